Background: an optimization exercise with open tools, aiming at small area. Do not read the settings as production practice.
At most, simulation tests tie the RTL to the original design; equivalence was not proved.
Runs are listed by start time; runs that overlapped did not see each other's results, and the first one shown may already differ from the original design.
Not every run is shown, and edits may drop behaviour that the tests do not exercise.
Only the layout flow was run in runs 3 to 7, 16 and 26; the RTL was not checked for function there.

==> design/flow/design.v <==
module median_filter_resource_optimized
(
    input                ck100m,
    input                srst_n,
    input                enable,        
    input        [15:0]  in,
    output reg           out_enable,    
    output reg   [15:0]  out            
);
    localparam int DEPTH = 11;
    localparam int MEDIAN_INDEX = DEPTH / 2;
    localparam [1:0] ST_IDLE   = 2'b00,  
                     ST_SORT   = 2'b01,  
                     ST_OUTPUT = 2'b10;  
    reg [1:0] state;
    reg [15:0] window     [0:DEPTH-1];  
    reg [15:0] sort_array [0:DEPTH-1];  
    reg [$clog2(DEPTH):0] sort_count;   
    always @(posedge ck100m or negedge srst_n) begin
        if (~srst_n) begin
            for (int i = 0; i < DEPTH; i++) begin
                window[i] <= 16'd0;
            end
        end else if (enable) begin
            window[0] <= in;
            for (int i = 1; i < DEPTH; i++) begin
                window[i] <= window[i-1];
            end
        end
    end
    always @(posedge ck100m or negedge srst_n) begin
        if (~srst_n) begin
            state       <= ST_IDLE;
            sort_count  <= '0;
            out_enable  <= 1'b0;
            out         <= 16'd0;
            for (int i = 0; i < DEPTH; i++) sort_array[i] <= 16'd0;
        end else begin
            out_enable <= 1'b0;
            case (state)
                ST_IDLE: begin
                    if (enable) begin
                        sort_array[0] <= in;
                        for (int i = 1; i < DEPTH; i++) begin
                            sort_array[i] <= window[i-1];
                        end
                        sort_count <= '0;
                        state      <= ST_SORT;
                    end
                end
                ST_SORT: begin
                    for (int i = 0; i < (DEPTH/2); i++) begin
                        int idx1, idx2;
                        if (sort_count[0] == 1'b0) begin  
                            idx1 = 2*i;
                            idx2 = 2*i + 1;
                        end else begin                  
                            idx1 = 2*i + 1;
                            idx2 = 2*i + 2;
                        end
                        if (idx2 < DEPTH) begin
                            logic [15:0] d1, d2;  
                            d1 = sort_array[idx1];
                            d2 = sort_array[idx2];
                            sort_array[idx1] <= (d1 <= d2) ? d1 : d2;  
                            sort_array[idx2] <= (d1 <= d2) ? d2 : d1;  
                        end
                    end
                    sort_count <= sort_count + 1'b1;
                    if (sort_count == (DEPTH - 1)) begin
                        state <= ST_OUTPUT;
                    end
                end
                ST_OUTPUT: begin
                    out        <= sort_array[MEDIAN_INDEX];
                    out_enable <= 1'b1;
                    state      <= ST_IDLE;  
                end
                default: begin
                    state <= ST_IDLE;
                end
            endcase
        end
    end
endmodule
==> design/flow/run.sh <==
#!/bin/bash
# synth_recipe.tcl (not shown) runs the flow's synth.tcl, then flattens the netlist and writes it again
# the make line also repeats each setting of config.mk as NAME=value (left out here)
make -C /OpenROAD-flow-scripts/flow DESIGN_CONFIG=/design/flow/config.mk WORK_HOME=/design/flow/orfs CLKGATE_MAP_FILE= SYNTH_SCRIPT=/design/flow/synth_recipe.tcl finish
==> design/flow/config.mk <==
export PLATFORM = sky130hd
export DESIGN_NAME = median_filter_resource_optimized
export DESIGN_NICKNAME = median_filter_resource_optimized
export VERILOG_FILES = /design/flow/design.v
export SDC_FILE = /design/flow/constraint.sdc
export NUM_CORES = 4
export LEC_CHECK = 0
export CAP_MARGIN = 20
export CORE_MARGIN = 2
export CORE_UTILIZATION = 40
export SLEW_MARGIN = 20
==> design/flow/constraint.sdc <==
create_clock -name core_clock -period 5.0 [get_ports {ck100m}]
set_input_delay 1.0000 -clock core_clock [delete_from_list [all_inputs] [get_ports {ck100m}]]
set_output_delay 1.0000 -clock core_clock [all_outputs]
set_load 0.01 [all_outputs]
==> flow_summary.ini, run 1 <==
[status]
status = no timing/DRC/antenna violations

[timing]
fin_ws_ps = 354.5
finalHoldViolations = 0
tns_ps = 0
setup_viol = 0
grt_setup_unrepaired = false
finalMaxSlewViolations = 0
max_freq_mhz = 215.3
period_share_pct = 92.91
period_needed_ps = 4645
clock_skew_ps = 37.56
worst_slew_pin_slew_ps = 1066
maxSlewHeadroom_pct = 28.80

[yosys]
synth_nets = 2210
yosys.area_share.simple_pct = 12.55
synthXorXnorAreaFrac_pct = 0.08380
async_reset_ff_share_pct = 100.0
synth_top_family_by_area = compound AO/OA/AOI/OAI gates
synth_top_cells_by_area = dfrtp_1, mux2_2, mux2i_1, ha_1, a21oi_1
synth.mux.area_fraction_pct = 16.94
synth_top_cell_area_share_pct = 43.10
synthFlopType = dfrtp_1
synth_fa_ha_area_share_pct = 4.908
yosysUniqueCellTypes = 67
avgSynthCellArea_um2 = 9.912
yosys_warnings = 3
seq_area_frac_synth_pct = 43.10
synth_edf_count = 0
synth_compound_area_share_pct = 18.11
synthTopCellsByCount = dfrtp_1, nand2_1, mux2_2
synth-seq-cells = 360
synth_area_leader_cell = dfrtp_1
yosysMostFrequentCell = dfrtp_1
syn-cell-area_mm2 = 0.02090
synthCells = 2109

[setup_path]
critPathMaxStageDelay_ps = 750
cp_max_fo = 38
slowest_stage = o21ai_2
crit_required_ps = 5500
worstPathArrival_ps = 5150
critPathTopFamily = simple AND/OR/NAND/NOR gates
rr_startpoint = sort_count[0]$_DFFE_PN0P_
r2r_slack_ps = 350
critPathLaunchType = register
worst-r2r-cell-count = 9
path_class = register to register
end_kind = register
cp.buffers_inverters = 1
path_cells = inv_2, o21ai_0, ha_1, nand4_1, nor4_1, nand2_1, and2_1, o21ai_2, a221o_1
r2r_end = sort_array[9][0]$_DFFE_PN0P_

[die]
dieHeight_um = 232.6
die_area_mm2 = 0.05411
io_pins = 36
core_area_mm2 = 0.05151
row_count = 83
initial_utilization_pct = 40.58
die_x_um = 232.6

[detailed_routing]
dr.pass1.iters = 5
remaining_drc_errors = 0
detail-route-antenna-nets = 0
drt_iter0_markers = 1494
routed_wl_mm = 64.20
vias = 17160
routed_via_density = 6.152
wl_per_cell_um = 23.02

[place]
gp_congestion = 0.9051
placed_cell_area_mm2 = 0.02190
post-place-ws_ps = 442.9
place_hpwl_mm = 42.69
io_buffers = 35

[cts]
cts.path.max_buffers = 3
clkTransAtPathRegs_ps = 60
cts-root-buf = clkbuf_16
numCtsBuffers = 43
cts_resized = 0
post_cts_buffers = 0
clkSinkCount = 360
tritoncts = done
ctsHtreeMaxLevel = 2
hold_buffers = 0
worstSkewPairLatency_ps = 590

[final_layout]
fin_nets = 2177
layout-drive-gt1-share_pct = 17.27
design_area_mm2 = 0.02326
area_growth_syn_to_layout_pct = 11.26
nFillCells = 4951
post-route-util_pct = 45.15

[global_route]
grt_util_met2_pct = 37.83
antenna_found_initial = 0
track_usage_pct = 24.01
met3_usage_pct = 3.566
grt_pass1_vias = 17210
grt_pass1_wl_mm = 101.9
grt-ovfl-total = 0
grt.busiest_layer = met2
grt_use_met1_pct = 33.81
grt_max_degree = 164

[flow_run]
drv_cap = 0

[worst_hold_path]
hold_class = input port to async pin
## worst register-to-register path: cells and delay by family, from the launching register on
| family | cells | cell delay, ps |
|---|---|---|
| AOI/OAI and AO/OA | 3 | 1310 |
| adders and majority gates | 1 | 340 |
| buffers and inverters | 1 | 540 |
| DFF | 1 | 600 |
| and+or+nand+nor | 4 | 1750 |
## per-layer routing
| layer | up-vias | wire [um] |
|---|---|---|
| met5 | - | 0 |
| met3 | 122 | 3882 |
| met1 | 8598 | 29130 |
| met2 | 628 | 29270 |
| li1 | 7809 | - |
| met4 | 0 | 1910 |
## flip-flops by register name (all words and copies together) (netlist names)
name and flops:
sort_array 176, state 2, out_enable 1, out 16, window 160, sort_count 5
## layout make-up
cell class              instances  area [um^2]  area share [%]
clock inverters                13        86.33          0.3712
clock buffers                  64         1266           5.444
diodes                          1        2.502         0.01076
repair buffers                 82        772.0           3.319
flip-flops and latches        360         9012           38.75
inverters                      58        217.7          0.9360
well taps                     680        850.8           3.658
multi-input cells            1531        11050           47.51
## through the flow
stage               hold slack (ps)  instances
detailed placement            491.1       2711
CTS                           431.0       2788
floorplan                     462.6       2109
global placement              465.0       2711
finish                        397.7       2789
global route                  459.1       2788
## kinds of logic (layout without fill, tap and decap cells)
| group | Yosys count | in the layout |
|---|---|---|
| and+or+nand+nor | 553 | 553 |
| other | 0 | 1 |
| xor gates and xnor gates | 2 | 2 |
| adders and majority gates | 82 | 82 |
| DFF | 360 | 360 |
| muxes | 326 | 326 |
| buffers and inverters | 218 | 217 |
| AOI/OAI and AO/OA | 568 | 568 |
## worst max path at each step
| stage | startpoint | to | slack, ps | depth (start not counted) |
|---|---|---|---|---|
| final | sort_count[0]$_DFFE_PN0P_ | sort_array[9][0]$_DFFE_PN0P_ | 350 | 9 |
| after global routing | sort_count[0]$_DFFE_PN0P_ | sort_array[9][0]$_DFFE_PN0P_ | 50 | 9 |
| after CTS | sort_count[0]$_DFFE_PN0P_ | sort_array[9][0]$_DFFE_PN0P_ | 430 | 9 |
| after detailed placement | sort_count[0]$_DFFE_PN0P_ | sort_array[9][4]$_DFFE_PN0P_ | 440 | 9 |
| after global placement | sort_count[0]$_DFFE_PN0P_ | sort_array[9][0]$_DFFE_PN0P_ | 470 | 9 |
| after floorplan | sort_count[0]$_DFFE_PN0P_ | sort_array[1][13]$_DFFE_PN0P_ | 1280 | 14 |
## layout by cell type (no fill, tap or decap), drive strengths merged, types with 59 or more instances in the layout
cell type,Yosys,routed
a21oi,200,200
inv,57,60
clkbuf,115,64
nand3,62,62
and3,82,82
nand2,252,252
ha,82,82
nor2,59,59
mux2i,104,104
o21ai,90,90
mux2,222,222
dfrtp,360,360
a221o,62,62
Power of run 1 is not shown: the default activity estimate is doubtful for this run.
==> run 2: changes to the inputs <==
==> design/flow/design.v (replaced) <==
module median_filter_resource_optimized
(
    input                ck100m,
    input                srst_n,
    input                enable,
    input        [15:0]  in,
    output               out_enable,
    output reg   [15:0]  out
);
    localparam int B  = 2;             
    localparam int S  = 16 / B;        
    localparam int NT = S - 1;         
    localparam int L  = 10 + NT;       
    reg [15:0] win [0:9];
    reg [15:0] tail [0:NT-1];          
    reg [L-1:0] cand;
    reg [2:0] k;                       
    reg [3:0] nval;                    
    reg [3:0] cnt;                     
    wire idle  = (cnt == 4'd0) | (cnt == 4'd13);
    wire start = idle & enable;
    assign out_enable = (cnt == 4'd13);
    always @(posedge ck100m or negedge srst_n) begin
        if (~srst_n) begin
            cnt  <= 4'd0;
            nval <= 4'd0;
        end else begin
            cnt <= start ? 4'd1 : (idle ? 4'd0 : cnt + 4'd1);
            if (enable && nval != 4'd10) nval <= nval + 4'd1;
        end
    end
    always @(posedge ck100m) begin
        if (enable) begin
            win[0] <= in;
            for (int i = 1; i < 10; i++) win[i] <= win[i-1];
            for (int t = 0; t < NT; t++) begin
                for (int b = 0; b < 16 - B*(t+1); b++)
                    tail[t][b] <= (t == 0) ? win[9][b] : tail[t-1][b];
            end
        end
    end
    logic [B-1:0] lane [0:L-1];
    always_comb begin
        for (int q = 0; q < L; q++) begin
            lane[q] = '0;
            if (start) begin
                if (q == 0)       lane[q] = in[15 -: B];
                else if (q <= 10) lane[q] = win[q-1][15 -: B];
            end else begin
                for (int j = 1; j < S; j++)
                    if (cnt == j) begin
                        if (q < 10)            lane[q] = win[q][15-B*j -: B];
                        else if (j >= q - 9)   lane[q] = tail[q-10][15-B*j -: B];
                    end
            end
        end
    end
    logic [L-1:0] c_cur, c_zero;
    logic [2:0] k_cur;
    logic [4:0] pc;
    logic [B-1:0] dbits;
    always_comb begin
        if (start) begin
            for (int q = 0; q < L; q++) c_cur[q] = (q == 0) || (q <= 10 && q <= nval);
            k_cur = (nval < 4'd5) ? 3'd7 : 3'(nval - 4'd5);
        end else begin
            c_cur = cand;
            k_cur = k;
        end
        for (int i = B - 1; i >= 0; i--) begin
            for (int q = 0; q < L; q++) c_zero[q] = c_cur[q] & ~lane[q][i];
            pc = '0;
            for (int q = 0; q < L; q++) pc = pc + {4'd0, c_zero[q]};
            dbits[i] = (k_cur != 3'd7) && (pc <= {2'd0, k_cur});
            if (dbits[i]) begin
                k_cur = k_cur - pc[2:0];
                for (int q = 0; q < L; q++) c_cur[q] = c_cur[q] & lane[q][i];
            end else begin
                c_cur = c_zero;
            end
        end
    end
    always @(posedge ck100m) begin
        k <= k_cur;
        for (int q = 0; q < L; q++)
            cand[q] <= (enable && !start) ? ((q == 0) ? 1'b0 : c_cur[q-1]) : c_cur[q];
        if (start) out[15 -: B] <= dbits;
        for (int j = 1; j < S; j++)
            if (cnt == j) out[15-B*j -: B] <= dbits;
    end
endmodule
==> flow_summary.ini, run 2 <==
[setup_path]
crit_required_ps = 5430
critPathMaxStageDelay_ps = 570
end_kind = register
slowest_stage = fa_1
worstPathArrival_ps = 11740
crit_path_frequent_cell = fa_1
path_class = register to register
cp_max_fo = 12
critPathLaunchType = register

[yosys]
async_reset_ff_share_pct = 3.077
yosysUniqueCellTypes = 83
synth-seq-cells = 260
yosys.area_share.simple_pct = 10.80
synthTopCellsByCount = edfxtp_1, inv_1, nand2_1
synth.mux.area_fraction_pct = 0.7661
seq_area_frac_synth_pct = 60.96
synth_compound_area_share_pct = 14.94
synth_fa_ha_area_share_pct = 6.592
avgSynthCellArea_um2 = 12.78
synth_edf_count = 232
synth_area_leader_cell = edfxtp_1
synthXorXnorAreaFrac_pct = 1.623
synth_top_cell_area_share_pct = 56.12
synthFlopType = edfxtp_1
synth_top_family_by_area = compound AO/OA/AOI/OAI gates
yosysMostFrequentCell = edfxtp_1
synthCells = 971
syn-cell-area_mm2 = 0.01241
yosys_warnings = 4
synth_nets = 1041
synth_top_cells_by_area = edfxtp_1, fa_1, dfxtp_1, ha_1, inv_1

[detailed_routing]
drt_iter0_markers = 789
dr.pass1.iters = 5
detail-route-antenna-nets = 0
routed_wl_mm = 32.59
remaining_drc_errors = 0
wl_per_cell_um = 19.58
vias = 9090
routed_via_density = 5.459

[final_layout]
fin_nets = 1319
most-common-layout-cells = buf_4, edfxtp_1, inv_1
layout_commonest_cell = buf_4
max_flop_register = win
area_growth_syn_to_layout_pct = 32.89
design_area_mm2 = 0.01650
antennaDiodeCount = 0
layout-drive-gt1-share_pct = 31.52
finalNonFillerCells = 1665
reg_top3 = win x160, tail x56, cand x17
post-route-util_pct = 53.93
largest_reg_flops = 160

[global_route]
grt_pass1_wl_mm = 50.89
grt_max_degree = 82
grt-ovfl-total = 0
grt_pass1_vias = 9175
antenna_found_initial = 0
track_usage_pct = 19.83

[die]
die_area_mm2 = 0.03246
core_area_mm2 = 0.03059
io_pins = 36
dieHeight_um = 180.2
initial_utilization_pct = 40.58
die_x_um = 180.2
row_count = 64

[cts]
cts-root-buf = clkbuf_16
clkTransAtPathRegs_ps = 60
tritoncts = done
ctsHtreeMaxLevel = 1
numCtsBuffers = 28
clkSinkCount = 260
hold_buffers = 0
worstSkewPairLatency_ps = 540
cts.path.max_buffers = 3

[place]
gp_congestion = 0.9062
io_buffers = 35
placed_cell_area_mm2 = 0.01511
placed_cells = 1601
place_hpwl_mm = 23.55

[timing]
finalMaxSlewViolations = 0
period_share_pct = 226.1
grt_setup_unrepaired = true
tns_ps = -184900
max_freq_mhz = 88.47
worst_slew_pin_slew_ps = 1000
setup_viol = 36
finalHoldViolations = 0
maxSlewHeadroom_pct = 33.31
period_needed_ps = 11300
fin_ws_ps = -6304
clock_skew_ps = 7.142

[flow_run]
drv_cap = 0

[worst_hold_path]
hold_class = register to register

[status]
so_faults = negative setup slack
status = finished with violations
run 2: per-stage QoR:
stage	hold WS, ps	worst slack, ps
finish	442.8	-6304
global route	450.7	-6664
CTS	443.3	-6359
detailed placement	429.6	-6919
global placement	425.0	-6707
floorplan	420.8	-6640
run 2: layout make-up:
type                    instances  area (um^2)
clock buffers                  37        755.7
clock inverters                13        117.6
fillers                      2562        14090
inverters                      72        277.8
multi-input cells             582         4786
flip-flops and latches        260         7569
well taps                     396        495.5
repair buffers                305         2495
run 2: worst paths after layout:
| kind | depth (start not counted) | to | from | slack, ps |
|---|---|---|---|---|
| min in group asynchronous | 1 | nval[0]$_DFFE_PN0P_ | srst_n | 790 |
| worst max register to register | 40 | cand[1]$_DFF_P_ | cnt[0]$_DFF_PN0_ | -6300 |
| worst max-delay path | 40 | cand[1]$_DFF_P_ | cnt[0]$_DFF_PN0_ | -6300 |
| max in group asynchronous | 1 | cnt[0]$_DFF_PN0_ | srst_n | 3850 |
| worst min-delay path | 0 | win[3][8]$_DFFE_PP_ | win[2][8]$_DFFE_PP_ | 440 |
| worst min register to register | 0 | win[3][8]$_DFFE_PP_ | win[2][8]$_DFFE_PP_ | 440 |
run 2: metal layers:
layer | wire (um) | part of all wire (%) | track usage, % | up-vias
li1 | - | - | - | 4283
met5 | 0 | 0 | 0 | -
met1 | 14460 | 44 | 27.27 | 4499
met4 | 955 | 2.9 | 5.968 | 0
met3 | 1715 | 5.3 | 3.234 | 57
met2 | 15460 | 47 | 32.44 | 251
run 2: critical path, delay by kind of cell, from the launching register on:
family | cells | cell delay (ps)
AOI/OAI and AO/OA | 9 | 1430
adders and majority gates | 15 | 6480
DFF | 1 | 430
xor gates and xnor gates | 1 | 220
muxes | 1 | 310
and+or+nand+nor | 7 | 1600
buffers and inverters | 7 | 700
run 2: cell families (layout without fill, tap and decap cells):
logic type	count (synthesis)	count (layout)
flops	260	260
compound gates	254	254
simple gates	245	245
fa+ha+maj	51	51
xor+xnor	23	23
buf+inv	129	427
mux	9	9
run 2: timing repair:
item,4_1_cts,5_1_grt
pin swaps,43,13
setup buffers,11,4
gates cloned,1,0
endpoints found under the setup margin,36,36
resized for setup,47,31
Power of run 2 is not shown: the default activity estimate is doubtful for this run.
==> run 3: changes to the inputs <==
--- a/design/flow/design.v
+++ b/design/flow/design.v
@@ -7,7 +7,7 @@
     output               out_enable,
     output reg   [15:0]  out
 );
-    localparam int B  = 2;             
+    localparam int B  = 4;             
     localparam int S  = 16 / B;        
     localparam int NT = S - 1;         
     localparam int L  = 10 + NT;       
==> flow_summary.ini, run 3 <==
[yosys]
synthFlopType = edfxtp_1
synthCells = 951
async_reset_ff_share_pct = 3.571
synthTopCellsByCount = edfxtp_1, o21ai_0, nand2_1
syn-cell-area_mm2 = 0.01155
yosysMostFrequentCell = edfxtp_1
yosysUniqueCellTypes = 67
avgSynthCellArea_um2 = 12.14
synth_top_cell_area_share_pct = 52.00
synth_area_leader_cell = edfxtp_1
synth_nets = 1046
yosys_warnings = 4
synth-seq-cells = 224
synth_edf_count = 200
synth_top_cells_by_area = edfxtp_1, fa_1, ha_1, o21ai_0, nand2_1
seq_area_frac_synth_pct = 56.51

[detailed_routing]
drt_iter0_markers = 789
routed_wl_mm = 34.05
vias = 9314
dr.pass1.iters = 5
detail-route-antenna-nets = 0
wl_per_cell_um = 19.16
remaining_drc_errors = 0
routed_via_density = 5.241

[die]
core_area_mm2 = 0.02855
initial_utilization_pct = 40.46
die_area_mm2 = 0.03025
die_x_um = 173.9
dieHeight_um = 173.9
row_count = 62
io_pins = 36

[setup_path]
cp_max_fo = 8
crit_path_frequent_cell = buf_4
worstPathArrival_ps = 21310
slowest_stage = fa_1
end_kind = register
cp.buffers_inverters = 57
critPathMaxStageDelay_ps = 540
crit_required_ps = 5440
critPathTopFamily = adder cells
critPathLaunchType = register
path_class = register to register

[place]
gp_congestion = 0.9081
io_buffers = 35
place_hpwl_mm = 20.72

[global_route]
grt_pass1_vias = 9498
antenna_found_initial = 0
grt_pass1_wl_mm = 51.92
track_usage_pct = 21.99
grt_max_degree = 74
grt-ovfl-total = 0

[final_layout]
layout-drive-gt1-share_pct = 39.91
nFillCells = 2313
most-common-layout-cells = buf_4, edfxtp_1, nand2_1
max_flop_register = win
antennaDiodeCount = 0
reg_top3 = win x160, tail x24, out x16
area_growth_syn_to_layout_pct = 45.05
fin_nets = 1471
largest_reg_flops = 160
layout_commonest_cell = buf_4

[cts]
tritoncts = done
ctsHtreeMaxLevel = 1
cts-root-buf = clkbuf_16
clkSinkCount = 224
clkTransAtPathRegs_ps = 60
cts.path.max_buffers = 3
numCtsBuffers = 25
hold_buffers = 0
worstSkewPairLatency_ps = 540

[worst_hold_path]
hold_class = register to register

[timing]
setup_viol = 32
finalMaxSlewViolations = 0
max_freq_mhz = 47.92
worst_slew_pin_slew_ps = 915.2
finalHoldViolations = 0
period_needed_ps = 20870
period_share_pct = 417.4
tns_ps = -382340
maxSlewHeadroom_pct = 38.99
grt_setup_unrepaired = true
clock_skew_ps = 29.16
fin_ws_ps = -15870

[flow_run]
drv_cap = 0

[status]
status = finished with violations
so_faults = negative setup slack
## run 3: changes by cell type after synthesis, sizes merged, moves of 15 or more
| cell | before | now |
|---|---|---|
| xor2 | 3 | 24 |
| a221o | 8 | 29 |
| nand2 | 58 | 95 |
| edfxtp | 232 | 200 |
| o21ai | 42 | 99 |
| a22oi | 19 | 0 |
| a22o | 15 | 0 |
| o22ai | 17 | 2 |
## run 3: area by class of cell
class	instances	area (um^2)	area share, %
Sequential cell	224	6528	38.96
Multi-Input combinational cell	615	5167	30.84
Timing Repair Buffer	440	3536	21.11
Clock buffer	29	640.6	3.824
Tap cell	384	480.5	2.868
Inverter	68	277.8	1.658
Clock inverter	15	108.9	0.6497
Timing Repair inverter	2	15.01	0.08962
## run 3: cell families after synthesis
group,Yosys count,synth area share [%]
adders and majority gates,76,10.57
DFF,224,56.51
AOI/OAI and AO/OA,231,13.70
muxes,9,0.8883
xor gates and xnor gates,56,4.247
buffers and inverters,113,3.857
and+or+nand+nor,242,10.23
## run 3: what timing repair did
action / CTS / global route
endpoints found under the setup margin: 32 / 32
pin swaps: 10 / 30
buffers inserted: 120 / 16
gates cloned: 4 / 0
resized for setup: 70 / 52
## run 3: final timing paths
kind | startpoint | end | slack, ps | cells past startpoint
setup / recovery | cnt[0]$_DFF_PN0_ | cand[4]$_DFF_P_ | -15870 | 104
hold / removal | win[5][3]$_DFFE_PP_ | win[6][3]$_DFFE_PP_ | 440 | 0
setup reg to reg | cnt[0]$_DFF_PN0_ | cand[4]$_DFF_P_ | -15870 | 104
hold reg to reg | win[5][3]$_DFFE_PP_ | win[6][3]$_DFFE_PP_ | 440 | 0
max in group asynchronous | srst_n | cnt[0]$_DFF_PN0_ | 3930 | 1
min in group asynchronous | srst_n | nval[1]$_DFFE_PN0P_ | 770 | 1
## run 3: stage by stage
step / std cells / utilization (%) / setup slack [ps] / hold slack [ps] / cell area [um^2]
finish: 1777 / 58.69 / -15870 / 437.9 / 16750
floorplan: 951 / - / -15420 / 420.8 / 11740
CTS: 1762 / 57.28 / -15130 / 436.9 / 16350
global route: 1777 / 58.69 / -16500 / 446.6 / 16750
detailed placement: 1598 / 50.39 / -15420 / 425.7 / 14380
global placement: 1598 / 50.39 / -15160 / 421.3 / 14380
## run 3: per-layer routing
metal	up-vias	track usage, %	routed length, um
met3	102	3.150	1746
met5	-	0	0
met2	315	37.05	16620
li1	4327	-	-
met1	4570	28.23	13960
met4	0	9.979	1720
Power of run 3 is not shown: the default activity estimate is doubtful for this run.
==> run 4: changes to the inputs <==
--- a/design/flow/design.v
+++ b/design/flow/design.v
@@ -7,7 +7,7 @@
     output               out_enable,
     output reg   [15:0]  out
 );
-    localparam int B  = 4;             
+    localparam int B  = 2;             
     localparam int S  = 16 / B;        
     localparam int NT = S - 1;         
     localparam int L  = 10 + NT;       
@@ -55,6 +55,26 @@
             end
         end
     end
+    function automatic [4:0] popcnt17(input [16:0] x);
+        logic t1, t2, t3, t4, t5, t6, t7, t8, t9, t10, t11, t12, t13, t14, t15, t16, t17, t18, t19, t20, t21, t22, t23, t24, t25, t26, t27, t28, t29, t30, t31, t32;
+        t1 = x[0] ^ x[1] ^ x[2]; t2 = (x[0] & x[1]) | (x[0] & x[2]) | (x[1] & x[2]);
+        t3 = x[3] ^ x[4] ^ x[5]; t4 = (x[3] & x[4]) | (x[3] & x[5]) | (x[4] & x[5]);
+        t5 = x[6] ^ x[7] ^ x[8]; t6 = (x[6] & x[7]) | (x[6] & x[8]) | (x[7] & x[8]);
+        t7 = x[9] ^ x[10] ^ x[11]; t8 = (x[9] & x[10]) | (x[9] & x[11]) | (x[10] & x[11]);
+        t9 = x[12] ^ x[13] ^ x[14]; t10 = (x[12] & x[13]) | (x[12] & x[14]) | (x[13] & x[14]);
+        t11 = x[15] ^ x[16]; t12 = x[15] & x[16];
+        t13 = t1 ^ t3 ^ t5; t14 = (t1 & t3) | (t1 & t5) | (t3 & t5);
+        t15 = t7 ^ t9 ^ t11; t16 = (t7 & t9) | (t7 & t11) | (t9 & t11);
+        t17 = t2 ^ t4 ^ t6; t18 = (t2 & t4) | (t2 & t6) | (t4 & t6);
+        t19 = t8 ^ t10 ^ t12; t20 = (t8 & t10) | (t8 & t12) | (t10 & t12);
+        t21 = t13 ^ t15; t22 = t13 & t15;
+        t23 = t14 ^ t16 ^ t17; t24 = (t14 & t16) | (t14 & t17) | (t16 & t17);
+        t25 = t22 ^ t23 ^ t19; t26 = (t22 & t23) | (t22 & t19) | (t23 & t19);
+        t27 = t24 ^ t18 ^ t20; t28 = (t24 & t18) | (t24 & t20) | (t18 & t20);
+        t29 = t26 ^ t27; t30 = t26 & t27;
+        t31 = t30 ^ t28; t32 = t30 & t28;
+        popcnt17 = {t32, t31, t29, t25, t21};
+    endfunction
     logic [L-1:0] c_cur, c_zero;
     logic [2:0] k_cur;
     logic [4:0] pc;
@@ -69,8 +89,7 @@
         end
         for (int i = B - 1; i >= 0; i--) begin
             for (int q = 0; q < L; q++) c_zero[q] = c_cur[q] & ~lane[q][i];
-            pc = '0;
-            for (int q = 0; q < L; q++) pc = pc + {4'd0, c_zero[q]};
+            pc = popcnt17(c_zero);
             dbits[i] = (k_cur != 3'd7) && (pc <= {2'd0, k_cur});
             if (dbits[i]) begin
                 k_cur = k_cur - pc[2:0];
==> flow_summary.ini, run 4 <==
[status]
status = finished with violations
so_faults = negative setup slack

[die]
die_area_mm2 = 0.03225
die_x_um = 179.6
initial_utilization_pct = 40.42
core_area_mm2 = 0.03051
io_pins = 36
row_count = 64
dieHeight_um = 179.6

[final_layout]
most-common-layout-cells = buf_4, edfxtp_1, nand2_1
layout_commonest_cell = buf_4
area_growth_syn_to_layout_pct = 38.75
layout-drive-gt1-share_pct = 34.15
post-route-util_pct = 56.09
antennaDiodeCount = 0
max_flop_register = win
reg_top3 = win x160, tail x56, cand x17
fin_nets = 1356
design_area_mm2 = 0.01711
largest_reg_flops = 160

[timing]
fin_ws_ps = -4229
setup_viol = 36
clock_skew_ps = 15.57
finalMaxSlewViolations = 0
max_freq_mhz = 108.4
worst_slew_pin_slew_ps = 953.2
grt_setup_unrepaired = true
period_needed_ps = 9229
maxSlewHeadroom_pct = 36.45
period_share_pct = 184.6
finalHoldViolations = 0

[yosys]
synth_top_cells_by_area = edfxtp_1, dfxtp_1, fa_1, ha_1, a21oi_1
synth_edf_count = 232
synthTopCellsByCount = edfxtp_1, nand2_1, a21oi_1
synth_nets = 1072
synthCells = 1003
synthFlopType = edfxtp_1
avgSynthCellArea_um2 = 12.30
synth_top_family_by_area = compound AO/OA/AOI/OAI gates
synth_area_leader_cell = edfxtp_1
synth-seq-cells = 260
synth_compound_area_share_pct = 14.64
yosys.area_share.simple_pct = 9.952
syn-cell-area_mm2 = 0.01233
yosysMostFrequentCell = edfxtp_1
synth_fa_ha_area_share_pct = 6.452
synth_top_cell_area_share_pct = 56.49
seq_area_frac_synth_pct = 61.36
synth.mux.area_fraction_pct = 0.4565
synthXorXnorAreaFrac_pct = 2.820
yosys_warnings = 4
yosysUniqueCellTypes = 77
async_reset_ff_share_pct = 3.077

[setup_path]
critPathLaunchType = register
critPathMaxStageDelay_ps = 540
worstPathArrival_ps = 9620
worst-r2r-cell-count = 43
cp_max_fo = 6
slowest_stage = fa_1
r2r_end = cand[15]$_DFF_P_
endpoint = cand[15]$_DFF_P_
cp.buffers_inverters = 13
critPathTopFamily = adder cells
r2r_slack_ps = -4230
rr_startpoint = cnt[0]$_DFF_PN0_
end_kind = register
crit_cells = 43
cp-startpoint = cnt[0]$_DFF_PN0_
crit_required_ps = 5390
path_class = register to register

[global_route]
grt_pass1_vias = 9095
track_usage_pct = 19.68
antenna_found_initial = 0
grt_util_met2_pct = 33.00
grt_pass1_wl_mm = 50.09
grt_max_degree = 160
grt.busiest_layer = met2
met3_usage_pct = 2.330
grt_use_met1_pct = 27.38
grt-ovfl-total = 0

[cts]
cts.path.max_buffers = 3
clkTransAtPathRegs_ps = 60
worstSkewPairLatency_ps = 540
cts-root-buf = clkbuf_16
tritoncts = done
clkSinkCount = 260
ctsHtreeMaxLevel = 1
hold_buffers = 0
numCtsBuffers = 29

[place]
place_hpwl_mm = 21.94
post-place-ws_ps = -4430
io_buffers = 35
placed_cell_area_mm2 = 0.01486
gp_congestion = 0.8474

[detailed_routing]
wl_per_cell_um = 19.12
detail-route-antenna-nets = 0
dr.pass1.iters = 5
vias = 8936
drt_iter0_markers = 767
routed_via_density = 5.241
remaining_drc_errors = 0
routed_wl_mm = 32.61

[flow_run]
drv_cap = 0

[worst_hold_path]
hold_class = register to register
worstHoldStart = win[1][9]$_DFFE_PP_
## run 4: changes by cell type after synthesis, sizes merged, moves of 12 or more
cell and delta:
a21oi +41, o21ai -34, edfxtp +32, a221o -25, nor2 +20, fa -16
a22oi +14, o22ai +12
## run 4: worst register-to-register path: cells and delay by family, from the launching register on
kind                     cells  cell delay, ps
adder cells (fa/ha/maj)     11            4100
AO/OA/AOI/OAI                7            1340
buffers and inverters       13            1320
AND/OR/NAND/NOR             10            1250
XOR/XNOR                     2             680
flip-flops                   1             400
## run 4: logic make-up after synthesis
| logic type | count (synthesis) |
|---|---|
| AO/OA/AOI/OAI | 270 |
| adder cells (fa/ha/maj) | 52 |
| flip-flops | 260 |
| XOR/XNOR | 38 |
| AND/OR/NAND/NOR | 252 |
| buffers and inverters | 126 |
| multiplexers | 5 |
## run 4: final cells by class
type / count / area [um^2]
Multi-Input combinational cell: 617 / 5062
Clock inverter: 14 / 146.4
Clock buffer: 39 / 773.2
Sequential cell: 260 / 7570
Inverter: 67 / 275.3
Timing Repair Buffer: 312 / 2790
Tap cell: 396 / 495.5
Fill cell: 2540 / 13400
## run 4: worst min-delay path by stage
stage / cells after the start / endpoint / slack (ps)
after floorplan: 0 / win[8][3]$_DFFE_PP_ / 420
after global placement: 0 / tail[1][0]$_DFFE_PP_ / 420
after detailed placement: 0 / win[2][9]$_DFFE_PP_ / 420
after CTS: 0 / win[2][9]$_DFFE_PP_ / 440
after global routing: 0 / win[5][7]$_DFFE_PP_ / 450
final: 0 / win[2][9]$_DFFE_PP_ / 440
## run 4: metrics by stage
stage / std cells / hold slack (ps) / TNS (ps)
floorplan: 1003 / 416.6 / -107480
global placement: 1604 / 422.5 / -121240
detailed placement: 1604 / 424.3 / -126430
CTS: 1695 / 438.9 / -114460
global route: 1705 / 448.2 / -130360
finish: 1705 / 437.3 / -119870
## run 4: metal layers
layer,vias to the layer above,routed length [um]
li1,4307,-
met1,4382,14770
met2,200,15840
met3,47,1288
met4,0,716
met5,-,0
## run 4: what timing repair did
action                                  CTS  global route
buffers inserted                         39             9
endpoints found under the setup margin   36            36
gates cloned                              3             2
resized for setup                       107            62
pin swaps                                47            34
Power of run 4 is left out: the tool's default activity adds up to more than one toggle a clock period on the data nets, which glitch-free logic cannot reach.
==> run 5: changes to the inputs <==
==> design/flow/design.v (replaced) <==
module median_filter_resource_optimized
(
    input                ck100m,
    input                srst_n,
    input                enable,
    input        [15:0]  in,
    output               out_enable,
    output reg   [15:0]  out
);
    localparam int NT = 7;              
    localparam int L  = 17;             
    localparam int N  = 18;             
    reg [15:0] win  [0:9];
    reg [15:0] tail [0:NT-1];
    reg [L-1:0] cand;
    reg [2:0]  k;
    reg [3:0]  nval;                     
    reg [3:0]  cnt;                      
    wire idle  = (cnt == 4'd0) | (cnt == 4'd13);
    wire start = idle & enable;
    assign out_enable = (cnt == 4'd13);
    wire [2:0] dig = idle ? 3'd0 : cnt[2:0];
    always @(posedge ck100m or negedge srst_n) begin
        if (~srst_n) begin
            cnt  <= 4'd0;
            nval <= 4'd0;
        end else begin
            cnt <= start ? 4'd1 : (idle ? 4'd0 : cnt + 4'd1);
            if (enable && nval != 4'd10) nval <= nval + 4'd1;
        end
    end
    always @(posedge ck100m) begin
        if (enable) begin
            win[0] <= in;
            for (int i = 1; i < 10; i++) win[i] <= win[i-1];
            for (int t = 0; t < NT; t++)
                for (int b = 0; b < 14 - 2*t; b++)
                    tail[t][b] <= (t == 0) ? win[9][b] : tail[t-1][b];
        end
    end
    logic [1:0] lane [0:N-1];
    always_comb begin
        for (int n = 0; n < N; n++) lane[n] = 2'b00;
        for (int n = 0; n < 10; n++)
            for (int j = 0; j < 8; j++)
                if (dig == j) lane[n] = win[n][15-2*j -: 2];
        for (int t = 0; t < NT; t++)
            for (int j = t + 1; j < 8; j++)
                if (dig == j) lane[10+t] = tail[t][15-2*j -: 2];
        lane[L] = in[15:14];
    end
    function automatic [4:0] popcnt18(input [17:0] x);
        logic t1, t2, t3, t4, t5, t6, t7, t8, t9, t10, t11, t12, t13, t14, t15, t16, t17, t18, t19, t20, t21, t22, t23, t24, t25, t26, t27, t28, t29, t30, t31, t32;
        t1 = x[0] ^ x[1] ^ x[2]; t2 = (x[0] & x[1]) | (x[0] & x[2]) | (x[1] & x[2]);
        t3 = x[3] ^ x[4] ^ x[5]; t4 = (x[3] & x[4]) | (x[3] & x[5]) | (x[4] & x[5]);
        t5 = x[6] ^ x[7] ^ x[8]; t6 = (x[6] & x[7]) | (x[6] & x[8]) | (x[7] & x[8]);
        t7 = x[9] ^ x[10] ^ x[11]; t8 = (x[9] & x[10]) | (x[9] & x[11]) | (x[10] & x[11]);
        t9 = x[12] ^ x[13] ^ x[14]; t10 = (x[12] & x[13]) | (x[12] & x[14]) | (x[13] & x[14]);
        t11 = x[15] ^ x[16] ^ x[17]; t12 = (x[15] & x[16]) | (x[15] & x[17]) | (x[16] & x[17]);
        t13 = t1 ^ t3 ^ t5; t14 = (t1 & t3) | (t1 & t5) | (t3 & t5);
        t15 = t7 ^ t9 ^ t11; t16 = (t7 & t9) | (t7 & t11) | (t9 & t11);
        t17 = t2 ^ t4 ^ t6; t18 = (t2 & t4) | (t2 & t6) | (t4 & t6);
        t19 = t8 ^ t10 ^ t12; t20 = (t8 & t10) | (t8 & t12) | (t10 & t12);
        t21 = t13 ^ t15; t22 = t13 & t15;
        t23 = t14 ^ t16 ^ t17; t24 = (t14 & t16) | (t14 & t17) | (t16 & t17);
        t25 = t22 ^ t23 ^ t19; t26 = (t22 & t23) | (t22 & t19) | (t23 & t19);
        t27 = t24 ^ t18 ^ t20; t28 = (t24 & t18) | (t24 & t20) | (t18 & t20);
        t29 = t26 ^ t27; t30 = t26 & t27;
        t31 = t30 ^ t28; t32 = t30 & t28;
        popcnt18 = {t32, t31, t29, t25, t21};
    endfunction
    logic [N-1:0] c_cur, lt1, lt2, lt3, c_new;
    logic [4:0] a1, a2, a3, asel;
    logic [2:0] k_cur, k_new;
    logic [1:0] d;
    always_comb begin
        if (idle) begin
            for (int n = 0; n < L; n++) c_cur[n] = (n < 10) && (n < nval);
            c_cur[L] = 1'b1;
            k_cur = (nval < 4'd5) ? 3'd7 : nval[2:0] - 3'd5;
        end else begin
            c_cur = {1'b0, cand};
            k_cur = k;
        end
        for (int n = 0; n < N; n++) begin
            lt1[n] = c_cur[n] & ~lane[n][1] & ~lane[n][0];
            lt2[n] = c_cur[n] & ~lane[n][1];
            lt3[n] = c_cur[n] & ~(lane[n][1] & lane[n][0]);
        end
        a1 = popcnt18(lt1);
        a2 = popcnt18(lt2);
        a3 = popcnt18(lt3);
        if (k_cur == 3'd7)                              begin d = 2'd0; asel = 5'd0; end
        else if (a3[4:3] == 2'b00 && a3[2:0] <= k_cur) begin d = 2'd3; asel = a3; end
        else if (a2[4:3] == 2'b00 && a2[2:0] <= k_cur) begin d = 2'd2; asel = a2; end
        else if (a1[4:3] == 2'b00 && a1[2:0] <= k_cur) begin d = 2'd1; asel = a1; end
        else                                            begin d = 2'd0; asel = 5'd0; end
        k_new = k_cur - asel[2:0];
        for (int n = 0; n < N; n++) c_new[n] = c_cur[n] & (lane[n] == d);
    end
    always @(posedge ck100m) begin
        k <= k_new;
        cand <= enable ? c_new[L-1:0] << 1 | {{(L-1){1'b0}}, c_new[L]} : c_new[L-1:0];
        for (int j = 0; j < 8; j++)
            if (dig == j && (j == 0 ? idle : !cnt[3])) out[15-2*j -: 2] <= d;
    end
endmodule
==> flow_summary.ini, run 5 <==
[cts]
cts.path.max_buffers = 3
numCtsBuffers = 28
cts-root-buf = clkbuf_16
worstSkewPairLatency_ps = 550
ctsHtreeMaxLevel = 1
clkTransAtPathRegs_ps = 60
clkSinkCount = 260
tritoncts = done

[global_route]
grt_pass1_wl_mm = 47.27
grt_pass1_vias = 8650
track_usage_pct = 19.09
antenna_found_initial = 0
grt_max_degree = 110
grt-ovfl-total = 0

[timing]
maxSlewHeadroom_pct = 48.15
fin_ws_ps = -1531
clock_skew_ps = 16.03
grt_setup_unrepaired = true
period_share_pct = 130.6
setup_viol = 36
finalHoldViolations = 0
worst_slew_pin_slew_ps = 777.7
period_needed_ps = 6531
tns_ps = -45150
max_freq_mhz = 153.1
finalMaxSlewViolations = 0

[place]
io_buffers = 35
gp_congestion = 0.8851
placed_cells = 1542
place_hpwl_mm = 20.69

[final_layout]
max_flop_register = win
area_growth_syn_to_layout_pct = 38.28
most-common-layout-cells = edfxtp_1, buf_4, nand2_1
layout_commonest_cell = edfxtp_1
finalNonFillerCells = 1631
layout-drive-gt1-share_pct = 38.46
largest_reg_flops = 160
fin_nets = 1297
antennaDiodeCount = 0
reg_top3 = win x160, tail x56, cand x17

[detailed_routing]
dr.pass1.iters = 7
remaining_drc_errors = 0
wl_per_cell_um = 18.74
routed_via_density = 5.285
drt_iter0_markers = 673
routed_wl_mm = 30.56
detail-route-antenna-nets = 0
vias = 8620

[yosys]
seq_area_frac_synth_pct = 61.58
yosysUniqueCellTypes = 66
avgSynthCellArea_um2 = 12.92
async_reset_ff_share_pct = 3.077
synthTopCellsByCount = edfxtp_1, nand2_1, nor2_1
syn-cell-area_mm2 = 0.01229
synth_edf_count = 232
synth_top_cell_area_share_pct = 56.69
synth_nets = 1034
yosysMostFrequentCell = edfxtp_1
synthCells = 951
synth-seq-cells = 260
yosys_warnings = 4
synth_top_cells_by_area = edfxtp_1, fa_1, dfxtp_1, ha_1, nand2_1
synthFlopType = edfxtp_1
synth_area_leader_cell = edfxtp_1

[die]
io_pins = 36
core_area_mm2 = 0.03043
die_area_mm2 = 0.03214
initial_utilization_pct = 40.39
dieHeight_um = 179.3
die_x_um = 179.3
row_count = 64

[setup_path]
worstPathArrival_ps = 6990
cp.buffers_inverters = 9
path_class = register to register
cp-startpoint = cnt[0]$_DFF_PN0_
crit_required_ps = 5460
slowest_stage = fa_2
rr_startpoint = cnt[0]$_DFF_PN0_
cp_max_fo = 5
critPathTopFamily = adder cells
worst-r2r-cell-count = 28
end_kind = register
critPathLaunchType = register
r2r_slack_ps = -1530
r2r_end = cand[13]$_DFF_P_
critPathMaxStageDelay_ps = 550

[worst_hold_path]
hold_end = win[5][6]$_DFFE_PP_
worstHoldStart = win[4][6]$_DFFE_PP_
whs_path_depth = 0
hold_class = register to register

[status]
status = finished with violations
so_faults = negative setup slack

[flow_run]
drv_cap = 0
## run 5: cell types whose count changed in the layout (fill, tap and decap cells not counted), sizes merged, moves of 9 or more
cell     before  now
xnor2        23   32
a21oi        72   56
nor2         65   78
a2bb2oi       1   13
nand2b       14    4
o22ai        14   26
o32ai        12    2
fa           20   39
buf         276  243
o21ai        65   37
mux2i         3   14
o221ai       11    0
nand3b       12    0
## run 5: cell type report
cell class | count | area (um^2)
Clock buffer | 38 | 748.2
Clock inverter | 13 | 107.6
Fill cell | 2472 | 13440
Inverter | 60 | 241.5
Multi-Input combinational cell | 586 | 5366
Sequential cell | 260 | 7569
Tap cell | 396 | 495.5
Timing Repair Buffer | 278 | 2466
## run 5: routing by layer
layer | vias to the layer above | GRT usage [%] | wire length [um] | share of wire, %
li1 | 4040 | - | - | -
met1 | 4314 | 25.81 | 13350 | 44
met2 | 220 | 32.34 | 14960 | 49
met3 | 46 | 2.566 | 1474 | 4.8
met4 | 0 | 5.108 | 770 | 2.5
met5 | - | 0 | 0 | 0
## run 5: what timing repair did
action / in CTS / in global routing
setup buffers: 27 / 13
gates resized for setup: 124 / 73
hold buffers: 0 / 0
endpoints found under the setup margin: 36 / 36
pin swaps: 44 / 42
gates cloned: 2 / 1
## run 5: kinds of logic (layout without fill, tap and decap cells)
kind of cell               count (synthesis)  count (layout)  synth area share (%)
buffers and inverters                    105             389                 3.543
adders and majority gates                 65              65                 8.980
AOI/OAI and AO/OA                        218             218                 12.01
DFF                                      260             260                 61.58
xor gates and xnor gates                  43              43                 3.065
muxes                                     24              24                 2.148
and+or+nand+nor                          236             236                 8.674
## run 5: stage by stage
step | worst slack (ps) | hold slack [ps] | utilization, % | instance area [um^2]
floorplan | -1581 | 418.0 | - | 12550
global placement | -1724 | 424.4 | 48.56 | 14780
detailed placement | -1763 | 429.9 | 48.56 | 14780
CTS | -1448 | 443.0 | 54.21 | 16500
global route | -1722 | 453.0 | 55.85 | 16990
finish | -1531 | 441.7 | 55.85 | 16990
## run 5: worst reg2reg max path, delay by kind of cell (launching register included)
kind	cells	cell delay, ps
AOI/OAI and AO/OA	7	1130
xor gates and xnor gates	1	150
adders and majority gates	6	2290
buffers and inverters	9	1060
DFF	1	440
and+or+nand+nor	5	1380
## run 5: how the worst max path moves through the flow
stage,to,slack [ps],cells after the start
3_5_place_dp,k[2]$_DFF_P_,-1760,25
6_report,cand[13]$_DFF_P_,-1530,28
3_3_place_gp,k[2]$_DFF_P_,-1720,25
2_1_floorplan,k[2]$_DFF_P_,-1580,31
5_1_grt,k[2]$_DFF_P_,-1720,28
4_1_cts,k[2]$_DFF_P_,-1450,29
Power of run 5 is left out for the same reason.
==> run 6: changes to the inputs <==
==> design/flow/design.v (replaced) <==
module median_filter_resource_optimized
(
    input                ck100m,
    input                srst_n,
    input                enable,
    input        [15:0]  in,
    output               out_enable,
    output reg   [15:0]  out
);
    localparam int NT = 7;              
    localparam int L  = 17;             
    localparam int N  = 18;             
    reg [15:0] win  [0:9];
    reg [15:0] tail [0:NT-1];            
    reg [L-1:0] cand;
    reg [3:0]  m;
    reg [3:0]  nval;                     
    reg [3:0]  cnt;
    wire [2:0] dig   = cnt[2:0];
    wire       idle  = (dig == 3'd0);
    wire       start = idle & enable;
    assign out_enable = (cnt == 4'd8);
    always @(posedge ck100m or negedge srst_n) begin
        if (~srst_n) begin
            cnt  <= 4'd0;
            nval <= 4'd0;
        end else begin
            if (idle)              cnt <= enable ? 4'd1 : 4'd0;
            else if (cnt == 4'd7)  cnt <= 4'd9;
            else if (cnt == 4'd13) cnt <= 4'd8;
            else                   cnt <= cnt + 4'd1;
            if (enable && nval != 4'd10) nval <= nval + 4'd1;
        end
    end
    logic [15:0] w9sh;
    always_comb begin
        w9sh = '0;
        for (int j = 0; j < 7; j++)
            if (dig == j) w9sh = win[9] << (2*j + 2);
    end
    always @(posedge ck100m) begin
        if (enable) begin
            win[0] <= in;
            for (int i = 1; i < 10; i++) win[i] <= win[i-1];
        end
        for (int t = 0; t < NT; t++)
            for (int b = 2 + 2*t; b < 16; b++)
                tail[t][b] <= enable ? ((t == 0) ? w9sh[b] : tail[t-1][b-2]) : tail[t][b-2];
    end
    logic [1:0] lane [0:N-1];
    always_comb begin
        for (int n = 0; n < 10; n++) begin
            lane[n] = 2'b00;
            for (int j = 0; j < 8; j++)
                if (dig == j) lane[n] = win[n][15-2*j -: 2];
        end
        for (int t = 0; t < NT; t++) lane[10+t] = tail[t][15:14];
        lane[L] = in[15:14];
    end
    function automatic [3:0] tsum(input [17:0] x, input [3:0] m);
        logic t1, t2, t3, t4, t5, t6, t7, t8, t9, t10, t11, t12, t13, t14, t15, t16, t17, t18, t19, t20, t21, t22, t23, t24, t25, t26, t27, t28, t29, t30, t31, t32, t33, t34, t35, t36, t37, t38, t39, t40;
        t1 = x[0] ^ x[1] ^ x[2]; t2 = (x[0] & x[1]) | (x[0] & x[2]) | (x[1] & x[2]);
        t3 = x[3] ^ x[4] ^ x[5]; t4 = (x[3] & x[4]) | (x[3] & x[5]) | (x[4] & x[5]);
        t5 = x[6] ^ x[7] ^ x[8]; t6 = (x[6] & x[7]) | (x[6] & x[8]) | (x[7] & x[8]);
        t7 = x[9] ^ x[10] ^ x[11]; t8 = (x[9] & x[10]) | (x[9] & x[11]) | (x[10] & x[11]);
        t9 = x[12] ^ x[13] ^ x[14]; t10 = (x[12] & x[13]) | (x[12] & x[14]) | (x[13] & x[14]);
        t11 = x[15] ^ x[16] ^ x[17]; t12 = (x[15] & x[16]) | (x[15] & x[17]) | (x[16] & x[17]);
        t13 = t1 ^ t3 ^ t5; t14 = (t1 & t3) | (t1 & t5) | (t3 & t5);
        t15 = t7 ^ t9 ^ t11; t16 = (t7 & t9) | (t7 & t11) | (t9 & t11);
        t17 = t2 ^ t4 ^ t6; t18 = (t2 & t4) | (t2 & t6) | (t4 & t6);
        t19 = t8 ^ t10 ^ t12; t20 = (t8 & t10) | (t8 & t12) | (t10 & t12);
        t21 = t13 ^ t15 ^ m[0]; t22 = (t13 & t15) | (t13 & m[0]) | (t15 & m[0]);
        t23 = t14 ^ t16 ^ t17; t24 = (t14 & t16) | (t14 & t17) | (t16 & t17);
        t25 = t19 ^ m[1]; t26 = t19 & m[1];
        t27 = t18 ^ t20 ^ m[2]; t28 = (t18 & t20) | (t18 & m[2]) | (t20 & m[2]);
        t29 = t22 ^ t23 ^ t25; t30 = (t22 & t23) | (t22 & t25) | (t23 & t25);
        t31 = t24 ^ t26 ^ t27; t32 = (t24 & t26) | (t24 & t27) | (t26 & t27);
        t33 = t30 ^ t31; t34 = t30 & t31;
        t35 = t32 ^ t28 ^ m[3]; t36 = (t32 & t28) | (t32 & m[3]) | (t28 & m[3]);
        t37 = t34 ^ t35; t38 = t34 & t35;
        t39 = t38 ^ t36; t40 = t38 & t36;
        tsum = {(t37 | t39 | t40), t33, t29, t21};
    endfunction
    logic [N-1:0] c_cur, lt1, lt2, lt3, c_new;
    logic [3:0] m_cur, t1, t2, t3, m_new;
    logic [1:0] d;
    always_comb begin
        if (idle) begin
            for (int n = 0; n < L; n++) c_cur[n] = (n < 10) && (n < nval);
            c_cur[L] = 1'b1;
            m_cur = 4'd12 - nval;
        end else begin
            c_cur = {1'b0, cand};
            m_cur = m;
        end
        for (int n = 0; n < N; n++) begin
            lt1[n] = c_cur[n] & ~lane[n][1] & ~lane[n][0];
            lt2[n] = c_cur[n] & ~lane[n][1];
            lt3[n] = c_cur[n] & ~(lane[n][1] & lane[n][0]);
        end
        t1 = tsum(lt1, m_cur);
        t2 = tsum(lt2, m_cur);
        t3 = tsum(lt3, m_cur);
        if (!t3[3])      begin d = 2'd3; m_new = t3; end
        else if (!t2[3]) begin d = 2'd2; m_new = t2; end
        else if (!t1[3]) begin d = 2'd1; m_new = t1; end
        else             begin d = 2'd0; m_new = m_cur; end
        for (int n = 0; n < N; n++) c_new[n] = c_cur[n] & (lane[n] == d);
    end
    always @(posedge ck100m) begin
        m <= m_new;
        cand <= enable ? {c_new[L-2:0], c_new[L]} : c_new[L-1:0];
        for (int j = 0; j < 8; j++)
            if (dig == j && (j == 0 || !cnt[3])) out[15-2*j -: 2] <= d;
    end
endmodule
==> flow_summary.ini, run 6 <==
[detailed_routing]
detail-route-antenna-nets = 0
dr.pass1.iters = 5
remaining_drc_errors = 0
wl_per_cell_um = 21.27
routed_wl_mm = 36.78
routed_via_density = 5.475
vias = 9466
drt_iter0_markers = 895

[yosys]
seq_area_frac_synth_pct = 55.07
async_reset_ff_share_pct = 3.065
synth-seq-cells = 261
synth_area_leader_cell = edfxtp_1
yosysMostFrequentCell = edfxtp_1
synthFlopType = edfxtp_1
synthCells = 1034
yosys_warnings = 18
synth_top_cells_by_area = edfxtp_1, dfxtp_1, fa_1, mux2_2, xnor2_1
synth_top_cell_area_share_pct = 41.42
syn-cell-area_mm2 = 0.01276
synthTopCellsByCount = edfxtp_1, dfxtp_1, inv_1
yosysUniqueCellTypes = 89
synth_nets = 1115
synth_edf_count = 176
avgSynthCellArea_um2 = 12.34

[die]
die_area_mm2 = 0.03334
core_area_mm2 = 0.03147
io_pins = 36
dieHeight_um = 182.6
die_x_um = 182.6
initial_utilization_pct = 40.54
row_count = 65

[worst_hold_path]
hold_end = tail[6][14]$_DFF_P_
worstHoldStart = tail[5][12]$_DFF_P_
whs_path_depth = 0
hold_class = register to register

[timing]
grt_setup_unrepaired = true
period_share_pct = 119.0
period_needed_ps = 5948
maxSlewHeadroom_pct = 36.55
max_freq_mhz = 168.1
fin_ws_ps = -948.3
tns_ps = -27580
worst_slew_pin_slew_ps = 950.7
setup_viol = 37
finalMaxSlewViolations = 0
clock_skew_ps = 13.91
finalHoldViolations = 0

[setup_path]
cp_max_fo = 6
worstPathArrival_ps = 6450
path_class = register to register
r2r_slack_ps = -950
worst-r2r-cell-count = 27
end_kind = register
r2r_end = cand[5]$_DFF_P_
critPathLaunchType = register
crit_required_ps = 5500
rr_startpoint = cnt[0]$_DFF_PN0_

[place]
io_buffers = 35
placed_cell_area_mm2 = 0.01523
place_hpwl_mm = 26.32
gp_congestion = 0.9235
placed_cells = 1632
post-place-ws_ps = -1406

[cts]
clkTransAtPathRegs_ps = 60
worstSkewPairLatency_ps = 560
hold_buffers = 0
cts-root-buf = clkbuf_16
clkSinkCount = 261
ctsHtreeMaxLevel = 1
cts.path.max_buffers = 3
numCtsBuffers = 29
tritoncts = done

[final_layout]
reg_top3 = win x160, tail x56, cand x17
finalNonFillerCells = 1729
nFillCells = 2570
layout_commonest_cell = buf_4
largest_reg_flops = 160
antennaDiodeCount = 0
layout-drive-gt1-share_pct = 40.92
design_area_mm2 = 0.01736
max_flop_register = win
most-common-layout-cells = buf_4, edfxtp_1, dfxtp_1
fin_nets = 1385
area_growth_syn_to_layout_pct = 36.06

[global_route]
antenna_found_initial = 1
grt_pass1_vias = 9677
grt_max_degree = 72
track_usage_pct = 22.14
grt_pass1_wl_mm = 56.04
grt-ovfl-total = 0

[status]
so_faults = negative setup slack
status = finished with violations

[flow_run]
drv_cap = 0
run 6: changes by cell type after synthesis, moves of 9 or more:
| cell | delta |
|---|---|
| nor2_1 | -16 |
| edfxtp_1 | -56 |
| inv_1 | +16 |
| o22ai_1 | -16 |
| dfxtp_1 | +57 |
| nand3b_1 | +9 |
| nand2_1 | -26 |
| mux2_2 | +34 |
| a221oi_1 | -14 |
| xnor2_1 | +9 |
run 6: worst max-delay path, cell delays in order (launching register included):
cell	delay, ps
dfrtp_2	420
inv_2	80
nor2_4	50
buf_6	110
ha_4	180
buf_6	130
a21o_4	190
a2111oi_4	460
nor2_2	140
or2_1	240
a21o_1	180
fa_2	340
fa_1	530
inv_2	50
fa_2	370
inv_2	60
fa_2	180
inv_2	40
fa_1	480
ha_2	190
ha_4	200
nor3_4	170
a21oi_4	120
buf_6	140
buf_6	110
or3_4	340
a211oi_4	220
a32o_1	160
run 6: layer usage:
layer / global-route usage [%] / wire (um) / vias to the layer above
li1: - / - / 4322
met1: 29.98 / 15710 / 4695
met2: 35.70 / 17230 / 387
met3: 4.011 / 2729 / 62
met4: 8.097 / 1122 / 0
met5: 0 / 0 / -
run 6: cells by family (layout without fill, tap and decap cells):
logic type / after synthesis / in the layout / synth area share [%]
DFF: 261 / 261 / 55.07
AOI/OAI and AO/OA: 234 / 234 / 13.43
and+or+nand+nor: 234 / 234 / 9.639
buffers and inverters: 135 / 428 / 4.570
adders and majority gates: 64 / 64 / 8.884
muxes: 60 / 60 / 5.138
xor gates and xnor gates: 46 / 46 / 3.265
run 6: layout make-up:
class                      count  area, um^2  share of cell area [%]
tap                          402       503.0                   2.897
clock buffer                  33       770.7                   4.440
multi-input combinational    638        5987                   34.49
inverter                      79       321.6                   1.852
clock inverter                21       180.2                   1.038
sequential                   261        7030                   40.50
timing repair buffer         295        2567                   14.79
run 6: stage by stage:
step           util (%)  hold WS [ps]
2_1_floorplan         -         327.2
3_3_place_gp      48.40         330.8
3_5_place_dp      48.40         334.5
4_1_cts           54.12         348.2
5_1_grt           55.16         355.6
6_report          55.16         348.2
run 6: worst max-delay path by stage:
stage,slack [ps],to,cells after the start,from
3_3_place_gp,-1390,cand[10]$_DFF_P_,23,cnt[1]$_DFF_PN0_
4_1_cts,-990,cand[6]$_DFF_P_,28,cnt[1]$_DFF_PN0_
5_1_grt,-1180,cand[5]$_DFF_P_,27,cnt[0]$_DFF_PN0_
2_1_floorplan,-780,cand[7]$_DFF_P_,27,cnt[1]$_DFF_PN0_
3_5_place_dp,-1410,cand[10]$_DFF_P_,24,cnt[1]$_DFF_PN0_
6_report,-950,cand[5]$_DFF_P_,27,cnt[0]$_DFF_PN0_
run 6: what timing repair did:
item / CTS / global route
setup buffers: 34 / 9
pin swaps: 58 / 30
cloned: 2 / 0
endpoints found under the setup margin: 37 / 37
gates resized for setup: 116 / 50
endpoints found under the hold margin: 0 / 0
Power of run 6 is not shown: the default activity estimate is doubtful for this run.
==> run 7: changes to the inputs <==
==> design/flow/design.v (replaced) <==
module median_filter_resource_optimized
(
    input                ck100m,
    input                srst_n,
    input                enable,
    input        [15:0]  in,
    output               out_enable,
    output reg   [15:0]  out
);
    localparam int NT = 7;              
    localparam int L  = 17;             
    reg [15:0] win  [0:9];
    reg [15:0] tail [0:NT-1];            
    reg [L-1:0] cand;
    reg [3:0]  m;
    reg [3:0]  nval;                     
    reg [6:0]  q;                        
    wire idle = ~q[6] & ~q[1];           
    assign out_enable = ~q[1] & q[0];    
    logic [7:0] sel;                     
    always_comb begin
        sel[0] = idle;
        for (int j = 1; j < 7; j++) sel[j] = q[7-j] & ~q[6-j];
        sel[7] = q[6] & q[0];
    end
    always @(posedge ck100m or negedge srst_n) begin
        if (~srst_n) begin
            q    <= 7'd0;
            nval <= 4'd0;
        end else begin
            q <= {idle ? enable : ~q[0], q[6:1]};
            if (enable && nval != 4'd10) nval <= nval + 4'd1;
        end
    end
    logic [15:0] w9sh;
    always_comb begin
        w9sh = '0;
        for (int j = 0; j < 7; j++)
            if (sel[j]) w9sh = w9sh | (win[9] << (2*j + 2));
    end
    always @(posedge ck100m) begin
        if (enable) begin
            win[0] <= in;
            for (int i = 1; i < 10; i++) win[i] <= win[i-1];
        end
        tail[0][15:2] <= w9sh[15:2];
        for (int t = 1; t < NT; t++)
            for (int b = 2 + 2*t; b < 16; b++) tail[t][b] <= tail[t-1][b-2];
    end
    logic [1:0] lane [0:L-1];
    always_comb begin
        for (int n = 0; n < 10; n++) begin
            lane[n] = 2'b00;
            for (int j = 0; j < 8; j++)
                if (sel[j]) lane[n] = lane[n] | win[n][15-2*j -: 2];
        end
        for (int t = 0; t < NT; t++) lane[10+t] = tail[t][15:14];
    end
    function automatic [3:0] tsum(input [16:0] x, input [3:0] m);
        logic t1, t2, t3, t4, t5, t6, t7, t8, t9, t10, t11, t12, t13, t14, t15, t16, t17, t18, t19, t20, t21, t22, t23, t24, t25, t26, t27, t28, t29, t30, t31, t32, t33, t34, t35, t36, t37, t38, t39, t40;
        t1 = x[0] ^ x[1] ^ x[2]; t2 = (x[0] & x[1]) | (x[0] & x[2]) | (x[1] & x[2]);
        t3 = x[3] ^ x[4] ^ x[5]; t4 = (x[3] & x[4]) | (x[3] & x[5]) | (x[4] & x[5]);
        t5 = x[6] ^ x[7] ^ x[8]; t6 = (x[6] & x[7]) | (x[6] & x[8]) | (x[7] & x[8]);
        t7 = x[9] ^ x[10] ^ x[11]; t8 = (x[9] & x[10]) | (x[9] & x[11]) | (x[10] & x[11]);
        t9 = x[12] ^ x[13] ^ x[14]; t10 = (x[12] & x[13]) | (x[12] & x[14]) | (x[13] & x[14]);
        t11 = x[15] ^ x[16] ^ m[0]; t12 = (x[15] & x[16]) | (x[15] & m[0]) | (x[16] & m[0]);
        t13 = t1 ^ t3 ^ t5; t14 = (t1 & t3) | (t1 & t5) | (t3 & t5);
        t15 = t7 ^ t9 ^ t11; t16 = (t7 & t9) | (t7 & t11) | (t9 & t11);
        t17 = t2 ^ t4 ^ t6; t18 = (t2 & t4) | (t2 & t6) | (t4 & t6);
        t19 = t8 ^ t10 ^ t12; t20 = (t8 & t10) | (t8 & t12) | (t10 & t12);
        t21 = t13 ^ t15; t22 = t13 & t15;
        t23 = t14 ^ t16 ^ t17; t24 = (t14 & t16) | (t14 & t17) | (t16 & t17);
        t25 = t19 ^ m[1]; t26 = t19 & m[1];
        t27 = t18 ^ t20 ^ m[2]; t28 = (t18 & t20) | (t18 & m[2]) | (t20 & m[2]);
        t29 = t22 ^ t23 ^ t25; t30 = (t22 & t23) | (t22 & t25) | (t23 & t25);
        t31 = t24 ^ t26 ^ t27; t32 = (t24 & t26) | (t24 & t27) | (t26 & t27);
        t33 = t30 ^ t31; t34 = t30 & t31;
        t35 = t32 ^ t28 ^ m[3]; t36 = (t32 & t28) | (t32 & m[3]) | (t28 & m[3]);
        t37 = t34 ^ t35; t38 = t34 & t35;
        t39 = t38 ^ t36; t40 = t38 & t36;
        tsum = {(t37 | t39 | t40), t33, t29, t21};
    endfunction
    logic [L-1:0] c_cur, lt1, lt2, lt3, c_new;
    logic [3:0] m_cur, s1, s2, s3, m_new;
    logic i1, i2, i3, ok1, ok2, ok3, cin;
    logic [1:0] d;
    always_comb begin
        if (idle) begin
            for (int n = 0; n < L; n++) c_cur[n] = (n < 10) && (n < nval);
            m_cur = 4'd12 - nval;
        end else begin
            c_cur = cand;
            m_cur = m;
        end
        for (int n = 0; n < L; n++) begin
            lt1[n] = c_cur[n] & ~lane[n][1] & ~lane[n][0];
            lt2[n] = c_cur[n] & ~lane[n][1];
            lt3[n] = c_cur[n] & ~(lane[n][1] & lane[n][0]);
        end
        i1 = idle & ~in[15] & ~in[14];
        i2 = idle & ~in[15];
        i3 = idle & ~(in[15] & in[14]);
        s1 = tsum(lt1, m_cur);
        s2 = tsum(lt2, m_cur);
        s3 = tsum(lt3, m_cur);
        ok1 = ~s1[3] & ~(i1 & (s1[2:0] == 3'd7));
        ok2 = ~s2[3] & ~(i2 & (s2[2:0] == 3'd7));
        ok3 = ~s3[3] & ~(i3 & (s3[2:0] == 3'd7));
        if (ok3)      begin d = 2'd3; m_new = s3 + {3'd0, i3}; end
        else if (ok2) begin d = 2'd2; m_new = s2 + {3'd0, i2}; end
        else if (ok1) begin d = 2'd1; m_new = s1 + {3'd0, i1}; end
        else          begin d = 2'd0; m_new = m_cur; end
        for (int n = 0; n < L; n++) c_new[n] = c_cur[n] & (lane[n] == d);
        cin = idle & (in[15:14] == d);
    end
    always @(posedge ck100m) begin
        m <= m_new;
        cand[9:0]    <= enable ? {c_new[8:0], cin} : c_new[9:0];
        cand[10]     <= enable & c_new[9];
        cand[L-1:11] <= c_new[L-2:10];
        for (int j = 0; j < 8; j++)
            if (sel[j]) out[15-2*j -: 2] <= d;
    end
endmodule
==> flow_summary.ini, run 7 <==
[status]
status = finished with violations
so_faults = negative setup slack

[place]
placed_cells = 1503
place_hpwl_mm = 20.68
post-place-ws_ps = -1047
io_buffers = 35
gp_congestion = 0.8690

[timing]
clock_skew_ps = 32.59
worst_slew_pin_slew_ps = 943.7
finalHoldViolations = 0
period_needed_ps = 5839
setup_viol = 37
finalMaxSlewViolations = 0
max_freq_mhz = 171.3
tns_ps = -24670
grt_setup_unrepaired = true
fin_ws_ps = -838.8
maxSlewHeadroom_pct = 36.60
period_share_pct = 116.8

[setup_path]
critPathLaunchType = register
crit_path_frequent_cell = fa_2
r2r_end = cand[6]$_DFF_P_
cp-startpoint = q[1]$_DFF_PN0_
cp_max_fo = 8
critPathTopFamily = adder cells
crit_required_ps = 5450
end_kind = register
crit_cells = 24
rr_startpoint = q[1]$_DFF_PN0_
worstPathArrival_ps = 6290
r2r_slack_ps = -840
path_class = register to register
slowest_stage = or4_4
cp.buffers_inverters = 6
worst-r2r-cell-count = 24
critPathMaxStageDelay_ps = 560
path_cells = or2_4, inv_8, buf_6, a32o_1, or4_4, buf_4, nand2_2, nand2_1, fa_2, fa_1, inv_1, fa_2, inv_2, fa_2, inv_1, fa_1, ha_4, ha_4, or3_4, a31o_4, nand2_8, nor3b_4, a311o_1, a32o_1

[yosys]
synthCells = 936
seq_area_frac_synth_pct = 60.01
yosysUniqueCellTypes = 66
synth_nets = 1024
synth_top_cells_by_area = edfxtp_1, dfxtp_1, fa_1, inv_1, ha_1
synth_edf_count = 176
avgSynthCellArea_um2 = 12.64
synth-seq-cells = 264
syn-cell-area_mm2 = 0.01184
synth_top_cell_area_share_pct = 44.66
yosysMostFrequentCell = edfxtp_1
yosys_warnings = 4
synth_area_leader_cell = edfxtp_1
async_reset_ff_share_pct = 4.167
synthFlopType = edfxtp_1
synthTopCellsByCount = edfxtp_1, inv_1, dfxtp_1, nand2_1, fa_1

[global_route]
antenna_found_initial = 0
grt-ovfl-total = 0
grt_pass1_vias = 8077
track_usage_pct = 18.78
grt_max_degree = 84
grt_pass1_wl_mm = 44.80

[final_layout]
post-route-util_pct = 54.41
largest_reg_flops = 160
multi_input_area_mm2 = 0.004747
layout_commonest_cell = buf_4
fin_nets = 1264
max_flop_register = win
finalNonFillerCells = 1581
area_growth_syn_to_layout_pct = 33.02
ff_latch_area_mm2 = 0.007104
reg_top3 = win x160, tail x56, cand x17
most-common-layout-cells = buf_4, edfxtp_1, dfxtp_1
layout-drive-gt1-share_pct = 33.50
antennaDiodeCount = 0
nFillCells = 2457

[worst_hold_path]
whs_path_depth = 0
hold_end = tail[2][14]$_DFF_P_
worstHoldStart = tail[1][12]$_DFF_P_
hold_class = register to register

[cts]
cts.path.max_buffers = 3
numCtsBuffers = 28
hold_buffers = 0
ctsHtreeMaxLevel = 1
clkTransAtPathRegs_ps = 60
clkSinkCount = 264
tritoncts = done
cts-root-buf = clkbuf_16
worstSkewPairLatency_ps = 560

[detailed_routing]
wl_per_cell_um = 18.11
drt_iter0_markers = 605
dr.pass1.iters = 5
vias = 8036
routed_wl_mm = 28.63
routed_via_density = 5.083
remaining_drc_errors = 0
detail-route-antenna-nets = 0

[die]
die_x_um = 176.0
row_count = 62
dieHeight_um = 176.0
io_pins = 36
core_area_mm2 = 0.02894
initial_utilization_pct = 40.90
die_area_mm2 = 0.03098

[flow_run]
drv_cap = 0
## run 7: cell count changes in the layout (fill, tap and decap cells not counted), sizes merged, moves of 20 or more
cell   previous run  this run
nand2            57        77
buf             259       222
a21oi            59        22
nor2             62        33
xnor2            41        16
a22oi             7        32
mux2             44         1
## run 7: routing by layer
metal	vias to the layer above	part of all wire [%]	wire [um]	track usage [%]
met1	3968	44	12480	25.15
li1	3845	-	-	-
met5	-	0	0	0
met2	179	50	14180	32.22
met4	0	2.8	792	5.165
met3	44	4.1	1177	2.519
## run 7: repair_timing
| action | 4_1_cts | 5_1_grt |
|---|---|---|
| cloned | 0 | 0 |
| setup buffers | 12 | 16 |
| resized for setup | 73 | 59 |
| pin swaps | 43 | 45 |
| endpoints found under the setup margin | 37 | 37 |
## run 7: kinds of logic (layout without fill, tap and decap cells)
kind of cell             after synthesis  count (layout)  share of synthesized area (%)
AO/OA/AOI/OAI                        168             168                          10.40
buffers and inverters                144             405                          5.159
AND/OR/NAND/NOR                      261             261                          12.03
adder cells (fa/ha/maj)               69              69                          10.15
multiplexers                           2               2                         0.1797
XOR/XNOR                              28              28                          2.072
flip-flops                           264             264                          60.01
## run 7: per-stage QoR
step	cell area [um^2]	hold WS, ps
final	15740	319.6
after global routing	15740	324.0
after CTS	15420	322.9
after detailed placement	14140	312.1
after global placement	14140	310.4
after floorplan	12060	309.6
## run 7: area by class of cell
| class | count | area share [%] |
|---|---|---|
| sequential | 264 | 45.13 |
| inverter | 98 | 2.416 |
| clock inverter | 6 | 0.3418 |
| timing repair buffer | 256 | 13.98 |
| clock buffer | 45 | 4.928 |
| tap | 384 | 3.052 |
| multi-input combinational | 528 | 30.15 |
## run 7: worst max path at each step
stage                  endpoint  slack (ps)
2_1_floorplan  cand[10]$_DFF_P_        -570
3_3_place_gp    cand[2]$_DFF_P_        -950
3_5_place_dp   cand[15]$_DFF_P_       -1050
4_1_cts         cand[8]$_DFF_P_        -760
5_1_grt         cand[8]$_DFF_P_        -970
6_report        cand[6]$_DFF_P_        -840
## run 7: worst register-to-register path: stages, from the launching register on
cell	delay [ps]
dfrtp_2	400
or2_4	180
inv_8	50
buf_6	100
a32o_1	200
or4_4	560
buf_4	170
nand2_2	50
nand2_1	80
fa_2	420
fa_1	510
inv_1	60
fa_2	330
inv_2	70
fa_2	180
inv_1	40
fa_1	470
ha_4	190
ha_4	230
or3_4	410
a31o_4	270
nand2_8	120
nor3b_4	50
a311o_1	340
a32o_1	250
Power of run 7 is not shown: default switching activity piles up to over one toggle a cycle in this logic, so the estimate is an artifact.
==> run 8: changes to the inputs <==
==> design/flow/design.v (replaced) <==
module median_filter_resource_optimized
(
    input                ck100m,
    input                srst_n,
    input                enable,
    input        [15:0]  in,
    output               out_enable,
    output reg   [15:0]  out
);
    localparam int NT = 7;              
    localparam int L  = 17;             
    reg [15:0] win  [0:9];
    reg [15:0] tail [0:NT-1];            
    reg [1:0]  lane [0:9];               
    reg [L-1:0] cand;
    reg [3:0]  m;
    reg [3:0]  nval;                     
    reg [6:0]  q;                        
    wire idle = ~q[6] & ~q[1];           
    assign out_enable = ~q[1] & q[0];    
    wire s12  = ~q[2] & q[1];            
    logic [7:0] sel;                     
    logic [7:0] nsel;                    
    logic nidle;                         
    always_comb begin
        sel[0] = idle;
        for (int j = 1; j < 7; j++) sel[j] = q[7-j] & ~q[6-j];
        sel[7] = q[6] & q[0];
        nidle = (idle & ~enable) | s12;
        nsel[0] = nidle;
        nsel[1] = idle & enable;
        for (int j = 2; j < 8; j++) nsel[j] = sel[j-1];
    end
    logic [3:0] nval_next;
    always_comb nval_next = nval + {3'd0, enable && nval != 4'd10};
    always @(posedge ck100m or negedge srst_n) begin
        if (~srst_n) begin
            q    <= 7'd0;
            nval <= 4'd0;
        end else begin
            q    <= {idle ? enable : ~q[0], q[6:1]};
            nval <= nval_next;
        end
    end
    logic [15:0] w9sh;
    always_comb begin
        w9sh = '0;
        for (int j = 0; j < 7; j++)
            if (sel[j]) w9sh = w9sh | (win[9] << (2*j + 2));
    end
    logic [1:0] xw [0:9];
    logic [1:0] xin;
    always_comb begin
        for (int n = 0; n < 10; n++) begin
            xw[n] = 2'b00;
            for (int j = 0; j < 8; j++)
                if (nsel[j]) xw[n] = xw[n] | win[n][15-2*j -: 2];
        end
        xin = 2'b00;
        for (int j = 0; j < 8; j++)
            if (nsel[j]) xin = xin | in[15-2*j -: 2];
    end
    always @(posedge ck100m) begin
        if (enable) begin
            win[0]  <= in;
            lane[0] <= xin;
            for (int i = 1; i < 10; i++) begin
                win[i]  <= win[i-1];
                lane[i] <= xw[i-1];
            end
        end else begin
            for (int i = 0; i < 10; i++) lane[i] <= xw[i];
        end
        tail[0][15:2] <= w9sh[15:2];
        for (int t = 1; t < NT; t++)
            for (int b = 2 + 2*t; b < 16; b++) tail[t][b] <= tail[t-1][b-2];
    end
    function automatic [3:0] tsum(input [16:0] x, input [3:0] m);
        logic t1, t2, t3, t4, t5, t6, t7, t8, t9, t10, t11, t12, t13, t14, t15, t16, t17, t18, t19, t20, t21, t22, t23, t24, t25, t26, t27, t28, t29, t30, g0, g1, g2, p0, p1, p2, c1, c2, c3;
        t1 = m[0] ^ x[0] ^ x[10]; t2 = (m[0] & x[0]) | (m[0] & x[10]) | (x[0] & x[10]);
        t3 = x[11] ^ x[12] ^ x[13]; t4 = (x[11] & x[12]) | (x[11] & x[13]) | (x[12] & x[13]);
        t5 = x[14] ^ x[15] ^ x[16]; t6 = (x[14] & x[15]) | (x[14] & x[16]) | (x[15] & x[16]);
        t7 = x[1] ^ x[2] ^ x[3]; t8 = (x[1] & x[2]) | (x[1] & x[3]) | (x[2] & x[3]);
        t9 = x[4] ^ x[5] ^ x[6]; t10 = (x[4] & x[5]) | (x[4] & x[6]) | (x[5] & x[6]);
        t11 = x[7] ^ x[8] ^ x[9]; t12 = (x[7] & x[8]) | (x[7] & x[9]) | (x[8] & x[9]);
        t13 = t1 ^ t11 ^ t3; t14 = (t1 & t11) | (t1 & t3) | (t11 & t3);
        t15 = t5 ^ t7 ^ t9; t16 = (t5 & t7) | (t5 & t9) | (t7 & t9);
        t17 = m[1] ^ t10 ^ t12; t18 = (m[1] & t10) | (m[1] & t12) | (t10 & t12);
        t19 = t2 ^ t4 ^ t6; t20 = (t2 & t4) | (t2 & t6) | (t4 & t6);
        t21 = t8 ^ t14 ^ t16; t22 = (t8 & t14) | (t8 & t16) | (t14 & t16);
        t23 = t17 ^ t19 ^ t21; t24 = (t17 & t19) | (t17 & t21) | (t19 & t21);
        t25 = m[2] ^ t18 ^ t20; t26 = (m[2] & t18) | (m[2] & t20) | (t18 & t20);
        t27 = t22 ^ t25 ^ t24; t28 = (t22 & t25) | (t22 & t24) | (t25 & t24);
        t29 = m[3] ^ t26 ^ t28; t30 = (m[3] & t26) | (m[3] & t28) | (t26 & t28);
        g0 = t13 & t15; p0 = t13 ^ t15;
        g1 = t23 & 1'b0; p1 = t23 ^ 1'b0;
        g2 = t27 & 1'b0; p2 = t27 ^ 1'b0;
        c1 = g0; c2 = g1 | (p1 & g0); c3 = g2 | (p2 & g1) | (p2 & p1 & g0);
        tsum = {c3 | t29 | t30, p2 ^ c2, p1 ^ c1, p0};
    endfunction
    logic [1:0] ln [0:L-1];
    logic [L-1:0] lt1, lt2, lt3, c_new;
    logic [3:0] s1, s2, s3, m_new;
    logic i1, i2, i3, ok1, ok2, ok3, cin;
    logic [1:0] d;
    always_comb begin
        for (int n = 0; n < 10; n++) ln[n] = lane[n];
        for (int t = 0; t < NT; t++) ln[10+t] = tail[t][15:14];
        for (int n = 0; n < L; n++) begin
            lt1[n] = cand[n] & ~ln[n][1] & ~ln[n][0];
            lt2[n] = cand[n] & ~ln[n][1];
            lt3[n] = cand[n] & ~(ln[n][1] & ln[n][0]);
        end
        i1 = idle & ~in[15] & ~in[14];
        i2 = idle & ~in[15];
        i3 = idle & ~(in[15] & in[14]);
        s1 = tsum(lt1, m);
        s2 = tsum(lt2, m);
        s3 = tsum(lt3, m);
        ok1 = ~s1[3] & ~(i1 & (s1[2:0] == 3'd7));
        ok2 = ~s2[3] & ~(i2 & (s2[2:0] == 3'd7));
        ok3 = ~s3[3] & ~(i3 & (s3[2:0] == 3'd7));
        if (ok3)      begin d = 2'd3; m_new = s3 + {3'd0, i3}; end
        else if (ok2) begin d = 2'd2; m_new = s2 + {3'd0, i2}; end
        else if (ok1) begin d = 2'd1; m_new = s1 + {3'd0, i1}; end
        else          begin d = 2'd0; m_new = m; end
        for (int n = 0; n < L; n++) c_new[n] = cand[n] & (ln[n] == d);
        cin = idle & (in[15:14] == d);
    end
    always @(posedge ck100m or negedge srst_n) begin
        if (~srst_n) begin
            cand <= '0;
            m    <= 4'd12;
        end else if (nidle) begin
            for (int n = 0; n < L; n++) cand[n] <= (n < 10) && (n < nval_next);
            m <= 4'd12 - nval_next;
        end else begin
            m <= m_new;
            cand[9:0]    <= enable ? {c_new[8:0], cin} : c_new[9:0];
            cand[10]     <= enable & c_new[9];
            cand[L-1:11] <= c_new[L-2:10];
        end
    end
    always @(posedge ck100m) begin
        for (int j = 0; j < 8; j++)
            if (sel[j]) out[15-2*j -: 2] <= d;
    end
endmodule
==> flow_summary.ini, run 8 <==
[status]
status = no timing/DRC/antenna violations

[yosys]
yosysMostFrequentCell = edfxtp_1
synth_top_cell_area_share_pct = 42.71
synth_compound_area_share_pct = 11.89
syn-cell-area_mm2 = 0.01237
async_reset_ff_share_pct = 11.27
synth_area_leader_cell = edfxtp_1
synthCells = 941
synth_fa_ha_area_share_pct = 8.392
synth_top_family_by_area = compound AO/OA/AOI/OAI gates
avgSynthCellArea_um2 = 13.15
seq_area_frac_synth_pct = 61.50
synth_nets = 1017
synth_top_cells_by_area = edfxtp_1, dfxtp_1, fa_1, dfrtp_1, a22oi_1
synth-seq-cells = 284
synthTopCellsByCount = edfxtp_1, dfxtp_1, nand2_1
synthXorXnorAreaFrac_pct = 2.548
yosysUniqueCellTypes = 78
synth_edf_count = 176
yosys.area_share.simple_pct = 10.42
synthFlopType = edfxtp_1
synth.mux.area_fraction_pct = 1.790
yosys_warnings = 6

[cts]
clkTransAtPathRegs_ps = 60
ctsHtreeMaxLevel = 1
numCtsBuffers = 29
worstSkewPairLatency_ps = 560
cts-root-buf = clkbuf_16
cts.path.max_buffers = 3
tritoncts = done
clkSinkCount = 284
hold_buffers = 0

[final_layout]
layout_commonest_cell = edfxtp_1
area_growth_syn_to_layout_pct = 16.69
design_area_mm2 = 0.01444
antennaDiodeCount = 0
reg_top3 = win x160, tail x56, lane x20
post-route-util_pct = 47.33
max_flop_register = win
most-common-layout-cells = edfxtp_1, dfxtp_1, nand2_1
layout-drive-gt1-share_pct = 13.86
fin_nets = 1092
largest_reg_flops = 160

[die]
initial_utilization_pct = 40.56
dieHeight_um = 179.9
io_pins = 36
die_area_mm2 = 0.03236
row_count = 64
core_area_mm2 = 0.03051
die_x_um = 179.9

[global_route]
grt_pass1_vias = 7848
grt_max_degree = 86
antenna_found_initial = 0
track_usage_pct = 16.91
grt-ovfl-total = 0
grt_pass1_wl_mm = 42.89

[setup_path]
cp_max_fo = 3
rr_startpoint = cand[14]$_DFF_PN0_
cp-startpoint = cand[14]$_DFF_PN0_
r2r_slack_ps = 190
worstPathArrival_ps = 5250
r2r_end = cand[3]$_DFF_PN0_
end_kind = register
critPathLaunchType = register
path_class = register to register
worst-r2r-cell-count = 14
crit_required_ps = 5440
endpoint = cand[3]$_DFF_PN0_

[timing]
finalMaxSlewViolations = 0
maxSlewHeadroom_pct = 28.94
setup_viol = 0
period_share_pct = 96.27
finalHoldViolations = 0
worst_slew_pin_slew_ps = 1066
tns_ps = 0
clock_skew_ps = 18.00
whs_ps = 323.4
period_needed_ps = 4813
max_freq_mhz = 207.7

[detailed_routing]
drt_iter0_markers = 642
dr.pass1.iters = 6
vias = 7718
detail-route-antenna-nets = 0
routed_wl_mm = 27.78
remaining_drc_errors = 0
wl_per_cell_um = 19.36
routed_via_density = 5.378

[flow_run]
drv_cap = 0

[place]
gp_congestion = 0.8744
place_hpwl_mm = 19.38
io_buffers = 35
placed_cell_area_mm2 = 0.01338

[worst_hold_path]
hold_class = register to register
run 8: changes by cell type in the layout (fill, tap and decap cells not counted), moves of 17 or more:
cell,delta
a21oi_1,+17
a22oi_1,+21
buf_4,-144
dfrtp_1,+21
inv_1,-22
inv_2,-17
mux2i_1,+21
nand3_1,+28
nand3b_1,-23
xnor2_1,+17
run 8: how the worst min path moves through the flow:
| stage | startpoint | to | slack (ps) | depth (start not counted) |
|---|---|---|---|---|
| 6_report | tail[3][9]$_DFF_P_ | tail[4][11]$_DFF_P_ | 320 | 0 |
| 5_1_grt | tail[2][13]$_DFF_P_ | tail[3][15]$_DFF_P_ | 330 | 0 |
| 4_1_cts | tail[0][8]$_DFF_P_ | tail[1][10]$_DFF_P_ | 330 | 0 |
| 3_5_place_dp | tail[0][8]$_DFF_P_ | tail[1][10]$_DFF_P_ | 310 | 0 |
| 3_3_place_gp | tail[0][5]$_DFF_P_ | tail[1][7]$_DFF_P_ | 310 | 0 |
| 2_1_floorplan | tail[0][8]$_DFF_P_ | tail[1][10]$_DFF_P_ | 310 | 0 |
run 8: area by class of cell:
class / instances / area [um^2]
fill: 2660 / 16070
sequential: 284 / 7611
multi-input combinational: 558 / 4398
clock buffer: 49 / 882.1
timing repair buffer: 87 / 774.5
tap: 396 / 495.5
inverter: 56 / 210.2
clock inverter: 5 / 68.82
run 8: layer usage:
layer	vias up	part of all wire [%]	wire [um]	GRT usage [%]
met3	58	6.6	1837	3.566
li1	3643	-	-	-
met1	3763	43	11970	21.95
met2	254	47	13000	27.97
met4	0	3.5	972	6.309
met5	-	0	0	0
run 8: timing repair:
action	4_1_cts	5_1_grt
pin swaps	1	12
setup endpoints to repair	1	29
gates resized for setup	0	21
buffers inserted	3	3
run 8: cell families after synthesis:
group	count (synthesis)
AOI/OAI and AO/OA	201
adders and majority gates	58
muxes	22
buffers and inverters	99
and+or+nand+nor	241
xor gates and xnor gates	36
DFF	284
run 8: worst max-delay path: stages (launching register included):
cell      delay (ps)
dfrtp_1          380
a21boi_0         150
fa_1             560
inv_1             80
fa_2             390
fa_1             450
fa_2             350
fa_2             340
inv_2             60
fa_1             430
or3_4            410
o211ai_1         280
mux2i_1          120
a32o_1           300
a2111o_1         400
run 8: metrics by stage:
stage / worst slack [ps] / std cells
2_1_floorplan: 235.9 / 941
3_3_place_gp: 92.85 / 1375
3_5_place_dp: -18.00 / 1375
4_1_cts: 6.902 / 1432
5_1_grt: -14.11 / 1435
6_report: 186.5 / 1435
Power of run 8 is not shown: the default activity estimate is doubtful for this run.
==> run 9: changes to the inputs <==
--- a/design/flow/config.mk
+++ b/design/flow/config.mk
@@ -8,4 +8,5 @@
 export CAP_MARGIN = 20
 export CORE_MARGIN = 2
 export CORE_UTILIZATION = 40
+export CTS_BUF_LIST = sky130_fd_sc_hd__clkbuf_4 sky130_fd_sc_hd__clkbuf_8
 export SLEW_MARGIN = 20
==> flow_summary.ini, run 9 <==
[final_layout]
antennaDiodeCount = 0
area_growth_syn_to_layout_pct = 17.15
reg_top3 = win x160, tail x56, lane x20
most-common-layout-cells = edfxtp_1, dfxtp_1, nand2_1
largest_reg_flops = 160
fin_nets = 1111
finalNonFillerCells = 1469
layout-drive-gt1-share_pct = 17.80
max_flop_register = win
layout_commonest_cell = edfxtp_1

[cts]
ctsHtreeMaxLevel = 2
clkTransAtPathRegs_ps = 70
cts-root-buf = clkbuf_8
numCtsBuffers = 46
tritoncts = done
worstSkewPairLatency_ps = 580
cts.path.max_buffers = 3
clkSinkCount = 284

[detailed_routing]
detail-route-antenna-nets = 0
routed_wl_mm = 28.10
vias = 7861
wl_per_cell_um = 19.13
dr.pass1.iters = 5
remaining_drc_errors = 0
drt_iter0_markers = 596
routed_via_density = 5.351

[global_route]
grt-ovfl-total = 0
grt_pass1_vias = 8077
grt_max_degree = 86
antenna_found_initial = 0
grt_pass1_wl_mm = 43.23
track_usage_pct = 17.16

[setup_path]
crit_required_ps = 5450
slowest_stage = fa_1
critPathMaxStageDelay_ps = 610
cp.buffers_inverters = 3
end_kind = register
worstPathArrival_ps = 5320
r2r_slack_ps = 120
path_class = register to register
path_cells = a21boi_0, fa_1, inv_1, fa_1, fa_1, fa_2, fa_2, inv_2, fa_1, or3_4, o211ai_1, buf_4, mux2i_1, a32o_2, a2111o_1
cp_max_fo = 3
critPathLaunchType = register
crit_path_frequent_cell = fa_1
critPathTopFamily = adder cells

[yosys]
synth_area_leader_cell = edfxtp_1
avgSynthCellArea_um2 = 13.15
seq_area_frac_synth_pct = 61.50
synthFlopType = edfxtp_1
yosys_warnings = 6
synth_top_cell_area_share_pct = 42.71
synthCells = 941
synth_edf_count = 176
async_reset_ff_share_pct = 11.27
yosysUniqueCellTypes = 78
synth_nets = 1017
syn-cell-area_mm2 = 0.01237
synthTopCellsByCount = edfxtp_1, dfxtp_1, nand2_1
synth-seq-cells = 284
synth_top_cells_by_area = edfxtp_1, dfxtp_1, fa_1, dfrtp_1, a22oi_1
yosysMostFrequentCell = edfxtp_1

[timing]
finalMaxSlewViolations = 0
max_freq_mhz = 205.1
setup_viol = 0
period_share_pct = 97.51
finalHoldViolations = 0
clock_skew_ps = 40.03
worst_slew_pin_slew_ps = 1066
period_needed_ps = 4875
maxSlewHeadroom_pct = 28.96

[place]
io_buffers = 35
gp_congestion = 0.8744
place_hpwl_mm = 19.38
placed_cells = 1375

[die]
core_area_mm2 = 0.03051
die_area_mm2 = 0.03236
row_count = 64
dieHeight_um = 179.9
io_pins = 36
initial_utilization_pct = 40.56
die_x_um = 179.9

[status]
status = no timing/DRC/antenna violations

[flow_run]
drv_cap = 0

[worst_hold_path]
hold_class = register to register
run 9: cell counts after synthesis:
Identical to the previous run, type by type.
run 9: through the flow:
stage / cell area (um^2) / setup TNS [ps] / util (%) / hold WS, ps / worst slack (ps)
after floorplan: 12370 / 0 / - / 309.6 / 235.9
after global placement: 13380 / 0 / 43.84 / 310.7 / 92.85
after detailed placement: 13380 / -18.00 / 43.84 / 312.1 / -18.00
after CTS: 14370 / 0 / 47.11 / 317.5 / 3.961
after global routing: 14500 / -12.20 / 47.51 / 327.6 / -12.20
final: 14500 / 0 / 47.51 / 313.6 / 124.6
run 9: what timing repair did:
action / 4_1_cts / 5_1_grt
endpoints found under the setup margin: 1 / 29
pin swaps: 1 / 12
cloned: 0 / 1
hold buffers: 0 / 0
hold endpoints to repair: 0 / 0
gates resized for setup: 0 / 24
buffers inserted: 2 / 5
run 9: layout make-up:
| class | count | area (um^2) |
|---|---|---|
| flip-flops and latches | 284 | 7611 |
| inverters | 56 | 210.2 |
| multi-input cells | 558 | 4404 |
| repair buffers | 89 | 793.3 |
| clock buffers | 76 | 902.1 |
| clock inverters | 10 | 80.08 |
| fillers | 2687 | 16010 |
| well taps | 396 | 495.5 |
run 9: cells by family after synthesis:
| family | count (synthesis) | share of synthesized area [%] |
|---|---|---|
| mux | 22 | 1.790 |
| xor+xnor | 36 | 2.548 |
| compound gates | 201 | 11.89 |
| fa+ha+maj | 58 | 8.392 |
| buf+inv | 99 | 3.458 |
| flops | 284 | 61.50 |
| simple gates | 241 | 10.42 |
run 9: worst paths after layout:
check | endpoint | depth (start not counted) | from
max | cand[3]$_DFF_PN0_ | 15 | cand[2]$_DFF_PN0_
min | tail[6][14]$_DFF_P_ | 0 | tail[5][12]$_DFF_P_
max reg2reg | cand[3]$_DFF_PN0_ | 15 | cand[2]$_DFF_PN0_
min reg2reg | tail[6][14]$_DFF_P_ | 0 | tail[5][12]$_DFF_P_
max in group asynchronous | m[3]$_DFFE_PN1P_ | 2 | srst_n
min in group asynchronous | cand[16]$_DFF_PN0_ | 2 | srst_n
run 9: routing by layer:
layer	GRT usage [%]	up-vias	share of wire, %
li1	-	3687	-
met1	21.65	3859	43
met2	28.25	253	47
met3	4.072	62	6.4
met4	7.447	0	3.4
met5	0	-	0
Power of run 9 is not shown: the default activity estimate is doubtful for this run.
==> run 10: changes to the inputs <==
--- a/design/flow/config.mk
+++ b/design/flow/config.mk
@@ -5,8 +5,8 @@
 export SDC_FILE = /design/flow/constraint.sdc
 export NUM_CORES = 4
 export LEC_CHECK = 0
+export ABC_AREA = 1
 export CAP_MARGIN = 20
 export CORE_MARGIN = 2
 export CORE_UTILIZATION = 40
-export CTS_BUF_LIST = sky130_fd_sc_hd__clkbuf_4 sky130_fd_sc_hd__clkbuf_8
 export SLEW_MARGIN = 20
==> flow_summary.ini, run 10 <==
[global_route]
grt_pass1_vias = 7867
grt-ovfl-total = 0
grt_util_met2_pct = 28.70
grt.busiest_layer = met2
grt_pass1_wl_mm = 41.34
track_usage_pct = 16.73
antenna_found_initial = 1
grt_use_met1_pct = 22.06
met3_usage_pct = 2.566
grt_max_degree = 82

[place]
placed_cells = 1513
place_hpwl_mm = 18.11
io_buffers = 35
post-place-ws_ps = 81.69
gp_congestion = 0.8844

[yosys]
yosysUniqueCellTypes = 46
synthFlopType = edfxtp_1
yosysMostFrequentCell = nand2_1
synth_area_leader_cell = edfxtp_1
synth_top_cell_area_share_pct = 42.98
synth_nets = 1171
yosys_warnings = 6
synth_edf_count = 176
seq_area_frac_synth_pct = 61.89
async_reset_ff_share_pct = 11.27
synth_top_cells_by_area = edfxtp_1, dfxtp_1, nand2_1, fa_1, dfrtp_1
synthTopCellsByCount = nand2_1, edfxtp_1, inv_1
synthCells = 1095
avgSynthCellArea_um2 = 11.23
syn-cell-area_mm2 = 0.01230
synth-seq-cells = 284

[flow_run]
drv_cap = 0

[detailed_routing]
dr.pass1.iters = 7
routed_wl_mm = 25.90
routed_via_density = 4.991
drt_iter0_markers = 615
remaining_drc_errors = 0
vias = 7836
wl_per_cell_um = 16.50
detail-route-antenna-nets = 0

[timing]
whs_ps = 323.7
period_needed_ps = 4798
finalMaxSlewViolations = 0
setup_viol = 0
maxSlewHeadroom_pct = 35.88
worst_slew_pin_slew_ps = 961.8
finalHoldViolations = 0
fin_ws_ps = 201.5
max_freq_mhz = 208.4
grt_setup_unrepaired = true
clock_skew_ps = 19.57
period_share_pct = 95.97

[setup_path]
critPathLaunchType = register
end_kind = register
rr_startpoint = lane[0][1]$_DFF_P_
slowest_stage = fa_1
r2r_slack_ps = 200
path_cells = inv_1, o21ai_1, fa_1, fa_1, fa_1, fa_1, fa_1, inv_1, fa_1, or2_0, a21oi_4, nand2_8, nand2_4, clkinvlp_4, nor2_1, nor3_2
worstPathArrival_ps = 5230
crit_path_frequent_cell = fa_1
cp_max_fo = 16
worst-r2r-cell-count = 16
path_class = register to register
crit_required_ps = 5430
critPathMaxStageDelay_ps = 490
r2r_end = cand[12]$_DFF_PN0_

[die]
dieHeight_um = 179.3
die_area_mm2 = 0.03216
initial_utilization_pct = 40.41
die_x_um = 179.3
row_count = 64
io_pins = 36
core_area_mm2 = 0.03043

[final_layout]
layout_commonest_cell = nand2_1
reg_top3 = win x160, tail x56, lane x20
max_flop_register = win
largest_reg_flops = 160
finalNonFillerCells = 1570
layout-drive-gt1-share_pct = 8.433
most-common-layout-cells = nand2_1, edfxtp_1, inv_1
fin_nets = 1226
area_growth_syn_to_layout_pct = 15.37
antennaDiodeCount = 0

[cts]
clkSinkCount = 284
numCtsBuffers = 30
worstSkewPairLatency_ps = 560
cts-root-buf = clkbuf_16
hold_buffers = 0
tritoncts = done
clkTransAtPathRegs_ps = 60
cts.path.max_buffers = 3
ctsHtreeMaxLevel = 1

[worst_hold_path]
hold_class = register to register
whs_path_depth = 0
hold_end = tail[4][12]$_DFF_P_
worstHoldStart = tail[3][10]$_DFF_P_

[status]
status = no timing/DRC/antenna violations
-- run 10: cell types whose count changed in the layout (fill, tap and decap cells not counted), moves of 33 or more --
cell       before  now
a22oi_1        51    0
clkbuf_16       0   34
clkbuf_8       53    2
inv_1          54  134
nand2_1        58  235
nor2_1         37   70
-- run 10: how the worst max path moves through the flow --
stage / startpoint / end / slack, ps / cells past startpoint
2_1_floorplan: cand[1]$_DFF_PN0_ / cand[3]$_DFF_PN0_ / 590 / 19
3_3_place_gp: lane[0][0]$_DFF_P_ / cand[5]$_DFF_PN0_ / 130 / 18
3_5_place_dp: lane[0][1]$_DFF_P_ / cand[2]$_DFF_PN0_ / 80 / 18
4_1_cts: lane[0][1]$_DFF_P_ / cand[2]$_DFF_PN0_ / 60 / 18
5_1_grt: lane[1][1]$_DFF_P_ / cand[16]$_DFF_PN0_ / -40 / 18
6_report: lane[0][1]$_DFF_P_ / cand[12]$_DFF_PN0_ / 200 / 16
-- run 10: logic make-up (layout without fill, tap and decap cells) --
family	after synthesis	count (layout)	synth area share, %
buffers and inverters	170	249	5.648
XOR/XNOR	8	8	0.6310
AND/OR/NAND/NOR	435	435	15.92
AO/OA/AOI/OAI	141	141	7.551
flip-flops	284	284	61.89
adder cells (fa/ha/maj)	57	57	8.365
-- run 10: timing repair --
| action | 4_1_cts | 5_1_grt |
|---|---|---|
| setup buffers | 0 | 1 |
| setup endpoints to repair | 0 | 18 |
| resized for setup | 0 | 5 |
-- run 10: per-layer routing --
layer  wire, um  vias to the layer above
met1      11750                     3785
met2      12350                      181
met3       1124                       39
met4        662                        2
li1           -                     3829
met5         13                        -
-- run 10: area by class of cell --
class | instances | area, um^2
well taps | 396 | 495.5
repair buffers | 53 | 486.7
clock inverters | 9 | 127.6
multi-input cells | 641 | 4016
clock buffers | 47 | 919.6
flip-flops and latches | 284 | 7610
fillers | 2801 | 16240
inverters | 140 | 529.3
-- run 10: stage by stage --
| stage | instance area [um^2] | TNS, ps | util, % |
|---|---|---|---|
| 2_1_floorplan | 12300 | 0 | - |
| 3_3_place_gp | 13110 | 0 | 43.07 |
| 3_5_place_dp | 13110 | 0 | 43.07 |
| 4_1_cts | 14150 | 0 | 46.51 |
| 5_1_grt | 14180 | -169.0 | 46.62 |
| 6_report | 14180 | 0 | 46.62 |
-- run 10: worst max-delay path, delay by kind of cell, from the launching register on --
| family | cells | cell delay (ps) |
|---|---|---|
| DFF | 1 | 350 |
| buffers and inverters | 3 | 380 |
| AOI/OAI and AO/OA | 2 | 450 |
| and+or+nand+nor | 5 | 880 |
| adders and majority gates | 6 | 2600 |
Power of run 10 is left out: the tool's default activity adds up to more than one toggle a clock period on the data nets, which glitch-free logic cannot reach.
==> run 11: changes to the inputs <==
--- a/design/flow/design.v
+++ b/design/flow/design.v
@@ -56,9 +56,7 @@
             for (int j = 0; j < 8; j++)
                 if (nsel[j]) xw[n] = xw[n] | win[n][15-2*j -: 2];
         end
-        xin = 2'b00;
-        for (int j = 0; j < 8; j++)
-            if (nsel[j]) xin = xin | in[15-2*j -: 2];
+        xin = nidle ? in[15:14] : in[13:12];
     end
     always @(posedge ck100m) begin
         if (enable) begin
--- a/design/flow/config.mk
+++ b/design/flow/config.mk
@@ -9,4 +9,6 @@
 export CAP_MARGIN = 20
 export CORE_MARGIN = 2
 export CORE_UTILIZATION = 40
+export CTS_CLUSTER_DIAMETER = 45
+export CTS_CLUSTER_SIZE = 30
 export SLEW_MARGIN = 20
==> flow_summary.ini, run 11 <==
[status]
status = no timing/DRC/antenna violations

[worst_hold_path]
hold_class = register to register

[yosys]
synthTopCellsByCount = nand2_1, edfxtp_1, inv_1
yosysUniqueCellTypes = 48
synthCells = 1075
synth_edf_count = 176
synth_top_cell_area_share_pct = 43.01
yosysMostFrequentCell = nand2_1
syn-cell-area_mm2 = 0.01229
avgSynthCellArea_um2 = 11.43
synth_top_cells_by_area = edfxtp_1, dfxtp_1, fa_1, nand2_1, dfrtp_1
yosys_warnings = 6
synth_area_leader_cell = edfxtp_1
synth-seq-cells = 284
async_reset_ff_share_pct = 11.27
synthFlopType = edfxtp_1
seq_area_frac_synth_pct = 61.92
synth_nets = 1151

[place]
post-place-ws_ps = 156.3
place_hpwl_mm = 17.51
gp_congestion = 0.8296
io_buffers = 35

[timing]
max_freq_mhz = 210.4
fin_ws_ps = 246.9
maxSlewHeadroom_pct = 35.27
period_share_pct = 95.06
grt_setup_unrepaired = false
tns_ps = 0
setup_viol = 0
period_needed_ps = 4753
finalMaxSlewViolations = 0
clock_skew_ps = 10.73
whs_ps = 321.7
finalHoldViolations = 0
worst_slew_pin_slew_ps = 971.0

[flow_run]
drv_cap = 0

[cts]
cts.path.max_buffers = 3
worstSkewPairLatency_ps = 570
tritoncts = done
cts-root-buf = clkbuf_16
clkSinkCount = 284
ctsHtreeMaxLevel = 1
clkTransAtPathRegs_ps = 80
numCtsBuffers = 30

[final_layout]
largest_reg_flops = 160
area_growth_syn_to_layout_pct = 16.17
layout_commonest_cell = nand2_1
layout-drive-gt1-share_pct = 10.15
reg_top3 = win x160, tail x56, lane x20
antennaDiodeCount = 0
max_flop_register = win
fin_nets = 1205
most-common-layout-cells = nand2_1, edfxtp_1, inv_1

[setup_path]
r2r_slack_ps = 250
end_kind = register
crit_required_ps = 5500
critPathLaunchType = register
worstPathArrival_ps = 5250
path_class = register to register
cp_max_fo = 10

[die]
die_area_mm2 = 0.03214
core_area_mm2 = 0.03043
die_x_um = 179.3
row_count = 64
io_pins = 36
dieHeight_um = 179.3
initial_utilization_pct = 40.39

[detailed_routing]
routed_wl_mm = 25.11
vias = 7636
detail-route-antenna-nets = 0
wl_per_cell_um = 16.21
dr.pass1.iters = 5
remaining_drc_errors = 0
routed_via_density = 4.930
drt_iter0_markers = 631

[global_route]
grt_max_degree = 110
grt-ovfl-total = 0
antenna_found_initial = 0
track_usage_pct = 16.12
grt_pass1_vias = 7544
grt_pass1_wl_mm = 39.91
==> run 11: final cells by class <==
cell class | instances | area (um^2)
Timing Repair Buffer | 51 | 471.7
Inverter | 140 | 530.5
Tap cell | 396 | 495.5
Multi-Input combinational cell | 622 | 3990
Sequential cell | 284 | 7614
Fill cell | 2750 | 16150
Clock inverter | 26 | 424.2
Clock buffer | 30 | 750.7
==> run 11: final timing paths <==
path,start,endpoint,cells after the start
min,tail[3][12]$_DFF_P_,tail[4][14]$_DFF_P_,0
min reg2reg,tail[3][12]$_DFF_P_,tail[4][14]$_DFF_P_,0
max,lane[5][1]$_DFF_P_,cand[9]$_DFF_PN0_,18
max in group asynchronous,srst_n,m[3]$_DFFE_PN1P_,2
min in group asynchronous,srst_n,q[1]$_DFF_PN0_,2
max reg2reg,lane[5][1]$_DFF_P_,cand[9]$_DFF_PN0_,18
==> run 11: logic make-up after synthesis <==
logic type      share of synthesized area (%)
fa+ha+maj                               8.369
buf+inv                                 5.803
flops                                   61.92
xor+xnor                               0.7127
simple gates                            15.55
compound gates                          7.646
==> run 11: per-stage QoR <==
| step | utilization (%) | cells | area [um^2] |
|---|---|---|---|
| finish | 46.92 | 1549 | 14280 |
| global route | 46.92 | 1549 | 14280 |
| CTS | 46.76 | 1544 | 14230 |
| detailed placement | 42.90 | 1488 | 13050 |
| global placement | 42.90 | 1488 | 13050 |
| floorplan | - | 1075 | 12290 |
==> run 11: layer usage <==
| metal | share of wire, % | global-route usage (%) |
|---|---|---|
| met1 | 45 | 21.58 |
| met2 | 48 | 27.12 |
| met3 | 5.1 | 2.290 |
| met4 | 2.7 | 5.040 |
| met5 | 0 | 0 |
==> run 11: worst max-delay path, stage by stage (launching register included) <==
cell	delay, ps
dfxtp_1	380
inv_1	70
o21ai_0	270
fa_1	520
fa_1	430
fa_1	460
fa_1	390
fa_1	360
inv_1	70
fa_1	400
or2_2	330
a21oi_4	170
nand2_4	140
buf_4	210
nand3_1	70
nand2_1	50
nor2_1	140
nand3_1	90
nand3_1	120
==> run 11: repair_timing <==
item                                    CTS  global route
endpoints found under the hold margin     0             0
setup buffers                             0             4
endpoints found under the setup margin    0            15
gates resized for setup                   0             5
hold buffers                              0             0
Power of run 11 is left out for the same reason.
==> run 12: changes to the inputs <==
--- a/design/flow/config.mk
+++ b/design/flow/config.mk
@@ -9,6 +9,6 @@
 export CAP_MARGIN = 20
 export CORE_MARGIN = 2
 export CORE_UTILIZATION = 40
-export CTS_CLUSTER_DIAMETER = 45
-export CTS_CLUSTER_SIZE = 30
+export CTS_CLUSTER_DIAMETER = 60
+export CTS_CLUSTER_SIZE = 25
 export SLEW_MARGIN = 20
==> flow_summary.ini, run 12 <==
[global_route]
antenna_found_initial = 0
grt_max_degree = 110
grt_pass1_wl_mm = 39.63
grt-ovfl-total = 0
grt_pass1_vias = 7447
track_usage_pct = 15.97

[flow_run]
drv_cap = 0

[die]
io_pins = 36
die_x_um = 179.3
initial_utilization_pct = 40.39
row_count = 64
dieHeight_um = 179.3
core_area_mm2 = 0.03043
die_area_mm2 = 0.03214

[detailed_routing]
drt_iter0_markers = 556
detail-route-antenna-nets = 0
wl_met3_mm = 1.180
vias = 7602
dr.max_layer_used = met4
drt-met1-wl_mm = 11.31
remaining_drc_errors = 0
dr.pass1.iters = 6
routed_via_density = 4.952
routed_wl_mm = 24.84
dr_wl_met2_mm = 11.65
wl_per_cell_um = 16.18

[setup_path]
cp_max_fo = 22
end_kind = register
critPathMaxStageDelay_ps = 540
cp.buffers_inverters = 4
crit_path_frequent_cell = fa_1
worstPathArrival_ps = 5240
r2r_slack_ps = 230
slowest_stage = fa_1
critPathTopFamily = adder cells
rr_startpoint = cand[14]$_DFF_PN0_
worst-r2r-cell-count = 20
path_cells = inv_1, nor2_1, fa_1, inv_1, fa_1, fa_1, fa_1, fa_1, inv_1, fa_1, or2_1, a21oi_4, nand2_8, nand2_8, nand2_8, inv_2, nand2_1, nand2_1, nand3_1, nand3_1
path_class = register to register
critPathLaunchType = register
crit_required_ps = 5470
r2r_end = cand[6]$_DFF_PN0_

[status]
status = no timing/DRC/antenna violations

[yosys]
yosysUniqueCellTypes = 48
synthFlopType = edfxtp_1
avgSynthCellArea_um2 = 11.43
seq_area_frac_synth_pct = 61.92
synthCells = 1075
synth_area_leader_cell = edfxtp_1
synth_top_cells_by_area = edfxtp_1, dfxtp_1, fa_1, nand2_1, dfrtp_1
synth_top_cell_area_share_pct = 43.01
syn-cell-area_mm2 = 0.01229
async_reset_ff_share_pct = 11.27
yosysMostFrequentCell = nand2_1
synthTopCellsByCount = nand2_1, edfxtp_1, inv_1
synth-seq-cells = 284
synth_edf_count = 176
yosys_warnings = 6
synth_nets = 1151

[worst_hold_path]
hold_class = register to register
worstHoldStart = tail[0][13]$_DFF_P_
hold_end = tail[1][15]$_DFF_P_
whs_path_depth = 0

[place]
place_hpwl_mm = 17.51
io_buffers = 35
gp_congestion = 0.8296
placed_cell_area_mm2 = 0.01305
post-place-ws_ps = 156.3

[final_layout]
reg_top3 = win x160, tail x56, lane x20
max_flop_register = win
area_growth_syn_to_layout_pct = 13.34
antennaDiodeCount = 0
layout-drive-gt1-share_pct = 8.867
largest_reg_flops = 160
most-common-layout-cells = nand2_1, edfxtp_1, inv_1
design_area_mm2 = 0.01393
layout_commonest_cell = nand2_1
fin_nets = 1198

[cts]
ctsHtreeMaxLevel = 1
cts-root-buf = clkbuf_16
clkSinkCount = 284
worstSkewPairLatency_ps = 540
tritoncts = done
numCtsBuffers = 23
cts.path.max_buffers = 3
clkTransAtPathRegs_ps = 90

[timing]
period_share_pct = 95.43
max_freq_mhz = 209.6
maxSlewHeadroom_pct = 31.97
fin_ws_ps = 228.5
finalHoldViolations = 0
worst_slew_pin_slew_ps = 1020
setup_viol = 0
period_needed_ps = 4771
finalMaxSlewViolations = 0
clock_skew_ps = 15.07
[run 12: cell counts after synthesis]
Identical to the previous run, type by type.
[run 12: area by class of cell]
cell class,count,area (um^2)
Sequential cell,284,7614
Clock inverter,17,244.0
Multi-Input combinational cell,622,3990
Tap cell,396,495.5
Fill cell,2780,16500
Timing Repair Buffer,51,471.7
Inverter,140,530.5
Clock buffer,25,583.1
[run 12: cell families after synthesis]
| group | Yosys count | share of synthesized area, % |
|---|---|---|
| fa+ha+maj | 57 | 8.369 |
| simple gates | 414 | 15.55 |
| buf+inv | 170 | 5.803 |
| flops | 284 | 61.92 |
| compound gates | 140 | 7.646 |
| xor+xnor | 10 | 0.7127 |
[run 12: metrics by stage]
stage	cells	utilization (%)	setup TNS, ps	hold WS [ps]
after floorplan	1075	-	0	309.6
after global placement	1488	42.90	0	309.8
after detailed placement	1488	42.90	0	312.1
after CTS	1530	45.62	0	325.6
after global routing	1535	45.77	-9.415	327.1
final	1535	45.77	0	325.7
[run 12: worst max path at each step]
stage                                    from                 to  slack [ps]  cells after the start
after floorplan            lane[0][1]$_DFF_P_   m[1]$_DFFE_PN0P_         560                     18
after global placement    tail[4][14]$_DFF_P_  cand[9]$_DFF_PN0_         270                     18
after detailed placement   lane[0][1]$_DFF_P_  cand[9]$_DFF_PN0_         160                     18
after CTS                  lane[0][1]$_DFF_P_  cand[9]$_DFF_PN0_         140                     18
after global routing       cand[14]$_DFF_PN0_  cand[4]$_DFF_PN0_          -5                     20
final                      cand[14]$_DFF_PN0_  cand[6]$_DFF_PN0_         230                     20
[run 12: timing repair]
item / in CTS / in global routing
setup buffers: 0 / 4
endpoints found under the setup margin: 0 / 15
endpoints found under the hold margin: 0 / 0
hold buffers: 0 / 0
gates resized for setup: 0 / 5
[run 12: worst reg2reg max path, stage by stage, from the launching register on]
cell and delay, ps:
dfrtp_1 380, inv_1 80, nor2_1 70, fa_1 540, inv_1 70, fa_1 450
fa_1 460, fa_1 390, fa_1 370, inv_1 70, fa_1 390, or2_1 260
a21oi_4 230, nand2_8 160, nand2_8 160, nand2_8 140, inv_2 190, nand2_1 70
nand2_1 70, nand3_1 70, nand3_1 90
[run 12: per-layer routing]
layer / GRT usage, % / vias up
met2: 26.45 / 199
met5: 0 / -
met1: 21.92 / 3638
met3: 2.142 / 38
li1: - / 3727
met4: 4.772 / 0
Power of run 12 is left out for the same reason.
==> run 13: changes to the inputs <==
==> design/flow/flow/run.sh (new file) <==
#!/bin/bash
# The standard layout (standard.sh), with two changes:
#  - the port buffers are sky130_fd_sc_hd__buf_1 rather than the default choice;
#  - clock tree synthesis inserts no dummy loads (same clustering as config.mk).
# make's full output goes to flow.log in this folder; ORFS keeps each step's log
# under orfs/logs/.
set -euo pipefail
bash standard.sh \
  "BUFFER_PORTS_ARGS=-buffer_cell sky130_fd_sc_hd__buf_1" \
  "CTS_ARGS=-sink_clustering_enable -repair_clock_nets -dont_use_dummy_load -sink_clustering_size 25 -sink_clustering_max_diameter 60" \
  finish > flow.log 2>&1
==> design/flow/standard.sh (new file) <==
#!/bin/bash
# synth_recipe.tcl (not shown) runs the flow's synth.tcl, then flattens the netlist and writes it again
# the make line also repeats each setting of config.mk as NAME=value (left out here)
make -C /OpenROAD-flow-scripts/flow DESIGN_CONFIG=/design/flow/config.mk WORK_HOME=/design/flow/orfs CLKGATE_MAP_FILE= SYNTH_SCRIPT=/design/flow/synth_recipe.tcl "${@:-finish}"
removed: design/flow/run.sh
==> flow_summary.ini, run 13 <==
[global_route]
grt_pass1_vias = 7576
antenna_found_initial = 0
grt-ovfl-total = 0
grt_pass1_wl_mm = 39.45
grt_max_degree = 147
track_usage_pct = 15.95

[yosys]
synthTopCellsByCount = nand2_1, edfxtp_1, inv_1
seq_area_frac_synth_pct = 61.92
yosysUniqueCellTypes = 48
avgSynthCellArea_um2 = 11.43
synth_edf_count = 176
synth-seq-cells = 284
synthFlopType = edfxtp_1
synth_nets = 1151
synth_area_leader_cell = edfxtp_1
yosysMostFrequentCell = nand2_1
async_reset_ff_share_pct = 11.27
synthCells = 1075
yosys_warnings = 6
synth_top_cells_by_area = edfxtp_1, dfxtp_1, fa_1, nand2_1, dfrtp_1
syn-cell-area_mm2 = 0.01229
synth_top_cell_area_share_pct = 43.01

[detailed_routing]
wl_per_cell_um = 16.38
vias = 7664
routed_wl_mm = 24.84
routed_via_density = 5.052
dr.pass1.iters = 8
detail-route-antenna-nets = 0
drt_iter0_markers = 556
remaining_drc_errors = 0

[final_layout]
most-common-layout-cells = nand2_1, edfxtp_1, inv_1
antennaDiodeCount = 0
fin_nets = 1199
area_growth_syn_to_layout_pct = 9.570
largest_reg_flops = 160
max_flop_register = win
reg_top3 = win x160, tail x56, lane x20
layout_commonest_cell = nand2_1
layout-drive-gt1-share_pct = 7.404

[flow_run]
drv_cap = 0

[cts]
worstSkewPairLatency_ps = 510
hold_buffers = 0
tritoncts = done
ctsHtreeMaxLevel = 1
cts.path.max_buffers = 3
clkSinkCount = 284
numCtsBuffers = 22
clkTransAtPathRegs_ps = 60
cts-root-buf = clkbuf_16

[worst_hold_path]
hold_class = register to register

[timing]
period_needed_ps = 4703
grt_setup_unrepaired = false
maxSlewHeadroom_pct = 26.84
worst_slew_pin_slew_ps = 1096
setup_viol = 0
period_share_pct = 94.05
finalHoldViolations = 0
tns_ps = 0
max_freq_mhz = 212.6
finalMaxSlewViolations = 0
clock_skew_ps = 44.86

[die]
die_area_mm2 = 0.03214
row_count = 64
io_pins = 36
initial_utilization_pct = 40.39
core_area_mm2 = 0.03043
die_x_um = 179.3
dieHeight_um = 179.3

[place]
io_buffers = 35
gp_congestion = 0.8234
place_hpwl_mm = 17.61

[setup_path]
end_kind = register
critPathLaunchType = register
worstPathArrival_ps = 5110
crit_required_ps = 5410
path_class = register to register
cp_max_fo = 11

[status]
status = no timing/DRC/antenna violations
==> run 13: changes by cell type in the layout (fill, tap and decap cells not counted), sizes merged <==
cell,change
buf,+35
bufinv,-1
clkbuf,-1
clkdlybuf4s50,-34
clkinv,-7
clkinvlp,-2
inv,-7
nand2,-1
==> run 13: critical path, cell delays in order (launching register included) <==
cell     delay (ps)
dfxtp_1         420
a21oi_1         130
fa_1            550
inv_1            90
fa_1            450
fa_1            450
fa_1            390
fa_1            380
inv_1            80
fa_1            400
or2_2           310
a21oi_2         150
nand2_4         150
buf_4           220
nand3_1          70
nand2_1          50
nor2_1          130
nand3_1          90
nand3_1         100
==> run 13: final timing paths <==
path,depth (start not counted),startpoint,to,slack [ps]
setup / recovery,18,tail[4][14]$_DFF_P_,cand[9]$_DFF_PN0_,300
hold / removal,0,tail[3][9]$_DFF_P_,tail[4][11]$_DFF_P_,330
setup reg to reg,18,tail[4][14]$_DFF_P_,cand[9]$_DFF_PN0_,300
hold reg to reg,0,tail[3][9]$_DFF_P_,tail[4][11]$_DFF_P_,330
max in group asynchronous,1,srst_n,m[0]$_DFFE_PN0P_,3760
min in group asynchronous,1,srst_n,q[0]$_DFF_PN0_,610
==> run 13: kinds of logic after synthesis <==
family / synth area share, %
AO/OA/AOI/OAI: 7.646
XOR/XNOR: 0.7127
adder cells (fa/ha/maj): 8.369
buffers and inverters: 5.803
flip-flops: 61.92
AND/OR/NAND/NOR: 15.55
==> run 13: repair_timing <==
action	in CTS	in global routing
endpoints found under the setup margin	0	10
buffers inserted	0	8
hold endpoints to repair	0	0
resized for setup	0	5
==> run 13: layout make-up <==
type	instances	area, um^2
Clock buffer	22	550.5
Inverter	140	533.0
Multi-Input combinational cell	621	3985
Tap cell	396	495.5
Timing Repair Buffer	54	291.5
Fill cell	2831	16960
Sequential cell	284	7610
==> run 13: routing by layer <==
metal	vias up	track usage, %	routed length [um]
met5	-	0	0
met4	0	5.511	871
met2	212	26.50	11530
met3	51	1.993	1172
met1	3704	21.59	11270
li1	3697	-	-
==> run 13: per-stage QoR <==
| stage | instances | worst slack, ps | hold WS (ps) | instance area, um^2 | utilization (%) |
|---|---|---|---|---|---|
| 5_1_grt | 1517 | 49.90 | 331.3 | 13470 | 44.25 |
| 6_report | 1517 | 297.3 | 327.1 | 13470 | 44.25 |
| 3_3_place_gp | 1487 | 296.8 | 310.9 | 12840 | 42.21 |
| 4_1_cts | 1509 | 196.7 | 325.4 | 13390 | 44.02 |
| 2_1_floorplan | 1075 | 555.4 | 309.6 | 12290 | - |
| 3_5_place_dp | 1487 | 219.6 | 312.1 | 12840 | 42.21 |
Power of run 13 is left out for the same reason.
==> run 14: changes to the inputs <==
--- a/design/flow/flow/run.sh
+++ b/design/flow/flow/run.sh
@@ -7,5 +7,5 @@
 set -euo pipefail
 bash standard.sh \
   "BUFFER_PORTS_ARGS=-buffer_cell sky130_fd_sc_hd__buf_1" \
-  "CTS_ARGS=-sink_clustering_enable -repair_clock_nets -dont_use_dummy_load -sink_clustering_size 25 -sink_clustering_max_diameter 60" \
+  "CTS_ARGS=-sink_clustering_enable -repair_clock_nets -dont_use_dummy_load -buf_list sky130_fd_sc_hd__clkbuf_8 -sink_clustering_size 25 -sink_clustering_max_diameter 60" \
   finish > flow.log 2>&1
==> flow_summary.ini, run 14 <==
[status]
status = no timing/DRC/antenna violations

[yosys]
yosysUniqueCellTypes = 48
async_reset_ff_share_pct = 11.27
synth-seq-cells = 284
seq_area_frac_synth_pct = 61.92
synthFlopType = edfxtp_1
synthTopCellsByCount = nand2_1, edfxtp_1, inv_1
synth_nets = 1151
syn-cell-area_mm2 = 0.01229
synth_area_leader_cell = edfxtp_1
synth_top_cell_area_share_pct = 43.01
synth_top_cells_by_area = edfxtp_1, dfxtp_1, fa_1, nand2_1, dfrtp_1
avgSynthCellArea_um2 = 11.43
yosys_warnings = 6
yosysMostFrequentCell = nand2_1
synthCells = 1075
synth_edf_count = 176

[final_layout]
layout-drive-gt1-share_pct = 7.493
largest_reg_flops = 160
ff_latch_area_mm2 = 0.007611
layout_commonest_cell = nand2_1
most-common-layout-cells = nand2_1, edfxtp_1, inv_1
antennaDiodeCount = 0
max_flop_register = win
reg_top3 = win x160, tail x56, lane x20
area_growth_syn_to_layout_pct = 7.564
fin_nets = 1199
multi_input_area_mm2 = 0.003985
design_area_mm2 = 0.01322
nFillCells = 2868

[timing]
fin_ws_ps = 276.4
setup_viol = 0
period_needed_ps = 4724
worst_slew_pin_slew_ps = 1090
tns_ps = 0
clock_skew_ps = 74.68
whs_ps = 329.4
period_share_pct = 94.47
maxSlewHeadroom_pct = 27.23
grt_setup_unrepaired = false
max_freq_mhz = 211.7
finalHoldViolations = 0
finalMaxSlewViolations = 0

[place]
post-place-ws_ps = 219.6
gp_congestion = 0.8234
io_buffers = 35
place_hpwl_mm = 17.61
placed_cell_area_mm2 = 0.01284

[cts]
numCtsBuffers = 22
tritoncts = done
cts.path.max_buffers = 3
clkTransAtPathRegs_ps = 100
worstSkewPairLatency_ps = 560
cts-root-buf = clkbuf_8
ctsHtreeMaxLevel = 1
clkSinkCount = 284

[setup_path]
critPathMaxStageDelay_ps = 550
r2r_end = m[3]$_DFFE_PN1P_
worstPathArrival_ps = 5140
critPathTopFamily = adder cells
slowest_stage = fa_1
crit_cells = 18
critPathLaunchType = register
cp.buffers_inverters = 4
path_class = register to register
crit_path_frequent_cell = fa_1
path_cells = a21oi_1, fa_1, inv_1, fa_1, fa_1, fa_1, fa_1, inv_1, fa_1, or2_2, a21oi_2, nand2_4, buf_4, inv_1, nand4_1, a21oi_1, nor2_1, nor2_1
rr_startpoint = tail[4][14]$_DFF_P_
worst-r2r-cell-count = 18
r2r_slack_ps = 280
crit_required_ps = 5420
cp_max_fo = 9
end_kind = register

[die]
io_pins = 36
initial_utilization_pct = 40.39
die_x_um = 179.3
dieHeight_um = 179.3
core_area_mm2 = 0.03043
row_count = 64
die_area_mm2 = 0.03214

[worst_hold_path]
whs_path_depth = 0
hold_class = register to register
worstHoldStart = tail[0][13]$_DFF_P_
hold_end = tail[1][15]$_DFF_P_

[global_route]
grt-ovfl-total = 0
grt_pass1_wl_mm = 39.32
antenna_found_initial = 0
track_usage_pct = 15.89
grt_pass1_vias = 7558
grt_max_degree = 147

[detailed_routing]
routed_via_density = 5.016
dr.pass1.iters = 5
vias = 7609
drt_iter0_markers = 587
wl_per_cell_um = 16.27
detail-route-antenna-nets = 0
remaining_drc_errors = 0
routed_wl_mm = 24.69

[flow_run]
drv_cap = 0
==> run 14: cell counts after synthesis <==
No cell type changed its count.
==> run 14: layout make-up <==
class | count | share of cell area (%)
inverter | 140 | 4.032
tap | 396 | 3.748
sequential | 284 | 57.58
clock buffer | 22 | 2.291
timing repair buffer | 54 | 2.205
multi-input combinational | 621 | 30.15
==> run 14: worst max path at each step <==
stage / to / slack (ps) / startpoint
floorplan: m[1]$_DFFE_PN0P_ / 560 / lane[0][1]$_DFF_P_
detailed placement: cand[5]$_DFF_PN0_ / 220 / lane[0][1]$_DFF_P_
finish: m[3]$_DFFE_PN1P_ / 280 / tail[4][14]$_DFF_P_
global placement: cand[4]$_DFF_PN0_ / 300 / cand[14]$_DFF_PN0_
global route: cand[1]$_DFF_PN0_ / 20 / cand[14]$_DFF_PN0_
CTS: cand[3]$_DFF_PN0_ / 170 / cand[14]$_DFF_PN0_
==> run 14: layer usage <==
metal	global-route usage, %	up-vias	wire (um)
li1	-	3688	-
met3	1.993	50	1316
met1	21.47	3649	10990
met4	5.410	0	857
met2	26.50	222	11520
met5	0	-	0
==> run 14: metrics by stage <==
step                      util (%)  std cells
after CTS                    43.20       1509
after global routing         43.44       1517
final                        43.44       1517
after detailed placement     42.21       1487
after floorplan                  -       1075
after global placement       42.21       1487
==> run 14: worst reg2reg max path: stages (launching register included) <==
cell and delay, ps:
dfxtp_1 430, a21oi_1 140, fa_1 550, inv_1 90
fa_1 450, fa_1 450, fa_1 390, fa_1 380
inv_1 80, fa_1 400, or2_2 310, a21oi_2 150
nand2_4 150, buf_4 200, inv_1 70, nand4_1 80
a21oi_1 140, nor2_1 70, nor2_1 90
==> run 14: cell families after synthesis <==
| family | Yosys count | share of synthesized area, % |
|---|---|---|
| buffers and inverters | 170 | 5.803 |
| adder cells (fa/ha/maj) | 57 | 8.369 |
| XOR/XNOR | 10 | 0.7127 |
| AO/OA/AOI/OAI | 140 | 7.646 |
| flip-flops | 284 | 61.92 |
| AND/OR/NAND/NOR | 414 | 15.55 |
==> run 14: repair_timing <==
action / 4_1_cts / 5_1_grt
endpoints found under the setup margin: 0 / 10
hold buffers: 0 / 0
resized for setup: 0 / 7
buffers inserted: 0 / 8
Power of run 14 is left out for the same reason.
==> run 15: changes to the inputs <==
--- a/design/flow/flow/run.sh
+++ b/design/flow/flow/run.sh
@@ -7,5 +7,5 @@
 set -euo pipefail
 bash standard.sh \
   "BUFFER_PORTS_ARGS=-buffer_cell sky130_fd_sc_hd__buf_1" \
-  "CTS_ARGS=-sink_clustering_enable -repair_clock_nets -dont_use_dummy_load -buf_list sky130_fd_sc_hd__clkbuf_8 -sink_clustering_size 25 -sink_clustering_max_diameter 60" \
+  "CTS_ARGS=-sink_clustering_enable -repair_clock_nets -dont_use_dummy_load -buf_list sky130_fd_sc_hd__clkbuf_8 -sink_clustering_size 20 -sink_clustering_max_diameter 50" \
   finish > flow.log 2>&1
--- a/design/flow/config.mk
+++ b/design/flow/config.mk
@@ -9,6 +9,6 @@
 export CAP_MARGIN = 20
 export CORE_MARGIN = 2
 export CORE_UTILIZATION = 40
-export CTS_CLUSTER_DIAMETER = 60
-export CTS_CLUSTER_SIZE = 25
+export CTS_CLUSTER_DIAMETER = 50
+export CTS_CLUSTER_SIZE = 20
 export SLEW_MARGIN = 20
==> flow_summary.ini, run 15 <==
[detailed_routing]
routed_via_density = 5.026
dr.pass1.iters = 6
routed_wl_mm = 24.81
vias = 7660
wl_per_cell_um = 16.28
detail-route-antenna-nets = 0
drt_iter0_markers = 580
remaining_drc_errors = 0

[die]
core_area_mm2 = 0.03043
io_pins = 36
initial_utilization_pct = 40.39
dieHeight_um = 179.3
die_area_mm2 = 0.03214
die_x_um = 179.3
row_count = 64

[timing]
tns_ps = 0
finalMaxSlewViolations = 0
grt_setup_unrepaired = false
maxSlewHeadroom_pct = 25.70
worst_slew_pin_slew_ps = 1113
finalHoldViolations = 0
period_needed_ps = 4736
clock_skew_ps = 70.20
setup_viol = 0
period_share_pct = 94.72
max_freq_mhz = 211.1

[place]
place_hpwl_mm = 17.61
io_buffers = 35
gp_congestion = 0.8234
placed_cells = 1487

[setup_path]
crit_required_ps = 5470
end_kind = register
path_cells = inv_1, o21ai_0, fa_1, fa_1, fa_1, fa_1, fa_1, inv_1, fa_1, or2_2, a21oi_2, nand2_4, buf_4, nand3_1, nand2_1, nor2_1, nand3_1, nand3_1
worstPathArrival_ps = 5200
r2r_end = cand[8]$_DFF_PN0_
worst-r2r-cell-count = 18
critPathLaunchType = register
crit_path_frequent_cell = fa_1
rr_startpoint = lane[0][0]$_DFF_P_
path_class = register to register
critPathMaxStageDelay_ps = 490
r2r_slack_ps = 260
cp_max_fo = 11
slowest_stage = fa_1

[final_layout]
most-common-layout-cells = nand2_1, edfxtp_1, inv_1
nFillCells = 2851
max_flop_register = win
antennaDiodeCount = 0
finalNonFillerCells = 1524
fin_nets = 1206
area_growth_syn_to_layout_pct = 8.359
layout_commonest_cell = nand2_1
reg_top3 = win x160, tail x56, lane x20
layout-drive-gt1-share_pct = 8.067
largest_reg_flops = 160

[global_route]
track_usage_pct = 15.97
grt_pass1_wl_mm = 39.47
grt_max_degree = 147
grt_pass1_vias = 7639
grt-ovfl-total = 0
antenna_found_initial = 0

[worst_hold_path]
worstHoldStart = tail[0][4]$_DFF_P_
hold_class = register to register
hold_end = tail[1][6]$_DFF_P_
whs_path_depth = 0

[cts]
clkSinkCount = 284
cts-root-buf = clkbuf_8
tritoncts = done
numCtsBuffers = 29
ctsHtreeMaxLevel = 1
hold_buffers = 0
cts.path.max_buffers = 3
clkTransAtPathRegs_ps = 100
worstSkewPairLatency_ps = 580

[yosys]
synth_area_leader_cell = edfxtp_1
synth_top_cell_area_share_pct = 43.01
synth_top_cells_by_area = edfxtp_1, dfxtp_1, fa_1, nand2_1, dfrtp_1
synthFlopType = edfxtp_1
synth_nets = 1151
seq_area_frac_synth_pct = 61.92
synthTopCellsByCount = nand2_1, edfxtp_1, inv_1
avgSynthCellArea_um2 = 11.43
syn-cell-area_mm2 = 0.01229
synth_edf_count = 176
yosysMostFrequentCell = nand2_1
synthCells = 1075
synth-seq-cells = 284
yosys_warnings = 6
yosysUniqueCellTypes = 48
async_reset_ff_share_pct = 11.27

[flow_run]
drv_cap = 0

[status]
status = no timing/DRC/antenna violations
==> run 15: cell counts after synthesis <==
Identical to the previous run, type by type.
==> run 15: cells by family (layout without fill, tap and decap cells) <==
group | Yosys count | in the layout | share of synthesized area [%]
fa+ha+maj | 57 | 57 | 8.369
compound gates | 140 | 140 | 7.646
xor+xnor | 10 | 10 | 0.7127
flops | 284 | 284 | 61.92
simple gates | 414 | 414 | 15.55
buf+inv | 170 | 223 | 5.803
==> run 15: area by class of cell <==
type / instances / area [um^2] / area share [%]
sequential: 284 / 7610 / 57.15
multi-input combinational: 621 / 3988 / 29.94
inverter: 140 / 533.0 / 4.003
tap: 396 / 495.5 / 3.721
clock buffer: 29 / 399.1 / 2.997
timing repair buffer: 54 / 291.5 / 2.189
==> run 15: worst max-delay path by stage <==
stage	from	end	slack, ps	cells past startpoint
floorplan	lane[0][1]$_DFF_P_	m[1]$_DFFE_PN0P_	560	18
global placement	cand[14]$_DFF_PN0_	cand[4]$_DFF_PN0_	300	20
detailed placement	lane[0][1]$_DFF_P_	cand[5]$_DFF_PN0_	220	18
CTS	lane[5][0]$_DFF_P_	cand[12]$_DFF_PN0_	190	17
global route	lane[0][0]$_DFF_P_	cand[9]$_DFF_PN0_	20	18
finish	lane[0][0]$_DFF_P_	cand[8]$_DFF_PN0_	260	18
==> run 15: metrics by stage <==
stage / cell area [um^2] / utilization, % / setup slack [ps] / hold WS [ps]
floorplan: 12290 / - / 555.4 / 309.6
global placement: 12840 / 42.21 / 296.8 / 310.9
detailed placement: 12840 / 42.21 / 219.6 / 312.1
CTS: 13240 / 43.52 / 188.9 / 281.9
global route: 13320 / 43.76 / 23.40 / 283.0
finish: 13320 / 43.76 / 263.9 / 283.0
==> run 15: layer usage <==
metal  wire length, um  up-vias  track usage (%)
met3              1242       62            2.502
met4               928        0            6.082
li1                  -     3704                -
met1             11150     3674            21.33
met5                 0        -                0
met2             11490      220            26.25
==> run 15: worst max-delay path: cells and delay by family (launching register included) <==
| kind | cells | cell delay [ps] |
|---|---|---|
| flip-flops | 1 | 380 |
| AO/OA/AOI/OAI | 2 | 380 |
| buffers and inverters | 3 | 390 |
| AND/OR/NAND/NOR | 7 | 900 |
| adder cells (fa/ha/maj) | 6 | 2590 |
==> run 15: what timing repair did <==
item,4_1_cts,5_1_grt
resized for setup,0,6
setup buffers,0,8
endpoints found under the setup margin,0,13
Power of run 15 is left out for the same reason.
==> run 16: changes to the inputs <==
--- a/design/flow/design.v
+++ b/design/flow/design.v
@@ -11,7 +11,6 @@
     localparam int L  = 17;             
     reg [15:0] win  [0:9];
     reg [15:0] tail [0:NT-1];            
-    reg [1:0]  lane [0:9];               
     reg [L-1:0] cand;
     reg [3:0]  m;
     reg [3:0]  nval;                     
@@ -48,26 +47,10 @@
         for (int j = 0; j < 7; j++)
             if (sel[j]) w9sh = w9sh | (win[9] << (2*j + 2));
     end
-    logic [1:0] xw [0:9];
-    logic [1:0] xin;
-    always_comb begin
-        for (int n = 0; n < 10; n++) begin
-            xw[n] = 2'b00;
-            for (int j = 0; j < 8; j++)
-                if (nsel[j]) xw[n] = xw[n] | win[n][15-2*j -: 2];
-        end
-        xin = nidle ? in[15:14] : in[13:12];
-    end
     always @(posedge ck100m) begin
         if (enable) begin
-            win[0]  <= in;
-            lane[0] <= xin;
-            for (int i = 1; i < 10; i++) begin
-                win[i]  <= win[i-1];
-                lane[i] <= xw[i-1];
-            end
-        end else begin
-            for (int i = 0; i < 10; i++) lane[i] <= xw[i];
+            win[0] <= in;
+            for (int i = 1; i < 10; i++) win[i] <= win[i-1];
         end
         tail[0][15:2] <= w9sh[15:2];
         for (int t = 1; t < NT; t++)
@@ -75,18 +58,18 @@
     end
     function automatic [3:0] tsum(input [16:0] x, input [3:0] m);
         logic t1, t2, t3, t4, t5, t6, t7, t8, t9, t10, t11, t12, t13, t14, t15, t16, t17, t18, t19, t20, t21, t22, t23, t24, t25, t26, t27, t28, t29, t30, g0, g1, g2, p0, p1, p2, c1, c2, c3;
-        t1 = m[0] ^ x[0] ^ x[10]; t2 = (m[0] & x[0]) | (m[0] & x[10]) | (x[0] & x[10]);
-        t3 = x[11] ^ x[12] ^ x[13]; t4 = (x[11] & x[12]) | (x[11] & x[13]) | (x[12] & x[13]);
-        t5 = x[14] ^ x[15] ^ x[16]; t6 = (x[14] & x[15]) | (x[14] & x[16]) | (x[15] & x[16]);
-        t7 = x[1] ^ x[2] ^ x[3]; t8 = (x[1] & x[2]) | (x[1] & x[3]) | (x[2] & x[3]);
-        t9 = x[4] ^ x[5] ^ x[6]; t10 = (x[4] & x[5]) | (x[4] & x[6]) | (x[5] & x[6]);
-        t11 = x[7] ^ x[8] ^ x[9]; t12 = (x[7] & x[8]) | (x[7] & x[9]) | (x[8] & x[9]);
-        t13 = t1 ^ t11 ^ t3; t14 = (t1 & t11) | (t1 & t3) | (t11 & t3);
-        t15 = t5 ^ t7 ^ t9; t16 = (t5 & t7) | (t5 & t9) | (t7 & t9);
-        t17 = m[1] ^ t10 ^ t12; t18 = (m[1] & t10) | (m[1] & t12) | (t10 & t12);
-        t19 = t2 ^ t4 ^ t6; t20 = (t2 & t4) | (t2 & t6) | (t4 & t6);
-        t21 = t8 ^ t14 ^ t16; t22 = (t8 & t14) | (t8 & t16) | (t14 & t16);
-        t23 = t17 ^ t19 ^ t21; t24 = (t17 & t19) | (t17 & t21) | (t19 & t21);
+        t1 = m[0] ^ x[10] ^ x[11]; t2 = (m[0] & x[10]) | (m[0] & x[11]) | (x[10] & x[11]);
+        t3 = x[12] ^ x[13] ^ x[14]; t4 = (x[12] & x[13]) | (x[12] & x[14]) | (x[13] & x[14]);
+        t5 = x[15] ^ x[16] ^ t1; t6 = (x[15] & x[16]) | (x[15] & t1) | (x[16] & t1);
+        t7 = t3 ^ x[0] ^ x[1]; t8 = (t3 & x[0]) | (t3 & x[1]) | (x[0] & x[1]);
+        t9 = x[2] ^ x[3] ^ x[4]; t10 = (x[2] & x[3]) | (x[2] & x[4]) | (x[3] & x[4]);
+        t11 = x[5] ^ x[6] ^ x[7]; t12 = (x[5] & x[6]) | (x[5] & x[7]) | (x[6] & x[7]);
+        t13 = x[8] ^ x[9] ^ t5; t14 = (x[8] & x[9]) | (x[8] & t5) | (x[9] & t5);
+        t15 = t11 ^ t7 ^ t9; t16 = (t11 & t7) | (t11 & t9) | (t7 & t9);
+        t17 = m[1] ^ t2 ^ t4; t18 = (m[1] & t2) | (m[1] & t4) | (t2 & t4);
+        t19 = t17 ^ t6 ^ t10; t20 = (t17 & t6) | (t17 & t10) | (t6 & t10);
+        t21 = t12 ^ t8 ^ t14; t22 = (t12 & t8) | (t12 & t14) | (t8 & t14);
+        t23 = t16 ^ t19 ^ t21; t24 = (t16 & t19) | (t16 & t21) | (t19 & t21);
         t25 = m[2] ^ t18 ^ t20; t26 = (m[2] & t18) | (m[2] & t20) | (t18 & t20);
         t27 = t22 ^ t25 ^ t24; t28 = (t22 & t25) | (t22 & t24) | (t25 & t24);
         t29 = m[3] ^ t26 ^ t28; t30 = (m[3] & t26) | (m[3] & t28) | (t26 & t28);
@@ -102,7 +85,11 @@
     logic i1, i2, i3, ok1, ok2, ok3, cin;
     logic [1:0] d;
     always_comb begin
-        for (int n = 0; n < 10; n++) ln[n] = lane[n];
+        for (int n = 0; n < 10; n++) begin
+            ln[n] = 2'b00;
+            for (int j = 0; j < 8; j++)
+                if (sel[j]) ln[n] = ln[n] | win[n][15-2*j -: 2];
+        end
         for (int t = 0; t < NT; t++) ln[10+t] = tail[t][15:14];
         for (int n = 0; n < L; n++) begin
             lt1[n] = cand[n] & ~ln[n][1] & ~ln[n][0];
==> flow_summary.ini, run 16 <==
[yosys]
synthTopCellsByCount = nand2_1, edfxtp_1, inv_1
synth-seq-cells = 264
yosys_warnings = 4
avgSynthCellArea_um2 = 10.59
synth_nets = 1197
synth_edf_count = 176
yosysMostFrequentCell = nand2_1
yosysUniqueCellTypes = 41
synth_area_leader_cell = edfxtp_1
syn-cell-area_mm2 = 0.01184
synthFlopType = edfxtp_1
seq_area_frac_synth_pct = 60.90
synth_top_cell_area_share_pct = 44.64
async_reset_ff_share_pct = 12.12
synth_top_cells_by_area = edfxtp_1, nand2_1, dfxtp_1, fa_1, dfrtp_1
synthCells = 1118

[status]
status = no timing/DRC/antenna violations

[final_layout]
antennaDiodeCount = 0
layout-drive-gt1-share_pct = 14.32
post-route-util_pct = 46.57
max_flop_register = win
design_area_mm2 = 0.01348
layout_commonest_cell = nand2_1
most-common-layout-cells = nand2_1, edfxtp_1, inv_1
fin_nets = 1303
reg_top3 = win x160, tail x56, cand x17
area_growth_syn_to_layout_pct = 13.82
largest_reg_flops = 160

[setup_path]
cp_max_fo = 4
crit_required_ps = 5430
r2r_slack_ps = 230
worstPathArrival_ps = 5200
r2r_end = cand[8]$_DFF_PN0_
endpoint = cand[8]$_DFF_PN0_
end_kind = register
critPathLaunchType = register
rr_startpoint = m[0]$_DFFE_PN0P_
cp-startpoint = m[0]$_DFFE_PN0P_
path_class = register to register
worst-r2r-cell-count = 21

[die]
core_area_mm2 = 0.02894
initial_utilization_pct = 40.91
dieHeight_um = 176.0
row_count = 62
die_area_mm2 = 0.03099
io_pins = 36
die_x_um = 176.0

[global_route]
grt_pass1_vias = 7733
track_usage_pct = 17.03
grt-ovfl-total = 0
grt_pass1_wl_mm = 40.79
grt_max_degree = 162
antenna_found_initial = 1

[detailed_routing]
drt-met1-wl_mm = 11.83
detail-route-antenna-nets = 0
wl_met3_mm = 1.176
dr.max_layer_used = met4
routed_via_density = 4.953
routed_wl_mm = 26.12
dr.pass1.iters = 5
dr_wl_met2_mm = 12.23
wl_per_cell_um = 16.27
remaining_drc_errors = 0
drt_iter0_markers = 694
vias = 7955

[cts]
worstSkewPairLatency_ps = 600
ctsHtreeMaxLevel = 1
cts.path.max_buffers = 3
clkTransAtPathRegs_ps = 110
cts-root-buf = clkbuf_8
hold_buffers = 0
tritoncts = done
numCtsBuffers = 25
clkSinkCount = 264

[timing]
max_freq_mhz = 209.8
grt_setup_unrepaired = true
maxSlewHeadroom_pct = 35.51
finalMaxSlewViolations = 0
whs_ps = 288.1
finalHoldViolations = 0
setup_viol = 0
worst_slew_pin_slew_ps = 967.4
tns_ps = 0
period_share_pct = 95.32
clock_skew_ps = 112.9
period_needed_ps = 4766

[worst_hold_path]
hold_class = register to register

[place]
place_hpwl_mm = 18.88
placed_cell_area_mm2 = 0.01276
io_buffers = 35
gp_congestion = 0.9392

[flow_run]
drv_cap = 0
==> run 16: cell types whose count changed after synthesis, sizes merged, moves of 18 or more <==
cell / before / now
nand2: 228 / 333
a22o: 42 / 0
dfxtp: 76 / 56
a21oi: 50 / 20
nand3: 79 / 102
nor2: 80 / 98
==> run 16: critical path: stages, from the launching register on <==
cell and delay [ps]:
dfrtp_1 460, fa_1 580, inv_1 60, fa_1 480, inv_1 70, fa_2 340, fa_1 490, inv_1 50
fa_2 340, fa_2 340, inv_2 60, fa_1 400, nor2_1 90, nand2_1 80, nor2_2 140, nand2_2 100
nand2_4 120, buf_6 130, nand2_1 50, nand2_1 80, nand3_1 90, nand3_1 110
==> run 16: kinds of logic after synthesis <==
kind of cell,count (synthesis),share of synthesized area [%]
DFF,264,60.90
AOI/OAI and AO/OA,69,3.519
and+or+nand+nor,559,20.05
buffers and inverters,159,5.823
xor gates and xnor gates,7,0.5179
adders and majority gates,60,9.195
==> run 16: area by class of cell <==
type | instances | area, um^2
well taps | 384 | 480.5
flip-flops and latches | 264 | 7218
repair buffers | 105 | 850.8
clock buffers | 25 | 344.1
fillers | 2656 | 15460
inverters | 132 | 506.7
multi-input cells | 696 | 4075
==> run 16: through the flow <==
step / setup WS (ps) / instances
floorplan: 320.7 / 1118
global placement: -17.22 / 1564
detailed placement: -94.22 / 1564
CTS: 2.478 / 1589
global route: -19.50 / 1606
finish: 233.8 / 1606
==> run 16: routing by layer <==
| metal | vias to the layer above | GRT usage [%] |
|---|---|---|
| met5 | - | 0 |
| met4 | 0 | 6.164 |
| met3 | 50 | 2.067 |
| met2 | 206 | 27.94 |
| met1 | 3837 | 23.42 |
| li1 | 3862 | - |
==> run 16: worst min-delay path by stage <==
| stage | from | endpoint | slack (ps) | cells past startpoint |
|---|---|---|---|---|
| 6_report | tail[0][13]$_DFF_P_ | tail[1][15]$_DFF_P_ | 290 | 0 |
| 5_1_grt | tail[0][13]$_DFF_P_ | tail[1][15]$_DFF_P_ | 290 | 0 |
| 4_1_cts | tail[0][13]$_DFF_P_ | tail[1][15]$_DFF_P_ | 300 | 0 |
| 3_5_place_dp | tail[0][12]$_DFF_P_ | tail[1][14]$_DFF_P_ | 310 | 0 |
| 3_3_place_gp | tail[0][4]$_DFF_P_ | tail[1][6]$_DFF_P_ | 310 | 0 |
| 2_1_floorplan | tail[0][8]$_DFF_P_ | tail[1][10]$_DFF_P_ | 310 | 0 |
==> run 16: what timing repair did <==
action / 4_1_cts / 5_1_grt
pin swaps: 0 / 16
setup buffers: 0 / 14
gates resized for setup: 10 / 65
gates cloned: 0 / 3
endpoints found under the setup margin: 25 / 29
Power of run 16 is left out for the same reason.
==> run 17: changes to the inputs <==
==> design/flow/design.v: back to that of run 11 <==
--- a/design/flow/flow/run.sh
+++ b/design/flow/flow/run.sh
@@ -1,7 +1,8 @@
 #!/bin/bash
 # The standard layout (standard.sh), with two changes:
 #  - the port buffers are sky130_fd_sc_hd__buf_1 rather than the default choice;
-#  - clock tree synthesis inserts no dummy loads (same clustering as config.mk).
+#  - clock tree synthesis inserts no dummy loads and builds the tree from
+#    sky130_fd_sc_hd__clkbuf_8, with the sink clustering of config.mk.
 # make's full output goes to flow.log in this folder; ORFS keeps each step's log
 # under orfs/logs/.
 set -euo pipefail
==> flow_summary.ini, run 17 <==
[status]
status = no timing/DRC/antenna violations

[setup_path]
worstPathArrival_ps = 5200
cp_max_fo = 11
end_kind = register
cp-startpoint = lane[0][0]$_DFF_P_
crit_required_ps = 5470
critPathLaunchType = register
rr_startpoint = lane[0][0]$_DFF_P_
path_class = register to register

[cts]
cts-root-buf = clkbuf_8
clkTransAtPathRegs_ps = 100
clkSinkCount = 284
ctsHtreeMaxLevel = 1
cts.path.max_buffers = 3
worstSkewPairLatency_ps = 580
numCtsBuffers = 29
tritoncts = done

[yosys]
synth_nets = 1151
syn-cell-area_mm2 = 0.01229
synthFlopType = edfxtp_1
async_reset_ff_share_pct = 11.27
synth_top_cell_area_share_pct = 43.01
synthTopCellsByCount = nand2_1, edfxtp_1, inv_1
synth_top_cells_by_area = edfxtp_1, dfxtp_1, fa_1, nand2_1, dfrtp_1
yosys_warnings = 6
synth-seq-cells = 284
yosysMostFrequentCell = nand2_1
avgSynthCellArea_um2 = 11.43
synthCells = 1075
synth_area_leader_cell = edfxtp_1
yosysUniqueCellTypes = 48
synth_edf_count = 176
seq_area_frac_synth_pct = 61.92

[die]
row_count = 64
die_x_um = 179.3
dieHeight_um = 179.3
initial_utilization_pct = 40.39
io_pins = 36
core_area_mm2 = 0.03043
die_area_mm2 = 0.03214

[timing]
worst_slew_pin_slew_ps = 1113
setup_viol = 0
period_share_pct = 94.72
finalMaxSlewViolations = 0
finalHoldViolations = 0
maxSlewHeadroom_pct = 25.70
max_freq_mhz = 211.1
period_needed_ps = 4736
grt_setup_unrepaired = false
clock_skew_ps = 70.20
tns_ps = 0

[final_layout]
layout-drive-gt1-share_pct = 8.067
design_area_mm2 = 0.01332
antennaDiodeCount = 0
largest_reg_flops = 160
area_growth_syn_to_layout_pct = 8.359
reg_top3 = win x160, tail x56, lane x20
max_flop_register = win
most-common-layout-cells = nand2_1, edfxtp_1, inv_1
fin_nets = 1206
layout_commonest_cell = nand2_1

[detailed_routing]
routed_via_density = 5.026
detail-route-antenna-nets = 0
wl_per_cell_um = 16.28
routed_wl_mm = 24.81
vias = 7660
dr.pass1.iters = 6
remaining_drc_errors = 0
drt_iter0_markers = 580

[place]
placed_cell_area_mm2 = 0.01284
place_hpwl_mm = 17.61
gp_congestion = 0.8234
io_buffers = 35

[global_route]
antenna_found_initial = 0
grt_pass1_wl_mm = 39.47
grt_pass1_vias = 7639
grt_max_degree = 147
grt-ovfl-total = 0
track_usage_pct = 15.97

[flow_run]
drv_cap = 0

[worst_hold_path]
hold_class = register to register
worstHoldStart = tail[0][4]$_DFF_P_
-- run 17: cell count changes in the layout (fill, tap and decap cells not counted), sizes merged, moves of 18 or more --
cell   before  now
a21oi      21   50
a22o        0   42
buf       101   52
dfxtp      56   76
nand2     333  228
nand3     102   79
nor2       98   80
-- run 17: stage by stage --
step / hold slack, ps / setup WS, ps / utilization [%] / std cells
after floorplan: 309.6 / 555.4 / - / 1075
after global placement: 310.9 / 296.8 / 42.21 / 1487
after detailed placement: 312.1 / 219.6 / 42.21 / 1487
after CTS: 281.9 / 188.9 / 43.52 / 1516
after global routing: 283.0 / 23.40 / 43.76 / 1524
final: 283.0 / 263.9 / 43.76 / 1524
-- run 17: cell type report --
class	count	area, um^2
Tap cell	396	495.5
Timing Repair Buffer	54	291.5
Sequential cell	284	7610
Inverter	140	533.0
Fill cell	2851	17110
Clock buffer	29	399.1
Multi-Input combinational cell	621	3988
-- run 17: repair_timing --
item                       in CTS  in global routing
setup endpoints to repair       0                 13
buffers inserted                0                  8
hold buffers                    0                  0
resized for setup               0                  6
-- run 17: kinds of logic (layout without fill, tap and decap cells) --
| logic type | count (synthesis) | after routing | share of synthesized area [%] |
|---|---|---|---|
| compound gates | 140 | 140 | 7.646 |
| xor+xnor | 10 | 10 | 0.7127 |
| fa+ha+maj | 57 | 57 | 8.369 |
| buf+inv | 170 | 223 | 5.803 |
| flops | 284 | 284 | 61.92 |
| simple gates | 414 | 414 | 15.55 |
-- run 17: worst paths after layout --
path / cells past startpoint / endpoint / slack [ps]
worst min register to register: 0 / tail[1][6]$_DFF_P_ / 280
worst min-delay path: 0 / tail[1][6]$_DFF_P_ / 280
worst max-delay path: 18 / cand[8]$_DFF_PN0_ / 260
worst max register to register: 18 / cand[8]$_DFF_PN0_ / 260
max in group asynchronous: 1 / m[0]$_DFFE_PN0P_ / 3830
min in group asynchronous: 1 / cand[5]$_DFF_PN0_ / 550
-- run 17: worst max-delay path, stage by stage (launching register included) --
cell     delay (ps)
dfxtp_1         380
inv_1           100
o21ai_0         230
fa_1            490
fa_1            450
fa_1            480
fa_1            390
fa_1            380
inv_1            80
fa_1            400
or2_2           310
a21oi_2         150
nand2_4         150
buf_4           210
nand3_1          70
nand2_1          50
nor2_1          130
nand3_1          90
nand3_1         100
-- run 17: per-layer routing --
metal	track usage (%)	vias to the layer above	wire, um	part of all wire [%]
li1	-	3704	-	-
met1	21.33	3674	11150	45
met2	26.25	220	11490	46
met3	2.502	62	1242	5.0
met4	6.082	0	928	3.7
met5	0	-	0	0
Power of run 17 is left out for the same reason.
==> run 18: changes to the inputs <==
--- a/design/flow/flow/run.sh
+++ b/design/flow/flow/run.sh
@@ -8,5 +8,5 @@
 set -euo pipefail
 bash standard.sh \
   "BUFFER_PORTS_ARGS=-buffer_cell sky130_fd_sc_hd__buf_1" \
-  "CTS_ARGS=-sink_clustering_enable -repair_clock_nets -dont_use_dummy_load -buf_list sky130_fd_sc_hd__clkbuf_8 -sink_clustering_size 20 -sink_clustering_max_diameter 50" \
+  "CTS_ARGS=-sink_clustering_enable -repair_clock_nets -dont_use_dummy_load -buf_list sky130_fd_sc_hd__clkbuf_8 -sink_clustering_size 23 -sink_clustering_max_diameter 55" \
   finish > flow.log 2>&1
--- a/design/flow/config.mk
+++ b/design/flow/config.mk
@@ -9,6 +9,6 @@
 export CAP_MARGIN = 20
 export CORE_MARGIN = 2
 export CORE_UTILIZATION = 40
-export CTS_CLUSTER_DIAMETER = 50
-export CTS_CLUSTER_SIZE = 20
+export CTS_CLUSTER_DIAMETER = 55
+export CTS_CLUSTER_SIZE = 23
 export SLEW_MARGIN = 20
==> flow_summary.ini, run 18 <==
[status]
status = no timing/DRC/antenna violations

[yosys]
synthXorXnorAreaFrac_pct = 0.7127
synth_top_cell_area_share_pct = 43.01
synth_top_cells_by_area = edfxtp_1, dfxtp_1, fa_1, nand2_1, dfrtp_1
yosysUniqueCellTypes = 48
synth_top_family_by_area = simple AND/OR/NAND/NOR gates
syn-cell-area_mm2 = 0.01229
synth_compound_area_share_pct = 7.646
yosysMostFrequentCell = nand2_1
synth_fa_ha_area_share_pct = 8.369
synth.mux.area_fraction_pct = 0
seq_area_frac_synth_pct = 61.92
synth-seq-cells = 284
avgSynthCellArea_um2 = 11.43
async_reset_ff_share_pct = 11.27
synthCells = 1075
yosys_warnings = 6
synth_area_leader_cell = edfxtp_1
synthFlopType = edfxtp_1
synthTopCellsByCount = nand2_1, edfxtp_1, inv_1
synth_nets = 1151
yosys.area_share.simple_pct = 15.55
synth_edf_count = 176

[die]
die_x_um = 179.3
initial_utilization_pct = 40.39
dieHeight_um = 179.3
row_count = 64
io_pins = 36
die_area_mm2 = 0.03214
core_area_mm2 = 0.03043

[final_layout]
area_growth_syn_to_layout_pct = 7.911
reg_top3 = win x160, tail x56, lane x20
layout-drive-gt1-share_pct = 7.740
antennaDiodeCount = 0
layout_commonest_cell = nand2_1
largest_reg_flops = 160
most-common-layout-cells = nand2_1, edfxtp_1, inv_1
max_flop_register = win
fin_nets = 1202

[detailed_routing]
detail-route-antenna-nets = 0
wl_per_cell_um = 16.27
drt_iter0_markers = 560
remaining_drc_errors = 0
vias = 7655
routed_via_density = 5.036
routed_wl_mm = 24.73
dr.pass1.iters = 5

[cts]
tritoncts = done
numCtsBuffers = 25
cts.path.max_buffers = 3
ctsHtreeMaxLevel = 1
clkSinkCount = 284
worstSkewPairLatency_ps = 560
clkTransAtPathRegs_ps = 100
cts-root-buf = clkbuf_8

[worst_hold_path]
hold_class = register to register

[timing]
grt_setup_unrepaired = false
worst_slew_pin_slew_ps = 1096
period_share_pct = 94.95
maxSlewHeadroom_pct = 26.87
finalMaxSlewViolations = 0
finalHoldViolations = 0
clock_skew_ps = 65.58
max_freq_mhz = 210.6
tns_ps = 0
period_needed_ps = 4748
setup_viol = 0

[flow_run]
drv_cap = 0

[global_route]
grt_max_degree = 147
grt_pass1_vias = 7593
track_usage_pct = 15.93
grt_pass1_wl_mm = 39.33
grt-ovfl-total = 0
antenna_found_initial = 0

[setup_path]
path_class = register to register
cp_max_fo = 11
end_kind = register
worstPathArrival_ps = 5190
crit_required_ps = 5440
critPathLaunchType = register

[place]
gp_congestion = 0.8234
io_buffers = 35
place_hpwl_mm = 17.61
## run 18: routing by layer
| metal | GRT usage, % | vias up | wire, um |
|---|---|---|---|
| met2 | 26.33 | 227 | 11500 |
| met5 | 0 | - | 0 |
| li1 | - | 3696 | - |
| met4 | 5.914 | 0 | 964 |
| met1 | 21.43 | 3677 | 11110 |
| met3 | 2.142 | 55 | 1152 |
## run 18: logic make-up after synthesis
group,count (synthesis)
buf+inv,170
compound gates,140
fa+ha+maj,57
simple gates,414
flops,284
xor+xnor,10
## run 18: final cells by class
| cell class | count | area, um^2 |
|---|---|---|
| fill | 2861 | 17170 |
| timing repair buffer | 54 | 291.5 |
| multi-input combinational | 621 | 3988 |
| sequential | 284 | 7610 |
| inverter | 140 | 533.0 |
| tap | 396 | 495.5 |
| clock buffer | 25 | 344.1 |
## run 18: repair_timing
action | CTS | global route
endpoints found under the setup margin | 0 | 11
hold buffers | 0 | 0
setup buffers | 0 | 8
resized for setup | 0 | 5
## run 18: worst paths after layout
kind | startpoint | to | slack, ps | depth (start not counted)
setup / recovery | lane[2][1]$_DFF_P_ | cand[8]$_DFF_PN0_ | 250 | 20
hold / removal | tail[0][13]$_DFF_P_ | tail[1][15]$_DFF_P_ | 310 | 0
setup reg to reg | lane[2][1]$_DFF_P_ | cand[8]$_DFF_PN0_ | 250 | 20
hold reg to reg | tail[0][13]$_DFF_P_ | tail[1][15]$_DFF_P_ | 310 | 0
max in group asynchronous | srst_n | m[0]$_DFFE_PN0P_ | 3800 | 1
min in group asynchronous | srst_n | q[0]$_DFF_PN0_ | 560 | 1
## run 18: per-stage QoR
| stage | util [%] | instance area [um^2] | instances | hold WS, ps | setup slack [ps] |
|---|---|---|---|---|---|
| finish | 43.58 | 13260 | 1520 | 307.0 | 252.5 |
| global placement | 42.21 | 12840 | 1487 | 310.9 | 296.8 |
| CTS | 43.34 | 13190 | 1512 | 302.6 | 175.0 |
| floorplan | - | 12290 | 1075 | 309.6 | 555.4 |
| global route | 43.58 | 13260 | 1520 | 313.6 | 15.70 |
| detailed placement | 42.21 | 12840 | 1487 | 312.1 | 219.6 |
## run 18: critical path, stage by stage (launching register included)
cell and delay [ps]:
dfxtp_1 390, inv_1 80, nand2_1 120, nand2_1 90
fa_1 510, inv_1 60, fa_1 410, fa_1 460
fa_1 390, fa_1 380, inv_1 80, fa_1 400
or2_2 310, a21oi_2 150, nand2_4 150, buf_4 210
nand3_1 70, nand2_1 50, nor2_1 140, nand3_1 100
nand3_1 100
Power of run 18 is left out for the same reason.
==> run 19: changes to the inputs <==
--- a/design/flow/flow/run.sh
+++ b/design/flow/flow/run.sh
@@ -8,5 +8,5 @@
 set -euo pipefail
 bash standard.sh \
   "BUFFER_PORTS_ARGS=-buffer_cell sky130_fd_sc_hd__buf_1" \
-  "CTS_ARGS=-sink_clustering_enable -repair_clock_nets -dont_use_dummy_load -buf_list sky130_fd_sc_hd__clkbuf_8 -sink_clustering_size 23 -sink_clustering_max_diameter 55" \
+  "CTS_ARGS=-sink_clustering_enable -repair_clock_nets -dont_use_dummy_load -buf_list sky130_fd_sc_hd__clkbuf_8 -sink_clustering_size 20 -sink_clustering_max_diameter 50" \
   finish > flow.log 2>&1
--- a/design/flow/config.mk
+++ b/design/flow/config.mk
@@ -8,7 +8,7 @@
 export ABC_AREA = 1
 export CAP_MARGIN = 20
 export CORE_MARGIN = 2
-export CORE_UTILIZATION = 40
-export CTS_CLUSTER_DIAMETER = 55
-export CTS_CLUSTER_SIZE = 23
+export CORE_UTILIZATION = 55
+export CTS_CLUSTER_DIAMETER = 50
+export CTS_CLUSTER_SIZE = 20
 export SLEW_MARGIN = 20
==> flow_summary.ini, run 19 <==
[status]
status = no timing/DRC/antenna violations

[final_layout]
max_flop_register = win
antennaDiodeCount = 0
reg_top3 = win x160, tail x56, lane x20
largest_reg_flops = 160
area_growth_syn_to_layout_pct = 6.934
layout_commonest_cell = nand2_1
nFillCells = 1863
post-route-util_pct = 60.03
layout-drive-gt1-share_pct = 8.014
fin_nets = 1201
most-common-layout-cells = nand2_1, edfxtp_1, inv_1

[die]
die_area_mm2 = 0.02356
core_area_mm2 = 0.02189
die_x_um = 153.5
dieHeight_um = 153.5
initial_utilization_pct = 56.14
row_count = 54
io_pins = 36

[yosys]
seq_area_frac_synth_pct = 61.92
synth_area_leader_cell = edfxtp_1
synth-seq-cells = 284
yosysMostFrequentCell = nand2_1
synthCells = 1075
yosysUniqueCellTypes = 48
syn-cell-area_mm2 = 0.01229
avgSynthCellArea_um2 = 11.43
synth_edf_count = 176
yosys_warnings = 6
synthTopCellsByCount = nand2_1, edfxtp_1, inv_1
async_reset_ff_share_pct = 11.27
synth_top_cell_area_share_pct = 43.01
synthFlopType = edfxtp_1
synth_nets = 1151
synth_top_cells_by_area = edfxtp_1, dfxtp_1, fa_1, nand2_1, dfrtp_1

[timing]
maxSlewHeadroom_pct = 35.19
clock_skew_ps = 101.7
period_share_pct = 95.08
finalHoldViolations = 0
setup_viol = 0
worst_slew_pin_slew_ps = 972.1
finalMaxSlewViolations = 0
tns_ps = 0
period_needed_ps = 4754
max_freq_mhz = 210.4

[setup_path]
crit_required_ps = 5440
worstPathArrival_ps = 5190
cp_max_fo = 18
cp-startpoint = lane[1][1]$_DFF_P_
critPathLaunchType = register
slowest_stage = fa_1
critPathTopFamily = adder cells
rr_startpoint = lane[1][1]$_DFF_P_
worst-r2r-cell-count = 20
r2r_end = cand[1]$_DFF_PN0_
r2r_slack_ps = 250
path_cells = inv_1, nand2_1, nand2_1, fa_1, inv_1, fa_1, fa_1, fa_1, fa_1, inv_1, fa_1, or2_2, a21oi_4, nand2_4, buf_8, nand3_1, nand3_1, nor2_1, nand2_1, nand3_1
cp.buffers_inverters = 4
crit_path_frequent_cell = fa_1
critPathMaxStageDelay_ps = 530
path_class = register to register
end_kind = register

[detailed_routing]
wl_per_cell_um = 18.08
detail-route-antenna-nets = 0
vias = 7530
routed_wl_mm = 25.36
dr.pass1.iters = 5
drt_iter0_markers = 462
remaining_drc_errors = 0
routed_via_density = 5.367

[worst_hold_path]
worstHoldStart = tail[0][10]$_DFF_P_
hold_end = tail[1][12]$_DFF_P_
whs_path_depth = 0
hold_class = register to register

[flow_run]
drv_cap = 0

[cts]
clkTransAtPathRegs_ps = 100
worstSkewPairLatency_ps = 590
numCtsBuffers = 27
tritoncts = done
cts.path.max_buffers = 3
ctsHtreeMaxLevel = 1
cts-root-buf = clkbuf_8
clkSinkCount = 284
hold_buffers = 0

[global_route]
track_usage_pct = 21.56
grt_pass1_vias = 7428
grt_max_degree = 163
grt-ovfl-total = 0
antenna_found_initial = 0
grt_pass1_wl_mm = 39.82

[place]
place_hpwl_mm = 18.18
gp_congestion = 0.8691
io_buffers = 35
-- run 19: cell counts after synthesis --
No cell type changed its count.
-- run 19: worst max-delay path by stage --
stage,endpoint,slack (ps),cells after the start
global route,m[0]$_DFFE_PN0P_,-3,19
global placement,cand[9]$_DFF_PN0_,120,18
floorplan,m[1]$_DFFE_PN0P_,560,18
finish,cand[1]$_DFF_PN0_,250,20
CTS,cand[1]$_DFF_PN0_,20,18
detailed placement,cand[3]$_DFF_PN0_,60,18
-- run 19: stage by stage --
step | cell area (um^2) | std cells | hold slack, ps | setup slack, ps
4_1_cts | 13080 | 1398 | 291.5 | 20.52
2_1_floorplan | 12290 | 1075 | 309.6 | 555.4
6_report | 13140 | 1403 | 296.9 | 246.2
3_3_place_gp | 12700 | 1371 | 310.0 | 124.3
5_1_grt | 13140 | 1403 | 292.4 | -2.760
3_5_place_dp | 12700 | 1371 | 312.1 | 60.10
-- run 19: routing by layer --
metal,track usage (%),vias to the layer above,wire [um]
met1,30.36,3663,11720
met5,0,-,0
met4,4.500,0,491
met2,36.70,135,12350
li1,-,3702,-
met3,2.382,30,801
-- run 19: worst reg2reg max path, cell delays in order, from the launching register on --
cell	delay, ps
dfxtp_2	360
inv_1	60
nand2_1	100
nand2_1	90
fa_1	530
inv_1	70
fa_1	410
fa_1	470
fa_1	400
fa_1	370
inv_1	70
fa_1	390
or2_2	320
a21oi_4	150
nand2_4	140
buf_8	190
nand3_1	70
nand3_1	70
nor2_1	160
nand2_1	80
nand3_1	80
-- run 19: kinds of logic (layout without fill, tap and decap cells) --
logic type	after synthesis	after routing	synth area share (%)
buffers and inverters	170	217	5.803
and+or+nand+nor	414	415	15.55
AOI/OAI and AO/OA	140	140	7.646
adders and majority gates	57	57	8.369
DFF	284	284	61.92
xor gates and xnor gates	10	10	0.7127
-- run 19: final cells by class --
| type | count | area [um^2] | area share, % |
|---|---|---|---|
| Tap cell | 280 | 350.3 | 2.666 |
| Clock buffer | 27 | 371.6 | 2.828 |
| Multi-Input combinational cell | 622 | 4003 | 30.46 |
| Timing Repair Buffer | 50 | 272.8 | 2.076 |
| Sequential cell | 284 | 7614 | 57.94 |
| Inverter | 140 | 530.5 | 4.037 |
-- run 19: timing repair --
item,CTS,global route
endpoints found under the setup margin,3,21
cloned,0,1
pin swaps,0,3
resized for setup,1,10
buffers inserted,0,4
Power of run 19 is left out for the same reason.
==> run 20: changes to the inputs <==
--- a/design/flow/config.mk
+++ b/design/flow/config.mk
@@ -6,9 +6,10 @@
 export NUM_CORES = 4
 export LEC_CHECK = 0
 export ABC_AREA = 1
+export ABC_CLOCK_PERIOD_IN_PS = 8000
 export CAP_MARGIN = 20
 export CORE_MARGIN = 2
-export CORE_UTILIZATION = 55
+export CORE_UTILIZATION = 40
 export CTS_CLUSTER_DIAMETER = 50
 export CTS_CLUSTER_SIZE = 20
 export SLEW_MARGIN = 20
==> flow_summary.ini, run 20 <==
[timing]
fin_ws_ps = 263.9
max_freq_mhz = 211.1
setup_viol = 0
grt_setup_unrepaired = false
worst_slew_pin_slew_ps = 1113
finalHoldViolations = 0
whs_ps = 283.0
period_share_pct = 94.72
period_needed_ps = 4736
tns_ps = 0
finalMaxSlewViolations = 0
clock_skew_ps = 70.20
maxSlewHeadroom_pct = 25.70

[final_layout]
most-common-layout-cells = nand2_1, edfxtp_1, inv_1
largest_reg_flops = 160
area_growth_syn_to_layout_pct = 8.359
layout-drive-gt1-share_pct = 8.067
max_flop_register = win
layout_commonest_cell = nand2_1
antennaDiodeCount = 0
reg_top3 = win x160, tail x56, lane x20
fin_nets = 1206

[die]
die_area_mm2 = 0.03214
die_x_um = 179.3
dieHeight_um = 179.3
row_count = 64
io_pins = 36
initial_utilization_pct = 40.39
core_area_mm2 = 0.03043

[cts]
tritoncts = done
cts-root-buf = clkbuf_8
worstSkewPairLatency_ps = 580
ctsHtreeMaxLevel = 1
numCtsBuffers = 29
clkSinkCount = 284
cts.path.max_buffers = 3
clkTransAtPathRegs_ps = 100
hold_buffers = 0

[yosys]
yosysMostFrequentCell = nand2_1
synth_area_leader_cell = edfxtp_1
syn-cell-area_mm2 = 0.01229
synthTopCellsByCount = nand2_1, edfxtp_1, inv_1
synth_edf_count = 176
yosysUniqueCellTypes = 48
synthCells = 1075
seq_area_frac_synth_pct = 61.92
synthFlopType = edfxtp_1
async_reset_ff_share_pct = 11.27
synth-seq-cells = 284
synth_top_cell_area_share_pct = 43.01
avgSynthCellArea_um2 = 11.43
yosys_warnings = 6
synth_nets = 1151
synth_top_cells_by_area = edfxtp_1, dfxtp_1, fa_1, nand2_1, dfrtp_1

[setup_path]
end_kind = register
path_cells = inv_1, o21ai_0, fa_1, fa_1, fa_1, fa_1, fa_1, inv_1, fa_1, or2_2, a21oi_2, nand2_4, buf_4, nand3_1, nand2_1, nor2_1, nand3_1, nand3_1
critPathLaunchType = register
crit_path_frequent_cell = fa_1
critPathTopFamily = adder cells
worstPathArrival_ps = 5200
slowest_stage = fa_1
path_class = register to register
cp.buffers_inverters = 3
critPathMaxStageDelay_ps = 490
cp_max_fo = 11
crit_required_ps = 5470

[place]
post-place-ws_ps = 219.6
place_hpwl_mm = 17.61
gp_congestion = 0.8234
io_buffers = 35

[global_route]
grt_pass1_vias = 7639
track_usage_pct = 15.97
grt_max_degree = 147
antenna_found_initial = 0
grt_pass1_wl_mm = 39.47
grt-ovfl-total = 0

[flow_run]
drv_cap = 0

[detailed_routing]
remaining_drc_errors = 0
routed_via_density = 5.026
dr.pass1.iters = 6
drt_iter0_markers = 580
detail-route-antenna-nets = 0
routed_wl_mm = 24.81
wl_per_cell_um = 16.28
vias = 7660

[worst_hold_path]
hold_class = register to register

[status]
status = no timing/DRC/antenna violations
run 20: final cells by class:
cell class                      count  area [um^2]
Clock buffer                       29        399.1
Fill cell                        2851        17110
Inverter                          140        533.0
Multi-Input combinational cell    621         3988
Sequential cell                   284         7610
Tap cell                          396        495.5
Timing Repair Buffer               54        291.5
run 20: metrics by stage:
step                area [um^2]  util [%]  instances
detailed placement        12840     42.21       1487
global placement          12840     42.21       1487
floorplan                 12290         -       1075
finish                    13320     43.76       1524
CTS                       13240     43.52       1516
global route              13320     43.76       1524
run 20: final timing paths:
| path | startpoint | end | slack, ps | cells past startpoint |
|---|---|---|---|---|
| max | lane[0][0]$_DFF_P_ | cand[8]$_DFF_PN0_ | 260 | 18 |
| min | tail[0][4]$_DFF_P_ | tail[1][6]$_DFF_P_ | 280 | 0 |
| max reg2reg | lane[0][0]$_DFF_P_ | cand[8]$_DFF_PN0_ | 260 | 18 |
| min reg2reg | tail[0][4]$_DFF_P_ | tail[1][6]$_DFF_P_ | 280 | 0 |
| max in group asynchronous | srst_n | m[0]$_DFFE_PN0P_ | 3830 | 1 |
| min in group asynchronous | srst_n | cand[5]$_DFF_PN0_ | 550 | 1 |
run 20: worst reg2reg max path, cell delays in order, from the launching register on:
cell,delay [ps]
dfxtp_1,380
inv_1,100
o21ai_0,230
fa_1,490
fa_1,450
fa_1,480
fa_1,390
fa_1,380
inv_1,80
fa_1,400
or2_2,310
a21oi_2,150
nand2_4,150
buf_4,220
nand3_1,70
nand2_1,50
nor2_1,130
nand3_1,90
nand3_1,100
run 20: timing repair:
| action | in CTS | in global routing |
|---|---|---|
| setup endpoints to repair | 0 | 13 |
| gates resized for setup | 0 | 6 |
| buffers inserted | 0 | 8 |
| endpoints found under the hold margin | 0 | 0 |
run 20: cell families (layout without fill, tap and decap cells):
| kind of cell | after synthesis | count (layout) | share of synthesized area [%] |
|---|---|---|---|
| compound gates | 140 | 140 | 7.646 |
| xor+xnor | 10 | 10 | 0.7127 |
| fa+ha+maj | 57 | 57 | 8.369 |
| buf+inv | 170 | 223 | 5.803 |
| flops | 284 | 284 | 61.92 |
| simple gates | 414 | 414 | 15.55 |
run 20: metal layers:
metal / track usage [%] / part of all wire, %
met5: 0 / 0
met4: 6.082 / 3.7
met3: 2.502 / 5.0
met2: 26.25 / 46
met1: 21.33 / 45
Power of run 20 is left out for the same reason.
==> run 21: changes to the inputs <==
--- a/design/flow/config.mk
+++ b/design/flow/config.mk
@@ -6,10 +6,10 @@
 export NUM_CORES = 4
 export LEC_CHECK = 0
 export ABC_AREA = 1
-export ABC_CLOCK_PERIOD_IN_PS = 8000
 export CAP_MARGIN = 20
 export CORE_MARGIN = 2
 export CORE_UTILIZATION = 40
 export CTS_CLUSTER_DIAMETER = 50
 export CTS_CLUSTER_SIZE = 20
+export GPL_TIMING_DRIVEN = 0
 export SLEW_MARGIN = 20
==> flow_summary.ini, run 21 <==
[place]
io_buffers = 35
place_hpwl_mm = 19.41
gp_congestion = 0.8957
placed_cells = 1511
placed_cell_area_mm2 = 0.01302

[die]
core_area_mm2 = 0.03043
initial_utilization_pct = 40.39
die_x_um = 179.3
row_count = 64
die_area_mm2 = 0.03214
dieHeight_um = 179.3
io_pins = 36

[yosys]
synth_nets = 1151
synthCells = 1075
synth_area_leader_cell = edfxtp_1
synth-seq-cells = 284
synthFlopType = edfxtp_1
synth_top_cell_area_share_pct = 43.01
async_reset_ff_share_pct = 11.27
synthTopCellsByCount = nand2_1, edfxtp_1, inv_1
yosysMostFrequentCell = nand2_1
seq_area_frac_synth_pct = 61.92
avgSynthCellArea_um2 = 11.43
synth_edf_count = 176
synth_top_cells_by_area = edfxtp_1, dfxtp_1, fa_1, nand2_1, dfrtp_1
yosys_warnings = 6
syn-cell-area_mm2 = 0.01229
yosysUniqueCellTypes = 48

[global_route]
grt-ovfl-total = 0
grt_max_degree = 37
grt_pass1_wl_mm = 42.03
track_usage_pct = 17.29
grt_pass1_vias = 7920
antenna_found_initial = 0

[final_layout]
largest_reg_flops = 160
finalNonFillerCells = 1541
reg_top3 = win x160, tail x56, lane x20
layout_commonest_cell = nand2_1
ff_latch_area_mm2 = 0.007615
most-common-layout-cells = nand2_1, edfxtp_1, inv_1
area_growth_syn_to_layout_pct = 9.367
multi_input_area_mm2 = 0.003980
fin_nets = 1223
nFillCells = 2855
max_flop_register = win
post-route-util_pct = 44.17
design_area_mm2 = 0.01344
layout-drive-gt1-share_pct = 8.035
antennaDiodeCount = 0

[setup_path]
end_kind = register
worstPathArrival_ps = 5160
critPathLaunchType = register
worst-r2r-cell-count = 18
r2r_slack_ps = 250
crit_required_ps = 5410
cp_max_fo = 13
path_class = register to register
rr_startpoint = lane[0][1]$_DFF_P_
r2r_end = cand[0]$_DFF_PN0_

[detailed_routing]
remaining_drc_errors = 0
routed_wl_mm = 26.73
routed_via_density = 5.042
vias = 7769
wl_per_cell_um = 17.35
dr.pass1.iters = 5
drt_iter0_markers = 618
detail-route-antenna-nets = 0

[worst_hold_path]
hold_class = input port to async pin

[cts]
numCtsBuffers = 27
cts-root-buf = clkbuf_8
ctsHtreeMaxLevel = 1
cts.path.max_buffers = 3
clkTransAtPathRegs_ps = 100
tritoncts = done
worstSkewPairLatency_ps = 580
clkSinkCount = 284

[timing]
max_freq_mhz = 210.4
worst_slew_pin_slew_ps = 846.8
finalMaxSlewViolations = 0
finalHoldViolations = 0
clock_skew_ps = 78.19
setup_viol = 0
tns_ps = 0
period_needed_ps = 4752
maxSlewHeadroom_pct = 43.54
period_share_pct = 95.04

[flow_run]
drv_cap = 0

[status]
status = no timing/DRC/antenna violations
[run 21: cell count changes in the layout (fill, tap and decap cells not counted), moves of 4 or more]
cell / delta
buf_4: -13
clkbuf_1: +12
buf_2: +9
buf_12: +6
nor2_1: +5
nor2_2: -5
buf_6: +4
o21ai_0: -4
[run 21: timing repair]
action,CTS,global route
setup endpoints to repair,0,16
hold buffers,0,0
resized for setup,0,15
buffers inserted,0,3
[run 21: critical path, cell delays in order, from the launching register on]
cell and delay [ps]:
dfxtp_1 380, inv_1 130, o21ai_2 180, fa_1 460
fa_1 470, fa_1 480, fa_1 390, fa_1 370
inv_1 70, fa_1 390, or2_2 320, a21oi_4 140
nand2_4 90, buf_12 160, nand2_8 120, buf_12 150
nand2_1 60, nand4_1 130, nand3_1 90
[run 21: per-layer routing]
| metal | up-vias | GRT usage (%) | routed length (um) |
|---|---|---|---|
| met5 | - | 0 | 0 |
| met3 | 49 | 3.032 | 1579 |
| li1 | 3747 | - | - |
| met4 | 0 | 5.511 | 685 |
| met1 | 3777 | 22.63 | 11680 |
| met2 | 196 | 29.21 | 12790 |
[run 21: logic make-up (layout without fill, tap and decap cells)]
family / Yosys count / count (layout) / synth area share [%]
AO/OA/AOI/OAI: 140 / 140 / 7.646
XOR/XNOR: 10 / 10 / 0.7127
adder cells (fa/ha/maj): 57 / 57 / 8.369
buffers and inverters: 170 / 240 / 5.803
flip-flops: 284 / 284 / 61.92
AND/OR/NAND/NOR: 414 / 414 / 15.55
[run 21: worst max-delay path by stage]
stage / start / endpoint
after global routing: lane[5][1]$_DFF_P_ / m[1]$_DFFE_PN0P_
after detailed placement: lane[0][1]$_DFF_P_ / cand[0]$_DFF_PN0_
final: lane[0][1]$_DFF_P_ / cand[0]$_DFF_PN0_
after CTS: lane[0][1]$_DFF_P_ / cand[0]$_DFF_PN0_
after global placement: enable / m[2]$_DFFE_PN1P_
after floorplan: lane[0][1]$_DFF_P_ / m[1]$_DFFE_PN0P_
[run 21: final cells by class]
cell class | count | area share [%]
Buffer | 30 | 1.424
Clock buffer | 27 | 2.765
Inverter | 140 | 3.947
Multi-Input combinational cell | 621 | 29.61
Sequential cell | 284 | 56.66
Tap cell | 396 | 3.686
Timing Repair Buffer | 43 | 1.908
[run 21: through the flow]
step,setup WS (ps),hold slack (ps)
after floorplan,555.4,309.6
after global placement,-4013,310.5
after detailed placement,91.93,312.1
after CTS,28.06,227.7
after global routing,-10.00,238.9
final,247.8,256.2
Power of run 21 is left out for the same reason.
==> run 22: changes to the inputs <==
--- a/design/flow/flow/run.sh
+++ b/design/flow/flow/run.sh
@@ -8,5 +8,5 @@
 set -euo pipefail
 bash standard.sh \
   "BUFFER_PORTS_ARGS=-buffer_cell sky130_fd_sc_hd__buf_1" \
-  "CTS_ARGS=-sink_clustering_enable -repair_clock_nets -dont_use_dummy_load -buf_list sky130_fd_sc_hd__clkbuf_8 -sink_clustering_size 20 -sink_clustering_max_diameter 50" \
+  "CTS_ARGS=-sink_clustering_enable -repair_clock_nets -dont_use_dummy_load -buf_list sky130_fd_sc_hd__clkbuf_4 -sink_clustering_size 12 -sink_clustering_max_diameter 40" \
   finish > flow.log 2>&1
--- a/design/flow/config.mk
+++ b/design/flow/config.mk
@@ -11,5 +11,4 @@
 export CORE_UTILIZATION = 40
 export CTS_CLUSTER_DIAMETER = 50
 export CTS_CLUSTER_SIZE = 20
-export GPL_TIMING_DRIVEN = 0
 export SLEW_MARGIN = 20
==> flow_summary.ini, run 22 <==
[status]
status = no timing/DRC/antenna violations

[final_layout]
most-common-layout-cells = nand2_1, edfxtp_1, inv_1
reg_top3 = win x160, tail x56, lane x20
max_flop_register = win
nFillCells = 2872
layout_commonest_cell = nand2_1
fin_nets = 1214
area_growth_syn_to_layout_pct = 7.402
layout-drive-gt1-share_pct = 8.803
largest_reg_flops = 160

[die]
dieHeight_um = 179.3
die_x_um = 179.3
die_area_mm2 = 0.03214
row_count = 64
io_pins = 36
core_area_mm2 = 0.03043
initial_utilization_pct = 40.39

[global_route]
track_usage_pct = 16.17
grt_pass1_wl_mm = 39.87
grt_max_degree = 147
grt-ovfl-total = 0
antenna_found_initial = 1
grt_pass1_vias = 7696

[timing]
setup_viol = 0
period_needed_ps = 4750
grt_setup_unrepaired = false
maxSlewHeadroom_pct = 27.71
tns_ps = 0
max_freq_mhz = 210.5
finalHoldViolations = 0
worst_slew_pin_slew_ps = 1083
clock_skew_ps = 106.3
finalMaxSlewViolations = 0
period_share_pct = 94.99

[cts]
numCtsBuffers = 37
hold_buffers = 0
cts.path.max_buffers = 3
clkTransAtPathRegs_ps = 120
cts-root-buf = clkbuf_4
worstSkewPairLatency_ps = 650
clkSinkCount = 284
ctsHtreeMaxLevel = 2
tritoncts = done

[detailed_routing]
wl_per_cell_um = 16.29
dr.pass1.iters = 5
routed_wl_mm = 24.97
drt_iter0_markers = 566
vias = 7692
remaining_drc_errors = 0
detail-route-antenna-nets = 0
routed_via_density = 5.018

[yosys]
seq_area_frac_synth_pct = 61.92
synth_top_cells_by_area = edfxtp_1, dfxtp_1, fa_1, nand2_1, dfrtp_1
synth-seq-cells = 284
synth_nets = 1151
yosys_warnings = 6
async_reset_ff_share_pct = 11.27
synth_top_cell_area_share_pct = 43.01
synth_area_leader_cell = edfxtp_1
yosysMostFrequentCell = nand2_1
yosysUniqueCellTypes = 48
synthCells = 1075
syn-cell-area_mm2 = 0.01229
synthFlopType = edfxtp_1
synthTopCellsByCount = nand2_1, edfxtp_1, inv_1
synth_edf_count = 176
avgSynthCellArea_um2 = 11.43

[setup_path]
worstPathArrival_ps = 5160
critPathLaunchType = register
crit_required_ps = 5410
cp_max_fo = 9
path_class = register to register
end_kind = register

[place]
io_buffers = 35
gp_congestion = 0.8234
place_hpwl_mm = 17.61

[worst_hold_path]
hold_class = register to register

[flow_run]
drv_cap = 0
[run 22: routing by layer]
metal / vias up / wire (um) / track usage, %
li1: 3731 / - / -
met1: 3728 / 11310 / 21.62
met2: 187 / 11790 / 26.71
met3: 46 / 1157 / 2.545
met4: 0 / 720 / 5.746
met5: - / 0 / 0
[run 22: worst max-delay path, cell delays in order, from the launching register on]
cell and delay, ps:
dfxtp_1 400, inv_1 70, o21ai_0 220, fa_1 500
fa_1 410, fa_1 450, fa_1 390, fa_1 380
inv_1 80, fa_1 400, or2_2 310, a21oi_2 150
nand2_4 150, buf_4 200, o21ai_0 160, nand2_1 70
nand2_1 80, o21ai_0 80
[run 22: kinds of logic after synthesis]
kind of cell,Yosys count,share of synthesized area (%)
compound gates,140,7.646
buf+inv,170,5.803
simple gates,414,15.55
xor+xnor,10,0.7127
fa+ha+maj,57,8.369
flops,284,61.92
[run 22: final cells by class]
class / instances / area, um^2 / share of cell area (%)
multi-input cells: 621 / 3988 / 30.21
clock buffers: 37 / 277.8 / 2.104
well taps: 396 / 495.5 / 3.754
flip-flops and latches: 284 / 7611 / 57.66
inverters: 140 / 533.0 / 4.038
diodes: 1 / 2.502 / 0.01896
repair buffers: 54 / 291.5 / 2.209
[run 22: path summary, 6_finish.rpt]
path | endpoint | start | slack [ps] | cells after the start
setup / recovery | m[1]$_DFFE_PN0P_ | lane[6][0]$_DFF_P_ | 250 | 17
hold / removal | tail[1][9]$_DFF_P_ | tail[0][7]$_DFF_P_ | 310 | 0
setup reg to reg | m[1]$_DFFE_PN0P_ | lane[6][0]$_DFF_P_ | 250 | 17
hold reg to reg | tail[1][9]$_DFF_P_ | tail[0][7]$_DFF_P_ | 310 | 0
max in group asynchronous | m[0]$_DFFE_PN0P_ | srst_n | 3860 | 1
min in group asynchronous | q[5]$_DFF_PN0_ | srst_n | 480 | 1
[run 22: metrics by stage]
step           instances  hold WS [ps]  setup slack (ps)  util (%)  cell area (um^2)
3_5_place_dp        1487         312.1             219.6     42.21             12840
4_1_cts             1524         303.9             101.5     43.12             13120
3_3_place_gp        1487         310.9             296.8     42.21             12840
5_1_grt             1533         309.8             11.13     43.38             13200
6_report            1533         305.7             250.3     43.38             13200
2_1_floorplan       1075         309.6             555.4         -             12290
[run 22: timing repair]
action                                  4_1_cts  5_1_grt
resized for setup                             0        7
buffers inserted                              0        8
endpoints found under the setup margin        0       17
Power of run 22 is left out for the same reason.
==> run 23: changes to the inputs <==
--- a/design/flow/flow/run.sh
+++ b/design/flow/flow/run.sh
@@ -8,5 +8,5 @@
 set -euo pipefail
 bash standard.sh \
   "BUFFER_PORTS_ARGS=-buffer_cell sky130_fd_sc_hd__buf_1" \
-  "CTS_ARGS=-sink_clustering_enable -repair_clock_nets -dont_use_dummy_load -buf_list sky130_fd_sc_hd__clkbuf_4 -sink_clustering_size 12 -sink_clustering_max_diameter 40" \
+  "CTS_ARGS=-sink_clustering_enable -repair_clock_nets -dont_use_dummy_load -buf_list {sky130_fd_sc_hd__clkbuf_4 sky130_fd_sc_hd__clkbuf_8} -sink_clustering_size 12 -sink_clustering_max_diameter 40" \
   finish > flow.log 2>&1
==> flow_summary.ini, run 23 <==
[final_layout]
max_flop_register = win
layout-drive-gt1-share_pct = 8.715
reg_top3 = win x160, tail x56, lane x20
layout_commonest_cell = nand2_1
largest_reg_flops = 160
design_area_mm2 = 0.01343
fin_nets = 1214
most-common-layout-cells = nand2_1, edfxtp_1, inv_1
antennaDiodeCount = 0
area_growth_syn_to_layout_pct = 9.255

[detailed_routing]
wl_per_cell_um = 16.28
remaining_drc_errors = 0
dr.pass1.iters = 5
detail-route-antenna-nets = 0
vias = 7682
routed_via_density = 5.014
drt_iter0_markers = 514
routed_wl_mm = 24.95

[die]
core_area_mm2 = 0.03043
die_area_mm2 = 0.03214
initial_utilization_pct = 40.39
die_x_um = 179.3
io_pins = 36
dieHeight_um = 179.3
row_count = 64

[yosys]
synth_fa_ha_area_share_pct = 8.369
syn-cell-area_mm2 = 0.01229
yosysUniqueCellTypes = 48
synthXorXnorAreaFrac_pct = 0.7127
synth_top_family_by_area = simple AND/OR/NAND/NOR gates
synthCells = 1075
synth.mux.area_fraction_pct = 0
async_reset_ff_share_pct = 11.27
synthFlopType = edfxtp_1
avgSynthCellArea_um2 = 11.43
synth_top_cells_by_area = edfxtp_1, dfxtp_1, fa_1, nand2_1, dfrtp_1
synth_area_leader_cell = edfxtp_1
synth-seq-cells = 284
seq_area_frac_synth_pct = 61.92
synth_edf_count = 176
yosysMostFrequentCell = nand2_1
synth_compound_area_share_pct = 7.646
synth_nets = 1151
yosys.area_share.simple_pct = 15.55
yosys_warnings = 6
synthTopCellsByCount = nand2_1, edfxtp_1, inv_1
synth_top_cell_area_share_pct = 43.01

[setup_path]
end_kind = register
worstPathArrival_ps = 5160
path_class = register to register
critPathLaunchType = register
crit_required_ps = 5420
cp_max_fo = 11

[timing]
finalHoldViolations = 0
clock_skew_ps = 65.37
finalMaxSlewViolations = 0
whs_ps = 311.0
worst_slew_pin_slew_ps = 1106
setup_viol = 0
period_share_pct = 94.84
max_freq_mhz = 210.9
period_needed_ps = 4742
maxSlewHeadroom_pct = 26.17
grt_setup_unrepaired = false
tns_ps = 0

[flow_run]
drv_cap = 0

[cts]
clkTransAtPathRegs_ps = 70
cts-root-buf = clkbuf_8
ctsHtreeMaxLevel = 2
cts.path.max_buffers = 3
worstSkewPairLatency_ps = 530
numCtsBuffers = 37
tritoncts = done
clkSinkCount = 284

[status]
status = no timing/DRC/antenna violations

[global_route]
grt_pass1_vias = 7711
grt-ovfl-total = 0
grt_pass1_wl_mm = 39.92
grt_max_degree = 147
antenna_found_initial = 0
track_usage_pct = 16.20

[place]
io_buffers = 35
placed_cell_area_mm2 = 0.01284
place_hpwl_mm = 17.61
gp_congestion = 0.8234

[worst_hold_path]
hold_class = register to register
==> run 23: kinds of logic (layout without fill, tap and decap cells) <==
logic type	Yosys count	after routing
buffers and inverters	170	231
flip-flops	284	284
AND/OR/NAND/NOR	414	414
adder cells (fa/ha/maj)	57	57
XOR/XNOR	10	10
AO/OA/AOI/OAI	140	140
==> run 23: path summary, 6_finish.rpt <==
check	start	end	slack [ps]	cells after the start
max in group asynchronous	srst_n	m[0]$_DFFE_PN0P_	3770	1
min in group asynchronous	srst_n	q[0]$_DFF_PN0_	590	1
max reg2reg	tail[4][14]$_DFF_P_	cand[8]$_DFF_PN0_	260	18
min reg2reg	tail[0][9]$_DFF_P_	tail[1][11]$_DFF_P_	310	0
min	tail[0][9]$_DFF_P_	tail[1][11]$_DFF_P_	310	0
max	tail[4][14]$_DFF_P_	cand[8]$_DFF_PN0_	260	18
==> run 23: per-layer routing <==
metal	share of wire, %	GRT usage (%)
met2	47	26.69
met1	45	21.55
met5	0	0
met3	4.8	2.735
met4	3.0	5.914
==> run 23: metrics by stage <==
step                setup slack (ps)  cells  utilization, %
floorplan                      555.4   1075               -
global placement               296.8   1487           42.21
detailed placement             219.6   1487           42.21
CTS                            160.1   1524           43.88
global route                   41.65   1532           44.12
finish                         257.9   1532           44.12
==> run 23: worst max-delay path: stages, from the launching register on <==
cell	delay (ps)
dfxtp_1	430
a21oi_1	140
fa_1	550
inv_1	80
fa_1	450
fa_1	450
fa_1	390
fa_1	380
inv_1	80
fa_1	400
or2_2	310
a21oi_2	150
nand2_4	150
buf_4	210
nand3_1	70
nand2_1	50
nor2_1	130
nand3_1	100
nand3_1	100
==> run 23: final cells by class <==
| type | count | area (um^2) |
|---|---|---|
| Sequential cell | 284 | 7610 |
| Inverter | 140 | 533.0 |
| Timing Repair Buffer | 54 | 291.5 |
| Fill cell | 2850 | 17000 |
| Clock buffer | 37 | 509.2 |
| Tap cell | 396 | 495.5 |
| Multi-Input combinational cell | 621 | 3988 |
==> run 23: timing repair <==
item	4_1_cts	5_1_grt
hold buffers	0	0
buffers inserted	0	8
resized for setup	0	6
setup endpoints to repair	0	13
Power of run 23 is left out for the same reason.
==> run 24: changes to the inputs <==
--- a/design/flow/flow/run.sh
+++ b/design/flow/flow/run.sh
@@ -8,5 +8,5 @@
 set -euo pipefail
 bash standard.sh \
   "BUFFER_PORTS_ARGS=-buffer_cell sky130_fd_sc_hd__buf_1" \
-  "CTS_ARGS=-sink_clustering_enable -repair_clock_nets -dont_use_dummy_load -buf_list {sky130_fd_sc_hd__clkbuf_4 sky130_fd_sc_hd__clkbuf_8} -sink_clustering_size 12 -sink_clustering_max_diameter 40" \
+  "CTS_ARGS=-sink_clustering_enable -repair_clock_nets -dont_use_dummy_load -buf_list sky130_fd_sc_hd__clkbuf_4 -sink_clustering_size 9 -sink_clustering_max_diameter 35" \
   finish > flow.log 2>&1
==> flow_summary.ini, run 24 <==
[setup_path]
cp-startpoint = tail[4][14]$_DFF_P_
path_cells = a21oi_1, fa_1, inv_1, fa_1, fa_1, fa_1, fa_1, inv_1, fa_1, or2_2, a21oi_2, nand2_4, buf_4, nand3_1, nand2_1, nor2_1, nand3_1, nand3_1
cp_max_fo = 11
worstPathArrival_ps = 5290
end_kind = register
rr_startpoint = tail[4][14]$_DFF_P_
path_class = register to register
critPathLaunchType = register
critPathMaxStageDelay_ps = 550
crit_required_ps = 5550
slowest_stage = fa_1
crit_path_frequent_cell = fa_1

[final_layout]
nFillCells = 2868
max_flop_register = win
most-common-layout-cells = nand2_1, edfxtp_1, inv_1
design_area_mm2 = 0.01325
fin_nets = 1221
reg_top3 = win x160, tail x56, lane x20
layout-drive-gt1-share_pct = 9.274
layout_commonest_cell = nand2_1
largest_reg_flops = 160
area_growth_syn_to_layout_pct = 7.819

[place]
place_hpwl_mm = 17.61
gp_congestion = 0.8234
placed_cell_area_mm2 = 0.01284
io_buffers = 35

[detailed_routing]
routed_wl_mm = 24.97
remaining_drc_errors = 0
vias = 7776
drt_iter0_markers = 524
detail-route-antenna-nets = 0
routed_via_density = 5.049
dr.pass1.iters = 9
wl_per_cell_um = 16.21

[yosys]
synthXorXnorAreaFrac_pct = 0.7127
yosys_warnings = 6
syn-cell-area_mm2 = 0.01229
yosys.area_share.simple_pct = 15.55
avgSynthCellArea_um2 = 11.43
synth_compound_area_share_pct = 7.646
yosysUniqueCellTypes = 48
synth_fa_ha_area_share_pct = 8.369
synth.mux.area_fraction_pct = 0
synth_edf_count = 176
synth-seq-cells = 284
synthFlopType = edfxtp_1
seq_area_frac_synth_pct = 61.92
synth_top_cells_by_area = edfxtp_1, dfxtp_1, fa_1, nand2_1, dfrtp_1
async_reset_ff_share_pct = 11.27
synth_top_cell_area_share_pct = 43.01
synth_area_leader_cell = edfxtp_1
synth_top_family_by_area = simple AND/OR/NAND/NOR gates
synthTopCellsByCount = nand2_1, edfxtp_1, inv_1
synthCells = 1075
synth_nets = 1151
yosysMostFrequentCell = nand2_1

[cts]
cts.path.max_buffers = 3
hold_buffers = 0
numCtsBuffers = 47
clkSinkCount = 284
clkTransAtPathRegs_ps = 90
cts-root-buf = clkbuf_4
ctsHtreeMaxLevel = 2
worstSkewPairLatency_ps = 660
tritoncts = done

[worst_hold_path]
worstHoldStart = tail[0][12]$_DFF_P_
hold_class = register to register

[status]
status = no timing/DRC/antenna violations

[timing]
worst_slew_pin_slew_ps = 1084
grt_setup_unrepaired = false
finalHoldViolations = 0
setup_viol = 0
max_freq_mhz = 211.2
clock_skew_ps = 85.44
period_needed_ps = 4736
maxSlewHeadroom_pct = 27.68
tns_ps = 0
finalMaxSlewViolations = 0
period_share_pct = 94.72

[die]
initial_utilization_pct = 40.39
core_area_mm2 = 0.03043
row_count = 64
die_x_um = 179.3
io_pins = 36
dieHeight_um = 179.3
die_area_mm2 = 0.03214

[global_route]
grt-ovfl-total = 0
grt_max_degree = 147
track_usage_pct = 16.21
grt_pass1_vias = 7743
antenna_found_initial = 1
grt_pass1_wl_mm = 39.84

[flow_run]
drv_cap = 0
## run 24: cell counts after synthesis
Identical to the previous run, type by type.
## run 24: cells by family after synthesis
| group | after synthesis |
|---|---|
| and+or+nand+nor | 414 |
| DFF | 284 |
| buffers and inverters | 170 |
| AOI/OAI and AO/OA | 140 |
| adders and majority gates | 57 |
| xor gates and xnor gates | 10 |
## run 24: per-stage QoR
step	hold WS [ps]	setup slack [ps]	std cells	utilization [%]
floorplan	309.6	555.4	1075	-
global placement	310.9	296.8	1487	42.21
detailed placement	312.1	219.6	1487	42.21
CTS	296.8	152.1	1534	43.37
global route	290.3	12.34	1540	43.54
finish	310.7	264.1	1540	43.54
## run 24: per-layer routing
layer,GRT usage (%),part of all wire [%],vias up
li1,-,-,3755
met1,21.29,45,3723
met2,26.44,47,247
met3,3.202,5.5,51
met4,6.418,3.1,0
met5,0,0,-
## run 24: worst paths after layout
check,cells after the start,to,slack [ps]
min reg2reg,0,tail[1][14]$_DFF_P_,310
min,0,tail[1][14]$_DFF_P_,310
max,18,cand[7]$_DFF_PN0_,260
max in group asynchronous,1,m[0]$_DFFE_PN0P_,3880
min in group asynchronous,1,q[0]$_DFF_PN0_,460
max reg2reg,18,cand[7]$_DFF_PN0_,260
## run 24: critical path: cells and delay by family, from the launching register on
family	cells	cell delay (ps)
DFF	1	430
AOI/OAI and AO/OA	2	280
and+or+nand+nor	7	930
adders and majority gates	6	2620
buffers and inverters	3	390
## run 24: cell type report
class / count / area [um^2] / share of cell area [%]
Sequential cell: 284 / 7610 / 57.43
Multi-Input combinational cell: 621 / 3988 / 30.09
Inverter: 140 / 533.0 / 4.023
Tap cell: 396 / 495.5 / 3.739
Clock buffer: 47 / 352.8 / 2.663
Timing Repair Buffer: 51 / 269.0 / 2.030
Antenna cell: 1 / 2.502 / 0.01889
## run 24: what timing repair did
action                                  4_1_cts  5_1_grt
endpoints found under the setup margin        0       18
setup buffers                                 0        5
resized for setup                             0        6
Power of run 24 is left out for the same reason.
==> run 25: changes to the inputs <==
--- a/design/flow/flow/run.sh
+++ b/design/flow/flow/run.sh
@@ -2,7 +2,8 @@
 # The standard layout (standard.sh), with two changes:
 #  - the port buffers are sky130_fd_sc_hd__buf_1 rather than the default choice;
 #  - clock tree synthesis inserts no dummy loads and builds the tree from
-#    sky130_fd_sc_hd__clkbuf_8, with the sink clustering of config.mk.
+#    sky130_fd_sc_hd__clkbuf_4, with small sink clusters (at most 9 sinks,
+#    35 um across) so that every flip-flop clock pin keeps a fast slew.
 # make's full output goes to flow.log in this folder; ORFS keeps each step's log
 # under orfs/logs/.
 set -euo pipefail
--- a/design/flow/config.mk
+++ b/design/flow/config.mk
@@ -9,6 +9,6 @@
 export CAP_MARGIN = 20
 export CORE_MARGIN = 2
 export CORE_UTILIZATION = 40
-export CTS_CLUSTER_DIAMETER = 50
-export CTS_CLUSTER_SIZE = 20
+export CTS_CLUSTER_DIAMETER = 35
+export CTS_CLUSTER_SIZE = 9
 export SLEW_MARGIN = 20
==> flow_summary.ini, run 25 <==
[status]
status = no timing/DRC/antenna violations

[die]
die_x_um = 179.3
dieHeight_um = 179.3
die_area_mm2 = 0.03214
row_count = 64
core_area_mm2 = 0.03043
io_pins = 36
initial_utilization_pct = 40.39

[place]
gp_congestion = 0.8234
io_buffers = 35
place_hpwl_mm = 17.61

[detailed_routing]
routed_via_density = 5.049
routed_wl_mm = 24.97
dr.pass1.iters = 9
remaining_drc_errors = 0
dr_wl_met2_mm = 11.68
wl_per_cell_um = 16.21
drt_iter0_markers = 524
drt-met1-wl_mm = 11.16
dr.max_layer_used = met4
wl_met3_mm = 1.362
vias = 7776
detail-route-antenna-nets = 0

[timing]
worst_slew_pin_slew_ps = 1084
period_needed_ps = 4736
maxSlewHeadroom_pct = 27.68
clock_skew_ps = 85.44
finalMaxSlewViolations = 0
finalHoldViolations = 0
tns_ps = 0
max_freq_mhz = 211.2
period_share_pct = 94.72
setup_viol = 0
grt_setup_unrepaired = false

[yosys]
synthTopCellsByCount = nand2_1, edfxtp_1, inv_1
synth-seq-cells = 284
syn-cell-area_mm2 = 0.01229
synth_area_leader_cell = edfxtp_1
async_reset_ff_share_pct = 11.27
yosysMostFrequentCell = nand2_1
synth_nets = 1151
synthCells = 1075
synth_top_cells_by_area = edfxtp_1, dfxtp_1, fa_1, nand2_1, dfrtp_1
seq_area_frac_synth_pct = 61.92
synth_edf_count = 176
yosysUniqueCellTypes = 48
synth_top_cell_area_share_pct = 43.01
synthFlopType = edfxtp_1
yosys_warnings = 6
avgSynthCellArea_um2 = 11.43

[cts]
tritoncts = done
cts-root-buf = clkbuf_4
numCtsBuffers = 47
clkTransAtPathRegs_ps = 90
cts.path.max_buffers = 3
ctsHtreeMaxLevel = 2
clkSinkCount = 284
worstSkewPairLatency_ps = 660
hold_buffers = 0

[global_route]
grt_pass1_wl_mm = 39.84
grt_max_degree = 147
antenna_found_initial = 1
track_usage_pct = 16.21
grt-ovfl-total = 0
grt_pass1_vias = 7743

[worst_hold_path]
hold_class = register to register

[flow_run]
drv_cap = 0

[setup_path]
critPathMaxStageDelay_ps = 550
end_kind = register
slowest_stage = fa_1
critPathLaunchType = register
cp_max_fo = 11
path_cells = a21oi_1, fa_1, inv_1, fa_1, fa_1, fa_1, fa_1, inv_1, fa_1, or2_2, a21oi_2, nand2_4, buf_4, nand3_1, nand2_1, nor2_1, nand3_1, nand3_1
worstPathArrival_ps = 5290
crit_required_ps = 5550
path_class = register to register
crit_path_frequent_cell = fa_1

[final_layout]
fin_nets = 1221
layout-drive-gt1-share_pct = 9.274
largest_reg_flops = 160
nFillCells = 2868
multi_input_area_mm2 = 0.003988
area_growth_syn_to_layout_pct = 7.819
ff_latch_area_mm2 = 0.007610
most-common-layout-cells = nand2_1, edfxtp_1, inv_1
reg_top3 = win x160, tail x56, lane x20
layout_commonest_cell = nand2_1
max_flop_register = win
-- run 25: cell counts in the layout (fill, tap and decap cells not counted) --
Identical to the previous run, type by type.
-- run 25: worst max-delay path, delay by kind of cell, from the launching register on --
kind / cells / cell delay [ps]
fa+ha+maj: 6 / 2620
buf+inv: 3 / 390
simple gates: 7 / 930
compound gates: 2 / 280
flops: 1 / 430
-- run 25: final timing paths --
kind                                       end  cells after the start  slack, ps           startpoint
max in group asynchronous     m[0]$_DFFE_PN0P_                      1       3880               srst_n
max                          cand[7]$_DFF_PN0_                     18        260  tail[4][14]$_DFF_P_
min                        tail[1][14]$_DFF_P_                      0        310  tail[0][12]$_DFF_P_
min reg2reg                tail[1][14]$_DFF_P_                      0        310  tail[0][12]$_DFF_P_
max reg2reg                  cand[7]$_DFF_PN0_                     18        260  tail[4][14]$_DFF_P_
min in group asynchronous       q[0]$_DFF_PN0_                      1        460               srst_n
-- run 25: cells by family after synthesis --
kind of cell | share of synthesized area (%)
xor+xnor | 0.7127
simple gates | 15.55
buf+inv | 5.803
compound gates | 7.646
fa+ha+maj | 8.369
flops | 61.92
-- run 25: routing by layer --
layer / vias to the layer above / GRT usage (%)
li1: 3755 / -
met1: 3723 / 21.29
met2: 247 / 26.44
met3: 51 / 3.202
met4: 0 / 6.418
met5: - / 0
-- run 25: timing repair --
action                                  4_1_cts  5_1_grt
endpoints found under the hold margin         0        0
endpoints found under the setup margin        0       18
buffers inserted                              0        5
gates resized for setup                       0        6
-- run 25: through the flow --
stage / area (um^2) / std cells / hold WS, ps / util [%] / worst slack [ps]
after global routing: 13250 / 1540 / 290.3 / 43.54 / 12.34
after CTS: 13200 / 1534 / 296.8 / 43.37 / 152.1
after floorplan: 12290 / 1075 / 309.6 / - / 555.4
final: 13250 / 1540 / 310.7 / 43.54 / 264.1
after detailed placement: 12840 / 1487 / 312.1 / 42.21 / 219.6
after global placement: 12840 / 1487 / 310.9 / 42.21 / 296.8
-- run 25: layout make-up --
cell class | instances | share of cell area, %
Inverter | 140 | 4.023
Timing Repair Buffer | 51 | 2.030
Clock buffer | 47 | 2.663
Multi-Input combinational cell | 621 | 30.09
Antenna cell | 1 | 0.01889
Tap cell | 396 | 3.739
Sequential cell | 284 | 57.43
Power of run 25 is left out for the same reason.
==> run 26: changes to the inputs <==
--- a/design/flow/design.v
+++ b/design/flow/design.v
@@ -12,7 +12,8 @@
     reg [15:0] win  [0:9];
     reg [15:0] tail [0:NT-1];            
     reg [1:0]  lane [0:9];               
-    reg [L-1:0] cand;
+    reg [9:0]  cw;                       
+    reg [NT-1:0] ct;                     
     reg [3:0]  m;
     reg [3:0]  nval;                     
     reg [6:0]  q;                        
@@ -97,12 +98,13 @@
         tsum = {c3 | t29 | t30, p2 ^ c2, p1 ^ c1, p0};
     endfunction
     logic [1:0] ln [0:L-1];
-    logic [L-1:0] lt1, lt2, lt3, c_new;
+    logic [L-1:0] cand, lt1, lt2, lt3, c_new;
     logic [3:0] s1, s2, s3, m_new;
     logic i1, i2, i3, ok1, ok2, ok3, cin;
     logic [1:0] d;
     always_comb begin
         for (int n = 0; n < 10; n++) ln[n] = lane[n];
+        cand = {ct & {NT{~idle}}, cw};
         for (int t = 0; t < NT; t++) ln[10+t] = tail[t][15:14];
         for (int n = 0; n < L; n++) begin
             lt1[n] = cand[n] & ~ln[n][1] & ~ln[n][0];
@@ -127,17 +129,19 @@
     end
     always @(posedge ck100m or negedge srst_n) begin
         if (~srst_n) begin
-            cand <= '0;
-            m    <= 4'd12;
+            cw <= '0;
+            m  <= 4'd12;
         end else if (nidle) begin
-            for (int n = 0; n < L; n++) cand[n] <= (n < 10) && (n < nval_next);
+            for (int n = 0; n < 10; n++) cw[n] <= (n < nval_next);
             m <= 4'd12 - nval_next;
         end else begin
             m <= m_new;
-            cand[9:0]    <= enable ? {c_new[8:0], cin} : c_new[9:0];
-            cand[10]     <= enable & c_new[9];
-            cand[L-1:11] <= c_new[L-2:10];
+            cw <= enable ? {c_new[8:0], cin} : c_new[9:0];
         end
+    end
+    always @(posedge ck100m) begin
+        ct[0]      <= enable & c_new[9];
+        ct[NT-1:1] <= c_new[L-2:10];
     end
     always @(posedge ck100m) begin
         for (int j = 0; j < 8; j++)
==> flow_summary.ini, run 26 <==
[detailed_routing]
routed_wl_mm = 25.63
dr.pass1.iters = 4
remaining_drc_errors = 0
wl_per_cell_um = 16.64
routed_via_density = 5.076
drt_iter0_markers = 584
vias = 7817
detail-route-antenna-nets = 0

[timing]
max_freq_mhz = 206.8
maxSlewHeadroom_pct = 23.12
worst_slew_pin_slew_ps = 1153
clock_skew_ps = 126.7
period_needed_ps = 4835
grt_setup_unrepaired = true
finalHoldViolations = 0
period_share_pct = 96.70
whs_ps = 239.3
setup_viol = 0
finalMaxSlewViolations = 0
tns_ps = 0

[die]
core_area_mm2 = 0.03035
row_count = 64
initial_utilization_pct = 40.35
die_area_mm2 = 0.03203
die_x_um = 179.0
io_pins = 36
dieHeight_um = 179.0

[yosys]
synth_area_leader_cell = edfxtp_1
synth_top_cell_area_share_pct = 43.15
synthCells = 1049
synthTopCellsByCount = nand2_1, edfxtp_1, inv_1
synth_edf_count = 176
yosysUniqueCellTypes = 52
synthFlopType = edfxtp_1
yosys_warnings = 6
synth_top_cells_by_area = edfxtp_1, dfxtp_1, fa_1, nand2_1, dfrtp_1
yosysMostFrequentCell = nand2_1
seq_area_frac_synth_pct = 61.85
avgSynthCellArea_um2 = 11.67
synth_nets = 1127
async_reset_ff_share_pct = 8.803
syn-cell-area_mm2 = 0.01225
synth-seq-cells = 284

[final_layout]
max_flop_register = win
layout_commonest_cell = nand2_1
largest_reg_flops = 160
reg_top3 = win x160, tail x56, lane x20
area_growth_syn_to_layout_pct = 10.94
layout-drive-gt1-share_pct = 14.97
fin_nets = 1222
design_area_mm2 = 0.01359
finalNonFillerCells = 1540
most-common-layout-cells = nand2_1, edfxtp_1, inv_1

[setup_path]
end_kind = register
crit_required_ps = 5420
worstPathArrival_ps = 5250
critPathLaunchType = register
path_class = register to register
cp_max_fo = 8

[global_route]
grt_pass1_vias = 7855
grt_pass1_wl_mm = 40.61
grt-ovfl-total = 0
grt_util_met2_pct = 27.36
grt_use_met1_pct = 21.83
met3_usage_pct = 2.841
grt.busiest_layer = met2
grt_max_degree = 202
track_usage_pct = 16.50
antenna_found_initial = 1

[cts]
hold_buffers = 0
worstSkewPairLatency_ps = 650
cts-root-buf = clkbuf_4
cts.path.max_buffers = 3
tritoncts = done
ctsHtreeMaxLevel = 2
numCtsBuffers = 47
clkTransAtPathRegs_ps = 90
clkSinkCount = 284

[place]
placed_cells = 1480
placed_cell_area_mm2 = 0.01296
io_buffers = 35
place_hpwl_mm = 17.78
gp_congestion = 0.9171

[status]
status = no timing/DRC/antenna violations

[flow_run]
drv_cap = 0

[worst_hold_path]
hold_class = register to register
-- run 26: cell types whose count changed in the layout (fill, tap and decap cells not counted), sizes merged, moves of 10 or more --
cell,change
a22o,-28
nor2,-28
buf,+26
a221oi,+25
a21oi,-23
nand2,+13
a31oi,+10
nand3,-10
-- run 26: cells by family after synthesis --
logic type | share of synthesized area (%)
AOI/OAI and AO/OA | 7.907
xor gates and xnor gates | 1.001
adders and majority gates | 8.725
buffers and inverters | 5.435
DFF | 61.85
and+or+nand+nor | 15.08
-- run 26: final cells by class --
cell class              count  area, um^2
diodes                      2       5.005
multi-input cells         605        4155
fillers                  2750       16760
well taps                 396       495.5
clock buffers              47       352.8
inverters                 130       493.0
repair buffers             76       510.5
flip-flops and latches    284        7575
-- run 26: what timing repair did --
| action | 4_1_cts | 5_1_grt |
|---|---|---|
| resized for setup | 3 | 55 |
| gates cloned | 0 | 2 |
| buffers inserted | 1 | 8 |
| setup endpoints to repair | 11 | 23 |
| pin swaps | 1 | 21 |
-- run 26: critical path: stages (launching register included) --
cell and delay, ps:
dfrtp_1 390, inv_2 120, nand2_4 100, nand2_1 140
nor2_2 70, a31oi_2 190, fa_1 470, fa_2 360
fa_1 470, fa_2 360, fa_2 350, inv_2 60
fa_1 410, or2_4 270, a21oi_4 170, nand2_8 130
buf_12 160, nand2_8 90, nand2_1 60, nand2_1 70
o21ai_1 60, nand3_1 130, nand2_1 60
-- run 26: per-layer routing --
metal / part of all wire, % / wire length [um] / vias to the layer above
li1: - / - / 3783
met1: 45 / 11470 / 3760
met2: 48 / 12220 / 219
met3: 5.0 / 1276 / 55
met4: 2.6 / 665 / 0
met5: 0 / 0 / -
-- run 26: stage by stage --
stage | worst slack (ps) | util [%]
5_1_grt | -41.08 | 44.77
3_5_place_dp | -70.61 | 42.71
6_report | 165.2 | 44.77
2_1_floorplan | 18.22 | -
4_1_cts | 2.012 | 43.92
3_3_place_gp | 48.08 | 42.71
-- run 26: final timing paths --
kind | from | to | slack [ps] | cells past startpoint
setup / recovery | q[6]$_DFF_PN0_ | cw[7]$_DFF_PN0_ | 170 | 22
hold / removal | tail[0][13]$_DFF_P_ | tail[1][15]$_DFF_P_ | 240 | 0
setup reg to reg | q[6]$_DFF_PN0_ | cw[7]$_DFF_PN0_ | 170 | 22
hold reg to reg | tail[0][13]$_DFF_P_ | tail[1][15]$_DFF_P_ | 240 | 0
max in group asynchronous | srst_n | m[0]$_DFFE_PN0P_ | 4230 | 2
min in group asynchronous | srst_n | cw[4]$_DFF_PN0_ | 360 | 2
Power of run 26 is left out for the same reason.
==> run 27: changes to the inputs <==
==> design/flow/design.v (replaced) <==
module median_filter_resource_optimized
(
    input                ck100m,
    input                srst_n,
    input                enable,
    input        [15:0]  in,
    output               out_enable,
    output reg   [15:0]  out
);
    localparam int NT = 7;              
    localparam int L  = 17;             
    reg [15:0] win  [0:9];
    reg [15:0] tail [0:NT-1];            
    reg [1:0]  lane [0:9];               
    reg [L-1:0] cand;
    reg [3:0]  m;
    reg [3:0]  nval;                     
    reg [6:0]  q;                        
    wire idle = ~q[6] & ~q[1];           
    assign out_enable = ~q[1] & q[0];    
    wire s12  = ~q[2] & q[1];            
    logic [7:0] sel;                     
    logic [7:0] nsel;                    
    logic nidle;                         
    always_comb begin
        sel[0] = idle;
        for (int j = 1; j < 7; j++) sel[j] = q[7-j] & ~q[6-j];
        sel[7] = q[6] & q[0];
        nidle = (idle & ~enable) | s12;
        nsel[0] = nidle;
        nsel[1] = idle & enable;
        for (int j = 2; j < 8; j++) nsel[j] = sel[j-1];
    end
    logic [3:0] nval_next;
    always_comb nval_next = nval + {3'd0, enable && nval != 4'd10};
    always @(posedge ck100m or negedge srst_n) begin
        if (~srst_n) begin
            q    <= 7'd0;
            nval <= 4'd0;
        end else begin
            q    <= {idle ? enable : ~q[0], q[6:1]};
            nval <= nval_next;
        end
    end
    logic [15:0] w9sh;
    always_comb begin
        w9sh = '0;
        for (int j = 0; j < 7; j++)
            if (sel[j]) w9sh = w9sh | (win[9] << (2*j + 2));
    end
    logic [1:0] xw [0:9];
    logic [1:0] xin;
    always_comb begin
        for (int n = 0; n < 10; n++) begin
            xw[n] = 2'b00;
            for (int j = 0; j < 8; j++)
                if (nsel[j]) xw[n] = xw[n] | win[n][15-2*j -: 2];
        end
        xin = nidle ? in[15:14] : in[13:12];
    end
    always @(posedge ck100m) begin
        if (enable) begin
            win[0]  <= in;
            lane[0] <= xin;
            for (int i = 1; i < 10; i++) begin
                win[i]  <= win[i-1];
                lane[i] <= xw[i-1];
            end
        end else begin
            for (int i = 0; i < 10; i++) lane[i] <= xw[i];
        end
        tail[0][15:2] <= w9sh[15:2];
        for (int t = 1; t < NT; t++)
            for (int b = 2 + 2*t; b < 16; b++) tail[t][b] <= tail[t-1][b-2];
    end
    function automatic [3:0] tsum(input [17:0] x, input [3:0] m);
        logic t1, t2, t3, t4, t5, t6, t7, t8, t9, t10, t11, t12, t13, t14, t15, t16, t17, t18, t19, t20, t21, t22, t23, t24, t25, t26, t27, t28, t29, t30, t31, t32, g0, g1, g2, p0, p1, p2, c1, c2, c3;
        t1 = m[0] ^ x[0] ^ x[10]; t2 = (m[0] & x[0]) | (m[0] & x[10]) | (x[0] & x[10]);
        t3 = x[11] ^ x[12] ^ x[13]; t4 = (x[11] & x[12]) | (x[11] & x[13]) | (x[12] & x[13]);
        t5 = x[14] ^ x[15] ^ x[16]; t6 = (x[14] & x[15]) | (x[14] & x[16]) | (x[15] & x[16]);
        t7 = x[1] ^ x[2] ^ x[3]; t8 = (x[1] & x[2]) | (x[1] & x[3]) | (x[2] & x[3]);
        t9 = x[4] ^ x[5] ^ x[6]; t10 = (x[4] & x[5]) | (x[4] & x[6]) | (x[5] & x[6]);
        t11 = x[7] ^ x[8] ^ x[9]; t12 = (x[7] & x[8]) | (x[7] & x[9]) | (x[8] & x[9]);
        t13 = t1 ^ t11 ^ t3; t14 = (t1 & t11) | (t1 & t3) | (t11 & t3);
        t15 = t5 ^ t7 ^ t9; t16 = (t5 & t7) | (t5 & t9) | (t7 & t9);
        t17 = t13 ^ t15 ^ x[17]; t18 = (t13 & t15) | (t13 & x[17]) | (t15 & x[17]);
        t19 = m[1] ^ t10 ^ t12; t20 = (m[1] & t10) | (m[1] & t12) | (t10 & t12);
        t21 = t2 ^ t4 ^ t6; t22 = (t2 & t4) | (t2 & t6) | (t4 & t6);
        t23 = t8 ^ t14 ^ t16; t24 = (t8 & t14) | (t8 & t16) | (t14 & t16);
        t25 = t19 ^ t21 ^ t23; t26 = (t19 & t21) | (t19 & t23) | (t21 & t23);
        t27 = m[2] ^ t20 ^ t22; t28 = (m[2] & t20) | (m[2] & t22) | (t20 & t22);
        t29 = t24 ^ t27 ^ t26; t30 = (t24 & t27) | (t24 & t26) | (t27 & t26);
        t31 = m[3] ^ t28 ^ t30; t32 = (m[3] & t28) | (m[3] & t30) | (t28 & t30);
        g0 = t17 & 1'b0; p0 = t17 ^ 1'b0;
        g1 = t18 & t25; p1 = t18 ^ t25;
        g2 = t29 & 1'b0; p2 = t29 ^ 1'b0;
        c1 = g0; c2 = g1 | (p1 & g0); c3 = g2 | (p2 & g1) | (p2 & p1 & g0);
        tsum = {c3 | t31 | t32, p2 ^ c2, p1 ^ c1, p0};
    endfunction
    logic [1:0] ln [0:L];
    logic [L:0] cc, lt1, lt2, lt3, c_new;
    logic [3:0] s1, s2, s3, m_new;
    logic [1:0] d;
    always_comb begin
        for (int n = 0; n < 10; n++) ln[n] = lane[n];
        for (int t = 0; t < NT; t++) ln[10+t] = tail[t][15:14];
        ln[L] = in[15:14];
        cc = {idle, cand};
        for (int n = 0; n <= L; n++) begin
            lt1[n] = cc[n] & ~ln[n][1] & ~ln[n][0];
            lt2[n] = cc[n] & ~ln[n][1];
            lt3[n] = cc[n] & ~(ln[n][1] & ln[n][0]);
        end
        s1 = tsum(lt1, m);
        s2 = tsum(lt2, m);
        s3 = tsum(lt3, m);
        if (!s3[3])      begin d = 2'd3; m_new = s3; end
        else if (!s2[3]) begin d = 2'd2; m_new = s2; end
        else if (!s1[3]) begin d = 2'd1; m_new = s1; end
        else             begin d = 2'd0; m_new = m; end
        for (int n = 0; n <= L; n++) c_new[n] = cc[n] & (ln[n] == d);
    end
    always @(posedge ck100m or negedge srst_n) begin
        if (~srst_n) begin
            cand <= '0;
            m    <= 4'd12;
        end else if (nidle) begin
            for (int n = 0; n < L; n++) cand[n] <= (n < 10) && (n < nval_next);
            m <= 4'd12 - nval_next;
        end else begin
            m <= m_new;
            cand[9:0]    <= enable ? {c_new[8:0], c_new[L]} : c_new[9:0];
            cand[10]     <= enable & c_new[9];
            cand[L-1:11] <= c_new[L-2:10];
        end
    end
    always @(posedge ck100m) begin
        for (int j = 0; j < 8; j++)
            if (sel[j]) out[15-2*j -: 2] <= d;
    end
endmodule
==> flow_summary.ini, run 27 <==
[detailed_routing]
vias = 7646
routed_wl_mm = 24.79
drt_iter0_markers = 524
remaining_drc_errors = 0
wl_per_cell_um = 15.87
dr.pass1.iters = 5
detail-route-antenna-nets = 0
routed_via_density = 4.895

[yosys]
synthFlopType = edfxtp_1
synth_edf_count = 176
synth_nets = 1183
synth-seq-cells = 284
synth_area_leader_cell = edfxtp_1
async_reset_ff_share_pct = 11.27
yosys_warnings = 6
synthCells = 1110
synth_top_cell_area_share_pct = 43.84
syn-cell-area_mm2 = 0.01206
yosysMostFrequentCell = nand2_1
avgSynthCellArea_um2 = 10.86
synthTopCellsByCount = nand2_1, edfxtp_1, inv_1
seq_area_frac_synth_pct = 63.12
synth_top_cells_by_area = edfxtp_1, dfxtp_1, nand2_1, fa_1, dfrtp_1
yosysUniqueCellTypes = 37

[worst_hold_path]
worstHoldStart = tail[2][13]$_DFF_P_
hold_end = tail[3][15]$_DFF_P_
hold_class = register to register
whs_path_depth = 0

[setup_path]
critPathTopFamily = adder cells
crit_required_ps = 5500
rr_startpoint = lane[0][1]$_DFF_P_
r2r_end = cand[7]$_DFF_PN0_
r2r_slack_ps = 380
cp_max_fo = 26
end_kind = register
critPathMaxStageDelay_ps = 540
critPathLaunchType = register
path_class = register to register
path_cells = inv_1, o21ai_0, fa_1, fa_1, fa_1, fa_1, inv_1, fa_1, fa_1, nor2_1, nand2_2, buf_4, nand3_1, nand2_1, nor2_1, nand4_1, nand3_1
worstPathArrival_ps = 5120
cp.buffers_inverters = 3
crit_path_frequent_cell = fa_1
slowest_stage = fa_1
worst-r2r-cell-count = 17

[flow_run]
drv_cap = 0

[final_layout]
layout-drive-gt1-share_pct = 7.173
largest_reg_flops = 160
fin_nets = 1246
max_flop_register = win
reg_top3 = win x160, tail x56, lane x20
nFillCells = 2845
most-common-layout-cells = nand2_1, edfxtp_1, inv_1
area_growth_syn_to_layout_pct = 7.420
ff_latch_area_mm2 = 0.007610
layout_commonest_cell = nand2_1
multi_input_area_mm2 = 0.003775

[timing]
tns_ps = 0
max_freq_mhz = 216.2
clock_skew_ps = 97.98
maxSlewHeadroom_pct = 34.71
finalMaxSlewViolations = 0
worst_slew_pin_slew_ps = 978.3
setup_viol = 0
period_needed_ps = 4624
period_share_pct = 92.49
finalHoldViolations = 0
grt_setup_unrepaired = false

[place]
gp_congestion = 0.8513
place_hpwl_mm = 17.28
io_buffers = 35

[cts]
clkSinkCount = 284
worstSkewPairLatency_ps = 690
cts_resized = 0
cts-root-buf = clkbuf_4
tritoncts = done
hold_buffers = 0
numCtsBuffers = 46
ctsHtreeMaxLevel = 2
clkTransAtPathRegs_ps = 90
post_cts_buffers = 0
cts.path.max_buffers = 3

[die]
core_area_mm2 = 0.02964
dieHeight_um = 177.6
row_count = 63
io_pins = 36
die_x_um = 177.6
die_area_mm2 = 0.03155
initial_utilization_pct = 40.68

[status]
status = no timing/DRC/antenna violations

[global_route]
grt_pass1_wl_mm = 39.61
grt-ovfl-total = 0
grt_max_degree = 175
track_usage_pct = 16.36
antenna_found_initial = 1
grt_pass1_vias = 7659
## run 27: cell families (layout without fill, tap and decap cells)
logic type                 Yosys count  in the layout  share of synthesized area [%]
adders and majority gates           54             54                          8.406
other                                0              1                              0
buffers and inverters              165            226                          5.594
AOI/OAI and AO/OA                   90             90                          4.182
DFF                                284            284                          63.12
and+or+nand+nor                    507            507                          17.97
xor gates and xnor gates            10             10                         0.7265
## run 27: metal layers
| layer | track usage, % | vias to the layer above | routed length [um] |
|---|---|---|---|
| li1 | - | 3772 | - |
| met1 | 21.61 | 3637 | 11020 |
| met2 | 27.13 | 183 | 11760 |
| met3 | 2.699 | 54 | 1243 |
| met4 | 6.113 | 0 | 763 |
| met5 | 0 | - | 0 |
## run 27: how the worst max path moves through the flow
stage / start / end / slack [ps] / cells after the start
3_3_place_gp: cand[14]$_DFF_PN0_ / cand[1]$_DFF_PN0_ / 490 / 20
6_report: lane[0][1]$_DFF_P_ / cand[7]$_DFF_PN0_ / 380 / 17
4_1_cts: cand[14]$_DFF_PN0_ / cand[7]$_DFF_PN0_ / 390 / 18
2_1_floorplan: lane[0][1]$_DFF_P_ / cand[8]$_DFF_PN0_ / 890 / 18
3_5_place_dp: cand[14]$_DFF_PN0_ / cand[9]$_DFF_PN0_ / 440 / 18
5_1_grt: cand[14]$_DFF_PN0_ / cand[7]$_DFF_PN0_ / 30 / 20
## run 27: metrics by stage
step                worst slack (ps)  std cells  area [um^2]  utilization [%]  hold WS (ps)
detailed placement             435.8       1515        12600            42.52         312.1
CTS                            385.6       1561        12950            43.69         307.5
global placement               490.8       1514        12590            42.49         310.0
finish                         375.6       1562        12950            43.70         308.6
global route                   30.18       1562        12950            43.70         319.5
floorplan                      893.8       1110        12060                -         309.6
## run 27: layout make-up
class	count	area share [%]
timing repair buffer	44	1.700
inverter	136	3.942
sequential	284	58.76
clock buffer	46	2.666
multi-input combinational	661	29.15
tap	390	3.768
antenna	1	0.01932
Power of run 27 is not shown: the default activity estimate is doubtful for this run.
==> run 28: changes to the inputs <==
--- a/design/flow/config.mk
+++ b/design/flow/config.mk
@@ -5,7 +5,7 @@
 export SDC_FILE = /design/flow/constraint.sdc
 export NUM_CORES = 4
 export LEC_CHECK = 0
-export ABC_AREA = 1
+export ABC_AREA = 0
 export CAP_MARGIN = 20
 export CORE_MARGIN = 2
 export CORE_UTILIZATION = 40
==> flow_summary.ini, run 28 <==
[status]
status = no timing/DRC/antenna violations

[yosys]
synth_area_leader_cell = edfxtp_1
yosysMostFrequentCell = edfxtp_1
syn-cell-area_mm2 = 0.01195
synth_top_cells_by_area = edfxtp_1, dfxtp_1, fa_1, dfrtp_1, a22oi_1
synth_top_cell_area_share_pct = 44.22
seq_area_frac_synth_pct = 63.67
synthFlopType = edfxtp_1
synthCells = 880
async_reset_ff_share_pct = 11.27
synth_edf_count = 176
yosysUniqueCellTypes = 67
synth-seq-cells = 284
synthTopCellsByCount = edfxtp_1, dfxtp_1, nand2_1
avgSynthCellArea_um2 = 13.58
yosys_warnings = 6
synth_nets = 953

[timing]
worst_slew_pin_slew_ps = 945.1
max_freq_mhz = 208.5
period_share_pct = 95.93
finalMaxSlewViolations = 0
finalHoldViolations = 0
whs_ps = 286.6
period_needed_ps = 4796
setup_viol = 0
maxSlewHeadroom_pct = 36.71
clock_skew_ps = 127.6

[die]
core_area_mm2 = 0.02956
io_pins = 36
row_count = 63
die_area_mm2 = 0.03128
initial_utilization_pct = 40.44
die_x_um = 176.9
dieHeight_um = 176.9

[global_route]
grt_pass1_wl_mm = 39.16
grt-ovfl-total = 0
track_usage_pct = 16.41
grt_pass1_vias = 7152
antenna_found_initial = 1
grt_max_degree = 92

[setup_path]
cp_max_fo = 6
path_class = register to register
worst-r2r-cell-count = 16
crit_required_ps = 5520
critPathLaunchType = register
end_kind = register
worstPathArrival_ps = 5320

[cts]
ctsHtreeMaxLevel = 2
cts-root-buf = clkbuf_4
worstSkewPairLatency_ps = 670
clkTransAtPathRegs_ps = 100
numCtsBuffers = 44
cts.path.max_buffers = 3
clkSinkCount = 284
tritoncts = done

[detailed_routing]
wl_per_cell_um = 18.71
drt_iter0_markers = 597
routed_wl_mm = 25.04
vias = 7095
dr.pass1.iters = 7
remaining_drc_errors = 0
routed_via_density = 5.303
detail-route-antenna-nets = 0

[final_layout]
ff_latch_area_mm2 = 0.007610
multi_input_area_mm2 = 0.003981
fin_nets = 1022
layout_commonest_cell = edfxtp_1
nFillCells = 2738
area_growth_syn_to_layout_pct = 8.605
layout-drive-gt1-share_pct = 10.77
max_flop_register = win
most-common-layout-cells = edfxtp_1, dfxtp_1, nand2_1
reg_top3 = win x160, tail x56, lane x20
largest_reg_flops = 160

[place]
gp_congestion = 0.8546
place_hpwl_mm = 17.47
io_buffers = 35

[flow_run]
drv_cap = 0

[worst_hold_path]
whs_path_depth = 0
hold_class = register to register
-- run 28: logic make-up (layout without fill, tap and decap cells) --
logic type | after synthesis | after routing | share of synthesized area (%)
buffers and inverters | 95 | 162 | 3.350
and+or+nand+nor | 224 | 224 | 9.630
other | 0 | 1 | 0
adders and majority gates | 56 | 56 | 8.646
DFF | 284 | 284 | 63.67
AOI/OAI and AO/OA | 163 | 163 | 10.02
xor gates and xnor gates | 31 | 31 | 2.397
muxes | 27 | 27 | 2.292
-- run 28: worst paths after layout --
kind	startpoint	end	slack, ps
min in group asynchronous	srst_n	q[0]$_DFF_PN0_	470
max	lane[0][1]$_DFF_P_	cand[8]$_DFF_PN0_	200
min	tail[0][10]$_DFF_P_	tail[1][12]$_DFF_P_	290
max in group asynchronous	srst_n	m[0]$_DFFE_PN0P_	3830
max reg2reg	lane[0][1]$_DFF_P_	cand[8]$_DFF_PN0_	200
min reg2reg	tail[0][10]$_DFF_P_	tail[1][12]$_DFF_P_	290
-- run 28: stage by stage --
stage	setup WS, ps	util, %	TNS (ps)	instances	area [um^2]
2_1_floorplan	448.4	-	0	880	11950
3_3_place_gp	140.8	42.55	0	1289	12580
3_5_place_dp	91.23	42.55	0	1289	12580
4_1_cts	94.51	43.67	0	1333	12910
5_1_grt	-15.45	43.92	-15.45	1338	12980
6_report	203.6	43.92	0	1338	12980
-- run 28: layer usage --
metal,track usage [%],vias up,wire length [um]
li1,-,3347,-
met1,21.85,3503,11390
met2,27.07,197,11810
met3,2.964,48,1202
met4,5.682,0,634
met5,0,-,0
-- run 28: cell type report --
class / count / area share [%]
inverters: 57 / 1.648
diodes: 1 / 0.01928
clock buffers: 44 / 2.545
multi-input cells: 501 / 30.67
flip-flops and latches: 284 / 58.62
repair buffers: 61 / 2.737
well taps: 390 / 3.759
-- run 28: critical path, cell delays in order, from the launching register on --
cell and delay, ps:
dfxtp_1 380, nand2b_1 260, or2_2 340, fa_1 540, fa_1 200, inv_1 60, fa_1 490, inv_1 50
fa_1 380, fa_1 380, inv_1 70, fa_1 440, nor3_4 210, buf_4 220, xor2_1 220, o22ai_1 120
a311o_1 350
-- run 28: repair_timing --
item,in CTS,in global routing
endpoints found under the setup margin,0,14
hold buffers,0,0
buffers inserted,0,2
hold endpoints to repair,0,0
gates resized for setup,0,8
Power of run 28 is not shown: the default activity estimate is doubtful for this run.
==> run 29: changes to the inputs <==
--- a/design/flow/flow/run.sh
+++ b/design/flow/flow/run.sh
@@ -9,5 +9,5 @@
 set -euo pipefail
 bash standard.sh \
   "BUFFER_PORTS_ARGS=-buffer_cell sky130_fd_sc_hd__buf_1" \
-  "CTS_ARGS=-sink_clustering_enable -repair_clock_nets -dont_use_dummy_load -buf_list sky130_fd_sc_hd__clkbuf_4 -sink_clustering_size 9 -sink_clustering_max_diameter 35" \
+  "CTS_ARGS=-sink_clustering_enable -repair_clock_nets -dont_use_dummy_load -buf_list sky130_fd_sc_hd__clkbuf_2 -sink_clustering_size 6 -sink_clustering_max_diameter 30" \
   finish > flow.log 2>&1
--- a/design/flow/config.mk
+++ b/design/flow/config.mk
@@ -5,7 +5,7 @@
 export SDC_FILE = /design/flow/constraint.sdc
 export NUM_CORES = 4
 export LEC_CHECK = 0
-export ABC_AREA = 0
+export ABC_AREA = 1
 export CAP_MARGIN = 20
 export CORE_MARGIN = 2
 export CORE_UTILIZATION = 40
==> flow_summary.ini, run 29 <==
[final_layout]
largest_reg_flops = 160
finalNonFillerCells = 1577
nFillCells = 2840
area_growth_syn_to_layout_pct = 7.088
layout-drive-gt1-share_pct = 8.347
reg_top3 = win x160, tail x56, lane x20
layout_commonest_cell = nand2_1
fin_nets = 1261
most-common-layout-cells = nand2_1, edfxtp_1, inv_1
post-route-util_pct = 43.56
max_flop_register = win

[yosys]
synth-seq-cells = 284
synth_area_leader_cell = edfxtp_1
async_reset_ff_share_pct = 11.27
synth_top_cell_area_share_pct = 43.84
yosysMostFrequentCell = nand2_1
yosys_warnings = 6
avgSynthCellArea_um2 = 10.86
synthTopCellsByCount = nand2_1, edfxtp_1, inv_1
synthFlopType = edfxtp_1
seq_area_frac_synth_pct = 63.12
synthCells = 1110
synth_edf_count = 176
syn-cell-area_mm2 = 0.01206
synth_top_cells_by_area = edfxtp_1, dfxtp_1, nand2_1, fa_1, dfrtp_1
synth_nets = 1183
yosysUniqueCellTypes = 37

[timing]
setup_viol = 0
period_needed_ps = 4605
worst_slew_pin_slew_ps = 965.1
max_freq_mhz = 217.2
clock_skew_ps = 167.8
tns_ps = 0
finalHoldViolations = 0
period_share_pct = 92.10
finalMaxSlewViolations = 0
maxSlewHeadroom_pct = 35.59
grt_setup_unrepaired = false

[setup_path]
rr_startpoint = cand[14]$_DFF_PN0_
r2r_end = cand[7]$_DFF_PN0_
worstPathArrival_ps = 5200
crit_required_ps = 5600
critPathLaunchType = register
r2r_slack_ps = 390
path_cells = inv_1, nor2_1, fa_1, inv_1, fa_1, fa_1, fa_1, inv_1, fa_1, ha_1, nor2_2, nand2_2, nand2_4, nand2_4, nand2_1, nand2_1, nand3_1, nand3_1
slowest_stage = fa_1
critPathMaxStageDelay_ps = 540
end_kind = register
worst-r2r-cell-count = 18
path_class = register to register
crit_path_frequent_cell = fa_1
cp_max_fo = 25

[detailed_routing]
drt_iter0_markers = 455
dr.pass1.iters = 6
routed_wl_mm = 24.82
detail-route-antenna-nets = 0
remaining_drc_errors = 0
vias = 7694
routed_via_density = 4.879
wl_per_cell_um = 15.74

[cts]
clkTransAtPathRegs_ps = 110
ctsHtreeMaxLevel = 2
post_cts_buffers = 0
cts_resized = 0
clkSinkCount = 284
tritoncts = done
hold_buffers = 0
worstSkewPairLatency_ps = 880
cts-root-buf = clkbuf_2
numCtsBuffers = 61
cts.path.max_buffers = 3

[worst_hold_path]
hold_end = win[0][7]$_DFFE_PP_
hold_class = input port to register
whs_path_depth = 1
worstHoldStart = in[7]

[global_route]
grt_use_met1_pct = 21.57
track_usage_pct = 16.40
antenna_found_initial = 1
grt-ovfl-total = 0
grt_util_met2_pct = 27.10
met3_usage_pct = 2.828
grt_pass1_vias = 7766
grt.busiest_layer = met2
grt_pass1_wl_mm = 39.69
grt_max_degree = 175

[die]
io_pins = 36
die_area_mm2 = 0.03155
dieHeight_um = 177.6
die_x_um = 177.6
row_count = 63
core_area_mm2 = 0.02964
initial_utilization_pct = 40.68

[flow_run]
drv_cap = 0

[place]
io_buffers = 35
place_hpwl_mm = 17.28
placed_cells = 1515
gp_congestion = 0.8513

[status]
status = no timing/DRC/antenna violations
-- run 29: cell count changes after synthesis, moves of 14 or more --
cell      delta
nand2_1    +240
inv_1       +72
nor2_1      +43
a22oi_1     -41
nand3_1     +41
mux2i_1     -24
nand4_1     +23
nor2b_1     -15
nand2b_1    -14
-- run 29: per-layer routing --
metal / vias up / routed length, um
met5: - / 0
met2: 194 / 11860
met1: 3654 / 11160
li1: 3799 / -
met3: 47 / 1167
met4: 0 / 637
-- run 29: critical path, delay by kind of cell, from the launching register on --
family / cells / cell delay [ps]
flip-flops: 1 / 390
AND/OR/NAND/NOR: 9 / 1430
buffers and inverters: 3 / 210
adder cells (fa/ha/maj): 6 / 2420
-- run 29: final cells by class --
| type | instances | area (um^2) | share of cell area (%) |
|---|---|---|---|
| Sequential cell | 284 | 7610 | 58.94 |
| Multi-Input combinational cell | 661 | 3775 | 29.24 |
| Timing Repair Buffer | 44 | 220.2 | 1.706 |
| Clock buffer | 61 | 305.3 | 2.365 |
| Inverter | 136 | 510.5 | 3.954 |
| Tap cell | 390 | 488.0 | 3.779 |
| Antenna cell | 1 | 2.502 | 0.01938 |
-- run 29: cells by family (layout without fill, tap and decap cells) --
kind of cell / count (synthesis) / after routing / share of synthesized area (%)
adders and majority gates: 54 / 54 / 8.406
DFF: 284 / 284 / 63.12
and+or+nand+nor: 507 / 507 / 17.97
other: 0 / 1 / 0
AOI/OAI and AO/OA: 90 / 90 / 4.182
xor gates and xnor gates: 10 / 10 / 0.7265
buffers and inverters: 165 / 241 / 5.594
-- run 29: worst max path at each step --
stage                              from  cells after the start                 to  slack [ps]
floorplan            lane[0][1]$_DFF_P_                     18  cand[8]$_DFF_PN0_         890
global placement     cand[14]$_DFF_PN0_                     20  cand[1]$_DFF_PN0_         490
detailed placement   cand[14]$_DFF_PN0_                     18  cand[9]$_DFF_PN0_         440
CTS                 tail[0][15]$_DFF_P_                     17   m[3]$_DFFE_PN1P_         370
global route         cand[14]$_DFF_PN0_                     20  cand[7]$_DFF_PN0_          30
finish               cand[14]$_DFF_PN0_                     18  cand[7]$_DFF_PN0_         390
-- run 29: per-stage QoR --
step	setup WS, ps	hold WS (ps)	cell area (um^2)
after floorplan	893.8	309.6	12060
after global placement	490.8	310.0	12590
after detailed placement	435.8	312.1	12600
after CTS	371.2	132.2	12910
after global routing	33.00	116.9	12910
final	395.0	274.4	12910
Power of run 29 is not shown: the default activity estimate is doubtful for this run.
==> run 30: changes to the inputs <==
--- a/design/flow/flow/run.sh
+++ b/design/flow/flow/run.sh
@@ -9,5 +9,5 @@
 set -euo pipefail
 bash standard.sh \
   "BUFFER_PORTS_ARGS=-buffer_cell sky130_fd_sc_hd__buf_1" \
-  "CTS_ARGS=-sink_clustering_enable -repair_clock_nets -dont_use_dummy_load -buf_list sky130_fd_sc_hd__clkbuf_2 -sink_clustering_size 6 -sink_clustering_max_diameter 30" \
+  "CTS_ARGS=-sink_clustering_enable -repair_clock_nets -dont_use_dummy_load -buf_list sky130_fd_sc_hd__clkbuf_4 -sink_clustering_size 12 -sink_clustering_max_diameter 30" \
   finish > flow.log 2>&1
==> flow_summary.ini, run 30 <==
[place]
io_buffers = 35
place_hpwl_mm = 17.28
placed_cells = 1515
gp_congestion = 0.8513

[die]
die_x_um = 177.6
core_area_mm2 = 0.02964
io_pins = 36
initial_utilization_pct = 40.68
row_count = 63
dieHeight_um = 177.6
die_area_mm2 = 0.03155

[setup_path]
critPathTopFamily = adder cells
cp.buffers_inverters = 3
r2r_end = cand[7]$_DFF_PN0_
endpoint = cand[7]$_DFF_PN0_
crit_path_frequent_cell = fa_1
worstPathArrival_ps = 5040
critPathLaunchType = register
r2r_slack_ps = 410
rr_startpoint = cand[14]$_DFF_PN0_
cp_max_fo = 25
crit_cells = 18
cp-startpoint = cand[14]$_DFF_PN0_
crit_required_ps = 5450
slowest_stage = fa_1
critPathMaxStageDelay_ps = 530
path_class = register to register
worst-r2r-cell-count = 18
end_kind = register
path_cells = inv_1, nor2_1, fa_1, inv_1, fa_1, fa_1, fa_1, inv_1, fa_1, ha_1, nor2_2, nand2_2, nand2_4, nand2_4, nand2_1, nand2_1, nand3_1, nand3_1

[detailed_routing]
detail-route-antenna-nets = 0
drt_iter0_markers = 480
vias = 7691
routed_via_density = 4.908
routed_wl_mm = 24.68
remaining_drc_errors = 0
wl_per_cell_um = 15.75
dr.pass1.iters = 5

[final_layout]
fin_nets = 1251
largest_reg_flops = 160
finalNonFillerCells = 1567
most-common-layout-cells = nand2_1, edfxtp_1, inv_1
area_growth_syn_to_layout_pct = 7.731
max_flop_register = win
layout_commonest_cell = nand2_1
reg_top3 = win x160, tail x56, lane x20
layout-drive-gt1-share_pct = 7.568

[yosys]
avgSynthCellArea_um2 = 10.86
yosys_warnings = 6
synth-seq-cells = 284
synth_top_cells_by_area = edfxtp_1, dfxtp_1, nand2_1, fa_1, dfrtp_1
seq_area_frac_synth_pct = 63.12
synth_edf_count = 176
async_reset_ff_share_pct = 11.27
synthFlopType = edfxtp_1
synth_nets = 1183
synthTopCellsByCount = nand2_1, edfxtp_1, inv_1
syn-cell-area_mm2 = 0.01206
synthCells = 1110
synth_area_leader_cell = edfxtp_1
yosysMostFrequentCell = nand2_1
synth_top_cell_area_share_pct = 43.84
yosysUniqueCellTypes = 37

[timing]
maxSlewHeadroom_pct = 35.68
finalMaxSlewViolations = 0
period_needed_ps = 4589
max_freq_mhz = 217.9
finalHoldViolations = 0
clock_skew_ps = 89.23
period_share_pct = 91.79
setup_viol = 0
grt_setup_unrepaired = false
worst_slew_pin_slew_ps = 963.8
tns_ps = 0

[global_route]
grt_pass1_wl_mm = 39.50
grt.busiest_layer = met2
grt-ovfl-total = 0
antenna_found_initial = 1
met3_usage_pct = 2.742
grt_pass1_vias = 7658
grt_max_degree = 175
grt_util_met2_pct = 27.24
grt_use_met1_pct = 21.42
track_usage_pct = 16.32

[cts]
cts-root-buf = clkbuf_4
cts.path.max_buffers = 3
post_cts_buffers = 0
clkSinkCount = 284
cts_resized = 0
hold_buffers = 0
ctsHtreeMaxLevel = 2
tritoncts = done
clkTransAtPathRegs_ps = 90
numCtsBuffers = 51
worstSkewPairLatency_ps = 690

[worst_hold_path]
whs_path_depth = 0
hold_class = register to register

[flow_run]
drv_cap = 0

[status]
status = no timing/DRC/antenna violations
## run 30: cell type report
cell class              instances  area [um^2]
fillers                      2818        16650
flip-flops and latches        284         7610
multi-input cells             661         3775
inverters                     136        510.5
well taps                     390        488.0
clock buffers                  51        382.9
repair buffers                 44        220.2
diodes                          1        2.502
## run 30: how the worst min path moves through the flow
stage                             from                   to  slack, ps
floorplan           tail[0][8]$_DFF_P_  tail[1][10]$_DFF_P_        310
global placement    tail[1][4]$_DFF_P_   tail[2][6]$_DFF_P_        310
detailed placement  tail[1][7]$_DFF_P_   tail[2][9]$_DFF_P_        310
CTS                 tail[1][6]$_DFF_P_   tail[2][8]$_DFF_P_        270
global route        tail[1][6]$_DFF_P_   tail[2][8]$_DFF_P_        260
finish              tail[1][6]$_DFF_P_   tail[2][8]$_DFF_P_        280
## run 30: kinds of logic after synthesis
kind of cell	Yosys count	synth area share, %
and+or+nand+nor	507	17.97
xor gates and xnor gates	10	0.7265
DFF	284	63.12
adders and majority gates	54	8.406
AOI/OAI and AO/OA	90	4.182
buffers and inverters	165	5.594
## run 30: metrics by stage
| step | hold WS [ps] | setup WS [ps] | util (%) | instance area, um^2 |
|---|---|---|---|---|
| 3_3_place_gp | 310.0 | 490.8 | 42.49 | 12590 |
| 6_report | 276.1 | 410.5 | 43.82 | 12990 |
| 2_1_floorplan | 309.6 | 893.8 | - | 12060 |
| 4_1_cts | 271.7 | 396.6 | 43.82 | 12990 |
| 5_1_grt | 262.1 | 41.04 | 43.82 | 12990 |
| 3_5_place_dp | 312.1 | 435.8 | 42.52 | 12600 |
## run 30: layer usage
| metal | routed length, um | vias to the layer above | part of all wire, % |
|---|---|---|---|
| li1 | - | 3781 | - |
| met1 | 10910 | 3674 | 44 |
| met2 | 11900 | 191 | 48 |
| met3 | 1246 | 45 | 5.0 |
| met4 | 634 | 0 | 2.6 |
| met5 | 0 | - | 0 |
Power of run 30 is not shown: the default activity estimate is doubtful for this run.

re-timing with driven ports:
The results above use ideal ports. As a check the final layouts listed here were re-extracted and re-timed, cells and wires unchanged. Step 1 (the two cells are an assumption about what drives the block):
set clk [get_ports {ck100m}]
set_driving_cell -lib_cell sky130_fd_sc_hd__clkbuf_16 $clk
set_driving_cell -lib_cell sky130_fd_sc_hd__buf_2 [delete_from_list [all_inputs] $clk]
Step 2 times the ports against the registers' clock, not the clock port: input delays grow and output delays shrink by t, the midpoint of the rising clock arrivals with the driver on. Slacks: ideal / step 1 / step 2; pairs: ideal / step 1.
| run | shift t [ns] | setup WS [ns] | worst data-port slew with drivers (ns) | pins driven straight from the clock port |
|---|---|---|---|---|
| run 1 | 0.630 | 0.355 / 0.355 / 0.355 | 0.05 | 1 |
| run 2 | 0.583 | -6.304 / -6.304 / -6.753 | 0.07 | 1 |
| run 3 | 0.572 | -15.868 / -15.868 / -16.005 | 0.04 | 1 |
| run 4 | 0.580 | -4.229 / -4.229 / -4.396 | 0.05 | 1 |
| run 5 | 0.592 | -1.531 / -1.531 / -1.531 | 0.05 | 1 |
| run 6 | 0.611 | -0.948 / -0.948 / -0.948 | 0.04 | 1 |
| run 7 | 0.591 | -0.839 / -0.839 / -0.839 | 0.04 | 1 |
| run 8 | 0.597 | 0.187 / 0.187 / 0.187 | 0.05 | 1 |
| run 9 | 0.605 | 0.125 / 0.125 / 0.125 | 0.05 | 1 |
| run 10 | 0.601 | 0.202 / 0.202 / 0.202 | 0.04 | 1 |
| run 11 | 0.614 | 0.247 / 0.247 / 0.247 | 0.04 | 1 |
| run 12 | 0.577 | 0.229 / 0.229 / 0.229 | 0.04 | 1 |
| run 13 | 0.539 | 0.297 / 0.297 / 0.297 | 0.03 | 1 |
| run 14 | 0.565 | 0.276 / 0.276 / 0.276 | 0.03 | 1 |
| run 15 | 0.607 | 0.264 / 0.264 / 0.264 | 0.03 | 1 |
| run 16 | 0.596 | 0.234 / 0.234 / 0.234 | 0.03 | 1 |
| run 17 | 0.607 | 0.264 / 0.264 / 0.264 | 0.03 | 1 |
| run 18 | 0.578 | 0.252 / 0.252 / 0.252 | 0.03 | 1 |
| run 19 | 0.588 | 0.246 / 0.246 / 0.246 | 0.03 | 1 |
| run 20 | 0.607 | 0.264 / 0.264 / 0.264 | 0.03 | 1 |
| run 21 | 0.596 | 0.248 / 0.248 / 0.248 | 0.03 | 1 |
| run 22 | 0.650 | 0.250 / 0.250 / 0.250 | 0.03 | 1 |
| run 23 | 0.549 | 0.258 / 0.258 / 0.258 | 0.03 | 1 |
| run 24 | 0.666 | 0.264 / 0.264 / 0.264 | 0.03 | 1 |
| run 25 | 0.666 | 0.264 / 0.264 / 0.264 | 0.03 | 1 |
| run 26 | 0.636 | 0.165 / 0.165 / 0.165 | 0.03 | 1 |
| run 27 | 0.675 | 0.376 / 0.376 / 0.376 | 0.03 | 1 |
| run 28 | 0.656 | 0.204 / 0.204 / 0.204 | 0.04 | 1 |
| run 29 | 0.839 | 0.395 / 0.395 / 0.395 | 0.03 | 1 |
| run 30 | 0.674 | 0.411 / 0.411 / 0.411 | 0.03 | 1 |
For run 2, which loses most, drivers alone change the setup slack by 0.000 ns; drivers and shift together by -0.449 ns.
